This design comes from an exercise in tuning for small area on the open sky130 flow, not from production work. At most, simulation tests tie the RTL to the original design; equivalence was not proved. The runs stand in the order in which they began. Some may have run side by side, so a run need not build on the results above it, and the first need not be the original design. Not every run is shown, and edits may drop behaviour that the tests do not exercise. Only the layout flow was run in runs 4 to 7; the RTL was not checked for function there. The clock port is modelled as an ideal driver; clocking choices that lean on that would not hold on a real chip. Power and IR drop assume default switching activity.

==> config.mk <==
export PLATFORM = sky130hd
export DESIGN_NAME = BCM
export DESIGN_NICKNAME = BCM
export VERILOG_FILES = /design/flow/design.v
export SDC_FILE = /design/flow/constraint.sdc
export NUM_CORES = 4
export LEC_CHECK = 0
export CAP_MARGIN = 20
export CORE_MARGIN = 2
export CORE_UTILIZATION = 40
export SLEW_MARGIN = 20
==> constraint.sdc <==
create_clock -name core_clock -period 5.0 [get_ports {clk}]
set_input_delay 1.0000 -clock core_clock [delete_from_list [all_inputs] [get_ports {clk}]]
set_output_delay 1.0000 -clock core_clock [all_outputs]
set_load 0.01 [all_outputs]
==> design.v <==
`timescale 1ns / 1ps
module BCM(input clk,rst, input pre,post,output reg signed [17:0]w,r1,r2,o1);
parameter T_plus = 4;  
parameter T_minus = 5;  
parameter Ty = 5;
parameter A3_plus = 4;    
parameter A2_minus = 7;  
reg  signed [17:0] dw;
reg  signed [17:0] dw1,dw2,dw_mux1,dw_mux2;  
reg  [3:0] r2xo1_mux1;            
reg  [4:0] r2xo1_mux2;            
reg  [5:0] r2xo1_mux3;            
reg  [6:0] r2xo1_mux4;            
reg  [7:0] r2xo1_4;                  
wire signed [17:0] r1_mux,r2_mux,o1_mux;
wire signed [17:0] r2xo1;
wire [5:0] r2xo1_add1;
wire [6:0] r2xo1_add2;
wire [7:0] r2xo1_add3;
wire  [3:0] wire_r2xo1_mux1;            
wire  [4:0] wire_r2xo1_mux2;            
wire  [5:0] wire_r2xo1_mux3;            
wire  [6:0] wire_r2xo1_mux4;            
always@(posedge clk) begin 
if(rst) begin
 w <= 18'sh0_0000;
 r1 <= 18'sh1_0000;
 r2 <= 18'sh1_0000;
 o1 <= 18'sh1_0000; 
 dw1 <= 18'sh0_0000;
 dw2 <= 18'sh0_0000;
 dw_mux1 <= 18'sh0_0000;
 dw_mux2 <= 18'sh0_0000;
 dw <= 18'sh0_0000; 
 r2xo1_mux1 <= 0;
 r2xo1_mux2 <= 0;
 r2xo1_mux3 <= 0;
 r2xo1_mux4 <= 0;
 r2xo1_4 <= 0;
 end
else begin 
r1 <= r1_mux;
r2 <= r2_mux;
o1 <= o1_mux;
r2xo1_mux1 <= wire_r2xo1_mux1;
r2xo1_mux2 <= wire_r2xo1_mux2;
r2xo1_mux3 <= wire_r2xo1_mux3;
r2xo1_mux4 <= wire_r2xo1_mux4;
r2xo1_4 <= r2xo1_add3;
dw1 <= (r2xo1>>>A3_plus);
dw2 <= (r1>>>A2_minus);
dw_mux1 <= (post)?dw1:18'sh0_0000;
dw_mux2 <= (pre)?dw2:18'sh0_0000;
dw <= dw_mux1 - dw_mux2;
w <= w + dw;
     end
end 
assign r1_mux = (post)? 18'sh1_0000:(r1 - (r1>>>T_minus));
assign r2_mux = (pre)? 18'sh1_0000:(r2 - (r2>>>T_plus));
assign o1_mux = (post)? 18'sh1_0000:(o1 - (o1>>>Ty));
assign wire_r2xo1_mux1 = r2[15:12]&{o1[12],o1[12],o1[12],o1[12]};
assign wire_r2xo1_mux2 = ({1'b0,r2[15:12]}<<1)&{o1[13],o1[13],o1[13],o1[13],o1[13]};  
assign wire_r2xo1_mux3 = ({2'b0,r2[15:12]}<<2)&{o1[14],o1[14],o1[14],o1[14],o1[14],o1[14]};
assign wire_r2xo1_mux4 = ({3'b0,r2[15:12]}<<3)&{o1[15],o1[15],o1[15],o1[15],o1[15],o1[15],o1[15]};
assign r2xo1_add1 = {1'b0,r2xo1_mux1} + r2xo1_mux2;
assign r2xo1_add2 = r2xo1_add1 + r2xo1_mux3;
assign r2xo1_add3 = r2xo1_add2 + r2xo1_mux4;
assign r2xo1 = {2'b00,r2xo1_4,8'b0};
endmodule
==> run.sh <==
#!/bin/bash
# synth_recipe.tcl (not shown) runs the flow's synth.tcl, then flattens the netlist and writes it again
# the make line also repeats each setting of config.mk as NAME=value (left out here)
make -C /OpenROAD-flow-scripts/flow DESIGN_CONFIG=/design/flow/config.mk WORK_HOME=/design/flow/orfs CLKGATE_MAP_FILE= SYNTH_SCRIPT=/design/flow/synth_recipe.tcl finish
==> results.ini, run 1 <==
[outcome]
status = timing/DRC/antenna clean

[placed_design]
port_buffers = 75
dp_hpwl_um = 11500
place_ws_ns = 2.35
place.gp.congestion = 0.809

[clock_tree]
clock-root-buffer = clkbuf_16
cts_buffers = 17
clock_latency_ns = 0.41
cts_max_path_buffers = 2
cts_tree = yes
cts_num_sinks = 152
hold_buffers = 0
cts_resized = 0
path_clk_slew_ns = 0.06
cts-htree-levels = 4
post_cts_buffers = 0

[setup_path]
r2r_cells = 10
timing.rr.start = r1[5]$_SDFF_PP0_
crit_cells = 10
cp_cell_sequence = ha_1 > inv_1 > fa_1 > a21o_1 > a221oi_2 > a221oi_1 > o41ai_2 > a31oi_1 > xnor2_1 > nand2_1
cp.arrival_ns = 2.86
reg2reg_to = r1[16]$_SDFF_PP1_
r2r_slack_ns = 2.41
cp_top_family = compound AO/OA/AOI/OAI gates
crit_type = reg2reg
critPathSlowestCell = fa_1
cp_max_fo = 3
cp_num_buf_inv = 1
endpoint_kind = flip-flop
max_stage_delay_ns = 0.41
cp_data_required_time_ns = 5.28
critPathLaunchType = flip-flop

[global_routing]
grt_use_met3_pct = 3.11
antenna_found_initial = 0
grt_max_degree = 50
grt_pass1_vias = 5842
grtUsageTotal_pct = 15.9
grtUsageMet1_pct = 20.5
overflow = 0
grt_pass1_wl_um = 26700
grt.met2_usage_pct = 26.6
busiest_layer = met2

[floorplan]
die_area_sq_um = 20800
start_util_pct = 40.6
io_pins = 76
die-width_um = 144
rows = 51
core_sq_um = 19400
die_h_um = 144

[power]
sw_frac_of_total_pct = 38.7
combPwrFrac_pct = 53.3
pwr-share-clk_pct = 20.8
power_switching_mw = 2.45
p_leak_nw = 4.04
internal_power_mw = 3.89
powerDensity_nw_per_um2 = 665
seqPwrFrac_pct = 25.9
ir_drop_uv = 394

[yosys]
ys_warn_count = 1
synth-seq-cells = 152
synth_cell_types = 59
synth_area_per_cell_sq_um = 8.95
netlist_area_sq_um = 7880
synth_edf_count = 0
synthCells = 881
ys.flop_type = dfxtp_1
synth_seq_area_share_pct = 38.6
synthArstFlopShare_pct = 0

[drt]
drc_errors = 0
wl_per_cell_um = 12.5
via_per_inst = 4.82
drtIter0Drc = 256
ant_nets = 0
wl_um = 15400
first_pass_iters = 4
vias = 5967

[final_layout]
drive_above_1_share_pct = 5.35
nFillCells = 1868
layout.area.seq_sq_um = 3040
final_util_pct = 49.1
final_cell_mix = dfxtp_1, nor2_1, ha_1, inv_1, clkdlybuf4s50_1
layout.nets = 1061
syn_to_final_growth_pct = 20.9
n_antenna_cell = 0
final_common_cell = dfxtp_1
multiInputGateArea_sq_um = 4460

[hold_path]
min_from = dw1[10]$_SDFF_PP0_
worstHoldPathCells = 1
hold_class = reg2reg
holdPathEnd = dw_mux1[10]$_SDFF_PP0_

[timing]
hold_viol_final = 0
finalSetupTns_ns = 0
drv_slew = 0
tightest_slew_ns = 0.682
period_share_pct = 51.7
fin_ws_ns = 2.41
whs_ns = 0.424
rsz0062_at_grt = no
finClkSkew_ns = 0.00512
finalSetupViolCount = 0
relSlewSlack_pct = 54.5
fmax_mhz = 387
period_minus_slack_ns = 2.59

[run]
drv_cap = 0

-- cells by family after synthesis --
group | count (synthesis) | share of synthesized area [%]
and+or+nand+nor | 299 | 19.0
DFF | 152 | 38.6
adders and majority gates | 97 | 16.3
AOI/OAI and AO/OA | 179 | 15.5
xor gates and xnor gates | 51 | 5.67
muxes | 1 | 0.143
buffers and inverters | 102 | 4.86
-- power by group through the flow --
stage	Clock [mW]	Combinational, mW	Sequential (mW)
floorplan	0	2.45	1.71
global placement	0	3.36	1.68
detailed placement	0	3.35	1.68
CTS	1.36	3.38	1.65
global route	1.41	3.83	1.68
finish	1.32	3.38	1.64
-- metal layers --
layer,part of all wire [%],vias to the layer above
li1,-,3204
met1,50,2681
met2,47,72
met3,2.6,10
met4,1.0,0
met5,0,-
-- cell type report --
type | instances | share of cell area (%)
multi-input combinational | 627 | 46.8
timing repair buffer | 77 | 7.98
tap | 265 | 3.48
sequential | 152 | 31.9
clock buffer | 26 | 5.66
clock inverter | 5 | 0.866
inverter | 85 | 3.35
-- how the worst max path moves through the flow --
stage / start / end / slack [ns]
floorplan: r2[4]$_SDFF_PP0_ / r2[16]$_SDFF_PP1_ / 2.54
global placement: post / r1[13]$_SDFF_PP0_ / 2.38
detailed placement: post / r1[13]$_SDFF_PP0_ / 2.35
CTS: r1[5]$_SDFF_PP0_ / r1[16]$_SDFF_PP1_ / 2.42
global route: r2[5]$_SDFF_PP0_ / r2[13]$_SDFF_PP0_ / 2.14
finish: r1[5]$_SDFF_PP0_ / r1[16]$_SDFF_PP1_ / 2.41
-- Yosys cell counts, drive strengths merged (5+ instances only) --
library cell | number | area, sq um
nand3 | 15 | 75.1
nor2 | 108 | 405
or2 | 6 | 37.5
fa | 9 | 180
dfxtp | 152 | 3040
o21ai | 34 | 174
o211ai | 5 | 37.5
nor4 | 10 | 77.6
clkbuf | 16 | 60.1
xnor2 | 29 | 254
a211oi | 7 | 62.6
nor3 | 41 | 205
a21o | 22 | 165
nand2 | 27 | 101
ha | 88 | 1100
and2 | 26 | 163
o21a | 13 | 97.6
nor2b | 28 | 175
nand2b | 7 | 43.8
a21oi | 51 | 255
o31a | 5 | 43.8
nand4 | 5 | 31.3
o21bai | 5 | 37.5
a31oi | 14 | 87.6
inv | 85 | 319
or3 | 5 | 31.3
xor2 | 22 | 193
and3 | 12 | 80.1
-- worst reg2reg max path: cells and delay by family (launching register included) --
| kind | cells | cell delay [ns] |
|---|---|---|
| flops | 1 | 0.36 |
| buf+inv | 1 | 0.05 |
| compound gates | 5 | 1.23 |
| xor+xnor | 1 | 0.16 |
| simple gates | 1 | 0.06 |
| fa+ha+maj | 2 | 0.59 |
-- state kept, by name (all words and copies together) (netlist names) --
name / count
r2xo1_mux4: 4
dw1: 8
r2xo1_mux2: 4
r1: 18
dw: 18
r2xo1_mux3: 4
dw_mux2: 11
o1: 18
r2xo1_4: 8
dw_mux1: 8
w: 18
dw2: 11
r2xo1_mux1: 4
r2: 18
-- metrics by stage --
stage | cells | area [sq um] | total power, mW
global placement | 1206 | 8910 | 5.04
CTS | 1237 | 9530 | 6.39
detailed placement | 1206 | 8910 | 5.03
floorplan | 881 | 7880 | 4.16
finish | 1237 | 9530 | 6.34
global route | 1237 | 9530 | 6.92
==> inputs of run 2 (changes only) <==
==> design.v (replaced) <==
module BCM(input clk, rst, input pre, post,
           output signed [17:0] w, r1, r2, o1);
reg  [16:0] tr1;           
reg  [16:0] tr2;           
reg  signed [17:0] wq;
reg  [3:0]  r2d;           
reg  [9:0]  d2;            
reg  [7:0]  q;             
reg  [7:0]  d1;            
reg  signed [12:0] m;      
reg  signed [12:0] dw;
reg  [2:0]  h;             
wire post_ok = ~(rst | h[0] | h[1] | h[2]);
wire pre_ok  = ~(rst | h[0]);
wire [16:0] tr1_dec = tr1 - {5'b0, tr1[16:5]};
wire [16:0] tr2_dec = tr2 - {4'b0, tr2[16:4]};
always @(posedge clk) begin
  h   <= {h[1:0], rst};
  r2d <= tr2[15:12];
  d2  <= tr1[16:7];
  q   <= d2[8:5] * r2d;
  d1  <= q;
  m   <= {1'b0, (post & post_ok) ? d1 : 8'd0, 4'b0}
       - {3'b0, (pre & pre_ok) ? d2 : 10'd0};
  if (rst) begin
    tr1 <= 17'h10000;
    tr2 <= 17'h10000;
    dw  <= 13'sd0;
    wq  <= 18'sd0;
  end else begin
    tr1 <= post ? 17'h10000 : tr1_dec;
    tr2 <= pre  ? 17'h10000 : tr2_dec;
    dw  <= m;
    wq  <= wq + {{5{dw[12]}}, dw};
  end
end
assign w  = wq;
assign r1 = {1'b0, tr1};
assign o1 = {1'b0, tr1};
assign r2 = {1'b0, tr2};
endmodule
==> results.ini, run 2 <==
[final_layout]
n_antenna_cell = 0  ; unchanged
largestRegisters = wq x18, tr1 x17, tr2 x17
drive_above_1_share_pct = 4.18  ; -1.2 points
design_area_sq_um = 7060  ; -26%
largest_register_ffs = 18
syn_to_final_growth_pct = 18.2
layout.nets = 785  ; -26%
top_register = wq
final_cell_mix = dfxtp_1, clkdlybuf4s50_1, nor2_1, ha_1, nand2_1
final_common_cell = dfxtp_1

[yosys]
netlist_area_sq_um = 5970  ; -24%
ys_warn_count = 1  ; unchanged
synth_cell_types = 58  ; -1.7%
synthArstFlopShare_pct = 0  ; unchanged
yosys-top-cells-area = dfxtp_1, ha_1, nor2_1
synth.most_common_cell = dfxtp_1
synth-seq-cells = 111  ; -27%
synth_top_cell_area_share_pct = 37.2  ; -1.4 points
synth_seq_area_share_pct = 37.2  ; -1.4 points
ys.flop_type = dfxtp_1
synth.top_cells.by_count = dfxtp_1, nor2_1, ha_1
synth_largest_area_cell = dfxtp_1
synth_edf_count = 0  ; unchanged
synth_area_per_cell_sq_um = 9.07  ; +1.3%
synthCells = 659  ; -25%

[outcome]
status = timing/DRC/antenna clean

[floorplan]
die_area_sq_um = 15900  ; -24%
start_util_pct = 41.0  ; +0.32 points
io_pins = 76  ; unchanged
die_h_um = 126  ; -13%
core_sq_um = 14600  ; -25%
die-width_um = 126  ; -13%
rows = 44  ; -14%

[global_routing]
antenna_found_initial = 0  ; unchanged
overflow = 0  ; unchanged
grt_max_degree = 42  ; -16%
grtUsageTotal_pct = 15.5  ; -0.44 points
grt_pass1_wl_um = 20200  ; -24%
grt_pass1_vias = 4366  ; -25%

[power]
sw_frac_of_total_pct = 39.2  ; +0.56 points
seqPwrFrac_pct = 30.2  ; +4.3 points
internal_power_mw = 2.69  ; -31%
pwr-share-clk_pct = 17.0  ; -3.8 points
combPwrFrac_pct = 52.8  ; -0.5 points
p_leak_nw = 3.09  ; -24%
total_power_mw = 4.43  ; -30%
ir_drop_uv = 361  ; -8.4%
power_switching_mw = 1.74  ; -29%
powerDensity_nw_per_um2 = 628  ; -5.6%

[drt]
wl_met3_um = 523  ; +31%
first_pass_iters = 8  ; +4
ant_nets = 0  ; unchanged
highest_layer = met4
drtIter0Drc = 204  ; -20%
wl_per_cell_um = 13.6  ; +8.8%
vias = 4691  ; -21%
dr_wl_met2_um = 5800  ; -19%
drc_errors = 0  ; unchanged
wl_met1_um = 5730  ; -26%
wl_um = 12200  ; -21%
via_per_inst = 5.21  ; +7.9%

[timing]
whs_ns = 0.328  ; -0.0959 ns
relSlewSlack_pct = 44.7  ; -9.8 points
period_minus_slack_ns = 3.62  ; +1.03 ns
period_share_pct = 72.3  ; +21 points
rsz0062_at_grt = no
fmax_mhz = 277  ; -29%
hold_viol_final = 0  ; unchanged
finalSetupTns_ns = 0  ; unchanged
drv_slew = 0  ; unchanged
finalSetupViolCount = 0  ; unchanged
tightest_slew_ns = 0.822  ; +0.140 ns
finClkSkew_ns = 0.00792  ; +0.00280 ns

[clock_tree]
cts_num_sinks = 111  ; -27%
post_cts_buffers = 0  ; unchanged
cts_buffers = 9  ; -8
cts-htree-levels = 3  ; -1
clock-root-buffer = clkbuf_16
clock_latency_ns = 0.35  ; -0.06 ns
cts_tree = yes
path_clk_slew_ns = 0.07  ; about the same
cts_max_path_buffers = 2  ; unchanged
hold_buffers = 0  ; unchanged
cts_resized = 0  ; unchanged

[hold_path]
holdPathEnd = d1[5]$_DFF_P_
min_from = q[5]$_DFF_P_
hold_class = reg2reg
worstHoldPathCells = 0  ; -1

[setup_path]
crit_type = in2reg
cp_max_fo = 7  ; +4
critPathSlowestCell = nor4_1
cp.arrival_ns = 3.86  ; +1.00 ns
cp_top_family = simple AND/OR/NAND/NOR gates
critPathLaunchType = input pin
reg2reg_to = m[11]$_DFF_P_
timing.rr.start = h[0]$_DFF_P_
r2r_slack_ns = 2.14  ; -0.27 ns
max_stage_delay_ns = 0.73  ; +0.32 ns
endpoint_kind = flip-flop
cp_num_buf_inv = 1  ; unchanged
cp_data_required_time_ns = 5.24  ; -0.04 ns
r2r_cells = 9  ; -1
cp_cell_sequence = clkdlybuf4s50_1 > nor4_1 > and3_1 > ha_1 > a21oi_1 > nor2b_1 > o31a_1 > o22ai_2 > and4b_1 > nor3_1

[placed_design]
dp_hpwl_um = 9300  ; -19%
place_area_sq_um = 6750  ; -24%
place.gp.congestion = 0.877  ; +8.4%
port_buffers = 72  ; -4.0%

[run]
drv_cap = 0  ; unchanged

==> run 2: changes by cell type after synthesis, sizes merged, moves of 8 or more <==
cell | before | now
inv | 85 | 37
dfxtp | 152 | 111
nor2 | 108 | 69
ha | 88 | 61
nor3 | 41 | 16
buf | 1 | 21
a21oi | 51 | 35
nand2 | 27 | 42
a21o | 22 | 12
xor2 | 22 | 12
a31oi | 14 | 6
and2 | 26 | 18
nor4 | 10 | 2
==> run 2: worst max path at each step <==
stage,cells past startpoint,endpoint,slack [ns],start
after floorplan,10,m[11]$_DFF_P_,1.69,rst
after global placement,10,m[11]$_DFF_P_,1.20,rst
after detailed placement,10,m[11]$_DFF_P_,1.07,rst
after global routing,10,m[11]$_DFF_P_,1.22,rst
after CTS,10,m[11]$_DFF_P_,1.44,rst
final,10,m[11]$_DFF_P_,1.38,rst
==> run 2: kinds of logic after synthesis <==
group,share of synthesized area [%]
fa+ha+maj,15.1
other cells,0.0628
flops,37.2
simple gates,18.0
mux,0.921
buf+inv,5.65
compound gates,17.8
xor+xnor,5.28
==> run 2: per-stage QoR <==
stage | utilization, % | setup slack, ns | cells
floorplan | - | 1.69 | 661
global placement | 46.3 | 1.20 | 886
detailed placement | 46.3 | 1.07 | 886
CTS | 48.4 | 1.44 | 901
global route | 48.4 | 1.22 | 901
finish | 48.4 | 1.38 | 901
==> run 2: cell type report <==
type	instances	area, sq um
fill	1364	7530
multi-input combinational	480	3420
sequential	111	2220
timing repair buffer	74	736
tap	184	230
clock buffer	10	229
inverter	37	139
clock inverter	5	82.6
==> run 2: per-layer routing <==
layer	global-route usage, %	up-vias
met2	25.7	124
met3	4.55	18
li1	-	2394
met1	19.3	2155
met4	5.11	0
met5	0	-
==> run 2: power by group through the flow <==
stage | Sequential, mW | Clock [mW] | Combinational [mW]
CTS | 1.34 | 0.784 | 2.33
global placement | 1.36 | 0 | 2.29
floorplan | 1.35 | 0 | 1.69
detailed placement | 1.36 | 0 | 2.32
finish | 1.34 | 0.754 | 2.34
global route | 1.38 | 0.818 | 2.59
==> run 2: worst reg2reg max path, stage by stage, from the launching register on <==
cell and delay [ns]:
dfxtp_1 0.34, nor4_1 0.73, and3_1 0.26, ha_1 0.29, a21oi_1 0.29, nor2b_1 0.09, o31a_1 0.33, o22ai_2 0.15
and4b_1 0.22, nor3_1 0.06
==> inputs of run 3 (changes only) <==
--- a/config.mk
+++ b/config.mk
@@ -6,4 +6,5 @@
 export NUM_CORES = 4
 export LEC_CHECK = 0
+export ABC_AREA = 1
 export CAP_MARGIN = 20
 export CORE_MARGIN = 2
==> results.ini, run 3 <==
[timing]
rsz0062_at_grt = no
hold_viol_final = 0  ; unchanged
finalSetupViolCount = 0  ; unchanged
finClkSkew_ns = 0.0101  ; +0.00223 ns
tightest_slew_ns = 1.03  ; +0.203 ns
whs_ns = 0.327  ; -0.000362 ns
period_minus_slack_ns = 2.95  ; -0.662 ns
relSlewSlack_pct = 31.4  ; -13 points
fin_ws_ns = 2.05  ; +0.662 ns
fmax_mhz = 338  ; +22%
drv_slew = 0  ; unchanged
period_share_pct = 59.1  ; -13 points
finalSetupTns_ns = 0  ; unchanged

[final_layout]
final_util_pct = 48.2  ; -0.22 points
final_common_cell = nand2_1
n_antenna_cell = 0  ; unchanged
syn_to_final_growth_pct = 17.7
final_cells = 1139  ; +26%
largest_register_ffs = 18  ; unchanged
drive_above_1_share_pct = 2.73  ; -1.5 points
largestRegisters = wq x18, tr1 x17, tr2 x17
top_register = wq
layout.nets = 1018  ; +30%
design_area_sq_um = 7320  ; +3.7%
final_cell_mix = nand2_1, inv_1, dfxtp_1, nor2_1, clkdlybuf4s50_1

[yosys]
synthArstFlopShare_pct = 0  ; unchanged
synth_cell_types = 34  ; -41%
synth_seq_area_share_pct = 35.7  ; -1.5 points
yosys-top-cells-area = dfxtp_1, nand2_1, ha_1
synth_area_per_cell_sq_um = 7.03  ; -22%
netlist_area_sq_um = 6220  ; +4.2%
synth_edf_count = 0  ; unchanged
synth-seq-cells = 111  ; unchanged
ys.flop_type = dfxtp_1
synthCells = 885  ; +34%
ys_warn_count = 1  ; unchanged
synth.most_common_cell = nand2_1
synth_largest_area_cell = dfxtp_1
synth.top_cells.by_count = nand2_1, inv_1, dfxtp_1
synth_top_cell_area_share_pct = 35.7  ; -1.5 points

[global_routing]
grt_pass1_wl_um = 21800  ; +7.8%
grt_pass1_vias = 4711  ; +7.9%
grt_max_degree = 22  ; -48%
antenna_found_initial = 0  ; unchanged
grtUsageTotal_pct = 16.3  ; +0.87 points
overflow = 0  ; unchanged

[floorplan]
start_util_pct = 40.9  ; about the same
io_pins = 76  ; unchanged
die_h_um = 129  ; +2.0%
die-width_um = 129  ; +2.0%
core_sq_um = 15200  ; +4.2%
rows = 45  ; +2.3%
die_area_sq_um = 16600  ; +4.0%

[placed_design]
place.gp.congestion = 0.883  ; +0.60%
place_area_sq_um = 7020  ; +4.0%
port_buffers = 72  ; unchanged
dp_hpwl_um = 10200  ; +9.9%
place_ws_ns = 1.68  ; +0.612 ns
placed_cells = 1123  ; +27%

[setup_path]
cp.arrival_ns = 3.20  ; -0.66 ns
max_stage_delay_ns = 0.40  ; -0.33 ns
critPathSlowestCell = clkdlybuf4s50_1
crit_type = in2reg
crit_path_frequent_cell = nand2_1
r2r_cells = 10  ; +1
cp_max_fo = 21  ; +14
critPathLaunchType = input pin
setup.worst_path.start = rst
cp_cell_sequence = clkdlybuf4s50_1 > buf_4 > nor2_2 > nand3_1 > nor2_1 > ha_1 > a21o_1 > a31oi_1 > nand2_1 > nand2_1 > nand2_1 > nand2_1 > nand2_1
timing.rr.start = d2[5]$_DFF_P_
endpoint_kind = flip-flop
cp_data_required_time_ns = 5.25  ; about the same

[drt]
via_per_inst = 4.60  ; -12%
ant_nets = 0  ; unchanged
drc_errors = 0  ; unchanged
vias = 5234  ; +12%
wl_um = 12900  ; +5.5%
drtIter0Drc = 257  ; +26%
wl_per_cell_um = 11.3  ; -17%
first_pass_iters = 5  ; -3

[run]
drv_cap = 0  ; unchanged

[clock_tree]
cts-htree-levels = 3  ; unchanged
clock_latency_ns = 0.35  ; about the same
cts_tree = yes
path_clk_slew_ns = 0.07  ; about the same
cts_resized = 0  ; unchanged
cts_num_sinks = 111  ; unchanged
clock-root-buffer = clkbuf_16
cts_max_path_buffers = 2  ; unchanged
post_cts_buffers = 0  ; unchanged
hold_buffers = 0  ; unchanged
cts_buffers = 9  ; unchanged

[outcome]
status = timing/DRC/antenna clean

[power]
powerDensity_nw_per_um2 = 571  ; -9.0%
total_power_mw = 4.19  ; -5.6%
ir_drop_uv = 242  ; -33%
p_leak_nw = 3.71  ; +20%

[hold_path]
min_from = q[5]$_DFF_P_
worstHoldPathCells = 0  ; unchanged
hold_class = reg2reg

-- run 3: cell count changes after synthesis, moves of 12 or more --
| cell | previous run | this run |
|---|---|---|
| and2_1 | 18 | 3 |
| inv_1 | 37 | 147 |
| nand2_1 | 42 | 233 |
| nor2_1 | 69 | 109 |
| xnor2_1 | 24 | 5 |
| o21a_1 | 14 | 1 |
| nor2b_1 | 24 | 0 |
| clkbuf_1 | 12 | 0 |
| nand3_1 | 10 | 42 |
| a21oi_1 | 35 | 66 |
-- run 3: layer usage --
metal | part of all wire, % | GRT usage (%) | wire length (um)
met5 | 0 | 0 | 0
met4 | 2.5 | 6.71 | 318
met3 | 3.2 | 2.54 | 410
met2 | 44 | 26.2 | 5700
met1 | 50 | 22.1 | 6490
-- run 3: worst max-delay path: cells and delay by family --
kind,cells,cell delay [ns]
and+or+nand+nor,8,0.92
buffers and inverters,2,0.61
AOI/OAI and AO/OA,2,0.37
adders and majority gates,1,0.31
-- run 3: final timing paths --
| kind | end | slack, ns |
|---|---|---|
| min reg2reg | d1[5]$_DFF_P_ | 0.33 |
| min | d1[5]$_DFF_P_ | 0.33 |
| max | m[11]$_DFF_P_ | 2.05 |
| max reg2reg | q[7]$_DFF_P_ | 2.38 |
-- run 3: final cells by class --
cell class / count / area (sq um)
tap: 188 / 235
clock buffer: 9 / 225
sequential: 111 / 2220
multi-input combinational: 603 / 3270
clock inverter: 7 / 82.6
inverter: 148 / 558
timing repair buffer: 73 / 728
fill: 1572 / 7880
-- run 3: where the power goes --
| part | leakage, nW | switching [mW] | internal (mW) | total [mW] |
|---|---|---|---|---|
| clock network | 0.144 | 0.339 | 0.395 | 0.734 |
| logic | 2.66 | 1.25 | 0.876 | 2.12 |
| registers | 0.910 | 0.203 | 1.13 | 1.33 |
-- run 3: cell families (layout without fill, tap and decap cells) --
| logic type | Yosys count | in the layout | share of synthesized area [%] |
|---|---|---|---|
| simple gates | 407 | 407 | 26.4 |
| buf+inv | 173 | 237 | 11.8 |
| compound gates | 111 | 111 | 9.55 |
| flops | 111 | 111 | 35.7 |
| fa+ha+maj | 68 | 68 | 14.5 |
| xor+xnor | 14 | 14 | 1.97 |
| other cells | 1 | 3 | 0.0602 |
==> inputs of run 4 (changes only) <==
==> design.v (replaced) <==
module BCM(input clk, rst, input pre, post,
           output signed [17:0] w, r1, r2, o1);
reg  [16:0] pr1;           
reg  [16:0] pr2;           
reg         sp1, sp2;      
reg  signed [17:0] wq;
reg  [7:0]  q;             
reg  [7:0]  d1;            
reg  [12:0] m;             
reg  [12:0] dw;
reg  [2:0]  h;             
wire [16:0] tr1 = sp1 ? 17'h10000 : pr1 - {5'b0, pr1[16:5]};
wire [16:0] tr2 = sp2 ? 17'h10000 : pr2 - {4'b0, pr2[16:4]};
wire post_ok = ~(h[0] | h[1] | h[2]);
wire pre_ok  = ~h[0];
always @(posedge clk) begin
  h   <= {h[1:0], rst};
  sp1 <= rst | post;
  sp2 <= rst | pre;
  pr1 <= tr1;
  pr2 <= tr2;
  q   <= pr1[15:12] * pr2[15:12];
  d1  <= q;
  m   <= {1'b0, (post & post_ok) ? d1 : 8'd0, 4'b0}
       - {3'b0, (pre & pre_ok) ? pr1[16:7] : 10'd0};
  dw  <= m;
  if (rst | h[0] | h[1])
    wq <= 18'sd0;
  else
    wq <= wq + {{5{dw[12]}}, dw};
end
assign w  = wq;
assign r1 = {1'b0, tr1};
assign o1 = {1'b0, tr1};
assign r2 = {1'b0, tr2};
endmodule
--- a/config.mk
+++ b/config.mk
@@ -6,5 +6,4 @@
 export NUM_CORES = 4
 export LEC_CHECK = 0
-export ABC_AREA = 1
 export CAP_MARGIN = 20
 export CORE_MARGIN = 2
==> results.ini, run 4 <==
[drt]
wl_um = 12300  ; -4.5%
dr_wl_met2_um = 6060  ; +6.3%
wl_met1_um = 5560  ; -14%
via_per_inst = 5.25  ; +14%
drc_errors = 0  ; unchanged
ant_nets = 0  ; unchanged
vias = 4586  ; -12%
first_pass_iters = 5  ; unchanged
wl_met3_um = 542  ; +32%
drtIter0Drc = 196  ; -24%
wl_per_cell_um = 14.1  ; +25%
highest_layer = met4

[hold_path]
min_from = q[4]$_DFF_P_
worstHoldPathCells = 0  ; unchanged
holdPathEnd = d1[4]$_DFF_P_
hold_class = reg2reg

[yosys]
synth-seq-cells = 99  ; -11%
synth_largest_area_cell = dfxtp_1
synth_area_per_cell_sq_um = 8.85  ; +26%
synth_seq_area_share_pct = 35.1  ; -0.64 points
synth.top_cells.by_count = dfxtp_1, nor2_1, ha_1
synth_edf_count = 0  ; unchanged
synth.most_common_cell = dfxtp_1
netlist_area_sq_um = 5650  ; -9.2%
yosys-top-cells-area = dfxtp_1, ha_1, nor2_1
ys_warn_count = 1  ; unchanged
synth_top_cell_area_share_pct = 35.1  ; -0.64 points
synthCells = 639  ; -28%
ys.flop_type = dfxtp_1
synth_cell_types = 57  ; +68%
synthArstFlopShare_pct = 0  ; unchanged

[timing]
finalSetupTns_ns = 0  ; unchanged
period_share_pct = 87.4  ; +28 points
hold_viol_final = 0  ; unchanged
finClkSkew_ns = 0.00869  ; -0.00146 ns
rsz0062_at_grt = no
fmax_mhz = 229  ; -32%
fin_ws_ns = 0.628  ; -1.42 ns
period_minus_slack_ns = 4.37  ; +1.42 ns
finalSetupViolCount = 0  ; unchanged
drv_slew = 0  ; unchanged
relSlewSlack_pct = 46.1  ; +15 points
tightest_slew_ns = 0.807  ; -0.218 ns

[clock_tree]
path_clk_slew_ns = 0.07  ; about the same
cts_tree = yes
post_cts_buffers = 0  ; unchanged
cts-htree-levels = 3  ; unchanged
cts_num_sinks = 99  ; -11%
cts_buffers = 9  ; unchanged
clock_latency_ns = 0.35  ; about the same
hold_buffers = 0  ; unchanged
cts_max_path_buffers = 2  ; unchanged
cts_resized = 0  ; unchanged
clock-root-buffer = clkbuf_16

[floorplan]
core_sq_um = 13800  ; -9.0%
rows = 43  ; -4.4%
start_util_pct = 40.9  ; -0.063 points
io_pins = 76  ; unchanged
die_area_sq_um = 15100  ; -8.9%
die-width_um = 123  ; -4.6%
die_h_um = 123  ; -4.6%

[global_routing]
grtUsageTotal_pct = 17.2  ; +0.84 points
overflow = 0  ; unchanged
antenna_found_initial = 0  ; unchanged
grt_pass1_vias = 4579  ; -2.8%
grt_pass1_wl_um = 20800  ; -4.8%
grt_max_degree = 25  ; +14%

[final_layout]
final_common_cell = dfxtp_1
largest_register_ffs = 18  ; unchanged
final_cell_mix = dfxtp_1, nor2_1, clkdlybuf4s50_1, ha_1, a21oi_1
nFillCells = 1332  ; -15%
largestRegisters = wq x18, pr1 x17, pr2 x17
design_area_sq_um = 6690  ; -8.6%
top_register = wq
drive_above_1_share_pct = 3.90  ; +1.2 points
n_antenna_cell = 0  ; unchanged
layout.nets = 761  ; -25%
syn_to_final_growth_pct = 18.4

[setup_path]
cp_cell_sequence = ha_1 > inv_1 > fa_1 > a21o_1 > a311oi_1 > or4_1 > nand3_1 > xnor2_1 > nor2_1 > clkdlybuf4s50_1
timing.rr.start = pr2[15]$_DFF_P_
cp.arrival_ns = 3.37  ; +0.17 ns
r2r_slack_ns = 2.11  ; -0.27 ns
max_stage_delay_ns = 0.60  ; +0.20 ns
crit_type = reg2out
cp_num_buf_inv = 2  ; unchanged
cp_data_required_time_ns = 4.00  ; -1.25 ns
critPathLaunchType = flip-flop
critPathSlowestCell = clkdlybuf4s50_1
r2r_cells = 10  ; unchanged
cp_max_fo = 4  ; -81%
cp_top_family = compound AO/OA/AOI/OAI gates
reg2reg_to = q[7]$_DFF_P_
endpoint_kind = output pin
setup.worst_path.start = pr1[5]$_DFF_P_

[run]
drv_cap = 0  ; unchanged

[power]
ir_drop_uv = 470  ; +94%
p_leak_nw = 2.85  ; -23%
powerDensity_nw_per_um2 = 662  ; +16%

[placed_design]
place.gp.congestion = 0.864  ; -2.1%
dp_hpwl_um = 9400  ; -8.1%
place_ws_ns = 1.05  ; -0.633 ns
port_buffers = 72  ; unchanged
place_area_sq_um = 6400  ; -8.8%

[outcome]
status = timing/DRC/antenna clean

==> run 4: cell types whose count changed after synthesis, sizes merged, moves of 12 or more <==
cell | before | now
nand2 | 234 | 35
inv | 148 | 34
nor2 | 110 | 77
nand3 | 44 | 14
a21oi | 66 | 39
a21o | 2 | 24
xnor2 | 5 | 24
clkbuf | 0 | 14
a211oi | 1 | 13
dfxtp | 111 | 99
==> run 4: where the power goes <==
part / switching (mW) / leakage, nW / internal [mW] / total [mW]
Combinational: 1.42 / 1.91 / 1.19 / 2.60
Clock: 0.307 / 0.135 / 0.388 / 0.695
Sequential: 0.119 / 0.813 / 1.01 / 1.13
==> run 4: per-stage QoR <==
stage / total power, mW / instances / util, % / hold WS, ns
3_3_place_gp: 3.71 / 858 / 46.3 / 0.310
2_1_floorplan: 3.03 / 641 / - / 0.310
4_1_cts: 4.45 / 873 / 48.4 / 0.321
5_1_grt: 4.82 / 873 / 48.4 / 0.328
6_report: 4.43 / 873 / 48.4 / 0.321
3_5_place_dp: 3.73 / 858 / 46.3 / 0.312
==> run 4: logic make-up after synthesis <==
group	count (synthesis)	synth area share, %
other cells	1	0.0663
flops	99	35.1
xor+xnor	43	6.66
compound gates	162	19.6
buf+inv	70	6.02
simple gates	192	15.8
fa+ha+maj	68	16.0
mux	4	0.775
==> run 4: worst max-delay path by stage <==
| stage | endpoint | slack (ns) | depth (start not counted) |
|---|---|---|---|
| CTS | r1[14] | 0.63 | 10 |
| floorplan | r1[14] | 1.70 | 11 |
| finish | r1[14] | 0.63 | 10 |
| global route | o1[12] | 0.40 | 10 |
| detailed placement | r1[14] | 1.05 | 10 |
| global placement | m[10]$_DFF_P_ | 1.12 | 9 |
==> run 4: layout make-up <==
| type | instances | area (sq um) | share of cell area [%] |
|---|---|---|---|
| clock buffer | 10 | 229 | 3.42 |
| clock inverter | 5 | 62.6 | 0.935 |
| inverter | 34 | 128 | 1.91 |
| multi-input combinational | 472 | 3340 | 49.9 |
| sequential | 99 | 1980 | 29.6 |
| tap | 180 | 225 | 3.37 |
| timing repair buffer | 73 | 728 | 10.9 |
==> run 4: per-layer routing <==
layer  vias up  GRT usage [%]
li1       2331              -
met1      2115           20.2
met2       121           29.5
met3        19           5.25
met4         0           6.03
met5         -              0
==> inputs of run 5 (changes only) <==
--- a/config.mk
+++ b/config.mk
@@ -9,3 +9,4 @@
 export CORE_MARGIN = 2
 export CORE_UTILIZATION = 40
+export CTS_BUF_LIST = sky130_fd_sc_hd__clkbuf_8
 export SLEW_MARGIN = 20
==> results.ini, run 5 <==
[outcome]
status = timing/DRC/antenna clean

[clock_tree]
post_cts_buffers = 0  ; unchanged
cts_buffers = 9  ; unchanged
cts_tree = yes
cts-htree-levels = 3  ; unchanged
path_clk_slew_ns = 0.09  ; +0.02 ns
cts_resized = 0  ; unchanged
cts_num_sinks = 99  ; unchanged
cts_max_path_buffers = 2  ; unchanged
clock_latency_ns = 0.38  ; +0.03 ns
clock-root-buffer = clkbuf_8
hold_buffers = 0  ; unchanged

[drt]
first_pass_iters = 4  ; -1
drtIter0Drc = 206  ; +5.1%
drc_errors = 0  ; unchanged
wl_per_cell_um = 14.0  ; -0.62%
via_per_inst = 5.28  ; +0.50%
vias = 4609  ; +0.50%
wl_um = 12300  ; -0.62%
ant_nets = 0  ; unchanged

[yosys]
yosys-top-cells-area = dfxtp_1, ha_1, nor2_1
synth.top_cells.by_count = dfxtp_1, nor2_1, ha_1
synthCells = 639  ; unchanged
synth_largest_area_cell = dfxtp_1
synth_seq_area_share_pct = 35.1  ; unchanged
synth.most_common_cell = dfxtp_1
synth_top_cell_area_share_pct = 35.1  ; unchanged
netlist_area_sq_um = 5650  ; unchanged
synth_area_per_cell_sq_um = 8.85  ; unchanged
ys.flop_type = dfxtp_1
synth-seq-cells = 99  ; unchanged
ys_warn_count = 1  ; unchanged
synth_edf_count = 0  ; unchanged
synth_cell_types = 57  ; unchanged
synthArstFlopShare_pct = 0  ; unchanged

[timing]
period_share_pct = 88.5  ; +1.1 points
period_minus_slack_ns = 4.43  ; +0.0555 ns
finClkSkew_ns = 0.0156  ; +0.00687 ns
fin_ws_ns = 0.573  ; -0.0555 ns
tightest_slew_ns = 0.825  ; +0.0177 ns
whs_ns = 0.328  ; +0.00736 ns
finalSetupViolCount = 0  ; unchanged
relSlewSlack_pct = 44.9  ; -1.2 points
drv_slew = 0  ; unchanged
hold_viol_final = 0  ; unchanged
fmax_mhz = 226  ; -1.3%
finalSetupTns_ns = 0  ; unchanged
rsz0062_at_grt = no

[setup_path]
cp_cell_sequence = ha_1 > inv_1 > fa_1 > a21o_1 > a311oi_1 > or4_1 > nand3_1 > xnor2_1 > nor2_1 > clkdlybuf4s50_1
cp_max_fo = 4  ; unchanged
cp_data_required_time_ns = 4.00  ; about the same
cp_num_buf_inv = 2  ; unchanged
crit_type = reg2out
cp.arrival_ns = 3.43  ; +0.06 ns
critPathSlowestCell = clkdlybuf4s50_1
critPathLaunchType = flip-flop
cp_top_family = compound AO/OA/AOI/OAI gates
max_stage_delay_ns = 0.61  ; about the same
endpoint_kind = output pin

[power]
total_power_mw = 4.25  ; -4.1%
p_leak_nw = 2.81  ; -1.5%
powerDensity_nw_per_um2 = 644  ; -2.7%
ir_drop_uv = 419  ; -11%

[global_routing]
grt_max_degree = 25  ; unchanged
antenna_found_initial = 0  ; unchanged
grtUsageTotal_pct = 17.0  ; -0.21 points
grt_pass1_wl_um = 20500  ; -1.1%
overflow = 0  ; unchanged
grt_pass1_vias = 4557  ; -0.48%

[floorplan]
die_area_sq_um = 15100  ; unchanged
rows = 43  ; unchanged
start_util_pct = 40.9  ; unchanged
die-width_um = 123  ; unchanged
die_h_um = 123  ; unchanged
io_pins = 76  ; unchanged
core_sq_um = 13800  ; unchanged

[placed_design]
place_ws_ns = 1.05  ; unchanged
dp_hpwl_um = 9400  ; unchanged
place.gp.congestion = 0.864  ; unchanged
port_buffers = 72  ; unchanged

[final_layout]
final_util_pct = 47.7  ; -0.73 points
top_register = wq
n_antenna_cell = 0  ; unchanged
largest_register_ffs = 18  ; unchanged
layout.nets = 761  ; unchanged
drive_above_1_share_pct = 3.90  ; unchanged
final_common_cell = dfxtp_1
final_cell_mix = dfxtp_1, nor2_1, clkdlybuf4s50_1, ha_1, a21oi_1
largestRegisters = wq x18, pr1 x17, pr2 x17
syn_to_final_growth_pct = 16.6

[hold_path]
hold_class = reg2reg

[run]
drv_cap = 0  ; unchanged

-- run 5: layout make-up --
class / instances / area (sq um)
tap: 180 / 225
inverter: 34 / 128
multi-input combinational: 472 / 3340
timing repair buffer: 73 / 728
clock inverter: 6 / 66.3
sequential: 99 / 1980
fill: 1343 / 7240
clock buffer: 9 / 124
-- run 5: cells by family after synthesis --
logic type | Yosys count | synth area share (%)
fa+ha+maj | 68 | 16.0
xor+xnor | 43 | 6.66
compound gates | 162 | 19.6
flops | 99 | 35.1
other cells | 1 | 0.0663
buf+inv | 70 | 6.02
mux | 4 | 0.775
simple gates | 192 | 15.8
-- run 5: routing by layer --
metal | global-route usage (%) | vias to the layer above | share of wire, %
met1 | 19.9 | 2134 | 44
li1 | - | 2333 | -
met2 | 29.4 | 120 | 49
met3 | 4.60 | 22 | 5.0
met4 | 6.47 | 0 | 1.6
met5 | 0 | - | 0
-- run 5: final timing paths --
check                                      from            end  depth (start not counted)  slack (ns)
worst max-delay path             pr1[5]$_DFF_P_         o1[12]                         10        0.57
worst min-delay path               q[4]$_DFF_P_  d1[4]$_DFF_P_                          0        0.33
worst max register to register  pr2[15]$_DFF_P_   q[7]$_DFF_P_                         10        2.09
worst min register to register     q[4]$_DFF_P_  d1[4]$_DFF_P_                          0        0.33
-- run 5: through the flow --
stage          std cells  cell area (sq um)
6_report             873               6590
5_1_grt              873               6590
4_1_cts              873               6590
3_5_place_dp         858               6400
3_3_place_gp         858               6400
2_1_floorplan        641               5660
-- run 5: where the power goes --
part	internal [mW]	leakage, nW	total, mW	switching, mW
registers	1.01	0.813	1.13	0.118
clock network	0.229	0.0931	0.515	0.285
logic	1.19	1.91	2.60	1.41
==> inputs of run 6 (changes only) <==
==> design.v (replaced) <==
module BCM_rca #(parameter N = 8) (input [N-1:0] a, b, input ci,
                                   output [N-1:0] s, output co);
  wire [N:0] c;
  assign c[0] = ci;
  genvar i;
  generate for (i = 0; i < N; i = i + 1) begin : bit_
    assign s[i]   = a[i] ^ b[i] ^ c[i];
    assign c[i+1] = (a[i] & b[i]) | (c[i] & (a[i] ^ b[i]));
  end endgenerate
  assign co = c[N];
endmodule
module BCM(input clk, rst, input pre, post,
           output signed [17:0] w, r1, r2, o1);
reg  [16:0] pr1;           
reg  [16:0] pr2;           
reg         sp1, sp2;      
reg  [17:0] wq;
reg  [7:0]  q;             
reg  [7:0]  d1;            
reg  [12:0] m;             
reg  [12:0] dw;
reg  [2:0]  h;             
wire [16:0] dec1, dec2;
BCM_rca #(17) u_dec1 (.a(pr1), .b(~{5'b0, pr1[16:5]}), .ci(1'b1), .s(dec1), .co());
BCM_rca #(17) u_dec2 (.a(pr2), .b(~{4'b0, pr2[16:4]}), .ci(1'b1), .s(dec2), .co());
wire [16:0] tr1 = sp1 ? 17'h10000 : dec1;
wire [16:0] tr2 = sp2 ? 17'h10000 : dec2;
wire [3:0] fa = pr1[15:12];
wire [3:0] fb = pr2[15:12];
wire [3:0] t1, t2, t3;
wire       c1, c2, c3;
BCM_rca #(4) u_m1 (.a({1'b0, fa[3:1] & {3{fb[0]}}}), .b(fa & {4{fb[1]}}),
                   .ci(1'b0), .s(t1), .co(c1));
BCM_rca #(4) u_m2 (.a({c1, t1[3:1]}), .b(fa & {4{fb[2]}}),
                   .ci(1'b0), .s(t2), .co(c2));
BCM_rca #(4) u_m3 (.a({c2, t2[3:1]}), .b(fa & {4{fb[3]}}),
                   .ci(1'b0), .s(t3), .co(c3));
wire [7:0] prod = {c3, t3, t2[0], t1[0], fa[0] & fb[0]};
wire post_ok = ~(h[0] | h[1] | h[2]);
wire pre_ok  = ~h[0];
wire [7:0]  ga = (post & post_ok) ? d1 : 8'd0;
wire [9:0]  gb = (pre & pre_ok) ? pr1[16:7] : 10'd0;
wire [12:0] mdiff;
BCM_rca #(13) u_ms (.a({1'b0, ga, 4'b0}), .b(~{3'b0, gb}), .ci(1'b1),
                    .s(mdiff), .co());
wire [17:0] wsum;
BCM_rca #(18) u_wa (.a(wq), .b({{5{dw[12]}}, dw}), .ci(1'b0), .s(wsum), .co());
always @(posedge clk) begin
  h   <= {h[1:0], rst};
  sp1 <= rst | post;
  sp2 <= rst | pre;
  pr1 <= tr1;
  pr2 <= tr2;
  q   <= prod;
  d1  <= q;
  m   <= mdiff;
  dw  <= m;
  if (rst | h[0] | h[1])
    wq <= 18'd0;
  else
    wq <= wsum;
end
assign w  = wq;
assign r1 = {1'b0, tr1};
assign o1 = {1'b0, tr1};
assign r2 = {1'b0, tr2};
endmodule
==> results.ini, run 6 <==
[setup_path]
critPathSlowestCell = fa_2
cp.arrival_ns = 5.79  ; +2.36 ns
max_stage_delay_ns = 0.35  ; -0.26 ns
setup.worst_path.start = pr2[0]$_DFF_P_
cp_num_buf_inv = 4  ; +2
endpoint_kind = output pin
r2r_slack_ns = -1.58  ; -3.67 ns
critPathLaunchType = flip-flop
cp_top_family = adder cells
cp_data_required_time_ns = 4.00  ; about the same
cp_cell_sequence = inv_2 > ha_4 > inv_2 > fa_2 > fa_2 > fa_2 > fa_2 > fa_2 > fa_2 > fa_2 > fa_2 > fa_2 > fa_2 > fa_2 > fa_2 > inv_2 > ha_4 > ha_4 > ha_4 > xnor2_2 > nand2b_1 > buf_2
reg2reg_to = wq[17]$_SDFF_PP0_
r2r_cells = 19  ; +9
crit_type = reg2out
crit_path_frequent_cell = fa_2
cp_max_fo = 2  ; -2
timing.rr.start = wq[0]$_SDFF_PP0_

[final_layout]
final_common_cell = dfxtp_1
layout.nets = 497  ; -35%
syn_to_final_growth_pct = 35.0
largestRegisters = wq x18, pr1 x17, pr2 x17
top_register = wq
nFillCells = 868  ; -35%
largest_register_ffs = 18  ; unchanged
final_util_pct = 55.1  ; +7.5 points
n_antenna_cell = 0  ; unchanged
drive_above_1_share_pct = 35.9  ; +32 points
final_cell_mix = dfxtp_1, inv_1, clkdlybuf4s50_1, fa_2, buf_6
layout.area.seq_sq_um = 1990  ; +0.32%
multiInputGateArea_sq_um = 2210  ; -34%

[placed_design]
dp_hpwl_um = 5190  ; -45%
port_buffers = 72  ; unchanged
place.gp.congestion = 0.773  ; -11%
place_ws_ns = -1.81  ; -2.86 ns

[global_routing]
grt_max_degree = 20  ; -20%
grt_pass1_wl_um = 11200  ; -45%
grt_pass1_vias = 2452  ; -46%
overflow = 0  ; unchanged
grtUsageTotal_pct = 12.8  ; -4.2 points
antenna_found_initial = 0  ; unchanged

[floorplan]
rows = 37  ; -14%
start_util_pct = 40.9  ; about the same
die_area_sq_um = 11300  ; -25%
die-width_um = 106  ; -14%
die_h_um = 106  ; -14%
core_sq_um = 10200  ; -26%
io_pins = 76  ; unchanged

[timing]
rsz0062_at_grt = yes
relSlewSlack_pct = 35.9  ; -9.0 points
hold_viol_final = 0  ; unchanged
finClkSkew_ns = 0.0158  ; +0.000284 ns
period_share_pct = 136  ; +47 points
fin_ws_ns = -1.79  ; -2.36 ns
finalSetupViolCount = 42  ; +42
drv_slew = 0  ; unchanged
tightest_slew_ns = 0.960  ; +0.135 ns
period_minus_slack_ns = 6.79  ; +2.36 ns
fmax_mhz = 147  ; -35%

[drt]
wl_per_cell_um = 11.8  ; -16%
first_pass_iters = 4  ; unchanged
vias = 2284  ; -50%
ant_nets = 0  ; unchanged
drtIter0Drc = 57  ; -72%
drc_errors = 0  ; unchanged
wl_um = 6640  ; -46%
via_per_inst = 4.06  ; -23%

[clock_tree]
path_clk_slew_ns = 0.11  ; +0.02 ns
cts_max_path_buffers = 2  ; unchanged
cts_num_sinks = 99  ; unchanged
cts-htree-levels = 3  ; unchanged
cts_tree = yes
clock-root-buffer = clkbuf_8
cts_buffers = 9  ; unchanged
clock_latency_ns = 0.36  ; -0.02 ns

[yosys]
ys.flop_type = dfxtp_1
ys_warn_count = 1  ; unchanged
synth_largest_area_cell = dfxtp_1
synthCells = 337  ; -47%
synth-seq-cells = 99  ; unchanged
synth.top_cells.by_count = dfxtp_1, fa_1, inv_1
synth_area_per_cell_sq_um = 12.4  ; +40%
synth_top_cell_area_share_pct = 47.4  ; +12 points
yosys-top-cells-area = dfxtp_1, fa_1, ha_1
synth_edf_count = 0  ; unchanged
synth_seq_area_share_pct = 47.4  ; +12 points
synth.most_common_cell = dfxtp_1
synthArstFlopShare_pct = 0  ; unchanged
netlist_area_sq_um = 4180  ; -26%
synth_cell_types = 17  ; -70%

[hold_path]
hold_class = reg2reg
worstHoldPathCells = 0  ; unchanged
holdPathEnd = dw[4]$_DFF_P_
min_from = m[4]$_DFF_P_

[run]
drv_cap = 0  ; unchanged

[power]
powerDensity_nw_per_um2 = 587  ; -8.8%
p_leak_nw = 2.37  ; -16%
ir_drop_uv = 261  ; -38%

[outcome]
status = complete, but fails checks
violations = negative setup slack

[run 6: what timing repair did]
action,CTS,global route
resized for setup,141,17
pin swaps,2,0
buffers inserted,1,1
setup endpoints to repair,47,46
hold buffers,0,0
[run 6: cells by family after synthesis]
| logic type | after synthesis | synth area share (%) |
|---|---|---|
| xor+xnor | 3 | 0.958 |
| fa+ha+maj | 72 | 31.1 |
| buf+inv | 70 | 8.26 |
| flops | 99 | 47.4 |
| other cells | 1 | 0.0897 |
| simple gates | 92 | 12.2 |
[run 6: how the worst max path moves through the flow]
stage / endpoint / slack (ns) / cells past startpoint
final: r2[16] / -1.79 / 22
after global routing: r2[16] / -1.99 / 22
after CTS: r2[16] / -1.84 / 22
after detailed placement: r2[15] / -1.81 / 21
after global placement: r2[15] / -1.72 / 21
after floorplan: wq[17]$_SDFF_PP0_ / -1.44 / 19
[run 6: layout make-up]
class	instances	share of cell area, %
Multi-Input combinational cell	170	39.2
Sequential cell	99	35.2
Timing Repair Buffer	95	16.1
Inverter	46	3.06
Tap cell	136	3.02
Clock buffer	9	2.20
Clock inverter	7	1.18
[run 6: power breakdown]
group	leakage, nW	internal (mW)	switching, mW
clock network	0.0918	0.194	0.297
registers	0.814	1.01	0.128
logic	1.46	0.988	0.702
total	2.37	2.19	1.13
[run 6: through the flow]
stage	std cells	setup TNS [ns]	area (sq um)	power, mW	hold WS (ns)
floorplan	339	-22.49	4530	2.25	0.310
global placement	544	-37.21	5380	2.76	0.311
detailed placement	544	-39.96	5380	2.83	0.312
CTS	561	-40.47	5590	3.36	0.327
global route	562	-45.28	5640	3.62	0.333
finish	562	-39.22	5640	3.31	0.327
[run 6: per-layer routing]
layer | part of all wire [%] | GRT usage, % | vias up
met3 | 3.4 | 2.21 | 6
met4 | 1.2 | 5.64 | 0
li1 | - | - | 1138
met2 | 49 | 20.4 | 41
met1 | 46 | 17.1 | 1099
met5 | 0 | 0 | -
==> inputs of run 7 (changes only) <==
==> flow/run.sh (new file) <==
#!/bin/bash
# Standard layout, except that the port buffers use the smallest buffer
# (sky130_fd_sc_hd__buf_1) instead of the one buffer_ports picks by default.
set -euo pipefail
export BUFFER_PORTS_ARGS="-buffer_cell sky130_fd_sc_hd__buf_1"
bash standard.sh > standard.log 2>&1
==> standard.sh (new file) <==
#!/bin/bash
# synth_recipe.tcl (not shown) runs the flow's synth.tcl, then flattens the netlist and writes it again
# the make line also repeats each setting of config.mk as NAME=value (left out here)
make -C /OpenROAD-flow-scripts/flow DESIGN_CONFIG=/design/flow/config.mk WORK_HOME=/design/flow/orfs CLKGATE_MAP_FILE= SYNTH_SCRIPT=/design/flow/synth_recipe.tcl "${@:-finish}"
removed: run.sh
==> results.ini, run 7 <==
[setup_path]
critPathLaunchType = flip-flop
cp.arrival_ns = 5.80  ; about the same
cp_max_fo = 2  ; unchanged
crit_path_frequent_cell = fa_2
cp_top_family = adder cells
cp_data_required_time_ns = 4.00  ; about the same
max_stage_delay_ns = 0.35  ; about the same
crit_type = reg2out
endpoint_kind = output pin
cp_cell_sequence = inv_2 > ha_4 > inv_2 > fa_2 > fa_2 > fa_2 > fa_2 > fa_2 > fa_2 > fa_2 > fa_2 > fa_2 > fa_2 > fa_2 > fa_2 > inv_2 > ha_4 > ha_4 > ha_4 > xnor2_2 > nand2b_1 > buf_2
cp_num_buf_inv = 4  ; unchanged
critPathSlowestCell = fa_2

[drt]
ant_nets = 0  ; unchanged
drc_errors = 0  ; unchanged
wl_um = 6520  ; -1.9%
vias = 2313  ; +1.3%
via_per_inst = 4.08  ; +0.38%
wl_per_cell_um = 11.5  ; -2.7%
drtIter0Drc = 38  ; -33%
first_pass_iters = 4  ; unchanged

[power]
p_leak_nw = 2.27  ; -3.9%
ir_drop_uv = 279  ; +6.8%
combPwrFrac_pct = 49.2  ; -1.8 points
sw_frac_of_total_pct = 34.8  ; +0.76 points
power_switching_mw = 1.12  ; -0.31%
internal_power_mw = 2.11  ; -3.6%
powerDensity_nw_per_um2 = 597  ; +1.5%
pwr-share-clk_pct = 15.4  ; +0.6 points
seqPwrFrac_pct = 35.3  ; +1.1 points

[yosys]
synth.most_common_cell = dfxtp_1
synth_seq_area_share_pct = 47.4  ; unchanged
synthCells = 337  ; unchanged
ys_warn_count = 1  ; unchanged
synth-seq-cells = 99  ; unchanged
synth.top_cells.by_count = dfxtp_1, fa_1, inv_1
synth_area_per_cell_sq_um = 12.4  ; unchanged
ys.flop_type = dfxtp_1
synth_largest_area_cell = dfxtp_1
synthArstFlopShare_pct = 0  ; unchanged
synth_cell_types = 17  ; unchanged
yosys-top-cells-area = dfxtp_1, fa_1, ha_1
synth_top_cell_area_share_pct = 47.4  ; unchanged
netlist_area_sq_um = 4180  ; unchanged
synth_edf_count = 0  ; unchanged

[global_routing]
overflow = 0  ; unchanged
antenna_found_initial = 0  ; unchanged
grt_pass1_wl_um = 11400  ; +1.1%
grt_pass1_vias = 2448  ; -0.16%
grt_max_degree = 21  ; +5.0%
grtUsageTotal_pct = 13.2  ; +0.42 points

[timing]
period_minus_slack_ns = 6.80  ; +0.0125 ns
fin_ws_ns = -1.80  ; -0.0125 ns
finClkSkew_ns = 0.0141  ; -0.00176 ns
finalSetupTns_ns = -38.93  ; +0.292 ns
relSlewSlack_pct = 34.6  ; -1.3 points
finalSetupViolCount = 40  ; -4.8%
fmax_mhz = 147  ; -0.18%
tightest_slew_ns = 0.979  ; +0.0194 ns
rsz0062_at_grt = yes
drv_slew = 0  ; unchanged
period_share_pct = 136  ; +0.25 points
hold_viol_final = 0  ; unchanged

[outcome]
violations = negative setup slack
status = complete, but fails checks

[final_layout]
layout.nets = 502  ; +1.0%
final_util_pct = 53.0  ; -2.2 points
n_antenna_cell = 0  ; unchanged
top_register = wq
final_cells = 567  ; +0.89%
final_common_cell = dfxtp_1
largestRegisters = wq x18, pr1 x17, pr2 x17
final_cell_mix = dfxtp_1, buf_1, inv_1, fa_2, buf_6
syn_to_final_growth_pct = 29.6
largest_register_ffs = 18  ; unchanged
drive_above_1_share_pct = 36.0  ; +0.047 points

[floorplan]
start_util_pct = 40.9  ; unchanged
die_h_um = 106  ; unchanged
rows = 37  ; unchanged
die_area_sq_um = 11300  ; unchanged
io_pins = 76  ; unchanged
core_sq_um = 10200  ; unchanged
die-width_um = 106  ; unchanged

[hold_path]
hold_class = reg2reg

[clock_tree]
clock-root-buffer = clkbuf_8
path_clk_slew_ns = 0.09  ; -0.02 ns
cts-htree-levels = 3  ; unchanged
cts_tree = yes
clock_latency_ns = 0.37  ; about the same
cts_num_sinks = 99  ; unchanged
cts_buffers = 9  ; unchanged
cts_max_path_buffers = 2  ; unchanged

[run]
drv_cap = 0  ; unchanged

[placed_design]
placed_cells = 543  ; -0.18%
port_buffers = 72  ; unchanged
dp_hpwl_um = 5110  ; -1.5%
place.gp.congestion = 0.783  ; +1.3%

run 7: cell type report:
| type | instances | area, sq um |
|---|---|---|
| multi-input cells | 170 | 2210 |
| flip-flops and latches | 99 | 1990 |
| well taps | 136 | 170 |
| clock buffers | 9 | 124 |
| clock inverters | 7 | 76.3 |
| inverters | 46 | 175 |
| repair buffers | 100 | 673 |
| fillers | 863 | 4810 |
run 7: worst paths after layout:
kind / endpoint / cells past startpoint / slack [ns] / from
worst max-delay path: r2[16] / 22 / -1.80 / pr2[0]$_DFF_P_
worst min-delay path: dw[10]$_DFF_P_ / 0 / 0.33 / m[10]$_DFF_P_
worst min register to register: dw[10]$_DFF_P_ / 0 / 0.33 / m[10]$_DFF_P_
worst max register to register: wq[17]$_SDFF_PP0_ / 19 / -1.52 / wq[0]$_SDFF_PP0_
run 7: power groups by stage:
stage	Sequential [mW]	Clock [mW]	Combinational, mW
global placement	1.16	0	1.37
detailed placement	1.16	0	1.43
global route	1.17	0.550	1.82
finish	1.14	0.499	1.59
floorplan	1.15	0	1.11
CTS	1.15	0.519	1.61
run 7: per-stage QoR:
| step | hold WS, ns | setup slack, ns | total power, mW | instance area (sq um) |
|---|---|---|---|---|
| after CTS | 0.326 | -1.85 | 3.28 | 5410 |
| after detailed placement | 0.312 | -1.55 | 2.59 | 4920 |
| after global placement | 0.311 | -1.52 | 2.53 | 4920 |
| final | 0.326 | -1.80 | 3.23 | 5420 |
| after global routing | 0.329 | -1.98 | 3.54 | 5420 |
| after floorplan | 0.310 | -1.44 | 2.25 | 4530 |
run 7: cells by family (layout without fill, tap and decap cells):
kind of cell,after synthesis,in the layout,synth area share (%)
other cells,1,3,0.0897
flops,99,99,47.4
simple gates,92,92,12.2
fa+ha+maj,72,72,31.1
buf+inv,70,162,8.26
xor+xnor,3,3,0.958
run 7: repair_timing:
action | 4_1_cts | 5_1_grt
pin swaps | 3 | 3
resized for setup | 53 | 15
setup buffers | 14 | 5
setup endpoints to repair | 43 | 45
hold buffers | 0 | 0
endpoints found under the hold margin | 0 | 0
run 7: routing by layer:
metal,vias to the layer above,global-route usage [%],part of all wire [%],wire length (um)
li1,1151,-,-,-
met1,1105,16.6,45,2940
met2,44,21.1,48,3150
met3,13,2.76,3.5,231
met4,0,7.61,3.0,194
met5,-,0,0,0
==> inputs of run 8 (changes only) <==
==> design.v (replaced) <==
module BCM_rca #(parameter N = 8) (input [N-1:0] a, b, input ci,
                                   output [N-1:0] s, output co);
  wire [N:0] c;
  assign c[0] = ci;
  genvar i;
  generate for (i = 0; i < N; i = i + 1) begin : bit_
    assign s[i]   = a[i] ^ b[i] ^ c[i];
    assign c[i+1] = (a[i] & b[i]) | (c[i] & (a[i] ^ b[i]));
  end endgenerate
  assign co = c[N];
endmodule
module BCM(input clk, rst, input pre, post,
           output signed [17:0] w, r1, r2, o1);
reg  [6:0]  l1;            
reg  [16:7] h1;            
reg         c1;            
reg         sp1;           
reg  [7:0]  l2;            
reg  [16:8] h2;            
reg         c2;
reg         sp2;
reg  [9:0]  wl;
reg  [17:10] wh;
reg         wc;
reg  [7:0]  q;             
reg  [7:0]  d1;            
reg  [12:0] m;             
reg  [12:0] dw;
reg  [2:0]  h;             
wire [15:7] r1h;
BCM_rca #(9) u_r1h (.a(h1[15:7]), .b(~{4'b0, h1[16:12]}), .ci(c1), .s(r1h), .co());
wire [16:0] t1 = {sp1, sp1 ? 9'd0 : r1h, l1};
wire [6:0]  l1n;
wire        c1n;
BCM_rca #(7) u_r1l (.a(t1[6:0]), .b(~t1[11:5]), .ci(1'b1), .s(l1n), .co(c1n));
wire [15:8] r2h;
BCM_rca #(8) u_r2h (.a(h2[15:8]), .b(~{3'b0, h2[16:12]}), .ci(c2), .s(r2h), .co());
wire [16:0] t2 = {sp2, sp2 ? 8'd0 : r2h, l2};
wire [7:0]  l2n;
wire        c2n;
BCM_rca #(8) u_r2l (.a(t2[7:0]), .b(~t2[11:4]), .ci(1'b1), .s(l2n), .co(c2n));
wire [3:0] fa = h1[15:12];
wire [3:0] fb = h2[15:12];
wire [3:0] p1, p2, p3;
wire       pc1, pc2, pc3;
BCM_rca #(4) u_m1 (.a({1'b0, fa[3:1] & {3{fb[0]}}}), .b(fa & {4{fb[1]}}),
                   .ci(1'b0), .s(p1), .co(pc1));
BCM_rca #(4) u_m2 (.a({pc1, p1[3:1]}), .b(fa & {4{fb[2]}}),
                   .ci(1'b0), .s(p2), .co(pc2));
BCM_rca #(4) u_m3 (.a({pc2, p2[3:1]}), .b(fa & {4{fb[3]}}),
                   .ci(1'b0), .s(p3), .co(pc3));
wire [7:0] prod = {pc3, p3, p2[0], p1[0], fa[0] & fb[0]};
wire post_ok = ~(h[0] | h[1] | h[2]);
wire pre_ok  = ~h[0];
wire [7:0]  ga = (post & post_ok) ? d1 : 8'd0;
wire [9:0]  gb = (pre & pre_ok) ? h1[16:7] : 10'd0;    
wire [12:0] mdiff;
BCM_rca #(13) u_ms (.a({1'b0, ga, 4'b0}), .b(~{3'b0, gb}), .ci(1'b1),
                    .s(mdiff), .co());
wire [9:0]  wln;
wire        wcn;
wire [17:10] whn, wout;
BCM_rca #(10) u_wl (.a(wl), .b(dw[9:0]), .ci(1'b0), .s(wln), .co(wcn));
BCM_rca #(8)  u_wh (.a(wh), .b({{5{dw[12]}}, dw[12:10]}), .ci(wc), .s(whn), .co());
BCM_rca #(8)  u_wo (.a(wh), .b(8'd0), .ci(wc), .s(wout), .co());
wire wclr = rst | h[0] | h[1];
always @(posedge clk) begin
  h   <= {h[1:0], rst};
  sp1 <= rst | post;
  sp2 <= rst | pre;
  l1  <= (rst | post) ? 7'd0 : l1n;
  l2  <= (rst | pre)  ? 8'd0 : l2n;
  h1  <= t1[16:7];
  h2  <= t2[16:8];
  c1  <= c1n;
  c2  <= c2n;
  q   <= prod;
  d1  <= q;
  m   <= mdiff;
  dw  <= m;
  if (wclr) begin
    wl <= 10'd0;
    wh <= 8'd0;
    wc <= 1'b0;
  end else begin
    wl <= wln;
    wh <= whn;
    wc <= wcn;
  end
end
assign w  = {wout, wl};
assign r1 = {1'b0, t1};
assign o1 = {1'b0, t1};
assign r2 = {1'b0, t2};
endmodule
==> results.ini, run 8 <==
[yosys]
synth.most_common_cell = dfxtp_1
netlist_area_sq_um = 4340  ; +3.9%
synth-seq-cells = 102  ; +3.0%
ys.flop_type = dfxtp_1
synth_seq_area_share_pct = 47.0  ; -0.38 points
synth_top_cell_area_share_pct = 47.0  ; -0.38 points
ys_warn_count = 1  ; unchanged
synth_edf_count = 0  ; unchanged
synthArstFlopShare_pct = 0  ; unchanged
yosys-top-cells-area = dfxtp_1, fa_1, ha_1
synth_cell_types = 20  ; +3
synthCells = 365  ; +8.3%
synth_area_per_cell_sq_um = 11.9  ; -4.1%
synth.top_cells.by_count = dfxtp_1, inv_1, fa_1
synth_largest_area_cell = dfxtp_1

[drt]
drc_errors = 0  ; unchanged
first_pass_iters = 4  ; unchanged
drtIter0Drc = 21  ; -45%
wl_um = 6090  ; -6.5%
ant_nets = 0  ; unchanged
wl_per_cell_um = 10.8  ; -6.3%
via_per_inst = 4.01  ; -1.7%
vias = 2269  ; -1.9%

[hold_path]
min_from = q[6]$_DFF_P_
hold_class = reg2reg
holdPathEnd = d1[6]$_DFF_P_
worstHoldPathCells = 0  ; unchanged

[final_layout]
n_antenna_cell = 0  ; unchanged
final_cell_mix = dfxtp_1, buf_1, inv_1, fa_1, nor2_1
layout.nets = 504  ; +0.40%
largestRegisters = dw x13, m x13
drive_above_1_share_pct = 4.46  ; -32 points
final_common_cell = dfxtp_1
syn_to_final_growth_pct = 10.3
design_area_sq_um = 4790  ; -12%

[clock_tree]
cts-htree-levels = 3  ; unchanged
hold_buffers = 0  ; unchanged
cts_buffers = 9  ; unchanged
cts_num_sinks = 102  ; +3.0%
clock-root-buffer = clkbuf_8
cts_resized = 0  ; -100%
post_cts_buffers = 0  ; -14
cts_max_path_buffers = 2  ; unchanged
cts_tree = yes
path_clk_slew_ns = 0.10  ; about the same
clock_latency_ns = 0.35  ; -0.02 ns

[timing]
drv_slew = 0  ; unchanged
hold_viol_final = 0  ; unchanged
period_share_pct = 89.1  ; -47 points
fmax_mhz = 225  ; +53%
relSlewSlack_pct = 56.3  ; +22 points
finClkSkew_ns = 0.0169  ; +0.00284 ns
tightest_slew_ns = 0.655  ; -0.324 ns
finalSetupViolCount = 0  ; -100%
finalSetupTns_ns = 0  ; +38.93 ns
rsz0062_at_grt = no
period_minus_slack_ns = 4.45  ; -2.35 ns

[floorplan]
die_h_um = 108  ; +1.8%
io_pins = 76  ; unchanged
start_util_pct = 40.6  ; -0.27 points
die_area_sq_um = 11700  ; +3.7%
die-width_um = 108  ; +1.8%
rows = 38  ; +2.7%
core_sq_um = 10700  ; +4.6%

[placed_design]
port_buffers = 72  ; unchanged
dp_hpwl_um = 4910  ; -3.9%
place.gp.congestion = 0.747  ; -4.6%
place_area_sq_um = 4600  ; -6.4%

[global_routing]
grt_max_degree = 16  ; -24%
grtUsageTotal_pct = 11.4  ; -1.8 points
grt_pass1_vias = 2279  ; -6.9%
grt_pass1_wl_um = 10200  ; -10%
overflow = 0  ; unchanged
antenna_found_initial = 0  ; unchanged

[setup_path]
reg2reg_to = wl[9]$_SDFF_PP0_
timing.rr.start = wl[0]$_SDFF_PP0_
endpoint_kind = flip-flop
critPathLaunchType = input pin
r2r_cells = 14  ; -5
crit_type = in2reg
cp.arrival_ns = 4.74  ; -1.06 ns
r2r_slack_ns = 0.83  ; +2.35 ns
cp_max_fo = 11  ; +9
cp_data_required_time_ns = 5.28  ; +1.28 ns

[power]
total_power_mw = 2.53  ; -22%
p_leak_nw = 2.11  ; -7.3%
ir_drop_uv = 292  ; +4.7%
powerDensity_nw_per_um2 = 529  ; -11%

[run]
drv_cap = 0  ; unchanged

[outcome]
status = timing/DRC/antenna clean

[run 8: cell count changes in the layout (fill, tap and decap cells not counted), sizes merged, moves of 3 or more]
cell / delta
inv: +11
nor2: +19
dfxtp: +3
ha: +5
buf: -27
nor2b: -19
[run 8: stage by stage]
stage | hold slack (ns) | setup slack (ns) | std cells | util, %
5_1_grt | 0.329 | 0.247 | 566 | 44.8
3_3_place_gp | 0.310 | 0.231 | 552 | 43.0
4_1_cts | 0.320 | 0.502 | 566 | 44.8
3_5_place_dp | 0.312 | 0.132 | 552 | 43.0
2_1_floorplan | 0.310 | 0.729 | 367 | -
6_report | 0.320 | 0.547 | 566 | 44.8
[run 8: worst max path at each step]
| stage | slack (ns) | endpoint | cells after the start | startpoint |
|---|---|---|---|---|
| 2_1_floorplan | 0.73 | m[11]$_DFF_P_ | 18 | pre |
| 3_3_place_gp | 0.23 | m[11]$_DFF_P_ | 18 | pre |
| 3_5_place_dp | 0.13 | m[11]$_DFF_P_ | 18 | pre |
| 4_1_cts | 0.50 | m[11]$_DFF_P_ | 18 | pre |
| 5_1_grt | 0.25 | m[11]$_DFF_P_ | 18 | pre |
| 6_report | 0.55 | m[11]$_DFF_P_ | 18 | pre |
[run 8: metal layers]
| metal | vias up | wire length (um) | global-route usage [%] |
|---|---|---|---|
| li1 | 1160 | - | - |
| met1 | 1059 | 2850 | 14.9 |
| met2 | 41 | 2900 | 18.4 |
| met3 | 9 | 250 | 2.65 |
| met4 | 0 | 95 | 4.40 |
| met5 | - | 0 | 0 |
[run 8: report_power, final]
part	switching [mW]	total [mW]	internal, mW
registers	0.132	1.16	1.03
logic	0.495	0.877	0.382
clock network	0.254	0.494	0.239
total	0.881	2.53	1.65
[run 8: layout make-up]
| class | instances | area [sq um] |
|---|---|---|
| clock buffer | 10 | 138 |
| clock inverter | 4 | 48.8 |
| fill | 1004 | 5910 |
| inverter | 62 | 233 |
| multi-input combinational | 176 | 1880 |
| sequential | 102 | 2040 |
| tap | 140 | 175 |
| timing repair buffer | 72 | 270 |
[run 8: critical path, cell delays in order]
cell	delay, ns
buf_1	0.08
nor2b_1	0.54
nand2_1	0.12
ha_1	0.23
ha_1	0.18
ha_1	0.19
fa_1	0.38
fa_1	0.39
fa_1	0.36
inv_1	0.07
fa_1	0.18
fa_1	0.16
inv_1	0.05
fa_1	0.35
inv_1	0.06
ha_1	0.13
ha_1	0.22
inv_1	0.06
[run 8: kinds of logic (layout without fill, tap and decap cells)]
logic type / count (synthesis) / in the layout / synth area share [%]
flops: 102 / 102 / 47.0
simple gates: 92 / 92 / 10.6
buf+inv: 89 / 148 / 9.77
fa+ha+maj: 77 / 77 / 31.4
xor+xnor: 4 / 4 / 1.12
other cells: 1 / 3 / 0.0864
==> inputs of run 9 (changes only) <==
==> run.sh (new file) <==
#!/bin/bash
# synth_recipe.tcl (not shown) runs the flow's synth.tcl, then flattens the netlist and writes it again
# the make line also repeats each setting of config.mk as NAME=value (left out here)
make -C /OpenROAD-flow-scripts/flow DESIGN_CONFIG=/design/flow/config.mk WORK_HOME=/design/flow/orfs CLKGATE_MAP_FILE= SYNTH_SCRIPT=/design/flow/synth_recipe.tcl finish
removed: flow/run.sh
removed: standard.sh
==> results.ini, run 9 <==
[outcome]
status = timing/DRC/antenna clean

[power]
sw_frac_of_total_pct = 32.0  ; -2.8 points
pwr-share-clk_pct = 20.2  ; +0.7 points
powerDensity_nw_per_um2 = 522  ; -1.2%
power_switching_uw = 886  ; +0.57%
combPwrFrac_pct = 37.6  ; +3.0 points
p_leak_nw = 2.30  ; +9.1%
internal_power_mw = 1.88  ; +14%
ir_drop_uv = 286  ; -2.3%
seqPwrFrac_pct = 42.1  ; -3.8 points

[setup_path]
setup.worst_path.start = h1[12]$_DFF_P_
cp_top_family = adder cells
crit_cells = 15  ; -3
crit_path_frequent_cell = fa_1
timing.rr.start = wl[0]$_SDFF_PP0_
cp_data_required_time_ns = 4.00  ; -1.28 ns
cp-endpoint = r1[15]
max_stage_delay_ns = 0.56  ; +0.02 ns
r2r_slack_ns = 0.90  ; +0.07 ns
critPathSlowestCell = clkdlybuf4s50_1
cp_num_buf_inv = 5  ; unchanged
cp_cell_sequence = inv_1 > fa_1 > fa_1 > inv_1 > fa_1 > fa_1 > inv_1 > fa_1 > inv_1 > ha_1 > ha_1 > ha_1 > xnor2_1 > nor2_2 > clkdlybuf4s50_1
reg2reg_to = wl[9]$_SDFF_PP0_
endpoint_kind = output pin
critPathLaunchType = flip-flop
cp.arrival_ns = 3.69  ; -1.05 ns
r2r_cells = 14  ; unchanged
crit_type = reg2out
cp_max_fo = 6  ; -5

[drt]
vias = 2358  ; +3.9%
ant_nets = 0  ; unchanged
wl_per_cell_um = 11.0  ; +2.0%
via_per_inst = 4.15  ; +3.6%
first_pass_iters = 3  ; -1
drtIter0Drc = 34  ; +62%
wl_um = 6230  ; +2.3%
drc_errors = 0  ; unchanged

[clock_tree]
clock-root-buffer = clkbuf_8
cts_tree = yes
cts-htree-levels = 3  ; unchanged
hold_buffers = 0  ; unchanged
cts_resized = 0  ; unchanged
clock_latency_ns = 0.35  ; about the same
cts_max_path_buffers = 2  ; unchanged
cts_buffers = 9  ; unchanged
cts_num_sinks = 102  ; unchanged
path_clk_slew_ns = 0.09  ; about the same
post_cts_buffers = 0  ; unchanged

[timing]
rsz0062_at_grt = no
finalSetupTns_ns = 0  ; unchanged
fmax_mhz = 213  ; -5.1%
finalSetupViolCount = 0  ; unchanged
period_minus_slack_ns = 4.69  ; +0.240 ns
period_share_pct = 93.9  ; +4.8 points
fin_ws_ns = 0.307  ; -0.240 ns
finClkSkew_ns = 0.00989  ; -0.00703 ns
tightest_slew_ns = 0.681  ; +0.0258 ns
relSlewSlack_pct = 54.4  ; -1.9 points
hold_viol_final = 0  ; unchanged
drv_slew = 0  ; unchanged

[final_layout]
layout.nets = 505  ; +0.20%
n_antenna_cell = 0  ; unchanged
syn_to_final_growth_pct = 22.1
final_util_pct = 49.6  ; +4.8 points
largestRegisters = dw x13, m x13
final_common_cell = dfxtp_1
drive_above_1_share_pct = 5.14  ; +0.68 points
final_cells = 568  ; +0.35%
design_area_sq_um = 5300  ; +11%
final_cell_mix = dfxtp_1, clkdlybuf4s50_1, inv_1, fa_1, nor2_1

[yosys]
synth-adder-area-share_pct = 31.4  ; unchanged
yosys-mux-area-fraction_pct = 0  ; unchanged
synth_xor_area_share_pct = 1.12  ; unchanged
yosys-top-cells-area = dfxtp_1, fa_1, ha_1
synth_area_per_cell_sq_um = 11.9  ; unchanged
synth.top_cells.by_count = dfxtp_1, inv_1, fa_1
synth_largest_area_cell = dfxtp_1
synthCells = 365  ; unchanged
synth.most_common_cell = dfxtp_1
ys_warn_count = 1  ; unchanged
synth_top_family_by_area = adder cells
synth_cell_types = 20  ; unchanged
synth_edf_count = 0  ; unchanged
netlist_area_sq_um = 4340  ; unchanged
synth-seq-cells = 102  ; unchanged
synthSimpleGateAreaFrac_pct = 10.6  ; unchanged
synth_top_cell_area_share_pct = 47.0  ; unchanged
synthArstFlopShare_pct = 0  ; unchanged
synth_seq_area_share_pct = 47.0  ; unchanged
ys.flop_type = dfxtp_1
synth_compound_area_share_pct = 0  ; unchanged

[global_routing]
grt_pass1_vias = 2327  ; +2.1%
grt_pass1_wl_um = 10600  ; +4.0%
antenna_found_initial = 0  ; unchanged
grtUsageTotal_pct = 11.9  ; +0.53 points
grt_max_degree = 16  ; unchanged
overflow = 0  ; unchanged

[run]
drv_cap = 0  ; unchanged

[floorplan]
die_area_sq_um = 11700  ; unchanged
rows = 38  ; unchanged
die-width_um = 108  ; unchanged
start_util_pct = 40.6  ; unchanged
die_h_um = 108  ; unchanged
core_sq_um = 10700  ; unchanged
io_pins = 76  ; unchanged

[placed_design]
place.gp.congestion = 0.786  ; +5.2%
dp_hpwl_um = 4980  ; +1.4%
placed_cells = 553  ; +0.18%
place_area_sq_um = 5070  ; +10%
place_ws_ns = 0.0670  ; -0.0650 ns
port_buffers = 72  ; unchanged

[hold_path]
hold_class = reg2reg

==> run 9: worst register-to-register path: cells and delay by family (launching register included) <==
| kind | cells | cell delay [ns] |
|---|---|---|
| and+or+nand+nor | 1 | 0.10 |
| DFF | 1 | 0.32 |
| buffers and inverters | 3 | 0.19 |
| adders and majority gates | 10 | 3.44 |
==> run 9: cells by family after synthesis <==
logic type               after synthesis
flip-flops                           102
AND/OR/NAND/NOR                       92
XOR/XNOR                               4
other                                  1
adder cells (fa/ha/maj)               77
buffers and inverters                 89
==> run 9: cell type report <==
type	instances	area, sq um
multi-input combinational	176	1890
clock inverter	4	71.3
tap	140	175
fill	983	5400
clock buffer	11	151
timing repair buffer	73	741
sequential	102	2040
inverter	62	233
==> run 9: stage by stage <==
stage / power, mW / hold slack [ns]
5_1_grt: 3.05 / 0.334
3_5_place_dp: 2.25 / 0.312
2_1_floorplan: 1.86 / 0.310
6_report: 2.77 / 0.319
3_3_place_gp: 2.21 / 0.310
4_1_cts: 2.83 / 0.321
==> run 9: worst min path at each step <==
stage,from,endpoint,slack (ns),cells after the start
final,m[7]$_DFF_P_,dw[7]$_DFF_P_,0.32,0
after global routing,m[7]$_DFF_P_,dw[7]$_DFF_P_,0.33,0
after CTS,m[7]$_DFF_P_,dw[7]$_DFF_P_,0.32,0
after detailed placement,q[5]$_DFF_P_,d1[5]$_DFF_P_,0.31,0
after global placement,q[4]$_DFF_P_,d1[4]$_DFF_P_,0.31,0
after floorplan,q[0]$_DFF_P_,d1[0]$_DFF_P_,0.31,0
==> run 9: routing by layer <==
| layer | up-vias | global-route usage (%) | wire length [um] |
|---|---|---|---|
| met2 | 48 | 18.5 | 3040 |
| met1 | 1148 | 15.5 | 2830 |
| li1 | 1157 | - | - |
| met4 | 0 | 3.66 | 55 |
| met3 | 5 | 4.64 | 304 |
| met5 | - | 0 | 0 |
==> run 9: power groups by stage <==
stage	clock, mW	sequential (mW)	combinational [mW]
4_1_cts	0.585	1.17	1.07
3_3_place_gp	0	1.19	1.02
5_1_grt	0.624	1.20	1.22
6_report	0.560	1.17	1.04
2_1_floorplan	0	1.18	0.681
3_5_place_dp	0	1.19	1.05
==> inputs of run 10 (changes only) <==
==> flow/run.sh (new file) <==
#!/bin/bash
set -euo pipefail
export BUFFER_PORTS_ARGS="-buffer_cell sky130_fd_sc_hd__buf_1"
export CTS_ARGS="-sink_clustering_enable -repair_clock_nets -dont_use_dummy_load -buf_list sky130_fd_sc_hd__clkbuf_8 -sink_clustering_size 30"
bash standard.sh > standard.log 2>&1
==> standard.sh (new file) <==
#!/bin/bash
# synth_recipe.tcl (not shown) runs the flow's synth.tcl, then flattens the netlist and writes it again
# the make line also repeats each setting of config.mk as NAME=value (left out here)
make -C /OpenROAD-flow-scripts/flow DESIGN_CONFIG=/design/flow/config.mk WORK_HOME=/design/flow/orfs CLKGATE_MAP_FILE= SYNTH_SCRIPT=/design/flow/synth_recipe.tcl "${@:-finish}"
removed: run.sh
==> results.ini, run 10 <==
[placed_design]
place.gp.congestion = 0.747  ; -4.9%
place_area_sq_um = 4600  ; -9.3%
placed_cells = 552  ; -0.18%
dp_hpwl_um = 4910  ; -1.3%
port_buffers = 72  ; unchanged
place_ws_ns = 0.132  ; +0.0650 ns

[floorplan]
rows = 38  ; unchanged
start_util_pct = 40.6  ; unchanged
die_h_um = 108  ; unchanged
die_area_sq_um = 11700  ; unchanged
die-width_um = 108  ; unchanged
core_sq_um = 10700  ; unchanged
io_pins = 76  ; unchanged

[drt]
wl_um = 6020  ; -3.4%
drtIter0Drc = 22  ; -35%
via_per_inst = 4.07  ; -2.1%
wl_per_cell_um = 10.7  ; -2.2%
ant_nets = 0  ; unchanged
drc_errors = 0  ; unchanged
first_pass_iters = 4  ; +1
vias = 2281  ; -3.3%

[global_routing]
grt_max_degree = 16  ; unchanged
grtUsageTotal_pct = 11.3  ; -0.57 points
grt_pass1_wl_um = 10200  ; -4.2%
antenna_found_initial = 0  ; unchanged
grt_pass1_vias = 2271  ; -2.4%
overflow = 0  ; unchanged

[timing]
finalSetupTns_ns = 0  ; unchanged
finalSetupViolCount = 0  ; unchanged
period_minus_slack_ns = 4.46  ; -0.231 ns
drv_slew = 0  ; unchanged
rsz0062_at_grt = no
finClkSkew_ns = 0.0289  ; +0.0190 ns
fmax_mhz = 224  ; +5.2%
hold_viol_final = 0  ; unchanged
period_share_pct = 89.2  ; -4.6 points
tightest_slew_ns = 0.650  ; -0.0305 ns
fin_ws_ns = 0.538  ; +0.231 ns
relSlewSlack_pct = 56.6  ; +2.2 points

[setup_path]
cp_data_required_time_ns = 5.27  ; +1.27 ns
r2r_cells = 14  ; unchanged
r2r_slack_ns = 0.84  ; -0.06 ns
crit_type = in2reg
setup.worst_path.start = pre
cp_top_family = adder cells
crit_path_frequent_cell = fa_1
cp_cell_sequence = buf_1 > nor2b_1 > nand2_1 > ha_1 > ha_1 > ha_1 > fa_1 > fa_1 > fa_1 > inv_1 > fa_1 > fa_1 > inv_1 > fa_1 > inv_1 > ha_1 > ha_1 > inv_1
cp_num_buf_inv = 5  ; unchanged
cp_max_fo = 11  ; +5
cp.arrival_ns = 4.73  ; +1.04 ns
crit_cells = 18  ; +3
timing.rr.start = wl[0]$_SDFF_PP0_
endpoint_kind = flip-flop
cp-endpoint = m[11]$_DFF_P_
max_stage_delay_ns = 0.54  ; -0.02 ns
reg2reg_to = wl[9]$_SDFF_PP0_
critPathSlowestCell = nor2b_1
critPathLaunchType = input pin

[yosys]
synth.top_cells.by_count = dfxtp_1, inv_1, fa_1
synthSimpleGateAreaFrac_pct = 10.6  ; unchanged
synth_top_cell_area_share_pct = 47.0  ; unchanged
ys_warn_count = 1  ; unchanged
ys.flop_type = dfxtp_1
yosys-mux-area-fraction_pct = 0  ; unchanged
synthArstFlopShare_pct = 0  ; unchanged
synth-seq-cells = 102  ; unchanged
yosys-top-cells-area = dfxtp_1, fa_1, ha_1
synth_compound_area_share_pct = 0  ; unchanged
synthCells = 365  ; unchanged
synth_cell_types = 20  ; unchanged
synth-adder-area-share_pct = 31.4  ; unchanged
synth_xor_area_share_pct = 1.12  ; unchanged
synth_seq_area_share_pct = 47.0  ; unchanged
synth_largest_area_cell = dfxtp_1
synth_area_per_cell_sq_um = 11.9  ; unchanged
netlist_area_sq_um = 4340  ; unchanged
synth_top_family_by_area = adder cells
synth.most_common_cell = dfxtp_1
synth_edf_count = 0  ; unchanged

[final_layout]
final_common_cell = dfxtp_1
layout.nets = 504  ; -0.20%
nFillCells = 1013  ; +3.1%
design_area_sq_um = 4730  ; -11%
drive_above_1_share_pct = 3.33  ; -1.8 points
final_util_pct = 44.2  ; -5.4 points
final_cell_mix = dfxtp_1, buf_1, inv_1, fa_1, nor2_1
n_antenna_cell = 0  ; unchanged
largestRegisters = dw x13, m x13
final_cells = 561  ; -1.2%
syn_to_final_growth_pct = 8.88

[clock_tree]
cts_tree = yes
cts_buffers = 9  ; unchanged
clock-root-buffer = clkbuf_8
cts_max_path_buffers = 2  ; unchanged
cts-htree-levels = 3  ; unchanged
cts_resized = 0  ; unchanged
clock_latency_ns = 0.35  ; about the same
cts_num_sinks = 102  ; unchanged
post_cts_buffers = 0  ; unchanged
path_clk_slew_ns = 0.10  ; about the same
hold_buffers = 0  ; unchanged

[power]
powerDensity_nw_per_um2 = 514  ; -1.5%
p_leak_nw = 2.07  ; -9.8%
ir_drop_uv = 284  ; -0.70%

[outcome]
status = timing/DRC/antenna clean

[hold_path]
hold_class = reg2reg

[run]
drv_cap = 0  ; unchanged

## run 10: worst min-delay path by stage
| stage | cells after the start | startpoint | endpoint | slack (ns) |
|---|---|---|---|---|
| 5_1_grt | 0 | m[11]$_DFF_P_ | dw[11]$_DFF_P_ | 0.31 |
| 3_3_place_gp | 0 | q[4]$_DFF_P_ | d1[4]$_DFF_P_ | 0.31 |
| 2_1_floorplan | 0 | q[0]$_DFF_P_ | d1[0]$_DFF_P_ | 0.31 |
| 6_report | 0 | q[6]$_DFF_P_ | d1[6]$_DFF_P_ | 0.31 |
| 4_1_cts | 0 | q[6]$_DFF_P_ | d1[6]$_DFF_P_ | 0.31 |
| 3_5_place_dp | 0 | q[6]$_DFF_P_ | d1[6]$_DFF_P_ | 0.31 |
## run 10: cells by family (layout without fill, tap and decap cells)
family | after synthesis | after routing
flip-flops | 102 | 102
AND/OR/NAND/NOR | 92 | 92
buffers and inverters | 89 | 143
adder cells (fa/ha/maj) | 77 | 77
XOR/XNOR | 4 | 4
other | 1 | 3
## run 10: cell type report
class | instances | area (sq um) | share of cell area, %
Sequential cell | 102 | 2040 | 43.2
Multi-Input combinational cell | 176 | 1880 | 39.8
Timing Repair Buffer | 72 | 270 | 5.72
Inverter | 62 | 233 | 4.92
Tap cell | 140 | 175 | 3.71
Clock buffer | 9 | 124 | 2.62
## run 10: layer usage
metal  global-route usage, %  wire length [um]
met5                       0                 0
met1                    15.0              2810
met3                    2.47               256
met2                    17.9              2870
met4                    5.13                82
## run 10: where the power goes
group	switching (mW)	internal, mW	total (mW)	leakage [nW]
logic	0.494	0.381	0.875	1.17
registers	0.132	1.03	1.16	0.837
clock network	0.232	0.162	0.394	0.0647
## run 10: through the flow
step / hold WS [ns] / power (mW)
final: 0.309 / 2.43
after global routing: 0.313 / 2.70
after CTS: 0.309 / 2.49
after detailed placement: 0.312 / 2.09
after global placement: 0.310 / 2.03
after floorplan: 0.310 / 1.86
==> inputs of run 11 (changes only) <==
==> flow/run.sh (replaced) <==
#!/bin/bash
set -euo pipefail
export BUFFER_PORTS_ARGS="-buffer_cell sky130_fd_sc_hd__buf_1"
export CTS_ARGS="-sink_clustering_enable -repair_clock_nets -dont_use_dummy_load -buf_list sky130_fd_sc_hd__clkbuf_16 -sink_clustering_size 100 -sink_clustering_max_diameter 500"
bash standard.sh > standard.log 2>&1
==> results.ini, run 11 <==
[outcome]
status = timing/DRC/antenna clean

[yosys]
synthCells = 365  ; unchanged
synth.top_cells.by_count = dfxtp_1, inv_1, fa_1
synth-seq-cells = 102  ; unchanged
synth_seq_area_share_pct = 47.0  ; unchanged
synth_cell_types = 20  ; unchanged
synth_area_per_cell_sq_um = 11.9  ; unchanged
synth_edf_count = 0  ; unchanged
synth.most_common_cell = dfxtp_1
synth_top_cell_area_share_pct = 47.0  ; unchanged
yosys-top-cells-area = dfxtp_1, fa_1, ha_1
ys.flop_type = dfxtp_1
netlist_area_sq_um = 4340  ; unchanged
synthArstFlopShare_pct = 0  ; unchanged
synth_largest_area_cell = dfxtp_1
ys_warn_count = 1  ; unchanged

[final_layout]
layout.nets = 504  ; unchanged
syn_to_final_growth_pct = 11.2
final_cells = 561  ; unchanged
largestRegisters = dw x13, m x13
nFillCells = 998  ; -1.5%
drive_above_1_share_pct = 3.33  ; unchanged
final_cell_mix = dfxtp_1, buf_1, inv_1, fa_1, nor2_1
final_common_cell = dfxtp_1
n_antenna_cell = 0  ; unchanged
final_util_pct = 45.1  ; +0.95 points

[clock_tree]
cts-htree-levels = 3  ; unchanged
cts_resized = 0  ; unchanged
hold_buffers = 0  ; unchanged
cts_tree = yes
clock-root-buffer = clkbuf_16
path_clk_slew_ns = 0.07  ; -0.03 ns
cts_max_path_buffers = 2  ; unchanged
clock_latency_ns = 0.33  ; -0.02 ns
cts_buffers = 9  ; unchanged
post_cts_buffers = 0  ; unchanged
cts_num_sinks = 102  ; unchanged

[drt]
drtIter0Drc = 22  ; unchanged
wl_per_cell_um = 10.8  ; +0.68%
ant_nets = 0  ; unchanged
drc_errors = 0  ; unchanged
wl_um = 6060  ; +0.68%
first_pass_iters = 4  ; unchanged
vias = 2266  ; -0.66%
via_per_inst = 4.04  ; -0.66%

[hold_path]
worstHoldPathCells = 0  ; unchanged
hold_class = reg2reg
min_from = q[6]$_DFF_P_
holdPathEnd = d1[6]$_DFF_P_

[timing]
rsz0062_at_grt = no
finalSetupTns_ns = 0  ; unchanged
fmax_mhz = 223  ; -0.61%
tightest_slew_ns = 0.677  ; +0.0267 ns
drv_slew = 0  ; unchanged
hold_viol_final = 0  ; unchanged
finClkSkew_ns = 0.0175  ; -0.0114 ns
relSlewSlack_pct = 54.8  ; -1.8 points
period_share_pct = 89.8  ; +0.55 points
period_minus_slack_ns = 4.49  ; +0.0274 ns
whs_ns = 0.314  ; +0.00475 ns
finalSetupViolCount = 0  ; unchanged

[power]
total_power_mw = 2.61  ; +7.5%
powerDensity_nw_per_um2 = 541  ; +5.2%
p_leak_nw = 2.12  ; +2.2%
ir_drop_uv = 264  ; -6.9%

[setup_path]
crit_type = in2reg
endpoint_kind = flip-flop
cp_data_required_time_ns = 5.27  ; about the same
r2r_cells = 14  ; unchanged
r2r_slack_ns = 0.85  ; about the same
setup.worst_path.start = pre
timing.rr.start = wl[0]$_SDFF_PP0_
cp.arrival_ns = 4.76  ; +0.03 ns
reg2reg_to = wl[9]$_SDFF_PP0_
critPathLaunchType = input pin
cp_max_fo = 11  ; unchanged

[global_routing]
grtUsageTotal_pct = 11.4  ; +0.090 points
grt_pass1_wl_um = 10200  ; +0.27%
antenna_found_initial = 0  ; unchanged
grt_pass1_vias = 2274  ; +0.13%
overflow = 0  ; unchanged
grt_max_degree = 16  ; unchanged

[placed_design]
port_buffers = 72  ; unchanged
dp_hpwl_um = 4910  ; unchanged
place.gp.congestion = 0.747  ; unchanged
placed_cells = 552  ; unchanged

[run]
drv_cap = 0  ; unchanged

[floorplan]
core_sq_um = 10700  ; unchanged
die-width_um = 108  ; unchanged
start_util_pct = 40.6  ; unchanged
die_area_sq_um = 11700  ; unchanged
rows = 38  ; unchanged
io_pins = 76  ; unchanged
die_h_um = 108  ; unchanged

[run 11: cell types whose count changed in the layout (fill, tap and decap cells not counted)]
cell and change:
clkbuf_16 +9, clkbuf_8 -9
[run 11: metrics by stage]
step	area (sq um)	worst slack, ns
2_1_floorplan	4350	0.729
3_3_place_gp	4600	0.231
3_5_place_dp	4600	0.132
4_1_cts	4830	0.480
5_1_grt	4830	0.219
6_report	4830	0.510
[run 11: cells by family (layout without fill, tap and decap cells)]
| logic type | after synthesis | in the layout | share of synthesized area [%] |
|---|---|---|---|
| DFF | 102 | 102 | 47.0 |
| and+or+nand+nor | 92 | 92 | 10.6 |
| buffers and inverters | 89 | 143 | 9.77 |
| adders and majority gates | 77 | 77 | 31.4 |
| xor gates and xnor gates | 4 | 4 | 1.12 |
| other | 1 | 3 | 0.0864 |
[run 11: cell type report]
cell class              count  area, sq um  share of cell area, %
repair buffers             72          270                   5.60
flip-flops and latches    102         2040                   42.3
well taps                 140          175                   3.63
clock buffers               9          225                   4.66
multi-input cells         176         1880                   39.0
inverters                  62          233                   4.82
[run 11: worst max-delay path by stage]
stage | to | depth (start not counted)
global route | m[11]$_DFF_P_ | 18
detailed placement | m[11]$_DFF_P_ | 18
global placement | m[11]$_DFF_P_ | 18
finish | m[11]$_DFF_P_ | 18
floorplan | m[11]$_DFF_P_ | 18
CTS | m[11]$_DFF_P_ | 18
[run 11: power by group]
part           internal [mW]  total [mW]  switching, mW
Clock                  0.317       0.573          0.256
Combinational          0.382       0.876          0.494
Sequential              1.03        1.16          0.132
Total                   1.73        2.61          0.882
[run 11: routing by layer]
layer | wire length, um | global-route usage (%)
met2 | 2860 | 18.1
met1 | 2840 | 15.0
met5 | 0 | 0
met3 | 251 | 2.29
met4 | 111 | 5.68
[run 11: worst max-delay path: stages]
cell,delay (ns)
buf_1,0.08
nor2b_1,0.56
nand2_1,0.12
ha_1,0.23
ha_1,0.18
ha_1,0.19
fa_1,0.38
fa_1,0.39
fa_1,0.36
inv_1,0.07
fa_1,0.18
fa_1,0.16
inv_1,0.05
fa_1,0.35
inv_1,0.06
ha_1,0.13
ha_1,0.22
inv_1,0.06
==> inputs of run 12 (changes only) <==
==> flow/run.sh (replaced) <==
#!/bin/bash
set -euo pipefail
export BUFFER_PORTS_ARGS="-buffer_cell sky130_fd_sc_hd__buf_1"
export CTS_ARGS="-sink_clustering_enable -repair_clock_nets -dont_use_dummy_load -root_buf sky130_fd_sc_hd__clkbuf_8 -buf_list sky130_fd_sc_hd__clkbuf_4"
bash standard.sh > standard.log 2>&1
==> results.ini, run 12 <==
[final_layout]
syn_to_final_growth_pct = 8.88
final_cells = 561  ; unchanged
drive_above_1_share_pct = 3.33  ; unchanged
largestRegisters = dw x13, m x13
final_cell_mix = dfxtp_1, buf_1, inv_1, fa_1, nor2_1
design_area_sq_um = 4730  ; -2.1%
n_antenna_cell = 0  ; unchanged
final_common_cell = dfxtp_1
layout.nets = 504  ; unchanged

[global_routing]
grt_pass1_vias = 2271  ; -0.13%
grtUsageTotal_pct = 11.3  ; -0.090 points
overflow = 0  ; unchanged
antenna_found_initial = 0  ; unchanged
grt_pass1_wl_um = 10200  ; -0.27%
grt_max_degree = 16  ; unchanged

[yosys]
synthArstFlopShare_pct = 0  ; unchanged
ys_warn_count = 1  ; unchanged
synth_cell_types = 20  ; unchanged
synth_seq_area_share_pct = 47.0  ; unchanged
synthCells = 365  ; unchanged
synth.most_common_cell = dfxtp_1
synth-seq-cells = 102  ; unchanged
synth_largest_area_cell = dfxtp_1
netlist_area_sq_um = 4340  ; unchanged
synth_area_per_cell_sq_um = 11.9  ; unchanged
synth.top_cells.by_count = dfxtp_1, inv_1, fa_1
synth_top_cell_area_share_pct = 47.0  ; unchanged
ys.flop_type = dfxtp_1
yosys-top-cells-area = dfxtp_1, fa_1, ha_1
synth_edf_count = 0  ; unchanged

[timing]
relSlewSlack_pct = 56.6  ; +1.8 points
finalSetupTns_ns = 0  ; unchanged
tightest_slew_ns = 0.650  ; -0.0267 ns
finalSetupViolCount = 0  ; unchanged
period_share_pct = 89.2  ; -0.55 points
finClkSkew_ns = 0.0289  ; +0.0114 ns
fmax_mhz = 224  ; +0.61%
whs_ns = 0.309  ; -0.00475 ns
hold_viol_final = 0  ; unchanged
rsz0062_at_grt = no
period_minus_slack_ns = 4.46  ; -0.0274 ns
drv_slew = 0  ; unchanged

[hold_path]
worstHoldPathCells = 0  ; unchanged
hold_class = reg2reg

[floorplan]
rows = 38  ; unchanged
die_area_sq_um = 11700  ; unchanged
io_pins = 76  ; unchanged
start_util_pct = 40.6  ; unchanged
die_h_um = 108  ; unchanged
die-width_um = 108  ; unchanged
core_sq_um = 10700  ; unchanged

[placed_design]
place_area_sq_um = 4600  ; unchanged
place.gp.congestion = 0.747  ; unchanged
dp_hpwl_um = 4910  ; unchanged
port_buffers = 72  ; unchanged
placed_cells = 552  ; unchanged

[clock_tree]
hold_buffers = 0  ; unchanged
cts_resized = 0  ; unchanged
post_cts_buffers = 0  ; unchanged
cts-htree-levels = 3  ; unchanged
cts_buffers = 9  ; unchanged
cts_tree = yes
cts_max_path_buffers = 2  ; unchanged
cts_num_sinks = 102  ; unchanged
clock_latency_ns = 0.35  ; +0.02 ns
clock-root-buffer = clkbuf_8
path_clk_slew_ns = 0.10  ; +0.03 ns

[setup_path]
crit_cells = 18  ; unchanged
critPathLaunchType = input pin
cp_max_fo = 11  ; unchanged
r2r_cells = 14  ; unchanged
max_stage_delay_ns = 0.54  ; -0.02 ns
crit_path_frequent_cell = fa_1
cp_top_family = adder cells
r2r_slack_ns = 0.84  ; about the same
critPathSlowestCell = nor2b_1
cp_data_required_time_ns = 5.27  ; about the same
cp_num_buf_inv = 5  ; unchanged
crit_type = in2reg
cp.arrival_ns = 4.73  ; -0.03 ns
endpoint_kind = flip-flop
cp_cell_sequence = buf_1 > nor2b_1 > nand2_1 > ha_1 > ha_1 > ha_1 > fa_1 > fa_1 > fa_1 > inv_1 > fa_1 > fa_1 > inv_1 > fa_1 > inv_1 > ha_1 > ha_1 > inv_1

[power]
sw_frac_of_total_pct = 35.3  ; +1.5 points
total_power_mw = 2.43  ; -7.0%
p_leak_nw = 2.07  ; -2.2%
combPwrFrac_pct = 36.0  ; +2.5 points
powerDensity_nw_per_um2 = 514  ; -5.0%
power_switching_uw = 857  ; -2.8%
seqPwrFrac_pct = 47.8  ; +3.2 points
pwr-share-clk_pct = 16.2  ; -5.7 points
ir_drop_uv = 284  ; +7.4%
internal_power_mw = 1.57  ; -9.1%

[drt]
drc_errors = 0  ; unchanged
wl_um = 6020  ; -0.68%
drtIter0Drc = 22  ; unchanged
via_per_inst = 4.07  ; +0.66%
vias = 2281  ; +0.66%
ant_nets = 0  ; unchanged
wl_per_cell_um = 10.7  ; -0.68%
first_pass_iters = 4  ; unchanged

[outcome]
status = timing/DRC/antenna clean

[run]
drv_cap = 0  ; unchanged

-- run 12: cell counts after synthesis --
No cell type changed its count.
-- run 12: metal layers --
| layer | track usage (%) | vias to the layer above | part of all wire (%) |
|---|---|---|---|
| met2 | 17.9 | 44 | 48 |
| li1 | - | 1154 | - |
| met3 | 2.47 | 8 | 4.3 |
| met1 | 15.0 | 1075 | 47 |
| met5 | 0 | - | 0 |
| met4 | 5.13 | 0 | 1.4 |
-- run 12: final cells by class --
cell class,instances,area [sq um]
tap,140,175
multi-input combinational,176,1880
timing repair buffer,72,270
clock buffer,9,124
fill,1013,5970
inverter,62,233
sequential,102,2040
-- run 12: cells by family (layout without fill, tap and decap cells) --
| kind of cell | Yosys count | count (layout) | share of synthesized area, % |
|---|---|---|---|
| xor+xnor | 4 | 4 | 1.12 |
| fa+ha+maj | 77 | 77 | 31.4 |
| buf+inv | 89 | 143 | 9.77 |
| flops | 102 | 102 | 47.0 |
| other cells | 1 | 3 | 0.0864 |
| simple gates | 92 | 92 | 10.6 |
-- run 12: final timing paths --
path / from / end
setup / recovery: pre / m[11]$_DFF_P_
hold / removal: q[6]$_DFF_P_ / d1[6]$_DFF_P_
setup reg to reg: wl[0]$_SDFF_PP0_ / wl[9]$_SDFF_PP0_
hold reg to reg: q[6]$_DFF_P_ / d1[6]$_DFF_P_
-- run 12: power by group through the flow --
stage	registers [mW]	logic (mW)	clock network, mW
floorplan	1.18	0.681	0
global placement	1.18	0.848	0
detailed placement	1.19	0.899	0
CTS	1.17	0.905	0.417
global route	1.20	1.06	0.447
finish	1.16	0.875	0.394
-- run 12: metrics by stage --
step | utilization, % | setup slack, ns
2_1_floorplan | - | 0.729
3_3_place_gp | 43.0 | 0.231
3_5_place_dp | 43.0 | 0.132
4_1_cts | 44.2 | 0.494
5_1_grt | 44.2 | 0.236
6_report | 44.2 | 0.538
==> inputs of run 13 (changes only) <==
==> flow/run.sh (replaced) <==
#!/bin/bash
# Standard layout with three changes:
#  - the port buffers use the smallest buffer (sky130_fd_sc_hd__buf_1)
#    instead of the one buffer_ports picks by default;
#  - clock tree synthesis does not add dummy loads;
#  - Yosys's synth runs without its generic abc pass (-noabc), so the
#    full-adder extraction sees the adders as the RTL writes them.
# Each tool's output goes to the ORFS logs under orfs/logs, and the whole
# make output to standard.log.
set -euo pipefail
export BUFFER_PORTS_ARGS="-buffer_cell sky130_fd_sc_hd__buf_1"
export CTS_ARGS="-sink_clustering_enable -repair_clock_nets -dont_use_dummy_load -buf_list sky130_fd_sc_hd__clkbuf_8 -sink_clustering_size 30"
export SYNTH_ARGS="-noabc"
bash standard.sh > standard.log 2>&1
==> results.ini, run 13 <==
[outcome]
status = timing/DRC/antenna clean

[global_routing]
grtUsageTotal_pct = 11.4  ; +0.028 points
antenna_found_initial = 0  ; unchanged
grt_max_degree = 20  ; +4
overflow = 0  ; unchanged
grt_pass1_vias = 2207  ; -2.8%
grt_pass1_wl_um = 10100  ; -1.1%

[setup_path]
setup.worst_path.start = h1[7]$_DFF_P_
cp_data_required_time_ns = 4.00  ; -1.27 ns
endpoint_kind = output pin
timing.rr.start = wl[0]$_SDFF_PP0_
critPathLaunchType = flip-flop
cp.arrival_ns = 3.72  ; -1.01 ns
crit_type = reg2out
cp_max_fo = 3  ; -8

[yosys]
yosys-top-cells-area = dfxtp_1, fa_1, ha_1
synth_top_cell_area_share_pct = 47.7  ; +0.63 points
synth_seq_area_share_pct = 47.7  ; +0.63 points
netlist_area_sq_um = 4280  ; -1.3%
synth_area_per_cell_sq_um = 12.3  ; +3.8%
synth_edf_count = 0  ; unchanged
synth-seq-cells = 102  ; unchanged
synthCells = 347  ; -4.9%
ys.flop_type = dfxtp_1
synthArstFlopShare_pct = 0  ; unchanged
synth.most_common_cell = dfxtp_1
synth_largest_area_cell = dfxtp_1
synth_cell_types = 21  ; +5.0%
ys_warn_count = 1  ; unchanged
synth.top_cells.by_count = dfxtp_1, fa_1, inv_1

[timing]
hold_viol_final = 0  ; unchanged
fin_ws_ns = 0.278  ; -0.259 ns
period_minus_slack_ns = 4.72  ; +0.259 ns
finClkSkew_ns = 0.0249  ; -0.00404 ns
finalSetupViolCount = 0  ; unchanged
rsz0062_at_grt = no
relSlewSlack_pct = 60.8  ; +4.2 points
tightest_slew_ns = 0.587  ; -0.0629 ns
fmax_mhz = 212  ; -5.5%
finalSetupTns_ns = 0  ; unchanged
period_share_pct = 94.4  ; +5.2 points
drv_slew = 0  ; unchanged

[floorplan]
start_util_pct = 41.3  ; +0.73 points
rows = 37  ; -2.6%
die-width_um = 107  ; -0.64%
die_area_sq_um = 11600  ; -1.3%
die_h_um = 107  ; -0.64%
core_sq_um = 10400  ; -3.1%
io_pins = 76  ; unchanged

[final_layout]
design_area_sq_um = 4660  ; -1.4%
largestRegisters = dw x13, m x13
final_cell_mix = dfxtp_1, buf_1, fa_1, inv_1, nor2_1
final_common_cell = dfxtp_1
n_antenna_cell = 0  ; unchanged
layout.nets = 485  ; -3.8%
syn_to_final_growth_pct = 8.82  ; about the same
drive_above_1_share_pct = 3.48  ; +0.16 points

[clock_tree]
path_clk_slew_ns = 0.08  ; -0.02 ns
cts_max_path_buffers = 2  ; unchanged
clock-root-buffer = clkbuf_8
hold_buffers = 0  ; unchanged
cts_buffers = 9  ; unchanged
clock_latency_ns = 0.35  ; about the same
cts-htree-levels = 3  ; unchanged
cts_tree = yes
cts_num_sinks = 102  ; unchanged

[power]
p_leak_nw = 2.04  ; -1.8%
powerDensity_nw_per_um2 = 518  ; +0.78%
seqPwrFrac_pct = 48.2  ; +0.4 points
ir_drop_uv = 327  ; +15%
power_switching_uw = 847  ; -1.2%
internal_power_mw = 1.57  ; -0.29%
pwr-share-clk_pct = 16.1  ; about the same
combPwrFrac_pct = 35.7  ; -0.3 points
sw_frac_of_total_pct = 35.0  ; -0.21 points

[drt]
wl_per_cell_um = 10.9  ; +1.1%
drtIter0Drc = 51  ; +130%
first_pass_iters = 3  ; -1
drc_errors = 0  ; unchanged
via_per_inst = 4.12  ; +1.2%
wl_um = 5840  ; -3.0%
vias = 2214  ; -2.9%
ant_nets = 0  ; unchanged

[placed_design]
port_buffers = 72  ; unchanged
dp_hpwl_um = 4710  ; -4.2%
place_ws_ns = 0.187  ; +0.0546 ns
place.gp.congestion = 0.760  ; +1.7%
place_area_sq_um = 4540  ; -1.5%

[hold_path]
hold_class = reg2reg
min_from = m[7]$_DFF_P_

[run]
drv_cap = 0  ; unchanged

[run 13: layer usage]
layer  global-route usage [%]  vias up  wire, um
met1                     14.0     1049      2610
met2                     18.6       45      2880
met5                        0        -         0
met3                     3.33        9       257
li1                         -     1111         -
met4                     4.67        0        90
[run 13: worst paths after layout]
check                                        end  slack [ns]  cells after the start
worst max register to register  wl[9]$_SDFF_PP0_        0.71                     11
worst min register to register     dw[7]$_DFF_P_        0.31                      0
worst min-delay path               dw[7]$_DFF_P_        0.31                      0
worst max-delay path                      o1[15]        0.28                     12
[run 13: cell type report]
| cell class | instances | area (sq um) |
|---|---|---|
| Multi-Input combinational cell | 176 | 1890 |
| Fill cell | 995 | 5710 |
| Inverter | 43 | 161 |
| Sequential cell | 102 | 2040 |
| Timing Repair Buffer | 72 | 270 |
| Clock buffer | 9 | 124 |
| Tap cell | 136 | 170 |
[run 13: critical path, stage by stage, from the launching register on]
cell and delay [ns]:
dfxtp_1 0.36, inv_1 0.07, fa_1 0.44, fa_1 0.39, fa_1 0.38, fa_1 0.39
fa_1 0.37, ha_1 0.19, ha_1 0.18, ha_1 0.19, xnor2_1 0.13, nor2_2 0.13
buf_1 0.17
[run 13: what timing repair did]
item                                    in CTS  in global routing
gates resized for setup                      0                  1
buffers inserted                             0                  0
endpoints found under the setup margin       0                  2
[run 13: cell families after synthesis]
family        count (synthesis)  synth area share (%)
flops                       102                  47.7
simple gates                 92                  11.0
fa+ha+maj                    77                  31.8
buf+inv                      71                  8.35
xor+xnor                      4                  1.14
other cells                   1                0.0875
[run 13: power groups by stage]
stage	registers (mW)	logic (mW)	clock network, mW
after floorplan	1.17	0.677	0
after global placement	1.19	0.836	0
after detailed placement	1.19	0.870	0
after CTS	1.17	0.881	0.413
after global routing	1.20	1.04	0.440
final	1.16	0.863	0.390
[run 13: metrics by stage]
stage	utilization (%)	cells	hold slack, ns	total power, mW
after floorplan	-	349	0.310	1.85
after global placement	43.7	529	0.311	2.02
after detailed placement	43.7	529	0.312	2.06
after CTS	44.9	538	0.313	2.47
after global routing	45.0	538	0.327	2.68
final	45.0	538	0.315	2.42
==> inputs of run 14 (changes only) <==
--- a/design.v
+++ b/design.v
@@ -14,9 +14,9 @@
 reg  [6:0]  l1;            
 reg  [16:7] h1;            
-reg         c1;            
+reg         b1;            
 reg         sp1;           
 reg  [7:0]  l2;            
 reg  [16:8] h2;            
-reg         c2;
+reg         b2;
 reg         sp2;
 reg  [9:0]  wl;
@@ -29,5 +29,5 @@
 reg  [2:0]  h;             
 wire [15:7] r1h;
-BCM_rca #(9) u_r1h (.a(h1[15:7]), .b(~{4'b0, h1[16:12]}), .ci(c1), .s(r1h), .co());
+BCM_rca #(9) u_r1h (.a(h1[15:7]), .b(~{4'b0, h1[16:12]}), .ci(~b1), .s(r1h), .co());
 wire [16:0] t1 = {sp1, sp1 ? 9'd0 : r1h, l1};
 wire [6:0]  l1n;
@@ -35,5 +35,5 @@
 BCM_rca #(7) u_r1l (.a(t1[6:0]), .b(~t1[11:5]), .ci(1'b1), .s(l1n), .co(c1n));
 wire [15:8] r2h;
-BCM_rca #(8) u_r2h (.a(h2[15:8]), .b(~{3'b0, h2[16:12]}), .ci(c2), .s(r2h), .co());
+BCM_rca #(8) u_r2h (.a(h2[15:8]), .b(~{3'b0, h2[16:12]}), .ci(~b2), .s(r2h), .co());
 wire [16:0] t2 = {sp2, sp2 ? 8'd0 : r2h, l2};
 wire [7:0]  l2n;
@@ -56,6 +56,13 @@
 wire [9:0]  gb = (pre & pre_ok) ? h1[16:7] : 10'd0;    
 wire [12:0] mdiff;
-BCM_rca #(13) u_ms (.a({1'b0, ga, 4'b0}), .b(~{3'b0, gb}), .ci(1'b1),
-                    .s(mdiff), .co());
+assign mdiff[0] = gb[0];
+assign mdiff[1] = gb[1] ^ gb[0];
+assign mdiff[2] = gb[2] ^ (gb[1] | gb[0]);
+assign mdiff[3] = gb[3] ^ (gb[2] | gb[1] | gb[0]);
+wire        mbor = |gb[3:0];
+wire [12:4] nmh;
+BCM_rca #(9) u_ms (.a(~{1'b0, ga}), .b({3'b0, gb[9:4]}), .ci(mbor),
+                   .s(nmh), .co());
+assign mdiff[12:4] = ~nmh;
 wire [9:0]  wln;
 wire        wcn;
@@ -73,6 +80,6 @@
   h1  <= t1[16:7];
   h2  <= t2[16:8];
-  c1  <= c1n;
-  c2  <= c2n;
+  b1  <= ~c1n;
+  b2  <= ~c2n;
   q   <= prod;
   d1  <= q;
==> results.ini, run 14 <==
[final_layout]
multiInputGateArea_sq_um = 1910  ; +0.99%
drive_above_1_share_pct = 4.80  ; +1.3 points
final_common_cell = dfxtp_1
layout.area.seq_sq_um = 2040  ; about the same
layout.nets = 477  ; -1.6%
syn_to_final_growth_pct = 9.12
nFillCells = 981  ; -1.4%
n_antenna_cell = 0  ; unchanged
final_cell_mix = dfxtp_1, buf_1, fa_1, nor2_1, inv_1
largestRegisters = dw x13, m x13
final_cells = 532  ; -1.1%

[global_routing]
grt_pass1_wl_um = 10500  ; +4.3%
overflow = 0  ; unchanged
grt_max_degree = 20  ; unchanged
grtUsageTotal_pct = 11.8  ; +0.41 points
grt_pass1_vias = 2283  ; +3.4%
antenna_found_initial = 0  ; unchanged

[timing]
drv_slew = 0  ; unchanged
finalSetupTns_ns = 0  ; unchanged
fin_ws_ns = 0.262  ; -0.0162 ns
finalSetupViolCount = 0  ; unchanged
hold_viol_final = 0  ; unchanged
rsz0062_at_grt = no
fmax_mhz = 211  ; -0.34%
finClkSkew_ns = 0.0229  ; -0.00195 ns
period_minus_slack_ns = 4.74  ; +0.0162 ns
relSlewSlack_pct = 64.7  ; +3.9 points
tightest_slew_ns = 0.528  ; -0.0596 ns
period_share_pct = 94.8  ; +0.32 points

[drt]
ant_nets = 0  ; unchanged
drc_errors = 0  ; unchanged
wl_um = 5960  ; +2.1%
wl_per_cell_um = 11.2  ; +3.3%
via_per_inst = 4.22  ; +2.6%
drtIter0Drc = 34  ; -33%
vias = 2247  ; +1.5%
first_pass_iters = 4  ; +1

[clock_tree]
post_cts_buffers = 0  ; unchanged
cts_max_path_buffers = 2  ; unchanged
clock_latency_ns = 0.35  ; about the same
cts_resized = 0  ; unchanged
clock-root-buffer = clkbuf_8
cts_buffers = 9  ; unchanged
cts_tree = yes
cts_num_sinks = 102  ; unchanged
hold_buffers = 0  ; unchanged
path_clk_slew_ns = 0.09  ; about the same
cts-htree-levels = 3  ; unchanged

[yosys]
yosys-top-cells-area = dfxtp_1, fa_1, ha_1
synth.most_common_cell = dfxtp_1
ys_warn_count = 1  ; unchanged
ys.flop_type = dfxtp_1
synth_top_cell_area_share_pct = 47.9  ; +0.21 points
synthArstFlopShare_pct = 0  ; unchanged
synth_edf_count = 0  ; unchanged
synth_area_per_cell_sq_um = 12.5  ; +1.6%
netlist_area_sq_um = 4270  ; -0.44%
synth_seq_area_share_pct = 47.9  ; +0.21 points
synth-seq-cells = 102  ; unchanged
synth_cell_types = 26  ; +24%
synth.top_cells.by_count = dfxtp_1, fa_1, nor2_1
synthCells = 340  ; -2.0%
synth_largest_area_cell = dfxtp_1

[placed_design]
dp_hpwl_um = 4840  ; +2.8%
port_buffers = 72  ; unchanged
place_ws_ns = 0.390  ; +0.203 ns
placed_cells = 523  ; -1.1%
place.gp.congestion = 0.797  ; +4.9%

[floorplan]
start_util_pct = 41.3  ; about the same
die_area_sq_um = 11500  ; -0.42%
io_pins = 76  ; unchanged
die_h_um = 107  ; -0.21%
die-width_um = 107  ; -0.21%
rows = 37  ; unchanged
core_sq_um = 10300  ; -0.45%

[power]
sw_frac_of_total_pct = 34.7  ; -0.35 points
internal_power_mw = 1.57  ; -0.18%
pwr-share-clk_pct = 16.2  ; about the same
combPwrFrac_pct = 35.1  ; -0.6 points
seqPwrFrac_pct = 48.7  ; +0.5 points
p_leak_nw = 1.99  ; -2.2%
power_switching_uw = 833  ; -1.7%
powerDensity_nw_per_um2 = 516  ; -0.56%
ir_drop_uv = 276  ; -16%

[hold_path]
hold_class = reg2reg
min_from = m[3]$_DFF_P_

[setup_path]
timing.rr.start = wl[0]$_SDFF_PP0_
cp_top_family = adder cells
cp_cell_sequence = inv_1 > fa_1 > fa_2 > fa_1 > fa_1 > fa_1 > ha_1 > ha_1 > ha_1 > xnor2_1 > nor2_1 > buf_2
crit_type = reg2out
cp_max_fo = 5  ; +2
cp_data_required_time_ns = 4.00  ; about the same
critPathSlowestCell = fa_1
setup.worst_path.start = h1[7]$_DFF_P_
cp.arrival_ns = 3.74  ; +0.02 ns
cp_num_buf_inv = 2  ; unchanged
crit_path_frequent_cell = fa_1
max_stage_delay_ns = 0.44  ; about the same
endpoint_kind = output pin
critPathLaunchType = flip-flop

[outcome]
status = timing/DRC/antenna clean

[run]
drv_cap = 0  ; unchanged

==> run 14: cell types whose count changed after synthesis <==
cell,previous run,this run
and3_1,0,1
inv_1,43,33
nand2_1,11,9
o31ai_1,0,1
ha_1,24,22
or4_1,0,1
xor2_1,1,2
or2_2,2,3
a21boi_1,0,1
nand3b_1,0,1
==> run 14: layout make-up <==
type,count,share of cell area [%]
Clock buffer,9,2.66
Inverter,33,2.66
Multi-Input combinational cell,179,41.1
Sequential cell,102,43.9
Tap cell,136,3.66
Timing Repair Buffer,73,6.02
==> run 14: final timing paths <==
path / slack [ns] / endpoint / depth (start not counted)
setup / recovery: 0.26 / r1[15] / 12
hold / removal: 0.31 / dw[3]$_DFF_P_ / 0
setup reg to reg: 0.67 / wl[9]$_SDFF_PP0_ / 11
hold reg to reg: 0.31 / dw[3]$_DFF_P_ / 0
==> run 14: cell families (layout without fill, tap and decap cells) <==
kind of cell | after synthesis | count (layout) | share of synthesized area [%]
buffers and inverters | 61 | 115 | 7.51
adders and majority gates | 75 | 75 | 31.3
and+or+nand+nor | 94 | 94 | 11.5
AOI/OAI and AO/OA | 2 | 2 | 0.352
other | 1 | 3 | 0.0879
xor gates and xnor gates | 5 | 5 | 1.35
DFF | 102 | 102 | 47.9
==> run 14: through the flow <==
step / hold WS (ns) / cell area, sq um / power, mW / utilization [%]
3_5_place_dp: 0.312 / 4520 / 2.06 / 43.8
5_1_grt: 0.315 / 4650 / 2.67 / 45.1
4_1_cts: 0.311 / 4650 / 2.45 / 45.0
2_1_floorplan: 0.310 / 4270 / 1.84 / -
6_report: 0.315 / 4650 / 2.40 / 45.1
3_3_place_gp: 0.311 / 4520 / 2.02 / 43.8
==> run 14: power by group through the flow <==
stage	combinational [mW]	sequential (mW)	clock [mW]
detailed placement	0.860	1.19	0
finish	0.842	1.17	0.390
global route	1.03	1.20	0.438
floorplan	0.662	1.18	0
global placement	0.830	1.19	0
CTS	0.864	1.18	0.410
==> run 14: metal layers <==
metal	share of wire, %	vias up	GRT usage, %
met1	45	1082	15.0
met4	1.3	0	3.90
met2	49	52	19.3
met5	0	-	0
li1	-	1107	-
met3	4.9	6	3.33
==> run 14: worst reg2reg max path: stages (launching register included) <==
cell	delay, ns
dfxtp_1	0.32
ha_1	0.21
fa_1	0.38
fa_1	0.39
fa_1	0.39
fa_1	0.39
fa_1	0.39
fa_1	0.39
fa_1	0.41
fa_1	0.40
fa_1	0.42
and2_1	0.15
==> inputs of run 15 (changes only) <==
--- a/flow/run.sh
+++ b/flow/run.sh
@@ -10,5 +10,5 @@
 set -euo pipefail
 export BUFFER_PORTS_ARGS="-buffer_cell sky130_fd_sc_hd__buf_1"
-export CTS_ARGS="-sink_clustering_enable -repair_clock_nets -dont_use_dummy_load -buf_list sky130_fd_sc_hd__clkbuf_8 -sink_clustering_size 30"
+export CTS_ARGS="-sink_clustering_enable -repair_clock_nets -dont_use_dummy_load -buf_list sky130_fd_sc_hd__clkbuf_8 -sink_clustering_size 60 -sink_clustering_max_diameter 200"
 export SYNTH_ARGS="-noabc"
 bash standard.sh > standard.log 2>&1
==> results.ini, run 15 <==
[outcome]
status = timing/DRC/antenna clean

[timing]
fmax_mhz = 211  ; unchanged
fin_ws_ns = 0.262  ; unchanged
relSlewSlack_pct = 64.7  ; unchanged
rsz0062_at_grt = no
finalSetupViolCount = 0  ; unchanged
drv_slew = 0  ; unchanged
tightest_slew_ns = 0.528  ; unchanged
hold_viol_final = 0  ; unchanged
period_minus_slack_ns = 4.74  ; unchanged
finClkSkew_ns = 0.0229  ; unchanged
period_share_pct = 94.8  ; unchanged
finalSetupTns_ns = 0  ; unchanged
whs_ns = 0.315  ; unchanged

[global_routing]
grt_max_degree = 20  ; unchanged
overflow = 0  ; unchanged
grtUsageTotal_pct = 11.8  ; unchanged
grt_pass1_wl_um = 10500  ; unchanged
antenna_found_initial = 0  ; unchanged
grt_pass1_vias = 2283  ; unchanged

[setup_path]
cp_max_fo = 5  ; unchanged
cp_cell_sequence = inv_1 > fa_1 > fa_2 > fa_1 > fa_1 > fa_1 > ha_1 > ha_1 > ha_1 > xnor2_1 > nor2_1 > buf_2
cp_top_family = adder cells
critPathSlowestCell = fa_1
crit_path_frequent_cell = fa_1
endpoint_kind = output pin
cp.arrival_ns = 3.74  ; about the same
critPathLaunchType = flip-flop
crit_type = reg2out
cp_data_required_time_ns = 4.00  ; about the same
cp_num_buf_inv = 2  ; unchanged
r2r_slack_ns = 0.67  ; about the same
max_stage_delay_ns = 0.44  ; about the same

[yosys]
synth_top_cell_area_share_pct = 47.9  ; unchanged
synth.most_common_cell = dfxtp_1
synth_cell_types = 26  ; unchanged
synth-seq-cells = 102  ; unchanged
synth_seq_area_share_pct = 47.9  ; unchanged
synth_edf_count = 0  ; unchanged
yosys-top-cells-area = dfxtp_1, fa_1, ha_1
synth.top_cells.by_count = dfxtp_1, fa_1, nor2_1
ys_warn_count = 1  ; unchanged
synthArstFlopShare_pct = 0  ; unchanged
synth_largest_area_cell = dfxtp_1
synth_area_per_cell_sq_um = 12.5  ; unchanged
netlist_area_sq_um = 4270  ; unchanged
ys.flop_type = dfxtp_1
synthCells = 340  ; unchanged

[final_layout]
design_area_sq_um = 4650  ; unchanged
final_common_cell = dfxtp_1
final_cell_mix = dfxtp_1, buf_1, fa_1, nor2_1, inv_1
largestRegisters = dw x13, m x13
final_util_pct = 45.1  ; unchanged
layout.nets = 477  ; unchanged
syn_to_final_growth_pct = 9.12  ; unchanged
n_antenna_cell = 0  ; unchanged
drive_above_1_share_pct = 4.80  ; unchanged
final_cells = 532  ; unchanged

[clock_tree]
cts_tree = yes
cts_buffers = 9  ; unchanged
path_clk_slew_ns = 0.09  ; about the same
cts_max_path_buffers = 2  ; unchanged
cts-htree-levels = 3  ; unchanged
cts_num_sinks = 102  ; unchanged
clock-root-buffer = clkbuf_8
hold_buffers = 0  ; unchanged
clock_latency_ns = 0.35  ; about the same

[drt]
wl_per_cell_um = 11.2  ; unchanged
drtIter0Drc = 34  ; unchanged
first_pass_iters = 4  ; unchanged
wl_um = 5960  ; unchanged
via_per_inst = 4.22  ; unchanged
drc_errors = 0  ; unchanged
ant_nets = 0  ; unchanged
vias = 2247  ; unchanged

[floorplan]
die_area_sq_um = 11500  ; unchanged
die_h_um = 107  ; unchanged
rows = 37  ; unchanged
start_util_pct = 41.3  ; unchanged
die-width_um = 107  ; unchanged
io_pins = 76  ; unchanged
core_sq_um = 10300  ; unchanged

[placed_design]
dp_hpwl_um = 4840  ; unchanged
port_buffers = 72  ; unchanged
place_area_sq_um = 4520  ; unchanged
placed_cells = 523  ; unchanged
place_ws_ns = 0.390  ; unchanged
place.gp.congestion = 0.797  ; unchanged

[hold_path]
hold_class = reg2reg

[power]
p_leak_nw = 1.99  ; unchanged
total_power_mw = 2.40  ; unchanged
powerDensity_nw_per_um2 = 516  ; unchanged
ir_drop_uv = 276  ; unchanged

[run]
drv_cap = 0  ; unchanged

-- run 15: cell counts after synthesis --
No cell type changed its count.
-- run 15: power breakdown --
group / internal (mW) / total (mW) / switching [mW] / leakage, nW
registers: 1.03 / 1.17 / 0.139 / 0.837
logic: 0.376 / 0.842 / 0.466 / 1.09
clock network: 0.162 / 0.390 / 0.228 / 0.0647
-- run 15: layout make-up --
type | count | area [sq um]
multi-input cells | 179 | 1910
fillers | 981 | 5670
inverters | 33 | 124
repair buffers | 73 | 280
flip-flops and latches | 102 | 2040
well taps | 136 | 170
clock buffers | 9 | 124
-- run 15: what timing repair did --
action	in CTS	in global routing
gates resized for setup	0	5
buffers inserted	0	0
setup endpoints to repair	0	2
-- run 15: path summary, 6_finish.rpt --
kind         cells past startpoint                to             start
min reg2reg                      0     dw[3]$_DFF_P_      m[3]$_DFF_P_
max reg2reg                     11  wl[9]$_SDFF_PP0_  wl[0]$_SDFF_PP0_
min                              0     dw[3]$_DFF_P_      m[3]$_DFF_P_
max                             12            r1[15]     h1[7]$_DFF_P_
-- run 15: cells by family (layout without fill, tap and decap cells) --
logic type	Yosys count	count (layout)	synth area share [%]
fa+ha+maj	75	75	31.3
xor+xnor	5	5	1.35
compound gates	2	2	0.352
other cells	1	3	0.0879
simple gates	94	94	11.5
buf+inv	61	115	7.51
flops	102	102	47.9
-- run 15: routing by layer --
metal	part of all wire, %	wire length [um]	global-route usage (%)
met1	45	2690	15.0
met2	49	2910	19.3
met3	4.9	290	3.33
met4	1.3	75	3.90
met5	0	0	0
==> inputs of run 16 (changes only) <==
--- a/flow/run.sh
+++ b/flow/run.sh
@@ -10,5 +10,5 @@
 set -euo pipefail
 export BUFFER_PORTS_ARGS="-buffer_cell sky130_fd_sc_hd__buf_1"
-export CTS_ARGS="-sink_clustering_enable -repair_clock_nets -dont_use_dummy_load -buf_list sky130_fd_sc_hd__clkbuf_8 -sink_clustering_size 60 -sink_clustering_max_diameter 200"
+export CTS_ARGS="-repair_clock_nets -dont_use_dummy_load -buf_list sky130_fd_sc_hd__clkbuf_8"
 export SYNTH_ARGS="-noabc"
 bash standard.sh > standard.log 2>&1
==> results.ini, run 16 <==
[timing]
finClkSkew_ns = 0.0229  ; unchanged
fmax_mhz = 211  ; unchanged
relSlewSlack_pct = 64.7  ; unchanged
hold_viol_final = 0  ; unchanged
rsz0062_at_grt = no
finalSetupViolCount = 0  ; unchanged
period_minus_slack_ns = 4.74  ; unchanged
whs_ns = 0.315  ; unchanged
finalSetupTns_ns = 0  ; unchanged
drv_slew = 0  ; unchanged
period_share_pct = 94.8  ; unchanged
tightest_slew_ns = 0.528  ; unchanged

[yosys]
ys.flop_type = dfxtp_1
synthArstFlopShare_pct = 0  ; unchanged
synth_largest_area_cell = dfxtp_1
synth_edf_count = 0  ; unchanged
netlist_area_sq_um = 4270  ; unchanged
synth.most_common_cell = dfxtp_1
synth_top_cell_area_share_pct = 47.9  ; unchanged
synthCells = 340  ; unchanged
yosys-top-cells-area = dfxtp_1, fa_1, ha_1
synth.top_cells.by_count = dfxtp_1, fa_1, nor2_1
synth_cell_types = 26  ; unchanged
synth_seq_area_share_pct = 47.9  ; unchanged
synth_area_per_cell_sq_um = 12.5  ; unchanged
ys_warn_count = 1  ; unchanged
synth-seq-cells = 102  ; unchanged

[setup_path]
critPathSlowestCell = fa_1
crit_path_frequent_cell = fa_1
cp_cell_sequence = inv_1 > fa_1 > fa_2 > fa_1 > fa_1 > fa_1 > ha_1 > ha_1 > ha_1 > xnor2_1 > nor2_1 > buf_2
max_stage_delay_ns = 0.44  ; about the same
endpoint_kind = output pin
cp_top_family = adder cells
crit_type = reg2out
critPathLaunchType = flip-flop
cp_max_fo = 5  ; unchanged
cp_data_required_time_ns = 4.00  ; about the same
cp_num_buf_inv = 2  ; unchanged
cp.arrival_ns = 3.74  ; about the same

[drt]
drtIter0Drc = 34  ; unchanged
wl_um = 5960  ; unchanged
via_per_inst = 4.22  ; unchanged
drc_errors = 0  ; unchanged
vias = 2247  ; unchanged
wl_per_cell_um = 11.2  ; unchanged
ant_nets = 0  ; unchanged
first_pass_iters = 4  ; unchanged

[power]
p_leak_nw = 1.99  ; unchanged
power_switching_uw = 833  ; unchanged
seqPwrFrac_pct = 48.7  ; about the same
pwr-share-clk_pct = 16.2  ; about the same
ir_drop_uv = 276  ; unchanged
internal_power_mw = 1.57  ; unchanged
sw_frac_of_total_pct = 34.7  ; unchanged
combPwrFrac_pct = 35.1  ; about the same
powerDensity_nw_per_um2 = 516  ; unchanged

[global_routing]
grt_use_met3_pct = 3.33  ; unchanged
grtUsageMet1_pct = 15.0  ; unchanged
overflow = 0  ; unchanged
grt.met2_usage_pct = 19.3  ; unchanged
busiest_layer = met2
grt_pass1_vias = 2283  ; unchanged
grt_pass1_wl_um = 10500  ; unchanged
grt_max_degree = 20  ; unchanged
antenna_found_initial = 0  ; unchanged
grtUsageTotal_pct = 11.8  ; unchanged

[final_layout]
n_antenna_cell = 0  ; unchanged
final_common_cell = dfxtp_1
final_cell_mix = dfxtp_1, buf_1, fa_1, nor2_1, inv_1
largestRegisters = dw x13, m x13
drive_above_1_share_pct = 4.80  ; unchanged
syn_to_final_growth_pct = 9.12  ; unchanged
layout.nets = 477  ; unchanged

[placed_design]
place.gp.congestion = 0.797  ; unchanged
dp_hpwl_um = 4840  ; unchanged
port_buffers = 72  ; unchanged

[floorplan]
die_h_um = 107  ; unchanged
die_area_sq_um = 11500  ; unchanged
rows = 37  ; unchanged
io_pins = 76  ; unchanged
start_util_pct = 41.3  ; unchanged
die-width_um = 107  ; unchanged
core_sq_um = 10300  ; unchanged

[run]
drv_cap = 0  ; unchanged

[clock_tree]
cts_max_path_buffers = 2  ; unchanged
path_clk_slew_ns = 0.09  ; about the same
hold_buffers = 0  ; unchanged
clock_latency_ns = 0.35  ; about the same
post_cts_buffers = 0  ; unchanged
cts_tree = yes
cts_buffers = 9  ; unchanged
cts_num_sinks = 102  ; unchanged
clock-root-buffer = clkbuf_8
cts-htree-levels = 3  ; unchanged

[hold_path]
hold_class = reg2reg

[outcome]
status = timing/DRC/antenna clean

==> run 16: cell counts in the layout (fill, tap and decap cells not counted) <==
Identical to the previous run, type by type.
==> run 16: stage by stage <==
stage          utilization, %  setup WS [ns]  cells  power (mW)  instance area [sq um]
2_1_floorplan               -          0.556    342        1.84                   4270
3_3_place_gp             43.8          0.461    523        2.02                   4520
3_5_place_dp             43.8          0.390    523        2.06                   4520
4_1_cts                  45.0          0.125    532        2.45                   4650
5_1_grt                  45.1         0.0293    532        2.67                   4650
6_report                 45.1          0.262    532        2.40                   4650
==> run 16: kinds of logic after synthesis <==
family,count (synthesis),synth area share (%)
AOI/OAI and AO/OA,2,0.352
xor gates and xnor gates,5,1.35
buffers and inverters,61,7.51
adders and majority gates,75,31.3
DFF,102,47.9
other,1,0.0879
and+or+nand+nor,94,11.5
==> run 16: final timing paths <==
| kind | start | endpoint | slack [ns] | cells past startpoint |
|---|---|---|---|---|
| worst max-delay path | h1[7]$_DFF_P_ | r1[15] | 0.26 | 12 |
| worst max register to register | wl[0]$_SDFF_PP0_ | wl[9]$_SDFF_PP0_ | 0.67 | 11 |
| worst min-delay path | m[3]$_DFF_P_ | dw[3]$_DFF_P_ | 0.31 | 0 |
| worst min register to register | m[3]$_DFF_P_ | dw[3]$_DFF_P_ | 0.31 | 0 |
==> run 16: timing repair <==
item	4_1_cts	5_1_grt
endpoints found under the setup margin	0	2
hold endpoints to repair	0	0
gates resized for setup	0	5
==> run 16: area by class of cell <==
class	count	area, sq um
fill	981	5670
sequential	102	2040
multi-input combinational	179	1910
timing repair buffer	73	280
tap	136	170
clock buffer	9	124
inverter	33	124
==> run 16: power by group through the flow <==
stage / Sequential [mW] / Combinational, mW / Clock [mW]
global placement: 1.19 / 0.830 / 0
detailed placement: 1.19 / 0.860 / 0
CTS: 1.18 / 0.864 / 0.410
floorplan: 1.18 / 0.662 / 0
finish: 1.17 / 0.842 / 0.390
global route: 1.20 / 1.03 / 0.438
==> run 16: metal layers <==
metal | vias up | wire length (um)
met5 | - | 0
met4 | 0 | 75
met3 | 6 | 290
met2 | 52 | 2910
met1 | 1082 | 2690
li1 | 1107 | -
==> run 16: worst reg2reg max path: stages (launching register included) <==
cell and delay [ns]:
dfxtp_1 0.32, ha_1 0.21, fa_1 0.38, fa_1 0.39, fa_1 0.39, fa_1 0.39
fa_1 0.39, fa_1 0.39, fa_1 0.41, fa_1 0.40, fa_1 0.42, and2_1 0.15
==> inputs of run 17 (changes only) <==
--- a/flow/run.sh
+++ b/flow/run.sh
@@ -10,5 +10,6 @@
 set -euo pipefail
 export BUFFER_PORTS_ARGS="-buffer_cell sky130_fd_sc_hd__buf_1"
-export CTS_ARGS="-repair_clock_nets -dont_use_dummy_load -buf_list sky130_fd_sc_hd__clkbuf_8"
+export CTS_ARGS="-sink_clustering_enable -repair_clock_nets -dont_use_dummy_load -buf_list sky130_fd_sc_hd__clkbuf_8 -sink_clustering_size 30"
 export SYNTH_ARGS="-noabc"
+export PRE_CTS_TCL="$PWD/flow/prects.tcl"
 bash standard.sh > standard.log 2>&1
==> flow/prects.tcl (new file) <==
set_max_fanout 32 [current_design]
==> results.ini, run 17 <==
[timing]
relSlewSlack_pct = 64.7  ; unchanged
whs_ns = 0.315  ; unchanged
drv_slew = 0  ; unchanged
fmax_mhz = 211  ; unchanged
hold_viol_final = 0  ; unchanged
period_share_pct = 94.8  ; unchanged
finalSetupViolCount = 0  ; unchanged
rsz0062_at_grt = no
period_minus_slack_ns = 4.74  ; unchanged
fin_ws_ns = 0.262  ; unchanged
finClkSkew_ns = 0.0229  ; unchanged
finalSetupTns_ns = 0  ; unchanged
tightest_slew_ns = 0.528  ; unchanged

[clock_tree]
path_clk_slew_ns = 0.09  ; about the same
cts_resized = 0  ; unchanged
cts_num_sinks = 102  ; unchanged
clock_latency_ns = 0.35  ; about the same
post_cts_buffers = 0  ; unchanged
cts_buffers = 9  ; unchanged
hold_buffers = 0  ; unchanged
cts_tree = yes

[final_layout]
nFillCells = 981  ; unchanged
n_antenna_cell = 0  ; unchanged
final_cells = 532  ; unchanged
layout.area.seq_sq_um = 2040  ; unchanged
syn_to_final_growth_pct = 9.12  ; unchanged
final_common_cell = dfxtp_1
final_util_pct = 45.1  ; unchanged
final_cell_mix = dfxtp_1, buf_1, fa_1, nor2_1, inv_1
largestRegisters = dw x13, m x13
layout.nets = 477  ; unchanged
multiInputGateArea_sq_um = 1910  ; unchanged
drive_above_1_share_pct = 4.80  ; unchanged

[yosys]
synth_cell_types = 26  ; unchanged
yosys-mux-area-fraction_pct = 0  ; unchanged
synth_area_per_cell_sq_um = 12.5  ; unchanged
synthSimpleGateAreaFrac_pct = 11.5  ; unchanged
synth_compound_area_share_pct = 0.352  ; unchanged
ys.flop_type = dfxtp_1
netlist_area_sq_um = 4270  ; unchanged
synth-seq-cells = 102  ; unchanged
synth.most_common_cell = dfxtp_1
ys_warn_count = 1  ; unchanged
synth-adder-area-share_pct = 31.3  ; unchanged
yosys-top-cells-area = dfxtp_1, fa_1, ha_1
synthArstFlopShare_pct = 0  ; unchanged
synth_top_cell_area_share_pct = 47.9  ; unchanged
synthCells = 340  ; unchanged
synth_top_family_by_area = adder cells
synth.top_cells.by_count = dfxtp_1, fa_1, nor2_1
synth_seq_area_share_pct = 47.9  ; unchanged
synth_largest_area_cell = dfxtp_1
synth_edf_count = 0  ; unchanged
synth_xor_area_share_pct = 1.35  ; unchanged

[global_routing]
overflow = 0  ; unchanged
busiest_layer = met2
antenna_found_initial = 0  ; unchanged
grtUsageTotal_pct = 11.8  ; unchanged
grt_use_met3_pct = 3.33  ; unchanged
grt.met2_usage_pct = 19.3  ; unchanged
grt_pass1_wl_um = 10500  ; unchanged
grtUsageMet1_pct = 15.0  ; unchanged
grt_max_degree = 20  ; unchanged
grt_pass1_vias = 2283  ; unchanged

[floorplan]
rows = 37  ; unchanged
core_sq_um = 10300  ; unchanged
die_h_um = 107  ; unchanged
die_area_sq_um = 11500  ; unchanged
io_pins = 76  ; unchanged
start_util_pct = 41.3  ; unchanged
die-width_um = 107  ; unchanged

[placed_design]
place.gp.congestion = 0.797  ; unchanged
dp_hpwl_um = 4840  ; unchanged
place_ws_ns = 0.390  ; unchanged
port_buffers = 72  ; unchanged
placed_cells = 523  ; unchanged

[setup_path]
cp_data_required_time_ns = 4.00  ; about the same
cp_cell_sequence = inv_1 > fa_1 > fa_2 > fa_1 > fa_1 > fa_1 > ha_1 > ha_1 > ha_1 > xnor2_1 > nor2_1 > buf_2
cp_max_fo = 5  ; unchanged
crit_path_frequent_cell = fa_1
crit_type = reg2out
cp_top_family = adder cells
cp.arrival_ns = 3.74  ; about the same
cp_num_buf_inv = 2  ; unchanged
max_stage_delay_ns = 0.44  ; about the same
critPathSlowestCell = fa_1
endpoint_kind = output pin
r2r_slack_ns = 0.67  ; about the same
critPathLaunchType = flip-flop

[drt]
wl_per_cell_um = 11.2  ; unchanged
ant_nets = 0  ; unchanged
wl_um = 5960  ; unchanged
drtIter0Drc = 34  ; unchanged
via_per_inst = 4.22  ; unchanged
drc_errors = 0  ; unchanged
first_pass_iters = 4  ; unchanged
vias = 2247  ; unchanged

[power]
powerDensity_nw_per_um2 = 516  ; unchanged
ir_drop_uv = 276  ; unchanged
p_leak_nw = 1.99  ; unchanged

[hold_path]
hold_class = reg2reg

[outcome]
status = timing/DRC/antenna clean

[run]
drv_cap = 0  ; unchanged

[run 17: path summary, 6_finish.rpt]
check | start | to | depth (start not counted)
setup / recovery | h1[7]$_DFF_P_ | r1[15] | 12
hold / removal | m[3]$_DFF_P_ | dw[3]$_DFF_P_ | 0
setup reg to reg | wl[0]$_SDFF_PP0_ | wl[9]$_SDFF_PP0_ | 11
hold reg to reg | m[3]$_DFF_P_ | dw[3]$_DFF_P_ | 0
[run 17: power by group]
part	switching (mW)	internal, mW
registers	0.139	1.03
logic	0.466	0.376
clock network	0.228	0.162
[run 17: metal layers]
layer	share of wire, %	vias to the layer above	wire, um
li1	-	1107	-
met1	45	1082	2690
met2	49	52	2910
met3	4.9	6	290
met4	1.3	0	75
met5	0	-	0
[run 17: kinds of logic (layout without fill, tap and decap cells)]
family	Yosys count	count (layout)
other cells	1	3
buf+inv	61	115
xor+xnor	5	5
simple gates	94	94
fa+ha+maj	75	75
compound gates	2	2
flops	102	102
[run 17: cell type report]
| class | count | share of cell area (%) |
|---|---|---|
| multi-input combinational | 179 | 41.1 |
| timing repair buffer | 73 | 6.02 |
| inverter | 33 | 2.66 |
| sequential | 102 | 43.9 |
| tap | 136 | 3.66 |
| clock buffer | 9 | 2.66 |
[run 17: stage by stage]
step                      cell area [sq um]  total power [mW]
final                                  4650              2.40
after global routing                   4650              2.67
after global placement                 4520              2.02
after floorplan                        4270              1.84
after CTS                              4650              2.45
after detailed placement               4520              2.06
==> inputs of run 18 (changes only) <==
--- a/flow/run.sh
+++ b/flow/run.sh
@@ -12,4 +12,3 @@
 export CTS_ARGS="-sink_clustering_enable -repair_clock_nets -dont_use_dummy_load -buf_list sky130_fd_sc_hd__clkbuf_8 -sink_clustering_size 30"
 export SYNTH_ARGS="-noabc"
-export PRE_CTS_TCL="$PWD/flow/prects.tcl"
 bash standard.sh > standard.log 2>&1
--- a/config.mk
+++ b/config.mk
@@ -8,5 +8,5 @@
 export CAP_MARGIN = 20
 export CORE_MARGIN = 2
-export CORE_UTILIZATION = 40
+export CORE_UTILIZATION = 75
 export CTS_BUF_LIST = sky130_fd_sc_hd__clkbuf_8
 export SLEW_MARGIN = 20
removed: flow/prects.tcl
==> results.ini, run 18 <==
[drt]
vias = 2301  ; +2.4%
wl_um = 6590  ; +10%
first_pass_iters = 4  ; unchanged
via_per_inst = 4.92  ; +16%
drc_errors = 0  ; unchanged
drtIter0Drc = 67  ; +97%
ant_nets = 0  ; unchanged
wl_per_cell_um = 14.1  ; +26%

[power]
total_power_mw = 2.45  ; +2.3%
pwr-share-clk_pct = 15.9  ; -0.3 points
internal_power_mw = 1.59  ; +1.2%
combPwrFrac_pct = 36.2  ; +1.1 points
power_switching_uw = 869  ; +4.4%
ir_drop_uv = 416  ; +50%
seqPwrFrac_pct = 47.9  ; -0.8 points
sw_frac_of_total_pct = 35.4  ; +0.72 points
p_leak_nw = 1.99  ; -0.20%
powerDensity_nw_per_um2 = 537  ; +4.2%

[yosys]
ys.flop_type = dfxtp_1
synth_largest_area_cell = dfxtp_1
synth_area_per_cell_sq_um = 12.5  ; unchanged
netlist_area_sq_um = 4270  ; unchanged
yosys-top-cells-area = dfxtp_1, fa_1, ha_1
synth_cell_types = 26  ; unchanged
ys_warn_count = 1  ; unchanged
synth.most_common_cell = dfxtp_1
synth-seq-cells = 102  ; unchanged
synth_seq_area_share_pct = 47.9  ; unchanged
synth_top_cell_area_share_pct = 47.9  ; unchanged
synth.top_cells.by_count = dfxtp_1, fa_1, nor2_1
synthCells = 340  ; unchanged
synthArstFlopShare_pct = 0  ; unchanged
synth_edf_count = 0  ; unchanged

[setup_path]
cp.arrival_ns = 3.85  ; +0.11 ns
crit_type = reg2out
crit_path_frequent_cell = fa_1
critPathSlowestCell = fa_1
endpoint_kind = output pin
critPathLaunchType = flip-flop
cp_cell_sequence = inv_1 > fa_1 > fa_1 > fa_1 > fa_1 > fa_1 > ha_1 > ha_1 > ha_1 > xnor2_1 > nor2_1 > buf_1
cp_data_required_time_ns = 4.00  ; about the same
max_stage_delay_ns = 0.43  ; about the same
cp_max_fo = 5  ; unchanged

[clock_tree]
path_clk_slew_ns = 0.09  ; about the same
cts_buffers = 9  ; unchanged
cts_tree = yes
cts-htree-levels = 3
cts_resized = 0  ; unchanged
clock-root-buffer = clkbuf_8
hold_buffers = 0  ; unchanged
cts_num_sinks = 102  ; unchanged
cts_max_path_buffers = 2
post_cts_buffers = 0  ; unchanged
clock_latency_ns = 0.35  ; about the same

[global_routing]
antenna_found_initial = 0  ; unchanged
overflow = 0  ; unchanged
grt_pass1_wl_um = 11000  ; +4.9%
grtUsageTotal_pct = 24.1  ; +12 points
grt_max_degree = 20  ; unchanged
grt_pass1_vias = 2407  ; +5.4%

[timing]
whs_ns = 0.321  ; +0.00611 ns
fmax_mhz = 206  ; -2.3%
period_minus_slack_ns = 4.85  ; +0.110 ns
relSlewSlack_pct = 61.1  ; -3.6 points
drv_slew = 0  ; unchanged
finalSetupTns_ns = 0  ; unchanged
tightest_slew_ns = 0.582  ; +0.0543 ns
finClkSkew_ns = 0.0168  ; -0.00612 ns
period_share_pct = 97.0  ; +2.2 points
rsz0062_at_grt = yes
finalSetupViolCount = 0  ; unchanged
hold_viol_final = 0  ; unchanged
fin_ws_ns = 0.152  ; -0.110 ns

[final_layout]
layout.nets = 477  ; unchanged
nFillCells = 302  ; -69%
n_antenna_cell = 0  ; unchanged
largestRegisters = dw x13, m x13
design_area_sq_um = 4570  ; -1.8%
multiInputGateArea_sq_um = 1910  ; -0.13%
final_cells = 468  ; -12%
drive_above_1_share_pct = 4.04  ; -0.76 points
final_common_cell = dfxtp_1
final_util_pct = 83.0  ; +38 points
final_cell_mix = dfxtp_1, buf_1, fa_1, nor2_1, inv_1
layout.area.seq_sq_um = 2040  ; about the same
syn_to_final_growth_pct = 7.13

[floorplan]
core_sq_um = 5510  ; -47%
start_util_pct = 77.5  ; +36 points
io_pins = 76  ; unchanged
die-width_um = 79.4  ; -26%
die_area_sq_um = 6310  ; -45%
rows = 27  ; -27%
die_h_um = 79.4  ; -26%

[run]
drv_cap = 0  ; unchanged

[placed_design]
place_area_sq_um = 4440  ; -1.8%
dp_hpwl_um = 4780  ; -1.1%
place_ws_ns = 0.343  ; -0.0464 ns
port_buffers = 72  ; unchanged
place.gp.congestion = 0.824  ; +3.5%
placed_cells = 459  ; -12%

[hold_path]
hold_class = reg2reg

[outcome]
status = timing/DRC/antenna clean

-- run 18: path summary, 6_finish.rpt --
check	start	end	slack, ns	cells past startpoint
max reg2reg	wl[0]$_SDFF_PP0_	wl[9]$_SDFF_PP0_	0.51	11
min	m[4]$_DFF_P_	dw[4]$_DFF_P_	0.32	0
max	h1[7]$_DFF_P_	o1[15]	0.15	12
min reg2reg	m[4]$_DFF_P_	dw[4]$_DFF_P_	0.32	0
-- run 18: logic make-up after synthesis --
family | Yosys count | share of synthesized area, %
AOI/OAI and AO/OA | 2 | 0.352
xor gates and xnor gates | 5 | 1.35
adders and majority gates | 75 | 31.3
buffers and inverters | 61 | 7.51
DFF | 102 | 47.9
other | 1 | 0.0879
and+or+nand+nor | 94 | 11.5
-- run 18: area by class of cell --
class | instances | share of cell area (%)
Timing Repair Buffer | 73 | 6.11
Sequential cell | 102 | 44.7
Tap cell | 72 | 1.97
Inverter | 33 | 2.71
Multi-Input combinational cell | 179 | 41.8
Clock buffer | 9 | 2.71
-- run 18: routing by layer --
layer	track usage (%)	up-vias	wire [um]
li1	-	1114	-
met1	29.0	1130	2730
met2	42.8	46	3520
met3	4.07	11	221
met4	10.3	0	123
met5	0	-	0
-- run 18: critical path: cells and delay by family, from the launching register on --
| family | cells | cell delay [ns] |
|---|---|---|
| adders and majority gates | 8 | 2.56 |
| DFF | 1 | 0.38 |
| buffers and inverters | 2 | 0.26 |
| and+or+nand+nor | 1 | 0.18 |
| xor gates and xnor gates | 1 | 0.12 |
-- run 18: power by group through the flow --
stage	Sequential [mW]	Clock, mW	Combinational [mW]
floorplan	1.18	0	0.662
global placement	1.19	0	0.797
detailed placement	1.20	0	0.877
CTS	1.18	0.399	0.912
global route	1.20	0.429	1.06
finish	1.18	0.390	0.889
==> inputs of run 19 (changes only) <==
--- a/config.mk
+++ b/config.mk
@@ -8,5 +8,5 @@
 export CAP_MARGIN = 20
 export CORE_MARGIN = 2
-export CORE_UTILIZATION = 75
+export CORE_UTILIZATION = 60
 export CTS_BUF_LIST = sky130_fd_sc_hd__clkbuf_8
 export SLEW_MARGIN = 20
==> results.ini, run 19 <==
[drt]
highest_layer = met4
dr_wl_met2_um = 2810  ; -20%
drc_errors = 0  ; unchanged
wl_per_cell_um = 12.0  ; -14%
wl_met1_um = 2850  ; +4.5%
via_per_inst = 4.48  ; -8.8%
wl_um = 5930  ; -10%
wl_met3_um = 199  ; -10%
vias = 2205  ; -4.2%
drtIter0Drc = 51  ; -24%
ant_nets = 0  ; unchanged
first_pass_iters = 4  ; unchanged

[clock_tree]
cts_tree = yes
cts_num_sinks = 102  ; unchanged
clock_latency_ns = 0.34  ; about the same
cts-htree-levels = 3  ; unchanged
cts_buffers = 9  ; unchanged
clock-root-buffer = clkbuf_8
cts_max_path_buffers = 2  ; unchanged
path_clk_slew_ns = 0.09  ; about the same
hold_buffers = 0  ; unchanged
post_cts_buffers = 0  ; unchanged
cts_resized = 0  ; unchanged

[yosys]
synth_xor_area_share_pct = 1.35  ; unchanged
synth-seq-cells = 102  ; unchanged
synth_area_per_cell_sq_um = 12.5  ; unchanged
synth_largest_area_cell = dfxtp_1
synth-adder-area-share_pct = 31.3  ; unchanged
synth_compound_area_share_pct = 0.352  ; unchanged
synth_edf_count = 0  ; unchanged
yosys-top-cells-area = dfxtp_1, fa_1, ha_1
synthSimpleGateAreaFrac_pct = 11.5  ; unchanged
synth.most_common_cell = dfxtp_1
synthCells = 340  ; unchanged
synth_top_cell_area_share_pct = 47.9  ; unchanged
ys.flop_type = dfxtp_1
synth_cell_types = 26  ; unchanged
synth.top_cells.by_count = dfxtp_1, fa_1, nor2_1
synth_seq_area_share_pct = 47.9  ; unchanged
ys_warn_count = 1  ; unchanged
yosys-mux-area-fraction_pct = 0  ; unchanged
synth_top_family_by_area = adder cells
netlist_area_sq_um = 4270  ; unchanged
synthArstFlopShare_pct = 0  ; unchanged

[placed_design]
placed_cells = 483  ; +5.2%
place_ws_ns = 0.368  ; +0.0250 ns
dp_hpwl_um = 4790  ; about the same
port_buffers = 72  ; unchanged
place.gp.congestion = 0.807  ; -2.1%
place_area_sq_um = 4470  ; +0.68%

[timing]
period_share_pct = 95.7  ; -1.3 points
whs_ns = 0.323  ; +0.00181 ns
finClkSkew_ns = 0.0232  ; +0.00638 ns
rsz0062_at_grt = no
period_minus_slack_ns = 4.78  ; -0.0632 ns
tightest_slew_ns = 0.547  ; -0.0349 ns
hold_viol_final = 0  ; unchanged
drv_slew = 0  ; unchanged
fmax_mhz = 209  ; +1.3%
relSlewSlack_pct = 63.4  ; +2.3 points
finalSetupTns_ns = 0  ; unchanged
fin_ws_ns = 0.215  ; +0.0632 ns
finalSetupViolCount = 0  ; unchanged

[global_routing]
antenna_found_initial = 0  ; unchanged
grt_max_degree = 20  ; unchanged
grt_pass1_wl_um = 9890  ; -10%
grt_pass1_vias = 2180  ; -9.4%
overflow = 0  ; unchanged
grtUsageTotal_pct = 16.9  ; -7.2 points

[setup_path]
cp.arrival_ns = 3.78  ; -0.07 ns
cp_data_required_time_ns = 4.00  ; about the same
endpoint_kind = output pin
cp_max_fo = 5  ; unchanged
cp_cell_sequence = inv_1 > fa_1 > fa_1 > fa_1 > fa_1 > fa_1 > ha_1 > ha_1 > ha_1 > xnor2_1 > nor2_1 > buf_1
crit_type = reg2out
crit_path_frequent_cell = fa_1
max_stage_delay_ns = 0.43  ; about the same
critPathSlowestCell = fa_1
critPathLaunchType = flip-flop

[floorplan]
start_util_pct = 62.4  ; -15 points
die_h_um = 88.3  ; +11%
die_area_sq_um = 7800  ; +24%
io_pins = 76  ; unchanged
rows = 30  ; +11%
die-width_um = 88.3  ; +11%
core_sq_um = 6830  ; +24%

[power]
p_leak_nw = 1.98  ; -0.17%
total_power_mw = 2.40  ; -2.0%
ir_drop_uv = 313  ; -25%
powerDensity_nw_per_um2 = 523  ; -2.6%

[final_layout]
final_util_pct = 67.3  ; -16 points
n_antenna_cell = 0  ; unchanged
design_area_sq_um = 4600  ; +0.63%
final_common_cell = dfxtp_1
final_cells = 492  ; +5.1%
final_cell_mix = dfxtp_1, buf_1, fa_1, nor2_1, inv_1
largestRegisters = dw x13, m x13
syn_to_final_growth_pct = 7.80
nFillCells = 562  ; +86%
layout.nets = 477  ; unchanged
drive_above_1_share_pct = 3.79  ; -0.25 points

[outcome]
status = timing/DRC/antenna clean

[hold_path]
hold_class = reg2reg

[run]
drv_cap = 0  ; unchanged

==> run 19: cell counts after synthesis <==
Identical to the previous run, type by type.
==> run 19: layer usage <==
layer | track usage [%] | vias up
met1 | 24.3 | 1052
met5 | 0 | -
met4 | 7.02 | 0
met2 | 25.9 | 44
met3 | 2.80 | 5
li1 | - | 1104
==> run 19: layout make-up <==
type,instances,area [sq um],area share [%]
clock buffer,9,124,2.69
multi-input combinational,179,1910,41.6
inverter,33,124,2.69
timing repair buffer,73,278,6.04
sequential,102,2040,44.4
tap,96,120,2.61
==> run 19: final timing paths <==
check                    from                to  slack [ns]  cells past startpoint
max             h1[7]$_DFF_P_            o1[15]        0.22                     12
min              m[8]$_DFF_P_     dw[8]$_DFF_P_        0.32                      0
max reg2reg  wl[0]$_SDFF_PP0_  wl[9]$_SDFF_PP0_        0.62                     11
min reg2reg      m[8]$_DFF_P_     dw[8]$_DFF_P_        0.32                      0
==> run 19: kinds of logic after synthesis <==
family	count (synthesis)
AND/OR/NAND/NOR	94
AO/OA/AOI/OAI	2
XOR/XNOR	5
flip-flops	102
adder cells (fa/ha/maj)	75
buffers and inverters	61
other	1
==> run 19: critical path: cells and delay by family, from the launching register on <==
family / cells / cell delay, ns
buffers and inverters: 2 / 0.25
adder cells (fa/ha/maj): 8 / 2.52
flip-flops: 1 / 0.40
XOR/XNOR: 1 / 0.12
AND/OR/NAND/NOR: 1 / 0.15
==> run 19: power breakdown <==
part	leakage, nW	switching (mW)	internal, mW	total (mW)
logic	1.08	0.465	0.374	0.839
clock network	0.0647	0.231	0.162	0.394
registers	0.837	0.143	1.03	1.17
total	1.98	0.839	1.57	2.40

-- what the ideal ports hide --
The flow's constraints put no driver on any port. The routed layouts listed below were extracted and timed again, unchanged, in two steps. Step 1: set_driving_cell puts a clkbuf_16 on clk and a buf_2 on each other input, an assumption about the parent block. Step 2 adds t to the input delays and takes it off the output delays; t is the mean of the earliest and latest rising clock arrival at the registers after step 1. Input paths then give back, and output paths get back, about the clock's delay inside the block. Slacks: ideal / step 1 / step 2; pairs: ideal / step 1.
run | t, ns | setup slack, ns | hold WS [ns]
run 1 | 0.456 | 2.415 / 2.415 / 2.352 | 0.424 / 0.424 / 0.424
run 2 | 0.384 | 1.384 / 1.386 / 1.002 | 0.328 / 0.328 / 0.328
run 3 | 0.393 | 2.045 / 2.057 / 1.665 | 0.327 / 0.327 / 0.327
run 4 | 0.383 | 0.628 / 0.589 / 0.972 | 0.321 / 0.321 / 0.321
run 5 | 0.410 | 0.573 / 0.538 / 0.948 | 0.328 / 0.328 / 0.328
run 6 | 0.387 | -1.787 / -1.819 / -1.584 | 0.327 / 0.327 / 0.327
run 7 | 0.397 | -1.799 / -1.831 / -1.518 | 0.326 / 0.326 / 0.326
run 8 | 0.369 | 0.547 / 0.556 / 0.186 | 0.320 / 0.320 / 0.320
run 9 | 0.382 | 0.307 / 0.274 / 0.084 | 0.319 / 0.319 / 0.319
run 10 | 0.363 | 0.538 / 0.546 / 0.183 | 0.309 / 0.309 / 0.309
run 11 | 0.361 | 0.510 / 0.523 / 0.162 | 0.314 / 0.314 / 0.314
run 12 | 0.363 | 0.538 / 0.546 / 0.183 | 0.309 / 0.309 / 0.309
run 13 | 0.373 | 0.278 / 0.246 / 0.224 | 0.315 / 0.315 / 0.315
run 14 | 0.366 | 0.262 / 0.231 / 0.343 | 0.315 / 0.315 / 0.315
run 15 | 0.366 | 0.262 / 0.231 / 0.343 | 0.315 / 0.315 / 0.315
run 16 | 0.366 | 0.262 / 0.231 / 0.343 | 0.315 / 0.315 / 0.315
run 17 | 0.366 | 0.262 / 0.231 / 0.343 | 0.315 / 0.315 / 0.315
run 18 | 0.370 | 0.152 / 0.124 / 0.286 | 0.321 / 0.321 / 0.321
run 19 | 0.361 | 0.215 / 0.186 / 0.370 | 0.323 / 0.323 / 0.323
For run 2, which loses most, drivers alone change the setup slack by +0.002 ns; drivers and shift together by -0.382 ns.
